From an optimization exercise on the open Yosys and OpenROAD flow, aimed at small area, a short achievable clock period and few clock cycles per item; shortcuts taken in it are not production practice. RTL that was checked went through simulation tests only; none was proved equivalent to the original. The runs stand in the order in which they began. Some may have run side by side, so a run need not build on the results above it, and the first need not be the original design. Some runs may be left out. An edit can pass the tests and still lose a function that they never use. The RTL of runs 2 to 5 and 17 was laid out without a check of its function.

`flow/design.v`:
```
module rsmul (
    r_r, 
    r_i, 
    s_r, 
    mul_r, 
    mul_i
);
    input signed [5:0] r_r, r_i;
    input [1:0] s_r;
    output signed [8:0] mul_r, mul_i;
    wire signed [2:0] s;
    assign s = {1'b0, s_r};
    assign mul_r = s * r_r;
    assign mul_i = s * r_i;
endmodule
module ml_demodulator(
    i_clk,
    i_reset,
    i_trig,
    i_y_hat,
    i_r,
    i_rd_rdy,
    o_rd_vld,
    o_llr,
    o_hard_bit
);
input i_clk;
input i_reset;
input i_trig;
input [159:0] i_y_hat;
input [319:0] i_r;
input i_rd_rdy;
output o_rd_vld;
output [7:0] o_llr;
output o_hard_bit;
localparam IDLE = 0;
localparam R44_S = 4'd1;
localparam R33_S = 4'd2;
localparam R34_S = 4'd3;
localparam R22_S = 4'd4;
localparam BUF = 3'd1;
localparam CAL_AB = 3'd2;
localparam OUT = 3'd3;
localparam CAL_CD = 3'd4;
localparam CAL_EF = 3'd5;
localparam CAL_GH = 3'd6;
localparam COMPARE = 3'd7;
integer i, j, k, m, n, p, q;
wire       gclk1, gclk2, gclk3; 
wire [1:0] SQRT   = 2'b1_1;  
wire [39:0] r34, r23, r24, r12, r13, r14;
wire [19:0] r44, r33, r22, r11;
wire [39:0] y4, y3, y2, y1;
reg [9:0] r34_r_r, r24_r_r, r14_r_r, r23_r_r, r13_r_r, r12_r_r, r34_i_r, r24_i_r, r14_i_r, r23_i_r, r13_i_r, r12_i_r;
wire [9:0] r34_r_w, r24_r_w, r14_r_w, r23_r_w, r13_r_w, r12_r_w, r34_i_w, r24_i_w, r14_i_w, r23_i_w, r13_i_w, r12_i_w;
reg [9:0] r44_r_r, r33_r_r, r22_r_r, r11_r_r;
wire [9:0] r44_r_w, r33_r_w, r22_r_w, r11_r_w;
reg [7:0] y1_r_r, y2_r_r, y3_r_r, y4_r_r, y1_i_r, y2_i_r, y3_i_r, y4_i_r;
reg [7:0] y1_r_w, y2_r_w, y3_r_w, y4_r_w, y1_i_w, y2_i_w, y3_i_w, y4_i_w;
wire [8:0] rsmul_o_r, rsmul_o_i;
reg [5:0] rsmul_i_r_r, rsmul_i_r_i;
reg [1:0] rsmul_i_s_r;
reg [3:0] rs_state_r, rs_state_w;
reg [1:0] rs_count_r, rs_count_w;
reg [2:0] state_r, state_w;
reg [1:0] count_r, count_w;
reg [12:0] L_tmp_r[0:3];
reg [12:0] L_tmp_w[0:3];
reg [1:0] j2_path_r[0:3];
reg [1:0] j2_path_w[0:3];
reg [1:0] j1_path_r[0:3];
reg [1:0] j1_path_w[0:3];
reg [9:0] y_tmp_r, y_tmp_i;
reg [9:0] rs1r, rs1i, rs2r, rs2i, rs3r, rs3i, rs4r, rs4i;
reg [9:0] rs_other_r, rs_other_i;
reg signed [11:0] a, b;
reg signed [11:0] c, d;
reg signed [11:0] e[0:3];
reg signed [11:0] f[0:3];
reg signed [11:0] g[0:3];
reg signed [11:0] h[0:3];
reg [11:0] cal_tmp_r, cal_tmp_i;
reg [12:0] L_tmp1;
reg [12:0] L_tmp2;
reg [12:0] L_tmp3[0:3];
reg [12:0] L_tmp4[0:3];
reg [1:0] j3_r, j3_w, j4_r, j4_w, j2_r, j2_w, j1_r, j1_w;
reg [12:0] L_min1_r[0:3];
reg [12:0] L_min1_w[0:3];
reg [12:0] min_r;
reg [12:0] min_w;
reg [12:0] min_tmp[0:6];
reg [1:0] trace_r[0:3];
reg [1:0] trace_w[0:3];
reg [1:0] trace_tmp[0:2];
reg [143:0] output_buf_r, output_buf_w;
reg [7:0] buf_count_r, buf_count_w;
reg [7:0] buf_out_r, buf_out_w;
reg       gclk_detect_w, gclk_detect_r;
assign {r44, r34, r24, r14, r33, r23, r13, r22, r12, r11} = i_r;
assign {y4, y3, y2, y1} = i_y_hat;
assign r34_i_w = (i_trig) ? r34[39:30] : r34_i_r;
assign r34_r_w = (i_trig) ? r34[19:10] : r34_r_r;
assign r24_i_w = (i_trig) ? r24[39:30] : r24_i_r;
assign r24_r_w = (i_trig) ? r24[19:10] : r24_r_r;
assign r14_i_w = (i_trig) ? r14[39:30] : r14_i_r;
assign r14_r_w = (i_trig) ? r14[19:10] : r14_r_r;
assign r23_i_w = (i_trig) ? r23[39:32] : r23_i_r;
assign r23_r_w = (i_trig) ? r23[19:10] : r23_r_r;
assign r13_i_w = (i_trig) ? r13[39:30] : r13_i_r;
assign r13_r_w = (i_trig) ? r13[19:10] : r13_r_r;
assign r12_i_w = (i_trig) ? r12[39:30] : r12_i_r;
assign r12_r_w = (i_trig) ? r12[19:10] : r12_r_r;
assign r44_r_w = (i_trig) ? r44[19:10] : r44_r_r;
assign r33_r_w = (i_trig) ? r33[19:10] : r33_r_r;
assign r22_r_w = (i_trig) ? r22[19:10] : r22_r_r;
assign r11_r_w = (i_trig) ? r11[19:10] : r11_r_r;
assign o_llr = {o_hard_bit, 6'b0, 1'b1};
assign o_hard_bit = output_buf_r[buf_out_r];
assign o_rd_vld = i_rd_rdy & (buf_count_r != buf_out_r);
rsmul rsmul0(.r_r(rsmul_i_r_r), .r_i(rsmul_i_r_i), 
            .s_r(rsmul_i_s_r),  
            .mul_r(rsmul_o_r), .mul_i(rsmul_o_i));
always @(*) begin
    rs_state_w = rs_state_r;
    rs_count_w = rs_count_r;
    y4_i_w = y4_i_r;
    y4_r_w = y4_r_r;
    y3_i_w = y3_i_r;
    y3_r_w = y3_r_r;
    y2_i_w = y2_i_r;
    y2_r_w = y2_r_r;
    y1_i_w = y1_i_r;
    y1_r_w = y1_r_r;
    gclk_detect_w = 0;
    case (rs_state_r)
        IDLE: begin
            rsmul_i_r_i = 0;
            rsmul_i_r_r = 0;
            rsmul_i_s_r = 0;
            if (i_trig) begin
                rs_state_w = R44_S;
                y4_i_w = y4[38:33];
                y4_r_w = y4[18:13];
                y3_i_w = y3[38:33];
                y3_r_w = y3[18:13];
                y2_i_w = y2[38:33];
                y2_r_w = y2[18:13];
                y1_i_w = y1[38:33];
                y1_r_w = y1[18:13];
                gclk_detect_w = 1;
            end
            else rs_state_w = IDLE;
        end
        R44_S: begin
            gclk_detect_w = 1;
            rsmul_i_r_r = y4_r_r;
            rsmul_i_r_i = y4_i_r;
            rsmul_i_s_r = SQRT;
            y4_r_w = rsmul_o_r[7:0];
            y4_i_w = rsmul_o_i[7:0];
            rs_state_w = R33_S;
        end
        R33_S: begin
            gclk_detect_w = 1;
            rsmul_i_r_r = y3_r_r;
            rsmul_i_r_i = y3_i_r;
            rsmul_i_s_r = SQRT;
            y3_r_w = rsmul_o_r[7:0];
            y3_i_w = rsmul_o_i[7:0];
            rs_state_w = R34_S;
        end
        R34_S: begin
            gclk_detect_w = 1;
            rsmul_i_r_r = y2_r_r;
            rsmul_i_r_i = y2_i_r;
            rsmul_i_s_r = SQRT;
            y2_r_w = rsmul_o_r[7:0];
            y2_i_w = rsmul_o_i[7:0];
            rs_state_w = R22_S;
        end
        R22_S: begin
            gclk_detect_w = 1;
            rsmul_i_r_r = y1_r_r;
            rsmul_i_r_i = y1_i_r;
            rsmul_i_s_r = SQRT;
            y1_r_w = rsmul_o_r[7:0];
            y1_i_w = rsmul_o_i[7:0];
            rs_state_w = IDLE;
        end
        default: begin
            rs_state_w = rs_state_r;
            rs_count_w = rs_count_r;
            rsmul_i_r_i = 0;
            rsmul_i_r_r = 0;
            rsmul_i_s_r = 0;
        end
    endcase
end
always @(*) begin
    state_w = state_r;
    count_w = count_r;
    for (j = 0; j < 4; j = j + 1) begin
        L_tmp_w[j] = L_tmp_r[j];
        L_min1_w[j] = L_min1_r[j];
        trace_w[j] = trace_r[j];
        j2_path_w[j] = j2_path_r[j];
        j1_path_w[j] = j1_path_r[j];
    end
    j1_w = j1_r;
    j2_w = j2_r;
    j3_w = j3_r;
    j4_w = j4_r;
    min_w = min_r;
    output_buf_w = output_buf_r;
    buf_count_w = buf_count_r;
    rs4i = 0;
    y_tmp_r = 0;
    y_tmp_i = 0;
    rs_other_r = 0;
    rs_other_i = 0;
    rs4r = 0;
    case (state_r)
        IDLE: begin
            if (i_trig) begin
                state_w = BUF;
                count_w = 0;
            end
            else begin
                state_w = IDLE;
            end
        end
        BUF: begin
            if (count_r < 1) begin
                count_w = count_r + 1;
            end
            else begin
                count_w = 0;
                state_w = CAL_AB;
                j1_w = 0;
                j2_w = 0;
                j3_w = 0;
                j4_w = 0;
            end
        end
        CAL_AB: begin
            state_w = CAL_CD;
            y_tmp_r = {y4_r_r, 2'b0};
            y_tmp_i = {y4_i_r, 2'b0};
            rs4r = (r44_r_r ^ {{10{j4_r[0]}}, 1'b1});
            rs4i = (r44_r_r ^ {{10{j4_r[1]}}, 1'b1});
            rs_other_r = 0;
            rs_other_i = 0;
            a = $signed(y_tmp_r) - $signed(rs4r);
            b = $signed(y_tmp_i) - $signed(rs4i);
            if (a < 0) a = ~a;  
            if (b < 0) b = ~b;  
            L_tmp1 = a + b;
            L_tmp_w[0] = L_tmp1; 
            L_tmp_w[1] = L_tmp1; 
            L_tmp_w[2] = L_tmp1; 
            L_tmp_w[3] = L_tmp1; 
        end
        CAL_CD: begin
            state_w = CAL_EF;
            y_tmp_r = {y3_r_r, 2'b0};
            y_tmp_i = {y3_i_r, 2'b0};
            rs4r = (r34_r_r ^ {11{j4_r[0]}}) + (r34_i_r ^ {11{~j4_r[1]}});
            rs4i = (r34_r_r ^ {11{j4_r[1]}}) + (r34_i_r ^ {11{j4_r[0]}});
            cal_tmp_r = $signed(y_tmp_r) - $signed(rs4r);
            cal_tmp_i = $signed(y_tmp_i) - $signed(rs4i);
            for (m = 0; m < 4; m = m + 1) begin
                rs3r = r33_r_r ^ {11{m[0]}};
                rs3i = r33_r_r ^ {11{m[1]}};
                c = $signed(cal_tmp_r) - $signed(rs3r);
                d = $signed(cal_tmp_i) - $signed(rs3i);
                rs2r = 0;
                rs2i = 0;
                if (c < 0) c = ~c;  
                if (d < 0) d = ~d;  
                L_tmp2 = c + d;
                L_tmp_w[m] = L_tmp_r[m] + L_tmp2; 
            end
        end
        CAL_EF: begin
            j2_w = j2_r + 1;
            y_tmp_r = {y2_r_r, 2'b10};
            y_tmp_i = {y2_i_r, 2'b10};
            rs2r = r22_r_r ^ {11{j2_r[0]}};
            rs2i = r22_r_r ^ {11{j2_r[1]}};
            rs4r = (r24_r_r ^ {11{j4_r[0]}}) + (r24_i_r ^ {11{~j4_r[1]}});
            rs4i = (r24_r_r ^ {11{j4_r[1]}}) + (r24_i_r ^ {11{j4_r[0]}});
            cal_tmp_r = $signed(y_tmp_r) - $signed(rs4r) - $signed(rs2r);
            cal_tmp_i = $signed(y_tmp_i) - $signed(rs4i) - $signed(rs2i);
            for (m = 0; m < 4; m = m + 1) begin  
                rs3r = {r23_r_r ^ {{9{m[0]}}, 2'b0}} + {r23_i_r[7:0] ^ {9{~m[1]}}, 2'b00} ;
                rs3i = {r23_r_r[9:1] ^ {10{m[1]}}, 1'b0} + {r23_i_r[7:1] ^ {8{m[0]}}, 3'b0};
                e[m] = $signed(cal_tmp_r) - $signed(rs3r);
                f[m] = $signed(cal_tmp_i) - $signed(rs3i);
                if (e[m] < 0) e[m] = ~e[m];  
                if (f[m] < 0) f[m] = ~f[m];  
                L_tmp3[m] = e[m] + f[m];
                if (L_tmp3[m] <= L_min1_r[m] || j2_r == 2'b0) begin
                    L_min1_w[m] = L_tmp3[m];
                    j2_path_w[m] = j2_r;
                end
            end
            if (j2_r == 2'b11) begin
                state_w = CAL_GH;
            end
        end
        CAL_GH: begin
            if (count_r == 0 && j1_r == 0) begin
                L_tmp_w[0] = L_tmp_r[0] + L_min1_r[0];
                L_tmp_w[1] = L_tmp_r[1] + L_min1_r[1];
                L_tmp_w[2] = L_tmp_r[2] + L_min1_r[2];
                L_tmp_w[3] = L_tmp_r[3] + L_min1_r[3];
            end
            y_tmp_r = {y1_r_r, 2'b0};
            y_tmp_i = {y1_i_r, 2'b0};
            rs1r = r11_r_r ^ {11{j1_r[0]}};
            rs1i = r11_r_r ^ {11{j1_r[1]}};
            rs4r = (r14_r_r ^ {11{j4_r[0]}}) + (r14_i_r ^ {11{~j4_r[1]}});
            rs4i = (r14_r_r ^ {11{j4_r[1]}}) + (r14_i_r ^ {11{j4_r[0]}});
            cal_tmp_r = $signed(y_tmp_r) - $signed(rs4r) - $signed(rs1r);
            cal_tmp_i = $signed(y_tmp_i) - $signed(rs4i) - $signed(rs1i);
            if (count_r == 0) begin
                count_w = count_r + 1;
                for (m = 0; m < 2; m = m + 1) begin  
                    rs3r = (r13_r_r ^ {11{m[0]}}) + (r13_i_r ^ {11{~m[1]}});
                    rs3i = (r13_r_r ^ {11{m[1]}}) + (r13_i_r ^ {11{m[0]}});
                    rs2r = (r12_r_r ^ {11{j2_path_r[m][0]}}) + (r12_i_r ^ {11{~j2_path_r[m][1]}});
                    rs2i = (r12_r_r ^ {11{j2_path_r[m][1]}}) + (r12_i_r ^ {11{j2_path_r[m][0]}});
                    g[m] = $signed(cal_tmp_r) - $signed(rs2r) - $signed(rs3r);
                    h[m] = $signed(cal_tmp_i) - $signed(rs2i) - $signed(rs3i);
                    if (g[m] < 0) g[m] = ~g[m];  
                    if (h[m] < 0) h[m] = ~h[m];  
                    L_tmp4[m] = g[m] + h[m];
                    if (L_tmp4[m] <= L_min1_r[m] || j1_r == 2'b0) begin
                        L_min1_w[m] = L_tmp4[m];
                        j1_path_w[m] = j1_r;
                    end
                end
            end
            else begin
                count_w = 0;
                j1_w = j1_r + 1;
                for (m = 2; m < 4; m = m + 1) begin  
                    rs3r = (r13_r_r ^ {11{m[0]}}) + (r13_i_r ^ {11{~m[1]}});
                    rs3i = (r13_r_r ^ {11{m[1]}}) + (r13_i_r ^ {11{m[0]}});
                    rs2r = (r12_r_r ^ {11{j2_path_r[m][0]}}) + (r12_i_r ^ {11{~j2_path_r[m][1]}});
                    rs2i = (r12_r_r ^ {11{j2_path_r[m][1]}}) + (r12_i_r ^ {11{j2_path_r[m][0]}});
                    g[m] = $signed(cal_tmp_r) - $signed(rs2r) - $signed(rs3r);
                    h[m] = $signed(cal_tmp_i) - $signed(rs2i) - $signed(rs3i);
                    if (g[m] < 0) g[m] = ~g[m];  
                    if (h[m] < 0) h[m] = ~h[m];  
                    L_tmp4[m] = g[m] + h[m];
                    if (L_tmp4[m] <= L_min1_r[m] || j1_r == 2'b0) begin
                        L_min1_w[m] = L_tmp4[m];
                        j1_path_w[m] = j1_r;
                    end
                end
            end
            if (j1_r == 2'b11 && count_r[0] == 1'b1) begin
                state_w = COMPARE;
            end
        end
        COMPARE: begin
            j4_w = j4_r + 1;
            min_tmp[0] = L_tmp_r[0] + L_min1_r[0];
            min_tmp[1] = L_tmp_r[1] + L_min1_r[1];
            min_tmp[2] = L_tmp_r[2] + L_min1_r[2];
            min_tmp[3] = L_tmp_r[3] + L_min1_r[3];
            if (min_tmp[0] > min_tmp[1]) begin
                min_tmp[4] = min_tmp[1];
                trace_tmp[0] = 1;
            end
            else begin
                min_tmp[4] = min_tmp[0];
                trace_tmp[0] = 0;
            end
            if (min_tmp[2] > min_tmp[3]) begin
                min_tmp[5] = min_tmp[3];
                trace_tmp[1] = 3;
            end
            else begin
                min_tmp[5] = min_tmp[2];
                trace_tmp[1] = 2;
            end
            if (min_tmp[4] > min_tmp[5]) begin
                min_tmp[6] = min_tmp[5];
                trace_tmp[2] = trace_tmp[1];
            end
            else begin
                min_tmp[6] = min_tmp[4];
                trace_tmp[2] = trace_tmp[0];
            end
            if ((min_tmp[6] < min_r) || j4_r == 2'b0) begin
                min_w = min_tmp[6];
                trace_w[0] = j1_path_w[trace_tmp[2]];
                trace_w[1] = j2_path_r[trace_tmp[2]];
                trace_w[2] = trace_tmp[2];
                trace_w[3] = j4_r;
            end
            if (j4_r == 2'b11) begin
                state_w = OUT;
            end
            else begin
                state_w = CAL_AB;
            end
        end
        OUT: begin
            output_buf_w[buf_count_r] = trace_r[0][0];
            output_buf_w[buf_count_r + 1] = trace_r[0][1];
            output_buf_w[buf_count_r + 2] = trace_r[1][0];
            output_buf_w[buf_count_r + 3] = trace_r[1][1];
            output_buf_w[buf_count_r + 4] = trace_r[2][0];
            output_buf_w[buf_count_r + 5] = trace_r[2][1];
            output_buf_w[buf_count_r + 6] = trace_r[3][0];
            output_buf_w[buf_count_r + 7] = trace_r[3][1];
            if (buf_count_r != 8'd136) buf_count_w = buf_count_r + 8;
            else buf_count_w = 0;
            state_w = IDLE;
        end
        default: state_w = IDLE;
    endcase
end
always @(*) begin
    buf_out_w = buf_out_r;
    if (i_rd_rdy) begin
        if (o_rd_vld) begin
            if (buf_out_r == 8'd143) buf_out_w = 8'd0;
            else buf_out_w = buf_out_r + 1;
        end
    end
end
always @(posedge i_clk or posedge i_reset) begin
    if (i_reset) begin
        for (j = 0; j < 4; j = j + 1) begin
            L_tmp_r[j] <= 0;
            L_min1_r[j] <= 13'b1_1111_1111_1111;
            trace_r[j] <= 0;
            j2_path_r[j] <= 0;
            j1_path_r[j] <= 0;
        end
        r34_i_r <= 0;
        r34_r_r <= 0;
        r24_i_r <= 0;
        r24_r_r <= 0;
        r14_i_r <= 0;
        r14_r_r <= 0;
        r23_i_r <= 0;
        r23_r_r <= 0;
        r13_i_r <= 0;
        r13_r_r <= 0;
        r12_i_r <= 0;
        r12_r_r <= 0;
        r44_r_r <= 0;
        r33_r_r <= 0;
        r22_r_r <= 0;
        r11_r_r <= 0;
        y4_i_r <=  0;
        y4_r_r <=  0;
        y3_i_r <=  0;
        y3_r_r <=  0;
        y2_i_r <=  0;
        y2_r_r <=  0;
        y1_i_r <=  0;
        y1_r_r <=  0;
        rs_state_r <= IDLE;
        rs_count_r <= 0;
        state_r <= IDLE;
        count_r <= 0;
        j1_r <= 0;
        j2_r <= 0;
        j3_r <= 0;
        j4_r <= 0;
        min_r <= 0;
        output_buf_r <= 0;
        buf_count_r <= 0;
        buf_out_r <= 0;
        gclk_detect_r <= 0;
    end
    else begin
        for (j = 0; j < 4; j = j + 1) begin
            L_tmp_r[j] <= L_tmp_w[j];
            L_min1_r[j] <= L_min1_w[j];
            trace_r[j] <= trace_w[j];
            j2_path_r[j] <= j2_path_w[j];
            j1_path_r[j] <= j1_path_w[j];
        end
        r34_i_r <= r34_i_w;
        r34_r_r <= r34_r_w;
        r24_i_r <= r24_i_w;
        r24_r_r <= r24_r_w;
        r14_i_r <= r14_i_w;
        r14_r_r <= r14_r_w;
        r23_i_r <= r23_i_w;
        r23_r_r <= r23_r_w;
        r13_i_r <= r13_i_w;
        r13_r_r <= r13_r_w;
        r12_i_r <= r12_i_w;
        r12_r_r <= r12_r_w;
        r44_r_r <= r44_r_w;
        r33_r_r <= r33_r_w;
        r22_r_r <= r22_r_w;
        r11_r_r <= r11_r_w;
        y4_i_r <=  y4_i_w;
        y4_r_r <=  y4_r_w;
        y3_i_r <=  y3_i_w;
        y3_r_r <=  y3_r_w;
        y2_i_r <=  y2_i_w;
        y2_r_r <=  y2_r_w;
        y1_i_r <=  y1_i_w;
        y1_r_r <=  y1_r_w;
        rs_state_r <= rs_state_w;
        rs_count_r <= rs_count_w;
        state_r <= state_w;
        count_r <= count_w;
        j1_r <= j1_w;
        j2_r <= j2_w;
        j3_r <= j3_w;
        j4_r <= j4_w;
        min_r <= min_w;
        output_buf_r <= output_buf_w;
        buf_count_r <= buf_count_w;
        buf_out_r <= buf_out_w;
        gclk_detect_r <= gclk_detect_w;
    end
end
endmodule
```
`flow/run.sh`:
```
#!/bin/bash
# synth_recipe.tcl (not shown) runs the flow's synth.tcl, then flattens the netlist and writes it again
# the make line also repeats each setting of config.mk as NAME=value (left out here)
make -C /OpenROAD-flow-scripts/flow DESIGN_CONFIG=/design/flow/config.mk WORK_HOME=/design/flow/orfs CLKGATE_MAP_FILE= SYNTH_SCRIPT=/design/flow/synth_recipe.tcl finish
```
`flow/constraint.sdc`:
```
create_clock -name core_clock -period 11.0 [get_ports {i_clk}]
set_input_delay 2.2000 -clock core_clock [delete_from_list [all_inputs] [get_ports {i_clk}]]
set_output_delay 2.2000 -clock core_clock [all_outputs]
set_load 0.01 [all_outputs]
```
`flow/config.mk`:
```
export PLATFORM = sky130hd
export DESIGN_NAME = ml_demodulator
export DESIGN_NICKNAME = ml_demodulator
export VERILOG_FILES = /design/flow/design.v
export SDC_FILE = /design/flow/constraint.sdc
export NUM_CORES = 4
export LEC_CHECK = 0
export CAP_MARGIN = 20
export CORE_MARGIN = 2
export CORE_UTILIZATION = 40
export PLACE_DENSITY = 0.6
export SLEW_MARGIN = 20
```
==> results of run 1 <==
[state kept, by name (all words and copies together), names as in the netlist, 13 cells and up, named ones only]
register      cells
L_min1_r         52
min_r            13
output_buf_r    144
L_tmp_r          52
[metal layers]
layer	vias to the layer above	routed length [um]	track usage, %
met4	0	7373	8.218
met1	24750	93080	34.23
met2	1346	88520	38.33
li1	24610	-	-
met3	276	10500	2.846
met5	-	0	0
[layout by cell type (no fill, tap or decap), drive strengths merged, types with 110 or more instances in the layout]
cell type,n
mux2,160
nor3,110
buf,120
clkdlybuf4s50,211
nor2,384
xnor2,790
fa,220
o21ai,445
a21o,142
ha,871
xor2,435
o21bai,151
a21oi,498
inv,713
nand2,489
dfrtp,482
[logic make-up (layout without fill, tap and decap cells)]
kind of cell             after synthesis  after routing  synth area share (%)
XOR/XNOR                            1227           1227                 17.09
multiplexers                         315            315                 6.212
AND/OR/NAND/NOR                     1313           1313                 9.237
other                                  2              7               0.01184
buffers and inverters                963           1170                 5.928
flip-flops                           534            534                 21.16
adder cells (fa/ha/maj)             1091           1091                 24.12
AO/OA/AOI/OAI                       1649           1649                 16.24
[stage by stage]
step                cell area [um2]  hold WS, ps  setup slack, ps  utilization (%)  std cells
global route                  70730        493.8            7.058            44.76       9378
CTS                           70550        478.7            277.0            44.65       9376
global placement              68080        455.7            384.7            43.09       9250
detailed placement            68080        465.1            326.9            43.09       9250
finish                        70730        476.0            553.6            44.76       9378
floorplan                     63470        443.4            918.6                -       7099
[worst max-delay path, delay by kind of cell, from the launching register on]
kind / cells / cell delay (ps)
adder cells (fa/ha/maj): 9 / 2980
AO/OA/AOI/OAI: 18 / 3240
AND/OR/NAND/NOR: 8 / 1850
buffers and inverters: 4 / 570
flip-flops: 1 / 580
XOR/XNOR: 5 / 1020
[cell type report]
type | instances | area (um2)
multi-input cells | 5602 | 46440
repair buffers | 333 | 3126
well taps | 2072 | 2592
clock inverters | 36 | 494.2
inverters | 711 | 2673
flip-flops and latches | 534 | 13440
clock buffers | 90 | 1969
fillers | 15360 | 87280
[repair_timing]
action                                  in CTS  in global routing
resized for setup                            0                 24
buffers inserted                             0                  1
endpoints found under the setup margin       0                 57
[worst max path at each step]
stage                       start              end  slack, ps  depth (start not counted)
after global routing      j4_r[1]   L_min1_r[1][1]          7                         44
final                     j4_r[1]   L_min1_r[2][0]        550                         44
after CTS                 j4_r[0]   L_min1_r[1][3]        280                         44
after floorplan           j4_r[1]   L_min1_r[3][0]        920                         47
after detailed placement  j4_r[0]   L_min1_r[1][9]        330                         44
after global placement    j4_r[0]  L_min1_r[1][12]        380                         44
==> impl_metrics.ini, run 1 <==
[global_routing]
grt_start_max_net_pins = 153
grt_first_pass_wirelength_mm = 303.4
antenna_found_initial = 1
grt_usage_pct = 24.25
grt_pass1_vias = 50340
overflow = 0

[detailed_routing]
drc_errors = 0
vias = 50990
first_pass_iters = 8
post_drt_wl_per_cell_um = 21.27
wirelength_mm = 199.5
vias_per_cell = 5.437
drt_iter0_markers = 3692
ant_nets = 0

[hold_path]
hold_depth = 2
hp-class = reg2reg
worstHoldStart = output_buf_r[27]
min_to = output_buf_r[27]

[logic_synthesis]
syn_avg_cell_area_um2 = 8.944
yosys.area.top_type = dfrtp_1
synth_seq_cells = 534
syn-instance-count = 7094
yosysMostFrequentCell = ha_1
yosysSeqAreaShare_pct = 21.16
synth_top_cells_by_count = ha_1, xnor2_1, inv_1
ys.warnings.count = 19
synth_edf_count = 0
async_reset_ff_share_pct = 100.0
netlist_area_um2 = 63450
synthFlopType = dfrtp_1
synth_cell_types = 93
synth_area_leaders = dfrtp_1, ha_1, xnor2_1
synth_top_area_share_pct = 19.01

[timing]
slew_headroom_pct = 26.62
finalHoldViolations = 0
final.period_utilization_pct = 94.97
max_slew.worst_pin.slew_ps = 1098
finalSetupViolCount = 0
slew_viol_final = 0
setup_tns_ps = 0
fmax_ghz = 0.09573
rsz0062_at_grt = false
fin_crit_ps = 10450
finClkSkew_ps = 54.91

[clock_tree]
cts_buffers = 70
cts_tree = yes
clk_path_buf_depth = 3
path_clk_slew_ps = 70
clock_latency_ps = 700
ctsRootBufferMaster = clkbuf_16
cts.sinks = 534
postCtsHoldBufs = 0
htreeDepth = 3

[floorplan]
die_y_um = 402.3
rows = 146
start_util_pct = 40.15
io_pins = 494
dieArea_um2 = 161800
die_width_um = 402.3
coreArea_um2 = 158000

[setup_path]
cp.required_ps = 11580
cpMostUsedCell = ha_1
startpoint_type = register
crit_arrival_ps = 11020
cpPeakStageDelay_ps = 580
r2r-end = L_min1_r[2][0]
crit_path_end_kind = register
reg2reg_from = j4_r[1]
cp_slowest_cell = dfrtp_4
worstPathMaxFanout = 29
r2r_cells = 44
worstSetupPathType = reg2reg
reg2reg_setup_slack_ps = 550

[layout]
antenna_cells = 0
synthToLayoutAreaGrowth_pct = 11.48
final_nets = 8827
layout-drive-gt1-share_pct = 8.048

[run_status]
outcome = no timing/DRC/antenna violations

[placed_design]
dp_hpwl_mm = 164.3
numPortBuffers = 212
gp_congestion = 0.9809

[flow_run]
maxCapViolations = 0
Testbench counts, summed over its fixed seeds: cycles 68,168, items 960.
Power of run 1 is not shown: default switching activity piles up to over one toggle a cycle in this logic, so the estimate is an artifact.
==> run 2, diff against run 1 <==
==> flow/design.v (replaced) <==
module rsmul (
    r_r, 
    r_i, 
    s_r, 
    mul_r, 
    mul_i
);
    input signed [5:0] r_r, r_i;
    input [1:0] s_r;
    output signed [8:0] mul_r, mul_i;
    wire signed [2:0] s;
    assign s = {1'b0, s_r};
    assign mul_r = s * r_r;
    assign mul_i = s * r_i;
endmodule
module ml_demodulator(
    i_clk,
    i_reset,
    i_trig,
    i_y_hat,
    i_r,
    i_rd_rdy,
    o_rd_vld,
    o_llr,
    o_hard_bit
);
input i_clk;
input i_reset;
input i_trig;
input [159:0] i_y_hat;
input [319:0] i_r;
input i_rd_rdy;
output o_rd_vld;
output [7:0] o_llr;
output o_hard_bit;
function [11:0] abs1;             
    input [11:0] x;
    abs1 = x[11] ? ~x : x;
endfunction
function [11:0] sx10;             
    input [9:0] x;
    sx10 = {{2{x[9]}}, x};
endfunction
function [9:0] rsx;
    input [9:0] r, i;
    input s, t;
    rsx = (r ^ {10{s}}) + (i ^ {10{t}});
endfunction
function [11:0] wmin;
    input [11:0] x;
    input [9:0]  a;
    reg   [11:0] w;
    begin
        w = abs1(x) + {3'b111, ~(a[8:0] ^ {9{a[9]}})} + {11'd0, ~x[11]};
        wmin = abs1(w);
    end
endfunction
function warg;
    input [11:0] x;
    input [9:0]  a;
    warg = a[9] ? (~x[11] | (&x)) : x[11];
endfunction
wire [39:0] r34, r24, r14, r23, r13, r12;
wire [19:0] r44, r33, r22, r11;
assign {r44, r34, r24, r14, r33, r23, r13, r22, r12, r11} = i_r;
wire [39:0] y4 = i_y_hat[159:120], y3 = i_y_hat[119:80], y2 = i_y_hat[79:40], y1 = i_y_hat[39:0];
reg [5:0] y4r, y4i, y3r, y3i, y2r, y2i, y1r, y1i;
reg [9:0] q44, q33, q22, q11;
reg [9:0] q34r, q34i, q24r, q24i, q14r, q14i, q23r, q13r, q13i, q12r, q12i;
reg [7:0] q23i;
always @(posedge i_clk) begin
    if (i_trig) begin
        y4r <= y4[18:13]; y4i <= y4[38:33];
        y3r <= y3[18:13]; y3i <= y3[38:33];
        y2r <= y2[18:13]; y2i <= y2[38:33];
        y1r <= y1[18:13]; y1i <= y1[38:33];
        q44 <= r44[19:10]; q33 <= r33[19:10]; q22 <= r22[19:10]; q11 <= r11[19:10];
        q34r <= r34[19:10]; q34i <= r34[39:30];
        q24r <= r24[19:10]; q24i <= r24[39:30];
        q14r <= r14[19:10]; q14i <= r14[39:30];
        q23r <= r23[19:10]; q23i <= r23[39:32];
        q13r <= r13[19:10]; q13i <= r13[39:30];
        q12r <= r12[19:10]; q12i <= r12[39:30];
    end
end
function [11:0] y12;
    input [5:0] y;
    reg [7:0] t;
    begin
        t = {{2{y[5]}}, y} + {y[5], y, 1'b0};
        y12 = {{2{t[7]}}, t, 2'b00};
    end
endfunction
reg        run;         
reg [3:0]  idx;         
reg        vB, vC, vD;
reg [3:0]  idxB, idxC, idxD;
always @(posedge i_clk or posedge i_reset) begin
    if (i_reset) begin
        run <= 1'b0; idx <= 4'd0;
        vB <= 1'b0; vC <= 1'b0; vD <= 1'b0;
    end else begin
        if (i_trig) begin
            run <= 1'b1; idx <= 4'd0;
        end else if (run) begin
            idx <= idx + 4'd1;
            if (idx == 4'd15) run <= 1'b0;
        end
        vB <= run; vC <= vB; vD <= vC;
    end
end
wire [1:0] j4 = idx[3:2];
wire [1:0] m  = idx[1:0];
wire [9:0]  rs44r = q44 ^ {{9{j4[0]}}, 1'b1};
wire [9:0]  rs44i = q44 ^ {{9{j4[1]}}, 1'b1};
wire [11:0] a4r = y12(y4r) - sx10(rs44r);
wire [11:0] a4i = y12(y4i) - sx10(rs44i);
wire [9:0]  rs34r = rsx(q34r, q34i, j4[0], ~j4[1]);
wire [9:0]  rs34i = rsx(q34r, q34i, j4[1],  j4[0]);
wire [11:0] x3r = y12(y3r) - sx10(rs34r) - sx10(q33 ^ {10{m[0]}});
wire [11:0] x3i = y12(y3i) - sx10(rs34i) - sx10(q33 ^ {10{m[1]}});
wire [12:0] lA = abs1(a4r) + abs1(a4i) + abs1(x3r) + abs1(x3i);
wire [9:0]  rs24r = rsx(q24r, q24i, j4[0], ~j4[1]);
wire [9:0]  rs24i = rsx(q24r, q24i, j4[1],  j4[0]);
wire [10:0] t23r = {1'b0, q23r} ^ {{9{m[0]}}, 2'b0};
wire [10:0] t23r2 = {q23i ^ {8{~m[1]}}, 2'b00};
wire [10:0] t23i = {q23r[9:1] ^ {9{m[1]}}, 1'b0};
wire [10:0] t23i2 = {q23i[7:1] ^ {7{m[0]}}, 3'b0};
wire [9:0]  rs23r = t23r[9:0] + t23r2[9:0];
wire [9:0]  rs23i = t23i[9:0] + t23i2[9:0];
wire [11:0] x2r = {y12(y2r)} + 12'd2 - sx10(rs24r) - sx10(rs23r);
wire [11:0] x2i = {y12(y2i)} + 12'd2 - sx10(rs24i) - sx10(rs23i);
wire [9:0]  rs14r = rsx(q14r, q14i, j4[0], ~j4[1]);
wire [9:0]  rs14i = rsx(q14r, q14i, j4[1],  j4[0]);
wire [9:0]  rs13r = rsx(q13r, q13i, m[0], ~m[1]);
wire [9:0]  rs13i = rsx(q13r, q13i, m[1],  m[0]);
wire [11:0] x1br = y12(y1r) - sx10(rs14r) - sx10(rs13r);
wire [11:0] x1bi = y12(y1i) - sx10(rs14i) - sx10(rs13i);
reg [11:0] x2rB, x2iB, x1brB, x1biB;
reg [12:0] lB;
always @(posedge i_clk) begin
    x2rB <= x2r; x2iB <= x2i; x1brB <= x1br; x1biB <= x1bi;
    lB <= lA;
    idxB <= idx;
end
wire        p2r = warg(x2rB, q22);
wire        p2i = warg(x2iB, q22);
wire [12:0] lBn = lB + wmin(x2rB, q22) + wmin(x2iB, q22);
wire [9:0]  rs12r = rsx(q12r, q12i, p2r, ~p2i);
wire [9:0]  rs12i = rsx(q12r, q12i, p2i,  p2r);
wire [11:0] x1r = x1brB - sx10(rs12r);
wire [11:0] x1i = x1biB - sx10(rs12i);
reg [11:0] x1rC, x1iC;
reg [12:0] lC;
reg [1:0]  p2C;
always @(posedge i_clk) begin
    x1rC <= x1r; x1iC <= x1i;
    lC <= lBn;
    p2C <= {p2i, p2r};
    idxC <= idxB;
end
wire        p1r = warg(x1rC, q11);
wire        p1i = warg(x1iC, q11);
wire [12:0] tC = lC + wmin(x1rC, q11) + wmin(x1iC, q11);
reg [12:0] tD;
reg [1:0]  p1D, p2D;
always @(posedge i_clk) begin
    tD <= tC;
    p1D <= {p1i, p1r};
    p2D <= p2C;
    idxD <= idxC;
end
reg [12:0] best;
reg [7:0]  res;
reg        have;
reg [2:0]  ptr;
wire take = vD & ((idxD == 4'd0) | (tD < best));
wire rd   = i_rd_rdy & have;
always @(posedge i_clk) begin
    if (take) begin
        best <= tD;
        res  <= {idxD, p2D, p1D};
    end
end
always @(posedge i_clk or posedge i_reset) begin
    if (i_reset) begin
        have <= 1'b0;
        ptr  <= 3'd0;
    end else begin
        if (vD & (idxD == 4'd15)) begin
            have <= 1'b1;
            ptr  <= 3'd0;
        end else if (rd) begin
            ptr <= ptr + 3'd1;
            if (ptr == 3'd7) have <= 1'b0;
        end
    end
end
assign o_rd_vld   = rd;
assign o_hard_bit = res[ptr];
assign o_llr      = {o_hard_bit, 6'b000000, 1'b1};
endmodule
==> run 2 against run 1 <==
  * Routed wire length fell by 67%
  * Core utilization rose by 2.2 points
  * Via count fell by 62%
  * Synthesized area fell by 54%
  * Register-to-register slack improved by 2400 ps
  * Global-route usage fell by 6.7 points
  * Cell count fell by 58%
  * Flip-flop and latch count fell by 166
  * Die area fell by 54%
  * Hold slack got worse by 150 ps
==> impl_metrics.ini, run 2 <==
[global_routing]
overflow = 0
grt_first_pass_wirelength_mm = 103.7
antenna_found_initial = 2
grt_pass1_vias = 19980
grt_start_max_net_pins = 80
grt_usage_pct = 17.57

[clock_tree]
ctsRootBufferMaster = clkbuf_16
cts_resized = 0
postCtsHoldBufs = 0
path_clk_slew_ps = 60
cts_tree = yes
cts.sinks = 368
cts_buffers = 43
post_cts_buffers = 0
clock_latency_ps = 580
clk_path_buf_depth = 3
htreeDepth = 2

[floorplan]
die_width_um = 272.9
dieArea_um2 = 74450
start_util_pct = 40.45
coreArea_um2 = 71490
die_y_um = 272.9
rows = 98
io_pins = 494

[setup_path]
crit_arrival_ps = 8520
cpMostUsedCell = fa_1
cp_top_family = adder cells
cpPeakStageDelay_ps = 830
crit_path_end_kind = register
cp.required_ps = 11490
worstSetupPathType = reg2reg
crit_buf_inv = 5
cp_slowest_cell = dfrtp_4
startpoint_type = register
worstPathMaxFanout = 38

[logic_synthesis]
yosysSeqAreaShare_pct = 33.55
synth_top_cells_by_count = ha_1, xnor2_1, xor2_1
netlist_area_um2 = 28910
synth_cell_types = 75
synthFlopType = edfxtp_1
synth_top_area_share_pct = 23.58
yosys.area.top_type = edfxtp_1
syn_avg_cell_area_um2 = 10.60
synth_edf_count = 227
async_reset_ff_share_pct = 3.261
ys.warnings.count = 1
yosysMostFrequentCell = ha_1
synth_area_leaders = edfxtp_1, ha_1, xnor2_1
synth_seq_cells = 368
syn-instance-count = 2727

[detailed_routing]
first_pass_iters = 5
vias_per_cell = 4.960
ant_nets = 0
drt_iter0_markers = 834
wl_met3_mm = 2.579
drc_errors = 0
wirelength_mm = 65.36
top_layer = met4
met1_length_mm = 30.51
post_drt_wl_per_cell_um = 16.64
wl_met2_mm = 30.41
vias = 19480

[layout]
layout-drive-gt1-share_pct = 3.697
final_nets = 3907
layoutNonFillerInstCount = 3927
post-route-util_pct = 46.94
design_area_um2 = 33550
final_common_cell = ha_1
synthToLayoutAreaGrowth_pct = 16.04
layout_common_cells = ha_1, xnor2_1, xor2_1, inv_1, edfxtp_1
fillers = 6563

[flow_run]
maxCapViolations = 0

[timing]
slew_headroom_pct = 28.60
max_slew.worst_pin.slew_ps = 1063
fin_crit_ps = 8032
setup_tns_ps = 0
final.period_utilization_pct = 73.01
finalHoldViolations = 0
finalSetupViolCount = 0
slew_viol_final = 0
finClkSkew_ps = 16.71
fmax_ghz = 0.1245
rsz0062_at_grt = false

[hold_path]
hp-class = reg2reg

[placed_design]
dp_hpwl_mm = 53.61
dp_cells = 3847
dpl_cell_area_um2 = 32070
gp_congestion = 0.8756
numPortBuffers = 212

[run_status]
outcome = no timing/DRC/antenna violations
run 2: cell types whose count changed after synthesis, moves of 315 or more:
| cell | before | now |
|---|---|---|
| o21ai_0 | 439 | 81 |
| inv_1 | 707 | 285 |
| ha_1 | 871 | 356 |
| dfrtp_1 | 482 | 12 |
| nand2_1 | 489 | 81 |
| xnor2_1 | 786 | 329 |
| a21oi_1 | 492 | 177 |
run 2: per-layer routing:
metal | vias to the layer above | track usage [%]
li1 | 9823 | -
met1 | 9251 | 23.53
met2 | 317 | 29.27
met3 | 86 | 2.487
met4 | 0 | 5.596
met5 | - | 0
run 2: final cells by class:
class                           count  area (um2)  area share, %
Multi-Input combinational cell   2020       17890          53.31
Sequential cell                   368        9709          28.94
Timing Repair Buffer              224        2216          6.604
Clock buffer                       66        1355          4.039
Tap cell                          950        1189          3.543
Inverter                          285        1070          3.188
Clock inverter                     12       122.6         0.3655
Antenna cell                        2       5.005        0.01492
run 2: worst paths after layout:
| path | startpoint | cells after the start | slack (ps) | end |
|---|---|---|---|---|
| setup / recovery | idx[3] | 31 | 2970 | lB[11] |
| hold / removal | idxB[1] | 0 | 330 | idxC[1] |
| setup reg to reg | idx[3] | 31 | 2970 | lB[11] |
| hold reg to reg | idxB[1] | 0 | 330 | idxC[1] |
| max in group asynchronous | i_reset | 2 | 8370 | idx[2] |
| min in group asynchronous | i_reset | 2 | 2160 | vD |
run 2: logic make-up after synthesis:
| kind of cell | after synthesis | share of synthesized area (%) |
|---|---|---|
| compound gates | 486 | 10.82 |
| simple gates | 409 | 7.227 |
| flops | 368 | 33.55 |
| mux | 14 | 0.5842 |
| fa+ha+maj | 481 | 24.06 |
| buf+inv | 344 | 4.686 |
| other cells | 2 | 0.02597 |
| xor+xnor | 623 | 19.05 |
run 2: worst reg2reg max path, delay by kind of cell (launching register included):
kind	cells	cell delay, ps
and+or+nand+nor	6	1180
buffers and inverters	5	940
DFF	1	830
AOI/OAI and AO/OA	11	2020
adders and majority gates	7	2640
xor gates and xnor gates	2	360
run 2: through the flow:
step	worst slack [ps]	hold slack, ps
6_report	2968	325.7
5_1_grt	2288	327.8
4_1_cts	2897	325.2
3_5_place_dp	2919	312.1
3_3_place_gp	2995	311.8
2_1_floorplan	3675	309.6
Power of run 2 is left out for the same reason.
==> run 3, diff against run 2 <==
--- a/flow/design.v
+++ b/flow/design.v
@@ -121,3 +121,3 @@
 wire [11:0] x3i = y12(y3i) - sx10(rs34i) - sx10(q33 ^ {10{m[1]}});
-wire [12:0] lA = abs1(a4r) + abs1(a4i) + abs1(x3r) + abs1(x3i);
+wire [12:0] l4 = abs1(a4r) + abs1(a4i);
 wire [9:0]  rs24r = rsx(q24r, q24i, j4[0], ~j4[1]);
@@ -138,3 +138,3 @@
 wire [11:0] x1bi = y12(y1i) - sx10(rs14i) - sx10(rs13i);
-reg [11:0] x2rB, x2iB, x1brB, x1biB;
+reg [11:0] x2rB, x2iB, x1brB, x1biB, x3rB, x3iB;
 reg [12:0] lB;
@@ -142,3 +142,4 @@
     x2rB <= x2r; x2iB <= x2i; x1brB <= x1br; x1biB <= x1bi;
-    lB <= lA;
+    x3rB <= x3r; x3iB <= x3i;
+    lB <= l4;
     idxB <= idx;
@@ -147,3 +148,3 @@
 wire        p2i = warg(x2iB, q22);
-wire [12:0] lBn = lB + wmin(x2rB, q22) + wmin(x2iB, q22);
+wire [12:0] lBn = lB + abs1(x3rB) + abs1(x3iB) + wmin(x2rB, q22) + wmin(x2iB, q22);
 wire [9:0]  rs12r = rsx(q12r, q12i, p2r, ~p2i);
@@ -177,3 +178,4 @@
 wire take = vD & ((idxD == 4'd0) | (tD < best));
-wire rd   = i_rd_rdy & have;
+wire last = vD & (idxD == 4'd15);
+wire rd   = i_rd_rdy & (have | last);
 always @(posedge i_clk) begin
@@ -189,5 +191,5 @@
     end else begin
-        if (vD & (idxD == 4'd15)) begin
+        if (last) begin
             have <= 1'b1;
-            ptr  <= 3'd0;
+            ptr  <= {2'b00, i_rd_rdy};
         end else if (rd) begin
@@ -199,3 +201,3 @@
 assign o_rd_vld   = rd;
-assign o_hard_bit = res[ptr];
+assign o_hard_bit = last ? (take ? p1D[0] : res[0]) : res[ptr];
 assign o_llr      = {o_hard_bit, 6'b000000, 1'b1};
==> run 3 against run 2 <==
  * Critical path depth fell by 9
  * Still clean
  * Sequential share of layout area rose by 0.66 points
  * Hold slack improved by 0.69 ps
  * Die area rose by 2.1%
  * Non-clock buffer count fell by 2
==> impl_metrics.ini, run 3 <==
[timing]
setup_tns_ps = 0
final.period_utilization_pct = 55.65
slew_viol_final = 0
rsz0062_at_grt = false
fin_crit_ps = 6122
fin_ws_ps = 4878
finalHoldViolations = 0
max_slew.worst_pin.slew_ps = 905.5
finClkSkew_ps = 24.45
slew_headroom_pct = 39.20
fmax_ghz = 0.1634
finalSetupViolCount = 0

[hold_path]
hp-class = reg2reg
worstHoldStart = idxC[2]

[layout]
layout_common_cells = ha_1, inv_1, xor2_1, xnor2_1, edfxtp_1
post-route-util_pct = 46.92
antenna_cells = 0
final_nets = 3974
layout-drive-gt1-share_pct = 4.066
fillers = 6738
final_common_cell = ha_1
reg_top3 = best (13), lC (13), tD (13)
layoutNonFillerInstCount = 4009
synthToLayoutAreaGrowth_pct = 16.13

[clock_tree]
htreeDepth = 2
postCtsHoldBufs = 0
cts_resized = 0
cts.sinks = 390
ctsRootBufferMaster = clkbuf_16
cts_buffers = 45
cts_tree = yes
clk_path_buf_depth = 3
path_clk_slew_ps = 60
post_cts_buffers = 0
clock_latency_ps = 590

[detailed_routing]
first_pass_iters = 16
post_drt_wl_per_cell_um = 15.88
drc_errors = 0
ant_nets = 0
vias = 19720
vias_per_cell = 4.919
drt_iter0_markers = 778
wirelength_mm = 63.66

[logic_synthesis]
ys.warnings.count = 1
yosysSeqAreaShare_pct = 34.34
synth_area_leaders = edfxtp_1, ha_1, dfxtp_1
async_reset_ff_share_pct = 3.077
synth_seq_cells = 390
synth_cell_types = 77
syn-instance-count = 2791
netlist_area_um2 = 29530
synth_top_cells_by_count = ha_1, inv_1, xor2_1
synthFlopType = edfxtp_1
yosysMostFrequentCell = ha_1
syn_avg_cell_area_um2 = 10.58
synth_edf_count = 227
synth_top_area_share_pct = 23.08
yosys.area.top_type = edfxtp_1

[setup_path]
crit_arrival_ps = 6620
cp_top_family = adder cells
startpoint_type = register
startpoint = q22[9]
worstPathMaxFanout = 13
crit_chain = xnor2_1, ha_1, a21oi_1, nand2_1, o211ai_1, a31oi_1, o211ai_2, nand2_2, xor2_1, fa_1, inv_1, fa_1, inv_1, ha_1, fa_1, a21o_1, a21oi_1, o21bai_1, a21oi_1, o21ai_0, or4_1, nand3_1
worstSetupPathType = reg2reg
crit_buf_inv = 2
reg2reg_from = q22[9]
reg2reg_setup_slack_ps = 4880
crit_path_end_kind = register
cp.required_ps = 11500
cp_slowest_cell = edfxtp_1
cpPeakStageDelay_ps = 870

[floorplan]
io_pins = 494
start_util_pct = 40.41
coreArea_um2 = 73080
dieArea_um2 = 76010
die_y_um = 275.7
rows = 99
die_width_um = 275.7

[placed_design]
dp_hpwl_mm = 52.15
gp_congestion = 0.8785
dp_cells = 3925
place_ws_ps = 4878
numPortBuffers = 212

[global_routing]
antenna_found_initial = 0
grt_usage_pct = 16.71
grt_pass1_vias = 20120
grt_start_max_net_pins = 96
grt_first_pass_wirelength_mm = 101.7
overflow = 0

[flow_run]
maxCapViolations = 0

[run_status]
outcome = no timing/DRC/antenna violations
run 3: changes by cell type after synthesis, moves of 10 or more:
cell,before,now
inv_1,285,335
xnor2_1,329,300
dfxtp_1,129,151
nor2_1,104,82
xor2_1,289,309
or4_1,9,24
o21ai_0,81,94
nand4_1,21,31
run 3: final timing paths:
path / end / cells after the start
min in group asynchronous: ptr[0] / 2
max in group asynchronous: idx[3] / 2
worst min-delay path: idxD[2] / 0
worst min register to register: idxD[2] / 0
worst max-delay path: lC[11] / 22
worst max register to register: lC[11] / 22
run 3: cell type report:
| class | instances | area [um2] | area share [%] |
|---|---|---|---|
| multi-input cells | 2019 | 17930 | 52.29 |
| clock inverters | 22 | 261.5 | 0.7626 |
| repair buffers | 222 | 2201 | 6.418 |
| clock buffers | 62 | 1292 | 3.769 |
| inverters | 335 | 1257 | 3.667 |
| well taps | 959 | 1200 | 3.499 |
| flip-flops and latches | 390 | 10150 | 29.60 |
run 3: kinds of logic after synthesis:
group,share of synthesized area (%)
XOR/XNOR,18.40
other,0.02543
adder cells (fa/ha/maj),23.39
buffers and inverters,5.072
flip-flops,34.34
AO/OA/AOI/OAI,11.09
multiplexers,0.8432
AND/OR/NAND/NOR,6.843
run 3: metrics by stage:
step,hold WS (ps),cell area (um2)
floorplan,309.6,29550
global placement,311.2,32730
detailed placement,312.1,32730
CTS,326.4,34280
global route,329.9,34290
finish,326.4,34290
run 3: layer usage:
metal | share of wire [%] | up-vias | GRT usage (%)
met1 | 47 | 9348 | 22.68
met3 | 3.1 | 67 | 2.018
li1 | - | 10010 | -
met5 | 0 | - | 0
met4 | 2.1 | 0 | 4.046
met2 | 48 | 296 | 28.38
Power of run 3 is left out for the same reason.
==> run 4, diff against run 3 <==
--- a/flow/config.mk
+++ b/flow/config.mk
@@ -11,2 +11,3 @@
 export PLACE_DENSITY = 0.6
+export SETUP_SLACK_MARGIN = 5
 export SLEW_MARGIN = 20
==> run 4 against run 3 <==
  * Still clean on timing, DRC and antenna
  * Synthesized area unchanged
  * Die area unchanged
  * Clock-buffer cell count unchanged
  * Sequential share of layout area decreased by 0.060 points
  * Critical path depth decreased by 19
  * Cell area increased by 0.22%
  * Setup slack improved by 430 ps
  * Non-clock buffer count increased by 6
  * Hold slack unchanged
  * Fmax increased by 7.6%
  * Via count increased by 0.38%
==> impl_metrics.ini, run 4 <==
[logic_synthesis]
syn-instance-count = 2791
yosysSeqAreaShare_pct = 34.34
yosysMostFrequentCell = ha_1
ys.warnings.count = 1
netlist_area_um2 = 29530
synthFlopType = edfxtp_1
synth_area_leaders = edfxtp_1, ha_1, dfxtp_1
synth_seq_cells = 390
syn_avg_cell_area_um2 = 10.58
synth_cell_types = 77
yosys.area.top_type = edfxtp_1
synth_top_area_share_pct = 23.08
synth_top_cells_by_count = ha_1, inv_1, xor2_1
async_reset_ff_share_pct = 3.077
synth_edf_count = 227

[detailed_routing]
wirelength_mm = 63.72
ant_nets = 0
drt_iter0_markers = 846
first_pass_iters = 16
vias = 19800
vias_per_cell = 4.931
post_drt_wl_per_cell_um = 15.87
drc_errors = 0

[hold_path]
worstHoldStart = idxC[2]
hp-class = reg2reg

[timing]
fmax_ghz = 0.1758
finalHoldViolations = 0
slew_headroom_pct = 40.96
hold-worst-slack_ps = 326.4
fin_crit_ps = 5689
finalSetupViolCount = 0
finClkSkew_ps = 24.32
final.period_utilization_pct = 51.72
max_slew.worst_pin.slew_ps = 879.3
rsz0062_at_grt = false
slew_viol_final = 0
setup_tns_ps = 0

[layout]
antenna_cells = 0
final_nets = 3980
layout_common_cells = ha_1, inv_1, xor2_1, xnor2_1, edfxtp_1
layout-drive-gt1-share_pct = 4.385
final_common_cell = ha_1
reg_top3 = best (13), lC (13), tD (13)
synthToLayoutAreaGrowth_pct = 16.38

[run_status]
outcome = no timing/DRC/antenna violations

[setup_path]
worstPathMaxFanout = 4
cpPeakStageDelay_ps = 580
crit_chain = clkdlybuf4s50_1, o21a_1, clkdlybuf4s50_1
crit_buf_inv = 2
crit_path_end_kind = primary output
reg2reg_setup_slack_ps = 5370
cp_top_family = buffers and inverters
startpoint = i_rd_rdy
reg2reg_from = q22[9]
startpoint_type = primary input
cp_slowest_cell = clkdlybuf4s50_1
cpMostUsedCell = clkdlybuf4s50_1
worstSetupPathType = in2out
crit_arrival_ps = 3490
cp.required_ps = 8800

[clock_tree]
htreeDepth = 2
ctsRootBufferMaster = clkbuf_16
path_clk_slew_ps = 60
clock_latency_ps = 590
cts_buffers = 45
cts.sinks = 390
cts_tree = yes
clk_path_buf_depth = 3
postCtsHoldBufs = 0

[floorplan]
die_width_um = 275.7
die_y_um = 275.7
dieArea_um2 = 76010
rows = 99
io_pins = 494
coreArea_um2 = 73080
start_util_pct = 40.41

[global_routing]
grt_start_max_net_pins = 96
grt_usage_pct = 16.73
grt_first_pass_wirelength_mm = 101.8
overflow = 0
antenna_found_initial = 0
grt_pass1_vias = 20120

[placed_design]
numPortBuffers = 212
dp_hpwl_mm = 52.15
gp_congestion = 0.8785

[flow_run]
maxCapViolations = 0
run 4: path summary, 6_finish.rpt:
check | to | cells after the start
max in group asynchronous | idx[3] | 2
worst min-delay path | idxD[2] | 0
worst max-delay path | o_rd_vld | 3
worst max register to register | lC[11] | 20
min in group asynchronous | ptr[0] | 2
worst min register to register | idxD[2] | 0
run 4: repair_timing:
item,4_1_cts,5_1_grt
gates resized for setup,0,5
pin swaps,0,1
endpoints found under the setup margin,1,1
buffers inserted,5,1
run 4: cell type report:
class / instances / area, um2
inverter: 335 / 1257
sequential: 390 / 10150
fill: 6737 / 38720
tap: 959 / 1200
timing repair buffer: 228 / 2246
clock inverter: 22 / 261.5
clock buffer: 62 / 1292
multi-input combinational: 2019 / 17960
run 4: metrics by stage:
step	util, %	worst slack (ps)	instances	instance area [um2]
after floorplan	-	5736	2796	29550
after global placement	44.79	4961	3925	32730
after detailed placement	44.79	4878	3925	32730
after CTS	46.96	5189	4014	34320
after global routing	47.02	4992	4015	34370
final	47.02	5311	4015	34370
run 4: logic make-up (layout without fill, tap and decap cells):
group | count (synthesis) | count (layout) | synth area share [%]
xor+xnor | 614 | 614 | 18.40
compound gates | 514 | 514 | 11.09
fa+ha+maj | 477 | 477 | 23.39
flops | 390 | 390 | 34.34
buf+inv | 387 | 647 | 5.072
simple gates | 385 | 385 | 6.843
mux | 22 | 22 | 0.8432
other cells | 2 | 7 | 0.02543
run 4: routing by layer:
layer	track usage [%]	share of wire, %	vias to the layer above
li1	-	-	10030
met5	0	0	-
met1	22.70	47	9374
met2	28.40	48	318
met4	4.117	2.2	0
met3	2.018	3.1	76
run 4: worst reg2reg max path, stage by stage, from the launching register on:
cell and delay, ps:
edfxtp_1 350, buf_4 180, buf_4 180, xnor2_1 410
ha_1 410, a21oi_1 420, nand2_4 170, xor2_1 200
fa_1 540, inv_1 50, fa_1 470, inv_1 40
ha_1 200, fa_1 460, a21o_1 180, a21oi_1 210
o21bai_1 100, a21oi_1 220, o21ai_0 180, or4_1 450
nand3_1 100
Power of run 4 is left out for the same reason.
==> run 5, diff against run 4 <==
==> flow/flow/run.sh (new file) <==
#!/bin/bash
# Standard layout, with the port buffers made of plain buffer cells
# (buf_2) instead of the delay-buffer cells buffer_ports picks by default.
set -o pipefail
cp standard.sh standard.sh.txt 2>/dev/null
export BUFFER_PORTS_ARGS="-buffer_cell sky130_fd_sc_hd__buf_2"
bash standard.sh > standard_flow.log 2>&1
==> flow/standard.sh (new file) <==
#!/bin/bash
# synth_recipe.tcl (not shown) runs the flow's synth.tcl, then flattens the netlist and writes it again
# the make line also repeats each setting of config.mk as NAME=value (left out here)
make -C /OpenROAD-flow-scripts/flow DESIGN_CONFIG=/design/flow/config.mk WORK_HOME=/design/flow/orfs CLKGATE_MAP_FILE= SYNTH_SCRIPT=/design/flow/synth_recipe.tcl "${@:-finish}"
--- a/flow/config.mk
+++ b/flow/config.mk
@@ -11,3 +11,2 @@
 export PLACE_DENSITY = 0.6
-export SETUP_SLACK_MARGIN = 5
 export SLEW_MARGIN = 20
removed: flow/run.sh
==> run 5 against run 4 <==
  * Routed wire length is 4.4% lower
  * Die area stayed put
  * Clock-buffer cell count stayed put
  * Flip-flop and latch count stayed put
  * First-iteration DRC count is 16% lower
  * Synthesized cell count stayed put
  * Sequential share of layout area is 1.0 points higher
  * Via count is 2.9% lower
  * Critical path depth is 19 higher
  * Core utilization is 1.6 points lower
  * Clock skew is 4.2 ps lower
==> impl_metrics.ini, run 5 <==
[logic_synthesis]
synth_compound_area_share_pct = 11.09
synth_seq_cells = 390
netlist_area_um2 = 29530
synthXorXnorAreaFrac_pct = 18.40
synthFlopType = edfxtp_1
syn-instance-count = 2791
yosysSeqAreaShare_pct = 34.34
synth_top_cells_by_count = ha_1, inv_1, xor2_1
synthSimpleGateAreaFrac_pct = 6.843
synth_edf_count = 227
synth_cell_types = 77
yosys.area.top_type = edfxtp_1
yosysMostFrequentCell = ha_1
syn_avg_cell_area_um2 = 10.58
synth_fa_ha_area_share_pct = 23.39
synth_top_family_by_area = adder cells
synth_area_leaders = edfxtp_1, ha_1, dfxtp_1
async_reset_ff_share_pct = 3.077
ys.warnings.count = 1
synth_mux_area_share_pct = 0.8432
synth_top_area_share_pct = 23.08

[setup_path]
crit_path_end_kind = register
worstSetupPathType = reg2reg
worstPathMaxFanout = 13
r2r_cells = 22
cp.required_ps = 11490
crit_arrival_ps = 6570
startpoint_type = register

[hold_path]
hp-class = reg2reg
hold_depth = 0

[floorplan]
die_width_um = 275.7
rows = 99
io_pins = 494
start_util_pct = 40.41
die_y_um = 275.7
coreArea_um2 = 73080
dieArea_um2 = 76010

[detailed_routing]
first_pass_iters = 15
wirelength_mm = 60.92
vias = 19220
ant_nets = 0
vias_per_cell = 4.801
drt_iter0_markers = 712
post_drt_wl_per_cell_um = 15.22
drc_errors = 0

[layout]
reg_top3 = best (13), lC (13), tD (13)
antenna_cells = 0
synthToLayoutAreaGrowth_pct = 12.38
final_nets = 3973
layout_common_cells = ha_1, inv_1, xor2_1, xnor2_1, edfxtp_1
fillers = 6930
layout-drive-gt1-share_pct = 10.91
register_area_um2 = 10150
final_common_cell = ha_1
multiInputGateArea_um2 = 17920

[clock_tree]
cts.sinks = 390
clk_path_buf_depth = 3
cts_tree = yes
cts_resized = 0
post_cts_buffers = 0
cts_buffers = 44
htreeDepth = 2
path_clk_slew_ps = 60
clock_latency_ps = 570
ctsRootBufferMaster = clkbuf_16
postCtsHoldBufs = 0

[flow_run]
maxCapViolations = 0

[timing]
final.period_utilization_pct = 55.22
fmax_ghz = 0.1646
max_slew.worst_pin.slew_ps = 899.7
finClkSkew_ps = 20.15
finalSetupViolCount = 0
rsz0062_at_grt = false
slew_headroom_pct = 39.59
setup_tns_ps = 0
slew_viol_final = 0
fin_crit_ps = 6074
finalHoldViolations = 0

[global_routing]
grt_first_pass_wirelength_mm = 97.38
grt_pass1_vias = 18970
antenna_found_initial = 1
grt_usage_pct = 16.11
grt_start_max_net_pins = 132
met1_usage_pct = 22.51
grt_util_met3_pct = 2.314
grtUsageMet2_pct = 26.27
overflow = 0
grt_busiest_layer = met2

[placed_design]
numPortBuffers = 212
gp_congestion = 0.8405
dp_hpwl_mm = 49.38

[run_status]
outcome = no timing/DRC/antenna violations
[run 5: layer usage]
| metal | vias up | wire [um] |
|---|---|---|
| met5 | - | 0 |
| met4 | 0 | 1203 |
| met3 | 66 | 1911 |
| met2 | 221 | 27980 |
| met1 | 8918 | 29820 |
| li1 | 10010 | - |
[run 5: critical path, cell delays in order (launching register included)]
cell and delay (ps):
edfxtp_1 880, xnor2_1 260, ha_1 430, a21oi_1 180
nand2_1 70, o211ai_1 160, a31oi_1 100, o211ai_2 310
nand2_2 220, xor2_1 220, fa_1 560, inv_1 50
fa_1 470, inv_1 40, ha_1 200, fa_1 460
a21o_1 170, a21oi_1 210, o21bai_1 90, a21oi_1 210
o21ai_0 180, or4_1 420, nand3_1 100
[run 5: layout make-up]
| class | count | area share [%] |
|---|---|---|
| Clock buffer | 62 | 4.046 |
| Clock inverter | 16 | 0.4675 |
| Inverter | 335 | 3.789 |
| Multi-Input combinational cell | 2019 | 54.01 |
| Sequential cell | 390 | 30.59 |
| Tap cell | 959 | 3.616 |
| Timing Repair Buffer | 222 | 3.488 |
[run 5: path summary, 6_finish.rpt]
path | from | endpoint | slack [ps]
worst max-delay path | q22[9] | lC[11] | 4930
worst min-delay path | p2C[0] | p2D[0] | 320
worst max register to register | q22[9] | lC[11] | 4930
worst min register to register | p2C[0] | p2D[0] | 320
max in group asynchronous | i_reset | idx[3] | 8930
min in group asynchronous | i_reset | ptr[2] | 1660
[run 5: stage by stage]
step | util (%) | cells | setup slack (ps) | hold slack (ps) | cell area (um2)
final | 45.41 | 4003 | 4926 | 318.2 | 33180
after global placement | 43.36 | 3925 | 4969 | 310.3 | 31690
after CTS | 45.41 | 4003 | 4905 | 319.5 | 33180
after global routing | 45.41 | 4003 | 4483 | 329.5 | 33180
after detailed placement | 43.36 | 3925 | 4946 | 312.8 | 31690
after floorplan | - | 2796 | 5736 | 309.6 | 29550
[run 5: cells by family after synthesis]
family | after synthesis
buffers and inverters | 387
AND/OR/NAND/NOR | 385
AO/OA/AOI/OAI | 514
flip-flops | 390
multiplexers | 22
other | 2
adder cells (fa/ha/maj) | 477
XOR/XNOR | 614
Power of run 5 is left out for the same reason.
==> run 6, diff against run 5 <==
--- a/flow/design.v
+++ b/flow/design.v
@@ -53,3 +53,3 @@
     begin
-        w = abs1(x) + {3'b111, ~(a[8:0] ^ {9{a[9]}})} + {11'd0, ~x[11]};
+        w = abs1(x) + {3'b111, a[8:0]} + {11'd0, ~x[11]};
         wmin = abs1(w);
@@ -76,3 +76,4 @@
         y1r <= y1[18:13]; y1i <= y1[38:33];
-        q44 <= r44[19:10]; q33 <= r33[19:10]; q22 <= r22[19:10]; q11 <= r11[19:10];
+        q44 <= r44[19:10]; q33 <= r33[19:10]; q22 <= {r22[19], ~(r22[18:10] ^ {9{r22[19]}})};
+        q11 <= {r11[19], ~(r11[18:10] ^ {9{r11[19]}})};
         q34r <= r34[19:10]; q34i <= r34[39:30];
==> flow/flow/run.sh (replaced) <==
#!/bin/bash
# Standard layout (standard.sh), with the port buffers made of plain
# buffer cells (buf_1) instead of the delay-buffer cells buffer_ports picks
# by default. Every input and output port still gets its own buffer.
set -o pipefail
export BUFFER_PORTS_ARGS="-buffer_cell sky130_fd_sc_hd__buf_1"
bash standard.sh > standard_flow.log 2>&1
--- a/flow/config.mk
+++ b/flow/config.mk
@@ -11,2 +11,3 @@
 export PLACE_DENSITY = 0.6
+export SETUP_SLACK_MARGIN = 5
 export SLEW_MARGIN = 20
==> run 6 against run 5 <==
  * Still clean on timing, DRC and antenna
  * Setup slack improved by 410 ps
  * Synthesized area fell by 3.2%
  * Via count is 4.9% lower
  * Register-to-register slack gained 410 ps
  * Hold slack better by 7.7 ps
  * Synthesized cell count down 5.3%
  * Clock skew is 7.8 ps higher
  * Clock-buffer cell count is 6 lower
  * Critical path type unchanged
  * Highest routed layer unchanged
==> impl_metrics.ini, run 6 <==
[run_status]
outcome = no timing/DRC/antenna violations

[timing]
finalSetupViolCount = 0
max_slew.worst_pin.slew_ps = 1005
finClkSkew_ps = 27.96
slew_headroom_pct = 32.73
finalHoldViolations = 0
rsz0062_at_grt = true
fin_crit_ps = 5663
slew_viol_final = 0
final.period_utilization_pct = 51.48
setup_tns_ps = 0
fmax_ghz = 0.1766

[logic_synthesis]
synth_top_cells_by_count = ha_1, xnor2_1, inv_1
syn_avg_cell_area_um2 = 10.82
synth_fa_ha_area_share_pct = 24.25
synth_edf_count = 227
synth_top_area_share_pct = 23.85
synth_area_leaders = edfxtp_1, ha_1, dfxtp_1
syn-instance-count = 2643
async_reset_ff_share_pct = 3.077
synthSimpleGateAreaFrac_pct = 4.377
synthFlopType = edfxtp_1
ys.warnings.count = 1
netlist_area_um2 = 28580
yosys.area.top_type = edfxtp_1
synth_cell_types = 61
synth_mux_area_share_pct = 0.6741
synthXorXnorAreaFrac_pct = 19.44
yosysMostFrequentCell = ha_1
synth_seq_cells = 390
yosysSeqAreaShare_pct = 35.47
synth_top_family_by_area = adder cells
synth_compound_area_share_pct = 10.87

[clock_tree]
postCtsHoldBufs = 0
cts.sinks = 390
clk_path_buf_depth = 3
clock_latency_ps = 600
htreeDepth = 2
cts_buffers = 46
ctsRootBufferMaster = clkbuf_16
path_clk_slew_ps = 60
cts_tree = yes

[layout]
fillers = 6752
reg_top3 = best (13), lC (13), tD (13)
design_area_um2 = 32090
final_common_cell = ha_1
synthToLayoutAreaGrowth_pct = 12.28
layout_common_cells = ha_1, xnor2_1, inv_1, xor2_1, edfxtp_1
layout-drive-gt1-share_pct = 4.261
final_nets = 3838

[setup_path]
crit_arrival_ps = 6180
worstPathMaxFanout = 13
crit_chain = xor2_1, ha_1, a21o_1, a21oi_1, nor2_1, a31oi_1, o31a_1, nor2b_1, nand2_2, xnor2_1, fa_1, inv_1, fa_1, inv_1, ha_1, fa_1, a21oi_1, nor2_1, nor2_1, o21bai_1, a21oi_1, o21bai_1, or4_1, nand4_1
startpoint_type = register
cp_slowest_cell = fa_1
cpPeakStageDelay_ps = 540
worstSetupPathType = reg2reg
r2r_cells = 24
cp.required_ps = 11520
crit_path_end_kind = register

[placed_design]
numPortBuffers = 212
dp_hpwl_mm = 50.26
gp_congestion = 0.8488
dpl_cell_area_um2 = 30470

[floorplan]
die_width_um = 271.3
die_y_um = 271.3
rows = 98
coreArea_um2 = 71120
start_util_pct = 40.19
dieArea_um2 = 73620
io_pins = 494

[hold_path]
hold_depth = 0
hp-class = reg2reg

[detailed_routing]
wirelength_mm = 60.82
vias = 18270
ant_nets = 0
first_pass_iters = 7
vias_per_cell = 4.729
drt_iter0_markers = 678
drc_errors = 0
post_drt_wl_per_cell_um = 15.74

[global_routing]
antenna_found_initial = 3
grt_pass1_vias = 18930
grt_usage_pct = 16.58
grt_start_max_net_pins = 79
overflow = 0
grt_first_pass_wirelength_mm = 97.43

[flow_run]
maxCapViolations = 0
## run 6: cell types whose count changed after synthesis, moves of 12 or more
cell / previous run / this run
a21o_1: 72 / 88
and3_1: 13 / 0
inv_1: 335 / 310
nand4_1: 31 / 16
nor2_1: 82 / 98
nor3_1: 34 / 10
nor4_1: 16 / 4
o21ai_0: 94 / 71
or4_1: 24 / 3
xnor2_1: 300 / 330
## run 6: logic make-up after synthesis
family / Yosys count
adder cells (fa/ha/maj): 479
AO/OA/AOI/OAI: 493
flip-flops: 390
AND/OR/NAND/NOR: 270
XOR/XNOR: 633
multiplexers: 16
buffers and inverters: 360
other: 2
## run 6: cell type report
type / instances / area (um2) / share of cell area [%]
clock buffer: 56 / 1275 / 3.973
clock inverter: 27 / 297.8 / 0.9278
inverter: 310 / 1164 / 3.626
timing repair buffer: 229 / 927.1 / 2.889
multi-input combinational: 1898 / 17080 / 53.22
sequential: 390 / 10150 / 31.64
antenna: 3 / 7.507 / 0.02339
tap: 950 / 1189 / 3.704
## run 6: final timing paths
path                       startpoint  endpoint  slack (ps)
max                          x2rB[11]    lC[11]        5340
min reg2reg                   idxC[3]   idxD[3]         330
min                           idxC[3]   idxD[3]         330
max in group asynchronous     i_reset    idx[3]        8960
min in group asynchronous     i_reset    ptr[2]        1610
max reg2reg                  x2rB[11]    lC[11]        5340
## run 6: stage by stage
| stage | instances | utilization [%] | hold slack (ps) | setup slack, ps |
|---|---|---|---|---|
| 2_1_floorplan | 2648 | - | 309.6 | 5770 |
| 5_1_grt | 3863 | 45.13 | 332.9 | 4994 |
| 3_5_place_dp | 3772 | 42.84 | 312.1 | 4973 |
| 3_3_place_gp | 3772 | 42.84 | 314.4 | 5123 |
| 6_report | 3863 | 45.13 | 325.9 | 5337 |
| 4_1_cts | 3855 | 45.05 | 325.9 | 5185 |
## run 6: what timing repair did
item | CTS | global route
endpoints found under the hold margin | 0 | 0
resized for setup | 1 | 3
setup buffers | 0 | 5
pin swaps | 0 | 1
endpoints found under the setup margin | 1 | 3
cloned | 0 | 0
## run 6: metal layers
layer  global-route usage, %  vias up  routed length, um
met5                       0        -                  0
met4                   5.451        0               1702
met3                   2.388       87               2049
met2                   26.64      254              27610
met1                   22.95     8563              29460
li1                        -     9365                  -
## run 6: worst max-delay path, delay by kind of cell, from the launching register on
family | cells | cell delay (ps)
adders and majority gates | 5 | 2020
AOI/OAI and AO/OA | 8 | 1360
and+or+nand+nor | 7 | 1240
DFF | 1 | 450
xor gates and xnor gates | 2 | 420
buffers and inverters | 2 | 90
Testbench counts for the RTL of run 6, summed over its fixed seeds: cycles 24,968, items 960.
Power of run 6 is left out for the same reason.
==> run 7, diff against run 6 <==
==> flow/flow/run.sh (replaced) <==
#!/bin/bash
# Standard layout (standard.sh), with the port buffers made of plain
# buffer cells (buf_2) instead of the delay-buffer cells buffer_ports picks
# by default. Every input and output port still gets its own buffer.
set -o pipefail
export BUFFER_PORTS_ARGS="-buffer_cell sky130_fd_sc_hd__buf_2"
bash standard.sh > standard_flow.log 2>&1
==> run 7 against run 6 <==
  * Cell count about the same
  * Core utilization increased by 0.31 points
  * Largest cell class unchanged
  * Hold slack got worse by 0.80 ps
  * Critical path type unchanged
==> impl_metrics.ini, run 7 <==
[clock_tree]
htreeDepth = 2
ctsRootBufferMaster = clkbuf_16
cts.sinks = 390
cts_tree = yes
path_clk_slew_ps = 60
cts_buffers = 46
clk_path_buf_depth = 3
clock_latency_ps = 580

[placed_design]
gp_congestion = 0.8643
dpl_cell_area_um2 = 30730
numPortBuffers = 212
dp_hpwl_mm = 50.05

[global_routing]
grt_util_met3_pct = 2.486
antenna_found_initial = 3
overflow = 0
grt_pass1_vias = 18770
grt_usage_pct = 16.38
grtUsageMet2_pct = 26.93
met1_usage_pct = 22.41
grt_start_max_net_pins = 81
grt_first_pass_wirelength_mm = 96.13
grt_busiest_layer = met2

[layout]
design_area_um2 = 32320
final_common_cell = ha_1
fillers = 6658
layout-drive-gt1-share_pct = 11.52
final_nets = 3837
synthToLayoutAreaGrowth_pct = 13.05
reg_top3 = best (13), lC (13), tD (13)
layout_common_cells = ha_1, xnor2_1, inv_1, xor2_1, edfxtp_1

[timing]
finClkSkew_ps = 16.89
final.period_utilization_pct = 50.78
finalHoldViolations = 0
slew_viol_final = 0
max_slew.worst_pin.slew_ps = 1025
setup_tns_ps = 0
fmax_ghz = 0.1790
finalSetupViolCount = 0
fin_crit_ps = 5586
slew_headroom_pct = 31.35
rsz0062_at_grt = true

[detailed_routing]
wirelength_mm = 60.63
ant_nets = 0
drt_iter0_markers = 684
post_drt_wl_per_cell_um = 15.70
drc_errors = 0
vias_per_cell = 4.761
first_pass_iters = 4
vias = 18390

[hold_path]
worstHoldStart = p2C[1]
hold_depth = 0
min_to = p2D[1]
hp-class = reg2reg

[logic_synthesis]
synthFlopType = edfxtp_1
synth_edf_count = 227
synth_top_area_share_pct = 23.85
synth_area_leaders = edfxtp_1, ha_1, dfxtp_1
yosysMostFrequentCell = ha_1
syn-instance-count = 2643
synth_seq_cells = 390
yosys.area.top_type = edfxtp_1
async_reset_ff_share_pct = 3.077
syn_avg_cell_area_um2 = 10.82
netlist_area_um2 = 28580
synth_top_cells_by_count = ha_1, xnor2_1, inv_1
ys.warnings.count = 1
yosysSeqAreaShare_pct = 35.47
synth_cell_types = 61

[floorplan]
coreArea_um2 = 71120
start_util_pct = 40.19
dieArea_um2 = 73620
io_pins = 494
rows = 98
die_y_um = 271.3
die_width_um = 271.3

[setup_path]
r2r-end = lC[11]
reg2reg_from = q22[4]
crit_arrival_ps = 6100
r2r_cells = 23
cp.required_ps = 11510
worstPathMaxFanout = 9
startpoint_type = register
reg2reg_setup_slack_ps = 5410
worstSetupPathType = reg2reg
crit_path_end_kind = register

[run_status]
outcome = no timing/DRC/antenna violations

[flow_run]
maxCapViolations = 0
==> run 7: cell types whose count changed in the layout (fill, tap and decap cells not counted), sizes merged <==
cell,before,now
clkbuf,57,59
buf,228,227
clkinv,13,11
==> run 7: what timing repair did <==
action	4_1_cts	5_1_grt
hold buffers	0	0
resized for setup	0	4
endpoints found under the hold margin	0	0
buffers inserted	0	5
setup endpoints to repair	0	4
==> run 7: cell type report <==
cell class / instances / area [um2] / area share (%)
Multi-Input combinational cell: 1898 / 17080 / 52.85
Sequential cell: 390 / 10150 / 31.42
Clock buffer: 58 / 1235 / 3.821
Timing Repair Buffer: 228 / 1190 / 3.682
Tap cell: 950 / 1189 / 3.678
Inverter: 310 / 1164 / 3.601
Clock inverter: 25 / 296.5 / 0.9176
Antenna cell: 3 / 7.507 / 0.02323
==> run 7: kinds of logic (layout without fill, tap and decap cells) <==
logic type | Yosys count | in the layout | share of synthesized area [%]
XOR/XNOR | 633 | 633 | 19.44
adder cells (fa/ha/maj) | 479 | 479 | 24.25
multiplexers | 16 | 16 | 0.6741
AND/OR/NAND/NOR | 270 | 270 | 4.377
AO/OA/AOI/OAI | 493 | 493 | 10.87
buffers and inverters | 360 | 621 | 4.889
flip-flops | 390 | 390 | 35.47
other | 2 | 10 | 0.02627
==> run 7: how the worst max path moves through the flow <==
stage | from | to | slack (ps)
finish | q22[4] | lC[11] | 5410
global route | x2rB[11] | lC[11] | 4990
CTS | x2rB[11] | lC[11] | 5080
detailed placement | x2rB[11] | lC[11] | 5110
global placement | x2rB[11] | lC[11] | 5220
floorplan | x2rB[11] | lC[11] | 5770
==> run 7: critical path, cell delays in order (launching register included) <==
cell and delay [ps]:
edfxtp_1 530, ha_1 440, a21o_1 180, a21oi_1 180, nor2_1 70, a31oi_1 150, o31a_1 200, nor2b_1 220
nand2_2 220, xnor2_1 210, fa_1 540, inv_1 50, fa_1 470, inv_1 40, ha_1 200, fa_1 460
a21oi_1 160, nor2_1 50, nor2_1 150, o21bai_1 90, a21oi_1 230, o21bai_1 150, or4_1 420, nand4_1 100
==> run 7: metal layers <==
metal  wire length (um)  part of all wire (%)
met1              29410                    48
met2              27880                    46
met3               1983                   3.3
met4               1360                   2.2
met5                  0                     0
==> run 7: per-stage QoR <==
step	std cells	hold WS (ps)	util [%]	worst slack, ps
floorplan	2648	309.6	-	5770
detailed placement	3771	312.8	43.21	5110
CTS	3854	324.7	45.36	5083
global placement	3771	314.9	43.21	5217
finish	3862	325.1	45.44	5414
global route	3861	326.8	45.44	4989
Power of run 7 is left out for the same reason.
==> run 8, diff against run 7 <==
==> flow/flow/run.sh (replaced) <==
#!/bin/bash
# Standard layout (standard.sh), with
#  - the port buffers made of plain buffer cells (buf_2) instead of the
#    delay-buffer cells buffer_ports picks by default (every input and
#    output port still gets its own buffer);
#  - timing repair asked to over-fix setup by 6.3 ns (the constraints and
#    the clock period are unchanged).
set -o pipefail
export BUFFER_PORTS_ARGS="-buffer_cell sky130_fd_sc_hd__buf_2"
export SETUP_SLACK_MARGIN=6.3
bash standard.sh > standard_flow.log 2>&1
--- a/flow/config.mk
+++ b/flow/config.mk
@@ -11,3 +11,2 @@
 export PLACE_DENSITY = 0.6
-export SETUP_SLACK_MARGIN = 5
 export SLEW_MARGIN = 20
==> run 8 against run 7 <==
  * Still clean
  * Clock skew increased by 9.7 ps
  * Clock-buffer cell count decreased by 5
  * Hold slack worse by 0.87 ps
  * Fmax up 14%
  * Global-route usage is 0.83 points higher
  * Critical path type unchanged
==> impl_metrics.ini, run 8 <==
[logic_synthesis]
synth_area_leaders = edfxtp_1, ha_1, dfxtp_1
synth_top_area_share_pct = 23.85
ys.warnings.count = 1
synth_seq_cells = 390
syn-instance-count = 2643
synthFlopType = edfxtp_1
syn_avg_cell_area_um2 = 10.82
yosys.area.top_type = edfxtp_1
synth_edf_count = 227
netlist_area_um2 = 28580
synth_cell_types = 61
async_reset_ff_share_pct = 3.077
synth_top_cells_by_count = ha_1, xnor2_1, inv_1
yosysSeqAreaShare_pct = 35.47
yosysMostFrequentCell = ha_1

[hold_path]
min_to = idxD[3]
hold_depth = 0
hp-class = reg2reg
worstHoldStart = idxC[3]

[timing]
slew_viol_final = 0
final.period_utilization_pct = 44.69
fmax_ghz = 0.2034
finClkSkew_ps = 26.63
fin_crit_ps = 4916
slew_headroom_pct = 31.90
hold-worst-slack_ps = 324.3
max_slew.worst_pin.slew_ps = 1021
finalHoldViolations = 0
setup_tns_ps = 0
finalSetupViolCount = 0
rsz0062_at_grt = true
fin_ws_ps = 6084

[layout]
synthToLayoutAreaGrowth_pct = 19.25
reg_top3 = best (13), lC (13), tD (13)
final_common_cell = ha_1
layout-drive-gt1-share_pct = 19.27
post-route-util_pct = 47.93
layout_common_cells = ha_1, xnor2_1, inv_1, xor2_1, edfxtp_1
final_nets = 3936

[clock_tree]
clock_latency_ps = 590
htreeDepth = 2
cts_buffers = 46
path_clk_slew_ps = 60
cts.sinks = 390
ctsRootBufferMaster = clkbuf_16
clk_path_buf_depth = 3
cts_tree = yes

[floorplan]
dieArea_um2 = 73620
start_util_pct = 40.19
coreArea_um2 = 71120
die_width_um = 271.3
die_y_um = 271.3
io_pins = 494
rows = 98

[detailed_routing]
ant_nets = 0
post_drt_wl_per_cell_um = 16.32
first_pass_iters = 5
wirelength_mm = 64.67
vias_per_cell = 4.806
drt_iter0_markers = 778
drc_errors = 0
vias = 19050

[setup_path]
reg2reg_setup_slack_ps = 6080
cpPeakStageDelay_ps = 500
cp_top_family = adder cells
worstSetupPathType = reg2reg
worstPathMaxFanout = 5
startpoint_type = register
crit_arrival_ps = 5430
crit_path_end_kind = register
crit_buf_inv = 3
reg2reg_from = x2rB[11]
r2r-end = lC[11]
cp_slowest_cell = fa_1
r2r_cells = 25
cp.required_ps = 11510

[global_routing]
grt_usage_pct = 17.21
grt_pass1_vias = 19460
overflow = 0
grt_first_pass_wirelength_mm = 100.5
antenna_found_initial = 6
grt_start_max_net_pins = 79

[placed_design]
numPortBuffers = 212
gp_congestion = 0.8642
place_ws_ps = 5400
dp_hpwl_mm = 50.42

[flow_run]
maxCapViolations = 0

[run_status]
outcome = no timing/DRC/antenna violations
==> run 8: cell types whose count changed in the layout (fill, tap and decap cells not counted), moves of 12 or more <==
cell,previous run,this run
buf_4,16,94
a21oi_1,183,139
a21oi_2,1,45
ha_1,354,330
xnor2_1,330,310
xnor2_2,0,20
ha_4,0,14
xor2_1,302,289
xor2_2,0,12
==> run 8: final cells by class <==
class | instances | area [um2]
fill | 6573 | 37030
multi-input combinational | 1899 | 17890
sequential | 390 | 10170
timing repair buffer | 326 | 2132
clock buffer | 53 | 1219
tap | 950 | 1189
inverter | 310 | 1164
clock inverter | 32 | 321.6
antenna | 3 | 7.507
==> run 8: layer usage <==
metal / track usage [%] / vias to the layer above / wire length (um)
met4: 5.451 / 0 / 1982
met1: 24.06 / 9063 / 31210
met5: 0 / - / 0
li1: - / 9580 / -
met2: 27.49 / 305 / 29160
met3: 2.494 / 99 / 2306
==> run 8: cell families after synthesis <==
family | synth area share (%)
AO/OA/AOI/OAI | 10.87
XOR/XNOR | 19.44
adder cells (fa/ha/maj) | 24.25
buffers and inverters | 4.889
flip-flops | 35.47
multiplexers | 0.6741
other | 0.02627
AND/OR/NAND/NOR | 4.377
==> run 8: worst max path at each step <==
stage | cells after the start | from | slack [ps] | end
after floorplan | 25 | x2rB[11] | 6120 | lC[11]
after global placement | 24 | x2rB[11] | 5520 | lC[11]
after detailed placement | 24 | x2rB[11] | 5400 | lC[11]
after CTS | 25 | x2rB[11] | 6050 | lC[11]
after global routing | 25 | x2rB[11] | 5810 | lC[11]
final | 25 | x2rB[11] | 6080 | lC[11]
==> run 8: timing repair <==
item                                    CTS  global route
cloned                                    2             2
resized for setup                        78           113
pin swaps                                37            87
hold buffers                              0             0
endpoints found under the setup margin   46            37
setup buffers                            50            49
==> run 8: per-stage QoR <==
stage	instances	area [um2]
6_report	3963	34090
4_1_cts	3909	33140
3_5_place_dp	3772	30800
3_3_place_gp	3772	30800
2_1_floorplan	2648	28690
5_1_grt	3962	34090
Power of run 8 is left out for the same reason.
==> run 9, diff against run 8 <==
--- a/flow/flow/run.sh
+++ b/flow/flow/run.sh
@@ -5,3 +5,3 @@
 #    output port still gets its own buffer);
-#  - timing repair asked to over-fix setup by 6.3 ns (the constraints and
+#  - timing repair asked to over-fix setup by 5 ns (the constraints and
 #    the clock period are unchanged).
@@ -9,3 +9,3 @@
 export BUFFER_PORTS_ARGS="-buffer_cell sky130_fd_sc_hd__buf_2"
-export SETUP_SLACK_MARGIN=6.3
+export SETUP_SLACK_MARGIN=5
 bash standard.sh > standard_flow.log 2>&1
--- a/flow/config.mk
+++ b/flow/config.mk
@@ -10,3 +10,6 @@
 export CORE_UTILIZATION = 40
+export CTS_BUF_LIST = sky130_fd_sc_hd__clkbuf_8
+export CTS_CLUSTER_SIZE = 30
 export PLACE_DENSITY = 0.6
+export SETUP_SLACK_MARGIN = 5
 export SLEW_MARGIN = 20
==> run 9 against run 8 <==
  * Non-clock buffer count down 98
  * Sequential share of layout area up 1.5 points
  * Critical path type unchanged
  * Largest cell class unchanged
  * Via count decreased by 2.7%
  * Hold slack worse by 3.9 ps
  * Still clean
  * Synthesized area stayed put
==> impl_metrics.ini, run 9 <==
[clock_tree]
postCtsHoldBufs = 0
htreeDepth = 3
clock_latency_ps = 650
ctsRootBufferMaster = clkbuf_8
clk_path_buf_depth = 3
path_clk_slew_ps = 60
cts.sinks = 390
cts_buffers = 72
cts_tree = yes

[layout]
layout_common_cells = ha_1, xnor2_1, inv_1, xor2_1, edfxtp_1
register_area_um2 = 10150
fillers = 6688
final_common_cell = ha_1
multiInputGateArea_um2 = 17090
layout-drive-gt1-share_pct = 12.58
synthToLayoutAreaGrowth_pct = 13.25
final_nets = 3863
design_area_um2 = 32370
reg_top3 = best (13), lC (13), tD (13)

[global_routing]
antenna_found_initial = 4
grt_first_pass_wirelength_mm = 96.86
grt_start_max_net_pins = 81
grt_pass1_vias = 19060
overflow = 0
grt_usage_pct = 16.54

[detailed_routing]
drt_iter0_markers = 629
post_drt_wl_per_cell_um = 15.56
vias = 18540
vias_per_cell = 4.739
drc_errors = 0
first_pass_iters = 5
wirelength_mm = 60.84
ant_nets = 0

[setup_path]
startpoint_type = register
crit_path_end_kind = register
crit_buf_inv = 2
cp.required_ps = 11560
reg2reg_setup_slack_ps = 5410
crit_chain = xor2_1, ha_1, a21o_1, a21oi_1, nor2_1, a31oi_1, o31a_1, nor2b_1, nand2_4, xnor2_1, fa_1, inv_1, fa_1, inv_1, ha_1, fa_1, a21oi_1, nor2_1, nor2_1, o21bai_1, a21oi_1, o21bai_1, or4_1, nand4_1
cpPeakStageDelay_ps = 540
worstPathMaxFanout = 13
crit_arrival_ps = 6150
cp_slowest_cell = fa_1
cp_top_family = adder cells
worstSetupPathType = reg2reg

[timing]
finalSetupViolCount = 0
fmax_ghz = 0.1788
fin_crit_ps = 5593
setup_tns_ps = 0
fin_ws_ps = 5407
slew_viol_final = 0
finClkSkew_ps = 33.55
rsz0062_at_grt = true
slew_headroom_pct = 32.52
max_slew.worst_pin.slew_ps = 1008
final.period_utilization_pct = 50.85
hold-worst-slack_ps = 320.4
finalHoldViolations = 0

[floorplan]
io_pins = 494
dieArea_um2 = 73620
start_util_pct = 40.19
die_y_um = 271.3
rows = 98
die_width_um = 271.3
coreArea_um2 = 71120

[logic_synthesis]
synthFlopType = edfxtp_1
synth_top_area_share_pct = 23.85
syn_avg_cell_area_um2 = 10.82
synth_area_leaders = edfxtp_1, ha_1, dfxtp_1
synth_edf_count = 227
yosys.area.top_type = edfxtp_1
synth_cell_types = 61
ys.warnings.count = 1
yosysMostFrequentCell = ha_1
synth_seq_cells = 390
netlist_area_um2 = 28580
yosysSeqAreaShare_pct = 35.47
syn-instance-count = 2643
async_reset_ff_share_pct = 3.077
synth_top_cells_by_count = ha_1, xnor2_1, inv_1

[placed_design]
numPortBuffers = 212
dpl_cell_area_um2 = 30730
place_ws_ps = 5110
dp_hpwl_mm = 50.05
gp_congestion = 0.8643

[hold_path]
hp-class = reg2reg

[flow_run]
maxCapViolations = 0

[run_status]
outcome = no timing/DRC/antenna violations
run 9: cell counts after synthesis:
Identical to the previous run, type by type.
run 9: layout make-up:
cell class,count,share of cell area (%)
Timing Repair Buffer,228,3.676
Inverter,310,3.594
Clock buffer,83,3.529
Tap cell,950,3.672
Clock inverter,48,1.353
Sequential cell,390,31.37
Multi-Input combinational cell,1898,52.78
Antenna cell,4,0.03092
run 9: per-stage QoR:
step / utilization [%] / cells
6_report: 45.52 / 3911
5_1_grt: 45.52 / 3910
4_1_cts: 45.43 / 3902
3_5_place_dp: 43.21 / 3771
3_3_place_gp: 43.21 / 3771
2_1_floorplan: - / 2648
run 9: cells by family after synthesis:
| family | after synthesis | synth area share (%) |
|---|---|---|
| XOR/XNOR | 633 | 19.44 |
| AO/OA/AOI/OAI | 493 | 10.87 |
| adder cells (fa/ha/maj) | 479 | 24.25 |
| flip-flops | 390 | 35.47 |
| buffers and inverters | 360 | 4.889 |
| AND/OR/NAND/NOR | 270 | 4.377 |
| multiplexers | 16 | 0.6741 |
| other | 2 | 0.02627 |
run 9: worst paths after layout:
check                              start      to  cells after the start
worst min-delay path              p2C[0]  p2D[0]                      0
max in group asynchronous        i_reset  idx[2]                      2
min in group asynchronous        i_reset  ptr[2]                      2
worst max register to register  x2rB[11]  lC[11]                     24
worst min register to register    p2C[0]  p2D[0]                      0
worst max-delay path            x2rB[11]  lC[11]                     24
run 9: per-layer routing:
metal	global-route usage (%)	share of wire, %
met1	22.34	48
met2	26.88	46
met3	2.813	3.7
met4	5.581	2.3
met5	0	0
run 9: what timing repair did:
item                       CTS  global route
resized for setup            0             5
setup endpoints to repair    0             4
setup buffers                0             5
hold endpoints to repair     0             0
Power of run 9 is left out for the same reason.
==> run 10, diff against run 9 <==
==> flow/flow/run.sh (replaced) <==
#!/bin/bash
# Standard layout (standard.sh), with
#  - the port buffers made of plain buffer cells (buf_1) instead of the
#    delay-buffer cells buffer_ports picks by default (every input and
#    output port still gets its own buffer);
#  - timing repair asked to over-fix setup by 6.3 ns (the constraints and
#    the clock period are unchanged).
set -o pipefail
export BUFFER_PORTS_ARGS="-buffer_cell sky130_fd_sc_hd__buf_1"
export SETUP_SLACK_MARGIN=6.3
bash standard.sh > standard_flow.log 2>&1
--- a/flow/config.mk
+++ b/flow/config.mk
@@ -7,2 +7,3 @@
 export LEC_CHECK = 0
+export ABC_AREA = 1
 export CAP_MARGIN = 20
@@ -10,6 +11,3 @@
 export CORE_UTILIZATION = 40
-export CTS_BUF_LIST = sky130_fd_sc_hd__clkbuf_8
-export CTS_CLUSTER_SIZE = 30
 export PLACE_DENSITY = 0.6
-export SETUP_SLACK_MARGIN = 5
 export SLEW_MARGIN = 20
==> run 10 against run 9 <==
  * Synthesized cell count up 13%
  * Synthesized area up 2.7%
  * Clock-buffer cell count down 19
  * Highest routed layer unchanged
  * Register-to-register slack better by 1000 ps
  * Critical endpoint is now o_rd_vld
==> impl_metrics.ini, run 10 <==
[clock_tree]
path_clk_slew_ps = 60
clk_path_buf_depth = 3
ctsRootBufferMaster = clkbuf_16
clock_latency_ps = 580
cts_buffers = 45
cts_tree = yes
postCtsHoldBufs = 0
cts.sinks = 390
htreeDepth = 2

[layout]
reg_top3 = best (13), lC (13), tD (13)
layout_common_cells = inv_1, xor2_1, ha_1, nand2_1, a21oi_1
multiInputGateArea_um2 = 17820
final_nets = 4209
synthToLayoutAreaGrowth_pct = 14.89
register_area_um2 = 10160
layout-drive-gt1-share_pct = 7.280
fillers = 6917
final_common_cell = inv_1
antenna_cells = 0

[setup_path]
cp.required_ps = 8800
crit_path_end_kind = primary output
worstPathMaxFanout = 2
crit_chain = buf_8, o21ai_4, inv_2, buf_6
cp_slowest_cell = buf_6
reg2reg_from = x2rB[11]
worstSetupPathType = in2out
r2r_cells = 28
crit_arrival_ps = 2560
cp_num_cells = 4
cp_top_family = buffers and inverters
startpoint_type = primary input
cpPeakStageDelay_ps = 130
crit_buf_inv = 3
startpoint = i_rd_rdy

[logic_synthesis]
syn-instance-count = 2983
synth_seq_cells = 390
synth_top_area_share_pct = 23.23
yosysMostFrequentCell = inv_1
netlist_area_um2 = 29350
yosysSeqAreaShare_pct = 34.55
synth_top_cells_by_count = inv_1, xor2_1, ha_1
synth_edf_count = 227
syn_avg_cell_area_um2 = 9.838
yosys.area.top_type = edfxtp_1
synthFlopType = edfxtp_1
ys.warnings.count = 1
synth_area_leaders = edfxtp_1, ha_1, xor2_1
synth_cell_types = 48
async_reset_ff_share_pct = 3.077

[global_routing]
grt_first_pass_wirelength_mm = 99.22
met1_usage_pct = 23.59
grt_usage_pct = 16.73
grt_start_max_net_pins = 148
grtUsageMet2_pct = 26.84
antenna_found_initial = 0
grt_util_met3_pct = 2.688
grt_pass1_vias = 19200
overflow = 0
grt_busiest_layer = met2

[timing]
fmax_ghz = 0.2102
fin_crit_ps = 4757
slew_viol_final = 0
rsz0062_at_grt = true
max_slew.worst_pin.slew_ps = 896.7
finalSetupViolCount = 0
finalHoldViolations = 0
setup_tns_ps = 0
slew_headroom_pct = 40.22
finClkSkew_ps = 21.97
final.period_utilization_pct = 43.24

[detailed_routing]
vias_per_cell = 4.620
ant_nets = 0
drt_iter0_markers = 739
vias = 19600
first_pass_iters = 5
post_drt_wl_per_cell_um = 15.03
drc_errors = 0
wirelength_mm = 63.76

[hold_path]
hp-class = reg2reg
hold_depth = 0
worstHoldStart = idxC[3]

[run_status]
outcome = no timing/DRC/antenna violations

[flow_run]
maxCapViolations = 0

[floorplan]
die_width_um = 274.9
die_y_um = 274.9
rows = 99
coreArea_um2 = 72830
io_pins = 494
dieArea_um2 = 75550
start_util_pct = 40.29

[placed_design]
gp_congestion = 0.8597
numPortBuffers = 212
dp_hpwl_mm = 50.77
## run 10: changes by cell type after synthesis, moves of 70 or more
| cell | change |
|---|---|
| inv_1 | +147 |
| a21o_1 | -70 |
| xnor2_1 | -104 |
| xor2_1 | +113 |
| a21oi_1 | +74 |
| nand3_1 | +94 |
| nand2_1 | +202 |
## run 10: cells by family (layout without fill, tap and decap cells)
logic type               after synthesis  in the layout  share of synthesized area [%]
XOR/XNOR                             643            643                          19.28
AND/OR/NAND/NOR                      534            534                          7.692
buffers and inverters                506            801                          6.690
adder cells (fa/ha/maj)              479            479                          23.62
AO/OA/AOI/OAI                        429            429                          8.139
flip-flops                           390            390                          34.55
other                                  2              7                        0.02559
## run 10: final timing paths
check	to	slack, ps
max	o_rd_vld	6240
min	idxD[3]	320
max reg2reg	lC[11]	6430
min reg2reg	idxD[3]	320
max in group asynchronous	idx[2]	8840
min in group asynchronous	vD	1720
## run 10: layout make-up
class                      count  share of cell area, %
sequential                   390                  30.14
multi-input combinational   2092                  52.85
clock buffer                  64                  3.956
inverter                     458                  5.099
clock inverter                20                 0.4713
timing repair buffer         259                  3.923
tap                          959                  3.559
## run 10: repair_timing
item,in CTS,in global routing
gates cloned,0,1
buffers inserted,21,18
endpoints found under the setup margin,45,35
gates resized for setup,45,105
pin swaps,16,40
## run 10: per-stage QoR
step                hold slack, ps  setup WS [ps]  utilization (%)  area (um2)  instances
finish                       322.8           6243            46.29       33710       4242
global route                 329.1           6132            46.29       33710       4242
CTS                          324.2           6204            45.40       33070       4223
detailed placement           312.1           5511            42.83       31190       4118
global placement             310.4           5516            42.83       31190       4118
floorplan                    309.6           6304                -       29370       2988
## run 10: per-layer routing
| metal | routed length (um) | vias to the layer above |
|---|---|---|
| met2 | 28580 | 279 |
| li1 | - | 10290 |
| met4 | 1268 | 0 |
| met1 | 31300 | 8960 |
| met5 | 0 | - |
| met3 | 2607 | 69 |
Power of run 10 is left out for the same reason.
==> run 11, diff against run 10 <==
==> flow/flow/run.sh (replaced) <==
#!/bin/bash
# Standard layout (standard.sh), with
#  - the port buffers made of plain buffer cells (buf_2) instead of the
#    delay-buffer cells buffer_ports picks by default (every input and
#    output port still gets its own buffer);
#  - timing repair asked to over-fix setup by 6.3 ns (the constraints and
#    the clock period are unchanged).
set -o pipefail
export BUFFER_PORTS_ARGS="-buffer_cell sky130_fd_sc_hd__buf_2"
export SETUP_SLACK_MARGIN=6.3
bash standard.sh > standard_flow.log 2>&1
==> run 11 against run 10 <==
  * Synthesized area did not move
  * Critical path depth did not move
  * Via count rose by 0.34%
  * First-iteration DRC count rose by 5.5%
  * Critical endpoint unchanged
  * Highest routed layer is now met5
==> impl_metrics.ini, run 11 <==
[clock_tree]
cts.sinks = 390
cts_tree = yes
postCtsHoldBufs = 0
ctsRootBufferMaster = clkbuf_16
clock_latency_ps = 590
htreeDepth = 2
cts_buffers = 44
path_clk_slew_ps = 60
clk_path_buf_depth = 3

[logic_synthesis]
syn_avg_cell_area_um2 = 9.838
synth_seq_cells = 390
ys.warnings.count = 1
yosys.area.top_type = edfxtp_1
yosysMostFrequentCell = inv_1
syn-instance-count = 2983
async_reset_ff_share_pct = 3.077
synth_top_area_share_pct = 23.23
synth_area_leaders = edfxtp_1, ha_1, xor2_1
netlist_area_um2 = 29350
synth_top_cells_by_count = inv_1, xor2_1, ha_1
synth_edf_count = 227
synth_cell_types = 48
yosysSeqAreaShare_pct = 34.55
synthFlopType = edfxtp_1

[layout]
final_common_cell = inv_1
final_nets = 4226
reg_top3 = best (13), lC (13), tD (13)
layout-drive-gt1-share_pct = 14.22
layout_common_cells = inv_1, xor2_1, ha_1, nand2_1, a21oi_1
post-route-util_pct = 47.02
fillers = 6908
multiInputGateArea_um2 = 17870
synthToLayoutAreaGrowth_pct = 16.70
antenna_cells = 0
layoutNonFillerInstCount = 4257
design_area_um2 = 34250
register_area_um2 = 10170

[detailed_routing]
drt_iter0_markers = 780
ant_nets = 0
vias = 19670
vias_per_cell = 4.619
wirelength_mm = 64.42
first_pass_iters = 5
post_drt_wl_per_cell_um = 15.13
drc_errors = 0

[timing]
rsz0062_at_grt = true
finClkSkew_ps = 23.83
slew_viol_final = 0
slew_headroom_pct = 37.96
fin_crit_ps = 4749
finalSetupViolCount = 0
finalHoldViolations = 0
final.period_utilization_pct = 43.17
max_slew.worst_pin.slew_ps = 930.6
fmax_ghz = 0.2106
setup_tns_ps = 0

[floorplan]
coreArea_um2 = 72830
die_width_um = 274.9
start_util_pct = 40.29
die_y_um = 274.9
rows = 99
io_pins = 494
dieArea_um2 = 75550

[global_routing]
overflow = 0
grt_start_max_net_pins = 76
grt_util_met3_pct = 3.177
grt_usage_pct = 16.78
grtUsageMet2_pct = 26.91
grt_first_pass_wirelength_mm = 99.77
grt_busiest_layer = met2
grt_pass1_vias = 19260
antenna_found_initial = 2
met1_usage_pct = 23.17

[setup_path]
crit_arrival_ps = 2550
crit_path_end_kind = primary output
worstSetupPathType = in2out
startpoint_type = primary input
cp.required_ps = 8800
worstPathMaxFanout = 2

[placed_design]
dp_cells = 4120
dp_hpwl_mm = 51.15
dpl_cell_area_um2 = 31470
gp_congestion = 0.8489
numPortBuffers = 212

[flow_run]
maxCapViolations = 0

[hold_path]
hp-class = reg2reg

[run_status]
outcome = no timing/DRC/antenna violations
==> run 11: cell counts after synthesis <==
Identical to the previous run, type by type.
==> run 11: worst paths after layout <==
| check | from | endpoint | slack (ps) | depth (start not counted) |
|---|---|---|---|---|
| setup / recovery | i_rd_rdy | o_rd_vld | 6250 | 4 |
| hold / removal | idxC[3] | idxD[3] | 330 | 0 |
| setup reg to reg | x2rB[11] | lC[11] | 6470 | 26 |
| hold reg to reg | idxC[3] | idxD[3] | 330 | 0 |
| max in group asynchronous | i_reset | idx[2] | 8860 | 2 |
| min in group asynchronous | i_reset | ptr[1] | 1690 | 2 |
==> run 11: kinds of logic after synthesis <==
family                     after synthesis  synth area share (%)
other                                    2               0.02559
DFF                                    390                 34.55
adders and majority gates              479                 23.62
and+or+nand+nor                        534                 7.692
AOI/OAI and AO/OA                      429                 8.139
xor gates and xnor gates               643                 19.28
buffers and inverters                  506                 6.690
==> run 11: critical path, stage by stage <==
cell	delay, ps
buf_6	100
o21ai_4	60
inv_2	60
buf_6	120
==> run 11: area by class of cell <==
type	count	area share (%)
multi-input cells	2092	52.18
well taps	959	3.504
inverters	458	5.020
clock buffers	49	3.391
repair buffers	277	5.031
flip-flops and latches	390	29.70
clock inverters	32	1.176
==> run 11: what timing repair did <==
action | in CTS | in global routing
pin swaps | 15 | 38
endpoints found under the setup margin | 43 | 37
buffers inserted | 14 | 40
gates resized for setup | 46 | 111
gates cloned | 0 | 2
==> run 11: metrics by stage <==
stage | hold WS (ps) | setup WS [ps]
floorplan | 309.6 | 6304
global placement | 311.1 | 5853
detailed placement | 312.1 | 5824
CTS | 326.5 | 6248
global route | 332.6 | 6205
finish | 325.8 | 6251
==> run 11: routing by layer <==
metal | wire [um] | part of all wire, %
met5 | 30 | 0.047
met4 | 1426 | 2.2
met3 | 2688 | 4.2
met2 | 29090 | 45
met1 | 31190 | 48
Power of run 11 is left out for the same reason.
==> run 12, diff against run 11 <==
--- a/flow/design.v
+++ b/flow/design.v
@@ -54,3 +54,3 @@
         w = abs1(x) + {3'b111, a[8:0]} + {11'd0, ~x[11]};
-        wmin = abs1(w);
+        wmin = {1'b0, abs1(w)} & 12'h7ff;      
     end
@@ -97,3 +97,3 @@
 reg        vB, vC, vD;
-reg [3:0]  idxB, idxC, idxD;
+reg [3:0]  idxD;        
 always @(posedge i_clk or posedge i_reset) begin
@@ -102,2 +102,3 @@
         vB <= 1'b0; vC <= 1'b0; vD <= 1'b0;
+        idxD <= 4'd0;
     end else begin
@@ -110,2 +111,3 @@
         vB <= run; vC <= vB; vD <= vC;
+        if (vD) idxD <= idxD + 4'd1;
     end
@@ -116,3 +118,3 @@
 wire [9:0]  rs44i = q44 ^ {{9{j4[1]}}, 1'b1};
-wire [11:0] a4r = y12(y4r) - sx10(rs44r);
+wire [11:0] a4r = y12(y4r) - sx10(rs44r);     
 wire [11:0] a4i = y12(y4i) - sx10(rs44i);
@@ -122,3 +124,5 @@
 wire [11:0] x3i = y12(y3i) - sx10(rs34i) - sx10(q33 ^ {10{m[1]}});
-wire [12:0] l4 = abs1(a4r) + abs1(a4i);
+wire [10:0] a4ra = abs1(a4r);
+wire [10:0] a4ia = abs1(a4i);
+wire [10:0] l4 = {1'b0, a4ra[9:0]} + {1'b0, a4ia[9:0]};
 wire [9:0]  rs24r = rsx(q24r, q24i, j4[0], ~j4[1]);
@@ -140,3 +144,3 @@
 reg [11:0] x2rB, x2iB, x1brB, x1biB, x3rB, x3iB;
-reg [12:0] lB;
+reg [10:0] lB;
 always @(posedge i_clk) begin
@@ -145,3 +149,2 @@
     lB <= l4;
-    idxB <= idx;
 end
@@ -161,3 +164,2 @@
     p2C <= {p2i, p2r};
-    idxC <= idxB;
 end
@@ -172,3 +174,2 @@
     p2D <= p2C;
-    idxD <= idxC;
 end
==> flow/flow/run.sh (replaced) <==
#!/bin/bash
# Standard layout (standard.sh), with
#  - the port buffers made of plain buffer cells (buf_1) instead of the
#    delay-buffer cells buffer_ports picks by default (every input and
#    output port still gets its own buffer);
#  - timing repair asked to over-fix setup by 6.3 ns (the constraints and
#    the clock period are unchanged);
#  - a clock tree with larger sink clusters and no dummy loads.
set -o pipefail
export BUFFER_PORTS_ARGS="-buffer_cell sky130_fd_sc_hd__buf_1"
export SETUP_SLACK_MARGIN=6.3
export CTS_ARGS="-sink_clustering_enable -repair_clock_nets -dont_use_dummy_load -sink_clustering_size 24 -sink_clustering_max_diameter 80 -buf_list sky130_fd_sc_hd__clkbuf_16"
bash standard.sh > standard_flow.log 2>&1
==> run 12 against run 11 <==
  * Synthesized cell count down 1.1%
  * Non-clock buffer count rose by 3
  * Core utilization fell by 1.8 points
  * Critical endpoint unchanged
  * Clock skew grew 22 ps
  * Largest cell class unchanged
  * Fmax about the same
  * Flip-flop and latch count decreased by 8
==> impl_metrics.ini, run 12 <==
[run_status]
outcome = no timing/DRC/antenna violations

[floorplan]
die_width_um = 274.0
dieArea_um2 = 75100
coreArea_um2 = 72590
die_y_um = 274.0
rows = 99
io_pins = 494
start_util_pct = 40.18

[clock_tree]
cts_tree = yes
path_clk_slew_ps = 70
clock_latency_ps = 610
cts_buffers = 30
clk_path_buf_depth = 3
htreeDepth = 1
cts.sinks = 382
ctsRootBufferMaster = clkbuf_16

[logic_synthesis]
netlist_area_um2 = 29170
async_reset_ff_share_pct = 4.188
yosysMostFrequentCell = inv_1
synthFlopType = edfxtp_1
yosys.area.top_type = edfxtp_1
synthSimpleGateAreaFrac_pct = 7.764
yosysSeqAreaShare_pct = 34.28
synth_fa_ha_area_share_pct = 23.85
synth_top_cells_by_count = inv_1, xor2_1, ha_1
synth_top_family_by_area = adder cells
syn_avg_cell_area_um2 = 9.891
synth_top_area_share_pct = 23.37
ys.warnings.count = 1
synth_edf_count = 227
synthXorXnorAreaFrac_pct = 19.61
syn-instance-count = 2949
synth_seq_cells = 382
synth_compound_area_share_pct = 7.944
synth_mux_area_share_pct = 0.03861
synth_area_leaders = edfxtp_1, ha_1, xor2_1
synth_cell_types = 52

[layout]
layout-drive-gt1-share_pct = 6.252
layout_common_cells = inv_1, xor2_1, ha_1, nand2_1, a21oi_1
design_area_um2 = 32850
reg_top3 = best (13), lC (13), tD (13)
post-route-util_pct = 45.25
synthToLayoutAreaGrowth_pct = 12.61
final_nets = 4182
final_common_cell = inv_1

[setup_path]
startpoint_type = primary input
worstPathMaxFanout = 2
cp.required_ps = 8800
r2r-end = lC[11]
reg2reg_setup_slack_ps = 6400
reg2reg_from = x2rB[11]
r2r_cells = 26
crit_path_end_kind = primary output
crit_arrival_ps = 2550
worstSetupPathType = in2out

[timing]
fin_crit_ps = 4750
finalHoldViolations = 0
final.period_utilization_pct = 43.19
finalSetupViolCount = 0
finClkSkew_ps = 46.10
rsz0062_at_grt = true
slew_viol_final = 0
setup_tns_ps = 0
hold-worst-slack_ps = 344.3
max_slew.worst_pin.slew_ps = 906.9
slew_headroom_pct = 39.54
fmax_ghz = 0.2105

[detailed_routing]
drc_errors = 0
first_pass_iters = 4
vias = 19320
ant_nets = 0
drt_iter0_markers = 741
wirelength_mm = 62.98
post_drt_wl_per_cell_um = 15.08
vias_per_cell = 4.627

[placed_design]
dp_hpwl_mm = 50.71
dpl_cell_area_um2 = 31010
gp_congestion = 0.8865
numPortBuffers = 212

[hold_path]
worstHoldStart = p2C[0]
hold_depth = 0
min_to = p2D[0]
hp-class = reg2reg

[global_routing]
antenna_found_initial = 8
grt_usage_pct = 16.74
grt_start_max_net_pins = 155
grt_first_pass_wirelength_mm = 98.88
overflow = 0
grt_pass1_vias = 19060

[flow_run]
maxCapViolations = 0
==> run 12: cell count changes after synthesis, moves of 4 or more <==
cell,delta
dfrtp_1,+4
inv_1,-22
o2111ai_1,-5
nor2_1,+6
nor3_1,-4
nor4_1,+4
xnor2_1,+15
dfxtp_1,-12
xor2_1,-13
nand3_1,-7
==> run 12: through the flow <==
step,cells,setup slack [ps]
final,4175,6250
after global routing,4174,6187
after CTS,4156,6277
after detailed placement,4083,5554
after global placement,4083,5542
after floorplan,2954,6327
==> run 12: kinds of logic after synthesis <==
kind of cell    Yosys count
compound gates          418
mux                       1
fa+ha+maj               481
buf+inv                 485
other cells               2
flops                   382
xor+xnor                647
simple gates            533
==> run 12: layer usage <==
metal | wire (um) | track usage, %
met4 | 1356 | 4.047
met3 | 2621 | 2.531
met5 | 42 | 0
met1 | 29910 | 23.03
met2 | 29050 | 27.62
==> run 12: worst max-delay path by stage <==
| stage | endpoint | slack [ps] | cells past startpoint | start |
|---|---|---|---|---|
| floorplan | o_rd_vld | 6330 | 2 | i_rd_rdy |
| global placement | x2rB[11] | 5540 | 20 | idx[3] |
| detailed placement | x2rB[11] | 5550 | 20 | idx[3] |
| CTS | o_rd_vld | 6280 | 4 | i_rd_rdy |
| global route | lC[11] | 6190 | 26 | x2rB[11] |
| finish | o_rd_vld | 6250 | 4 | i_rd_rdy |
==> run 12: timing repair <==
action	CTS	global route
setup endpoints to repair	39	37
gates cloned	1	0
hold buffers	0	0
pin swaps	4	47
setup buffers	42	18
resized for setup	30	111
==> run 12: critical path, stage by stage <==
cell and delay, ps:
buf_8 100, o21ai_4 60, inv_2 70, buf_6 120
==> run 12: layout make-up <==
| cell class | count | area [um2] |
|---|---|---|
| well taps | 959 | 1200 |
| inverters | 436 | 1637 |
| flip-flops and latches | 382 | 10030 |
| clock buffers | 30 | 750.7 |
| fillers | 7076 | 39740 |
| multi-input cells | 2087 | 17730 |
| repair buffers | 280 | 1498 |
| diodes | 1 | 2.502 |
Testbench counts for the RTL of run 12, summed over its fixed seeds: cycles 24,968, items 960.
Power of run 12 is left out for the same reason.
==> run 13, diff against run 12 <==
--- a/flow/flow/run.sh
+++ b/flow/flow/run.sh
@@ -11,3 +11,3 @@
 export SETUP_SLACK_MARGIN=6.3
-export CTS_ARGS="-sink_clustering_enable -repair_clock_nets -dont_use_dummy_load -sink_clustering_size 24 -sink_clustering_max_diameter 80 -buf_list sky130_fd_sc_hd__clkbuf_16"
+export CTS_ARGS="-sink_clustering_enable -repair_clock_nets -dont_use_dummy_load -sink_clustering_size 16 -sink_clustering_max_diameter 60 -buf_list sky130_fd_sc_hd__clkbuf_8"
 bash standard.sh > standard_flow.log 2>&1
==> run 13 against run 12 <==
  * Still clean
  * Non-clock buffer count up 5
  * Setup slack worse by 1.6 ps
  * Register-to-register slack better by 50 ps
  * Clock-buffer cell count up 15
  * Hold slack worse by 31 ps
  * Clock skew up 28 ps
  * Cell area about the same
  * Core utilization about the same
  * Synthesized cell count unchanged
==> impl_metrics.ini, run 13 <==
[global_routing]
grt_first_pass_wirelength_mm = 99.20
antenna_found_initial = 7
grt_usage_pct = 16.88
grt_pass1_vias = 19210
overflow = 0
grt_start_max_net_pins = 155

[timing]
fin_crit_ps = 4752
rsz0062_at_grt = true
fmax_ghz = 0.2104
setup_tns_ps = 0
finClkSkew_ps = 73.79
final.period_utilization_pct = 43.20
slew_headroom_pct = 39.16
slew_viol_final = 0
finalHoldViolations = 0
max_slew.worst_pin.slew_ps = 912.7
finalSetupViolCount = 0

[placed_design]
numPortBuffers = 212
dp_hpwl_mm = 50.71
gp_congestion = 0.8865

[floorplan]
die_y_um = 274.0
rows = 99
dieArea_um2 = 75100
start_util_pct = 40.18
io_pins = 494
die_width_um = 274.0
coreArea_um2 = 72590

[detailed_routing]
vias = 19410
first_pass_iters = 4
drt_iter0_markers = 756
ant_nets = 0
vias_per_cell = 4.627
drc_errors = 0
wirelength_mm = 63.37
post_drt_wl_per_cell_um = 15.10

[logic_synthesis]
synth_seq_cells = 382
syn-instance-count = 2949
async_reset_ff_share_pct = 4.188
yosys.area.top_type = edfxtp_1
ys.warnings.count = 1
synth_area_leaders = edfxtp_1, ha_1, xor2_1
netlist_area_um2 = 29170
synth_top_area_share_pct = 23.37
synthFlopType = edfxtp_1
yosysSeqAreaShare_pct = 34.28
yosysMostFrequentCell = inv_1
synth_cell_types = 52
synth_edf_count = 227
synth_top_cells_by_count = inv_1, xor2_1, ha_1
syn_avg_cell_area_um2 = 9.891

[clock_tree]
cts.sinks = 382
path_clk_slew_ps = 90
cts_tree = yes
cts_buffers = 45
htreeDepth = 2
clock_latency_ps = 650
ctsRootBufferMaster = clkbuf_8
clk_path_buf_depth = 3
postCtsHoldBufs = 0

[run_status]
outcome = no timing/DRC/antenna violations

[hold_path]
min_to = p2D[0]
hp-class = reg2reg
hold_depth = 0
worstHoldStart = p2C[0]

[layout]
reg_top3 = best (13), lC (13), tD (13)
synthToLayoutAreaGrowth_pct = 12.50
final_common_cell = inv_1
layout_common_cells = inv_1, xor2_1, ha_1, nand2_1, a21oi_1
layout-drive-gt1-share_pct = 7.110
final_nets = 4202

[setup_path]
worstSetupPathType = in2out
cp.required_ps = 8800
reg2reg_from = x2rB[11]
worstPathMaxFanout = 2
reg2reg_setup_slack_ps = 6450
r2r-end = lC[12]
startpoint_type = primary input
crit_arrival_ps = 2550
crit_path_end_kind = primary output
r2r_cells = 24

[flow_run]
maxCapViolations = 0
-- run 13: cell count changes in the layout (fill, tap and decap cells not counted), moves of 3 or more --
cell       delta
a21oi_4       +3
buf_8         +3
clkbuf_8     +45
buf_4         +4
a21oi_1       -3
clkbuf_16    -30
-- run 13: cell families (layout without fill, tap and decap cells) --
kind of cell / Yosys count / after routing / synth area share (%)
xor gates and xnor gates: 647 / 647 / 19.61
and+or+nand+nor: 533 / 533 / 7.764
buffers and inverters: 485 / 766 / 6.486
adders and majority gates: 481 / 481 / 23.85
AOI/OAI and AO/OA: 418 / 418 / 7.944
DFF: 382 / 382 / 34.28
other: 2 / 8 / 0.02575
muxes: 1 / 1 / 0.03860
-- run 13: per-stage QoR --
step                area [um2]  std cells  util (%)  setup slack (ps)  hold WS [ps]
floorplan                29190       2954         -              6327         309.6
global placement         31010       4083     42.72              5542         313.9
detailed placement       31010       4083     42.72              5554         329.4
CTS                      32120       4171     44.26              6277         323.8
global route             32820       4195     45.21              6178         314.3
finish                   32820       4195     45.21              6248         312.8
-- run 13: critical path: stages --
cell and delay (ps):
buf_8 100, o21ai_4 60, inv_2 70, buf_6 120
-- run 13: timing repair --
item	CTS	global route
cloned	1	0
pin swaps	6	61
gates resized for setup	36	121
setup endpoints to repair	42	37
buffers inserted	42	23
-- run 13: worst max-delay path by stage --
stage	slack [ps]	from	to
after floorplan	6330	i_rd_rdy	o_rd_vld
after global placement	5540	idx[3]	x2rB[11]
after detailed placement	5550	idx[3]	x2rB[11]
after CTS	6280	i_rd_rdy	o_rd_vld
after global routing	6180	x2rB[11]	lC[12]
final	6250	i_rd_rdy	o_rd_vld
-- run 13: metal layers --
metal,wire (um),vias to the layer above,track usage (%)
li1,-,10180,-
met1,30000,8857,22.85
met2,29030,272,27.66
met3,2630,95,3.083
met4,1652,10,4.591
met5,50,-,0
-- run 13: area by class of cell --
cell class	count	area (um2)
Fill cell	7086	39770
Multi-Input combinational cell	2087	17800
Sequential cell	382	10030
Inverter	436	1637
Timing Repair Buffer	285	1533
Tap cell	959	1200
Clock buffer	45	619.3
Antenna cell	1	2.502
Power of run 13 is left out for the same reason.
==> run 14, diff against run 13 <==
--- a/flow/config.mk
+++ b/flow/config.mk
@@ -10,4 +10,4 @@
 export CORE_MARGIN = 2
-export CORE_UTILIZATION = 40
-export PLACE_DENSITY = 0.6
+export CORE_UTILIZATION = 55
+export PLACE_DENSITY = 0.7
 export SLEW_MARGIN = 20
==> run 14 against run 13 <==
  * Cell count decreased by 6.7%
  * Synthesized cell count is the same
  * Highest routed layer unchanged
  * Clock-buffer cell count decreased by 9
  * Critical path depth unchanged
  * Die area down 27%
  * Non-clock buffer count is 4 lower
  * Hold slack improved by 20 ps
  * Critical endpoint unchanged
  * Global-route usage is 5.7 points higher
  * Core utilization increased by 16 points
  * Sequential share of layout area rose by 0.45 points
  * Synthesized area unchanged
==> impl_metrics.ini, run 14 <==
[run_status]
outcome = no timing/DRC/antenna violations

[logic_synthesis]
yosys.area.top_type = edfxtp_1
yosysSeqAreaShare_pct = 34.28
synth_top_cells_by_count = inv_1, xor2_1, ha_1
synth_top_area_share_pct = 23.37
async_reset_ff_share_pct = 4.188
syn_avg_cell_area_um2 = 9.891
synthFlopType = edfxtp_1
yosysMostFrequentCell = inv_1
synth_seq_cells = 382
synth_area_leaders = edfxtp_1, ha_1, xor2_1
syn-instance-count = 2949
synth_edf_count = 227
synth_cell_types = 52
ys.warnings.count = 1
netlist_area_um2 = 29170

[detailed_routing]
drt_iter0_markers = 743
drc_errors = 0
ant_nets = 0
first_pass_iters = 5
vias_per_cell = 5.108
vias = 20000
post_drt_wl_per_cell_um = 15.95
wirelength_mm = 62.46

[setup_path]
crit_chain = buf_8, o21ai_4, inv_2, buf_6
r2r_cells = 26
crit_arrival_ps = 2530
crit_buf_inv = 3
cp.required_ps = 8800
cp_top_family = buffers and inverters
reg2reg_from = x2rB[11]
startpoint_type = primary input
worstPathMaxFanout = 2
cpPeakStageDelay_ps = 120
crit_path_end_kind = primary output
cp_slowest_cell = buf_6
reg2reg_setup_slack_ps = 6320
worstSetupPathType = in2out
r2r-end = lC[11]

[floorplan]
rows = 84
die_y_um = 234.3
coreArea_um2 = 52450
dieArea_um2 = 54890
io_pins = 494
die_width_um = 234.3
start_util_pct = 55.62

[global_routing]
grt_first_pass_wirelength_mm = 97.22
overflow = 0
antenna_found_initial = 7
grt_usage_pct = 22.60
grt_start_max_net_pins = 151
grt_pass1_vias = 19800

[timing]
slew_viol_final = 0
max_slew.worst_pin.slew_ps = 932.5
fin_ws_ps = 6272
rsz0062_at_grt = true
finClkSkew_ps = 43.72
setup_tns_ps = 0
final.period_utilization_pct = 42.98
finalSetupViolCount = 0
fin_crit_ps = 4728
finalHoldViolations = 0
slew_headroom_pct = 37.83
fmax_ghz = 0.2115

[clock_tree]
cts.sinks = 382
path_clk_slew_ps = 90
clk_path_buf_depth = 3
clock_latency_ps = 620
htreeDepth = 2
ctsRootBufferMaster = clkbuf_8
cts_buffers = 36
cts_tree = yes

[layout]
synthToLayoutAreaGrowth_pct = 10.91
final_nets = 4190
final_common_cell = inv_1
fillers = 4333
reg_top3 = best (13), lC (13), tD (13)
post-route-util_pct = 61.68
layout-drive-gt1-share_pct = 6.888
multiInputGateArea_um2 = 17830
layout_common_cells = inv_1, xor2_1, ha_1, nand2_1, a21oi_1
register_area_um2 = 10030

[flow_run]
maxCapViolations = 0

[hold_path]
min_to = p2D[1]
worstHoldStart = p2C[1]
hp-class = reg2reg
hold_depth = 0

[placed_design]
gp_congestion = 0.9301
place_ws_ps = 5756
dp_hpwl_mm = 50.19
numPortBuffers = 212
==> run 14: changes by cell type in the layout (fill, tap and decap cells not counted), sizes merged <==
| cell | before | now |
|---|---|---|
| clkbuf | 46 | 41 |
| nand2 | 272 | 273 |
| diode | 1 | 4 |
| buf | 283 | 276 |
| bufbuf | 1 | 0 |
==> run 14: through the flow <==
step                hold slack [ps]  instance area, um2  instances
finish                        332.7               32350       3915
detailed placement            312.1               30660       3811
CTS                           333.7               31430       3866
global route                  341.3               32340       3913
floorplan                     309.6               29190       2954
global placement              313.1               30660       3811
==> run 14: area by class of cell <==
type	instances	share of cell area, %
diodes	4	0.03094
clock buffers	36	1.532
inverters	436	5.059
multi-input cells	2088	55.12
flip-flops and latches	382	31.00
well taps	688	2.661
repair buffers	281	4.595
==> run 14: worst register-to-register path: stages, from the launching register on <==
cell      delay (ps)
dfxtp_4          490
buf_6            150
buf_6             90
nand2_2           40
o21ai_2           80
inv_1             80
fa_2             350
a21oi_2          160
o21bai_2         130
a21oi_2          160
nor2_1            60
nor2_1           130
xor2_1           270
xnor2_2          190
fa_2             500
fa_2             550
inv_2             50
ha_4             280
buf_4            120
nand3_2           70
nand2_2           90
nand3_2           70
nand2_2           80
a21oi_2           50
nor2_1           110
nor2_1            70
xor2_1           150
==> run 14: timing repair <==
item | CTS | global route
endpoints found under the setup margin | 43 | 39
hold buffers | 0 | 0
cloned | 0 | 3
resized for setup | 37 | 116
setup buffers | 19 | 42
pin swaps | 5 | 53
==> run 14: worst max-delay path by stage <==
stage                         from       end  slack [ps]  cells past startpoint
after floorplan           i_rd_rdy  o_rd_vld        6330                      2
after detailed placement  x2iB[11]  x1iC[11]        5760                     25
after global placement    x2iB[11]  x1rC[11]        5920                     26
final                     i_rd_rdy  o_rd_vld        6270                      4
after global routing      x2rB[11]    lC[12]        6070                     24
after CTS                 i_rd_rdy  o_rd_vld        6260                      4
==> run 14: metal layers <==
| layer | vias to the layer above | wire length [um] | GRT usage [%] |
|---|---|---|---|
| met4 | 6 | 2453 | 8.491 |
| met3 | 114 | 2644 | 3.368 |
| met5 | - | 41 | 0 |
| met1 | 9329 | 27880 | 29.29 |
| li1 | 10190 | - | - |
| met2 | 362 | 29440 | 38.27 |
==> run 14: kinds of logic (layout without fill, tap and decap cells) <==
family                     after synthesis  after routing  share of synthesized area, %
xor gates and xnor gates               647            647                         19.61
and+or+nand+nor                        533            534                         7.764
buffers and inverters                  485            753                         6.486
adders and majority gates              481            481                         23.85
AOI/OAI and AO/OA                      418            418                         7.944
DFF                                    382            382                         34.28
other                                    2             11                       0.02575
muxes                                    1              1                       0.03860
Power of run 14 is left out for the same reason.
==> run 15, diff against run 14 <==
--- a/flow/config.mk
+++ b/flow/config.mk
@@ -10,4 +10,4 @@
 export CORE_MARGIN = 2
-export CORE_UTILIZATION = 55
-export PLACE_DENSITY = 0.7
+export CORE_UTILIZATION = 62
+export PLACE_DENSITY = 0.78
 export SLEW_MARGIN = 20
==> run 15 against run 14 <==
  * Non-clock buffer count increased by 15
  * Cell area is 0.35% higher
  * Via count is 2.2% higher
  * Synthesized area did not move
  * Clock skew increased by 2.8 ps
  * Die area down 11%
  * Routed wire length is 5.4% higher
  * Synthesized cell count unchanged
  * Hold slack got worse by 57 ps
  * Clock-buffer cell count up 1
  * Register-to-register slack hardly changed
==> impl_metrics.ini, run 15 <==
[logic_synthesis]
yosysMostFrequentCell = inv_1
syn_avg_cell_area_um2 = 9.891
synthXorXnorAreaFrac_pct = 19.61
syn-instance-count = 2949
synth_area_leaders = edfxtp_1, ha_1, xor2_1
ys.warnings.count = 1
synth_seq_cells = 382
yosysSeqAreaShare_pct = 34.28
synth_top_area_share_pct = 23.37
yosys.area.top_type = edfxtp_1
synth_top_cells_by_count = inv_1, xor2_1, ha_1
async_reset_ff_share_pct = 4.188
synth_compound_area_share_pct = 7.944
synth_mux_area_share_pct = 0.03861
synth_fa_ha_area_share_pct = 23.85
synth_top_family_by_area = adder cells
synth_edf_count = 227
synthFlopType = edfxtp_1
synth_cell_types = 52
synthSimpleGateAreaFrac_pct = 7.764
netlist_area_um2 = 29170

[setup_path]
worstSetupPathType = in2reg
crit_path_end_kind = register
cpMostUsedCell = buf_4
cpPeakStageDelay_ps = 130
startpoint_type = primary input
reg2reg_setup_slack_ps = 6310
r2r-end = lC[11]
cp.required_ps = 11520
r2r_cells = 27
reg2reg_from = x2rB[11]
cp_slowest_cell = buf_4
worstPathMaxFanout = 2
crit_arrival_ps = 5440

[clock_tree]
htreeDepth = 2
cts.sinks = 382
path_clk_slew_ps = 90
clock_latency_ps = 620
cts_buffers = 37
ctsRootBufferMaster = clkbuf_8
cts_tree = yes
clk_path_buf_depth = 3

[detailed_routing]
post_drt_wl_per_cell_um = 17.11
vias_per_cell = 5.311
drc_errors = 0
vias = 20440
first_pass_iters = 5
wirelength_mm = 65.84
ant_nets = 0
drt_iter0_markers = 1121

[layout]
post-route-util_pct = 69.88
final_nets = 4206
final_common_cell = inv_1
fillers = 3513
layout-drive-gt1-share_pct = 7.657
layout_common_cells = inv_1, xor2_1, ha_1, nand2_1, a21oi_1
reg_top3 = best (13), lC (13), tD (13)
synthToLayoutAreaGrowth_pct = 11.29

[global_routing]
overflow = 0
grt_pass1_vias = 20570
grt_start_max_net_pins = 157
grt_usage_pct = 25.94
grt_first_pass_wirelength_mm = 101.2
antenna_found_initial = 7

[timing]
final.period_utilization_pct = 44.77
slew_headroom_pct = 42.90
fmax_ghz = 0.2031
max_slew.worst_pin.slew_ps = 855.5
rsz0062_at_grt = true
finalHoldViolations = 0
finalSetupViolCount = 0
finClkSkew_ps = 46.52
fin_crit_ps = 4924
hold-worst-slack_ps = 275.7
setup_tns_ps = 0
slew_viol_final = 0

[hold_path]
hold_depth = 0
worstHoldStart = p2C[1]
min_to = p2D[1]
hp-class = reg2reg

[run_status]
outcome = no timing/DRC/antenna violations

[flow_run]
maxCapViolations = 0

[floorplan]
rows = 79
die_width_um = 220.9
io_pins = 494
start_util_pct = 62.78
coreArea_um2 = 46460
die_y_um = 220.9
dieArea_um2 = 48800

[placed_design]
dp_hpwl_mm = 50.76
numPortBuffers = 212
gp_congestion = 0.8911
[run 15: cell counts after synthesis]
No cell type changed its count.
[run 15: routing by layer]
layer	share of wire [%]	GRT usage, %
met1	44	33.67
met2	48	44.36
met3	4.4	4.342
met4	3.2	8.227
met5	0.091	0
[run 15: kinds of logic (layout without fill, tap and decap cells)]
| group | after synthesis | after routing |
|---|---|---|
| AO/OA/AOI/OAI | 418 | 418 |
| XOR/XNOR | 647 | 647 |
| adder cells (fa/ha/maj) | 481 | 481 |
| buffers and inverters | 485 | 769 |
| flip-flops | 382 | 382 |
| multiplexers | 1 | 1 |
| other | 2 | 9 |
| AND/OR/NAND/NOR | 533 | 534 |
[run 15: per-stage QoR]
stage               instance area, um2  worst slack, ps  cells
finish                           32460             6076   3848
global route                     32460             6062   3846
CTS                              31590             6271   3816
detailed placement               30570             5695   3731
global placement                 30570             5796   3731
floorplan                        29190             6327   2954
[run 15: critical path: cells and delay by family]
kind	cells	cell delay [ps]
buf+inv	26	3030
compound gates	2	130
simple gates	1	50
[run 15: area by class of cell]
cell class              count  area, um2  area share, %
multi-input cells        2088      17910          55.16
flip-flops and latches    382      10030          30.89
inverters                 436       1637          5.041
repair buffers            296       1618          4.984
well taps                 607      759.5          2.340
clock buffers              37      509.2          1.569
diodes                      2      5.005        0.01542
[run 15: how the worst max path moves through the flow]
stage               slack, ps  startpoint       end  depth (start not counted)
floorplan                6330    i_rd_rdy  o_rd_vld                          2
global placement         5800      idx[2]  x2iB[11]                         23
CTS                      6270    i_rd_rdy  o_rd_vld                          4
finish                   6080    i_rd_rdy    ptr[2]                         29
detailed placement       5690      idx[3]  x2iB[11]                         23
global route             6060    x2rB[11]    lC[11]                         27
[run 15: timing repair]
action / in CTS / in global routing
hold buffers: 0 / 0
resized for setup: 39 / 129
setup buffers: 48 / 27
pin swaps: 6 / 58
endpoints found under the setup margin: 31 / 29
gates cloned: 0 / 3
Power of run 15 is left out for the same reason.
==> run 16, diff against run 15 <==
==> flow/flow/run.sh (replaced) <==
#!/bin/bash
# Standard layout (standard.sh), with
#  - the port buffers made of plain buffer cells (buf_1) instead of the
#    delay-buffer cells buffer_ports picks by default (every input and
#    output port still gets its own buffer);
#  - timing repair asked to over-fix setup by 6.25 ns (the constraints and
#    the clock period are unchanged);
#  - a clock tree with larger sink clusters and no dummy loads.
set -o pipefail
export BUFFER_PORTS_ARGS="-buffer_cell sky130_fd_sc_hd__buf_1"
export SETUP_SLACK_MARGIN=6.25
export CTS_ARGS="-sink_clustering_enable -repair_clock_nets -dont_use_dummy_load -sink_clustering_size 20 -sink_clustering_max_diameter 70 -buf_list sky130_fd_sc_hd__clkbuf_8"
bash standard.sh > standard_flow.log 2>&1
--- a/flow/config.mk
+++ b/flow/config.mk
@@ -10,4 +10,4 @@
 export CORE_MARGIN = 2
-export CORE_UTILIZATION = 62
-export PLACE_DENSITY = 0.78
+export CORE_UTILIZATION = 55
+export PLACE_DENSITY = 0.7
 export SLEW_MARGIN = 20
==> run 16 against run 15 <==
  * Global-route usage is 2.9 points lower
  * Highest routed layer unchanged
  * Fmax grew 3.9%
  * Routed wire length decreased by 4.3%
  * First-iteration DRC count shrank 25%
  * Synthesized area is the same
  * Register-to-register slack improved by 90 ps
  * Via count decreased by 3.0%
  * Setup slack better by 180 ps
  * Cell area decreased by 1.7%
  * Core utilization fell by 9.1 points
==> impl_metrics.ini, run 16 <==
[flow_run]
maxCapViolations = 0

[logic_synthesis]
synth_area_leaders = edfxtp_1, ha_1, xor2_1
syn-instance-count = 2949
synth_top_cells_by_count = inv_1, xor2_1, ha_1
ys.warnings.count = 1
syn_avg_cell_area_um2 = 9.891
yosysMostFrequentCell = inv_1
synth_cell_types = 52
synth_edf_count = 227
synthFlopType = edfxtp_1
synth_top_area_share_pct = 23.37
yosysSeqAreaShare_pct = 34.28
netlist_area_um2 = 29170
yosys.area.top_type = edfxtp_1
async_reset_ff_share_pct = 4.188
synth_seq_cells = 382

[floorplan]
start_util_pct = 55.62
coreArea_um2 = 52450
die_width_um = 234.3
dieArea_um2 = 54890
io_pins = 494
rows = 84
die_y_um = 234.3

[global_routing]
grt_busiest_layer = met2
grtUsageMet2_pct = 38.48
grt_pass1_vias = 19770
grt_first_pass_wirelength_mm = 98.87
antenna_found_initial = 4
overflow = 0
grt_usage_pct = 23.00
grt_util_met3_pct = 3.332
grt_start_max_net_pins = 158
met1_usage_pct = 30.47

[timing]
fmax_ghz = 0.2109
finalHoldViolations = 0
finalSetupViolCount = 0
slew_headroom_pct = 37.82
max_slew.worst_pin.slew_ps = 932.7
rsz0062_at_grt = true
hold-worst-slack_ps = 336.5
setup_tns_ps = 0
final.period_utilization_pct = 43.10
finClkSkew_ps = 81.30
fin_crit_ps = 4741
slew_viol_final = 0

[setup_path]
crit_buf_inv = 3
startpoint_type = primary input
cpPeakStageDelay_ps = 120
worstPathMaxFanout = 2
crit_path_end_kind = primary output
cp_slowest_cell = buf_6
crit_arrival_ps = 2540
reg2reg_setup_slack_ps = 6400
cp.required_ps = 8800
worstSetupPathType = in2out
crit_chain = buf_6, o21ai_4, inv_2, buf_6
cpMostUsedCell = buf_6
cp_top_family = buffers and inverters

[clock_tree]
path_clk_slew_ps = 90
clock_latency_ps = 630
postCtsHoldBufs = 0
ctsRootBufferMaster = clkbuf_8
cts.sinks = 382
cts_tree = yes
clk_path_buf_depth = 3
htreeDepth = 2
cts_buffers = 35

[layout]
final_common_cell = inv_1
reg_top3 = best (13), lC (13), tD (13)
synthToLayoutAreaGrowth_pct = 9.351
fillers = 4506
final_nets = 4164
layout-drive-gt1-share_pct = 5.130
layout_common_cells = inv_1, xor2_1, ha_1, nand2_1, a21oi_1
layoutNonFillerInstCount = 3888

[detailed_routing]
vias_per_cell = 5.099
wirelength_mm = 63.02
ant_nets = 0
drc_errors = 0
vias = 19830
drt_iter0_markers = 836
first_pass_iters = 5
post_drt_wl_per_cell_um = 16.21

[placed_design]
dp_hpwl_mm = 50.84
dp_cells = 3811
numPortBuffers = 212
gp_congestion = 0.9292

[hold_path]
hp-class = reg2reg

[run_status]
outcome = no timing/DRC/antenna violations
[run 16: cell types whose count changed in the layout (fill, tap and decap cells not counted), sizes merged]
| cell | previous run | this run |
|---|---|---|
| diode | 2 | 3 |
| clkbuf | 40 | 38 |
| buf | 293 | 253 |
[run 16: kinds of logic after synthesis]
family	share of synthesized area [%]
xor gates and xnor gates	19.61
and+or+nand+nor	7.764
buffers and inverters	6.486
adders and majority gates	23.85
AOI/OAI and AO/OA	7.944
DFF	34.28
other	0.02575
muxes	0.03860
[run 16: metal layers]
metal  up-vias  part of all wire, %
li1      10130                    -
met1      9223                   46
met2       368                   46
met3       103                  4.0
met4         2                  3.6
met5         -                0.017
[run 16: per-stage QoR]
step           worst slack (ps)  cell area, um2  utilization [%]
4_1_cts                    6251           31330            59.73
3_5_place_dp               5663           30660            58.46
6_report                   6259           31900            60.82
3_3_place_gp               5731           30660            58.46
5_1_grt                    6103           31890            60.81
2_1_floorplan              6298           29190                -
[run 16: final cells by class]
cell class                 instances  area (um2)  share of cell area (%)
multi-input combinational       2088       17630                   55.26
sequential                       382       10030                   31.44
inverter                         436        1637                   5.131
timing repair buffer             256        1255                   3.935
tap                              688       860.8                   2.699
clock buffer                      35       481.7                   1.510
antenna                            3       7.507                 0.02354
[run 16: worst paths after layout]
| check | from | endpoint | depth (start not counted) |
|---|---|---|---|
| worst max-delay path | i_rd_rdy | o_rd_vld | 4 |
| worst min-delay path | p2C[1] | p2D[1] | 0 |
| worst max register to register | y4r[2] | lB[10] | 25 |
| worst min register to register | p2C[1] | p2D[1] | 0 |
| max in group asynchronous | i_reset | idx[1] | 2 |
| min in group asynchronous | i_reset | idx[2] | 2 |
[run 16: what timing repair did]
action                     CTS  global route
setup buffers               13            24
gates cloned                 0             2
pin swaps                    2            34
resized for setup           26            75
setup endpoints to repair   37            25
Power of run 16 is left out for the same reason.
==> run 17, diff against run 16 <==
--- a/flow/design.v
+++ b/flow/design.v
@@ -95,23 +95,23 @@
 reg        run;         
-reg [3:0]  idx;         
+reg [2:0]  idx;         
 reg        vB, vC, vD;
-reg [3:0]  idxD;        
+reg [2:0]  idxD;        
 always @(posedge i_clk or posedge i_reset) begin
     if (i_reset) begin
-        run <= 1'b0; idx <= 4'd0;
+        run <= 1'b0; idx <= 3'd0;
         vB <= 1'b0; vC <= 1'b0; vD <= 1'b0;
-        idxD <= 4'd0;
+        idxD <= 3'd0;
     end else begin
         if (i_trig) begin
-            run <= 1'b1; idx <= 4'd0;
+            run <= 1'b1; idx <= 3'd0;
         end else if (run) begin
-            idx <= idx + 4'd1;
-            if (idx == 4'd15) run <= 1'b0;
+            idx <= idx + 3'd1;
+            if (idx == 3'd7) run <= 1'b0;
         end
         vB <= run; vC <= vB; vD <= vC;
-        if (vD) idxD <= idxD + 4'd1;
-    end
-end
-wire [1:0] j4 = idx[3:2];
-wire [1:0] m  = idx[1:0];
+        if (vD) idxD <= idxD + 3'd1;
+    end
+end
+wire [1:0] j4 = idx[2:1];
+wire       k  = idx[0];
 wire [9:0]  rs44r = q44 ^ {{9{j4[0]}}, 1'b1};
@@ -120,6 +120,2 @@
 wire [11:0] a4i = y12(y4i) - sx10(rs44i);
-wire [9:0]  rs34r = rsx(q34r, q34i, j4[0], ~j4[1]);
-wire [9:0]  rs34i = rsx(q34r, q34i, j4[1],  j4[0]);
-wire [11:0] x3r = y12(y3r) - sx10(rs34r) - sx10(q33 ^ {10{m[0]}});
-wire [11:0] x3i = y12(y3i) - sx10(rs34i) - sx10(q33 ^ {10{m[1]}});
 wire [10:0] a4ra = abs1(a4r);
@@ -127,49 +123,66 @@
 wire [10:0] l4 = {1'b0, a4ra[9:0]} + {1'b0, a4ia[9:0]};
+wire [9:0]  rs34r = rsx(q34r, q34i, j4[0], ~j4[1]);
+wire [9:0]  rs34i = rsx(q34r, q34i, j4[1],  j4[0]);
+wire [11:0] u3r = y12(y3r) - sx10(rs34r);
+wire [11:0] x3ra = u3r - sx10(q33);
+wire [11:0] x3rb = u3r - sx10(~q33);
+wire [11:0] x3i  = y12(y3i) - sx10(rs34i) - sx10(q33 ^ {10{k}});
 wire [9:0]  rs24r = rsx(q24r, q24i, j4[0], ~j4[1]);
 wire [9:0]  rs24i = rsx(q24r, q24i, j4[1],  j4[0]);
-wire [10:0] t23r = {1'b0, q23r} ^ {{9{m[0]}}, 2'b0};
-wire [10:0] t23r2 = {q23i ^ {8{~m[1]}}, 2'b00};
-wire [10:0] t23i = {q23r[9:1] ^ {9{m[1]}}, 1'b0};
-wire [10:0] t23i2 = {q23i[7:1] ^ {7{m[0]}}, 3'b0};
-wire [9:0]  rs23r = t23r[9:0] + t23r2[9:0];
-wire [9:0]  rs23i = t23i[9:0] + t23i2[9:0];
-wire [11:0] x2r = {y12(y2r)} + 12'd2 - sx10(rs24r) - sx10(rs23r);
-wire [11:0] x2i = {y12(y2i)} + 12'd2 - sx10(rs24i) - sx10(rs23i);
+wire [11:0] u2r = (y12(y2r) | 12'd2) - sx10(rs24r);
+wire [11:0] u2i = (y12(y2i) | 12'd2) - sx10(rs24i);
+wire [9:0]  rs23ra = q23r + {q23i ^ {8{~k}}, 2'b00};
+wire [9:0]  rs23rb = (q23r ^ 10'h3fc) + {q23i ^ {8{~k}}, 2'b00};
+wire [9:0]  rs23ia = {q23r[9:1] ^ {9{k}}, 1'b0} + {q23i[7:1], 3'b0};
+wire [9:0]  rs23ib = {q23r[9:1] ^ {9{k}}, 1'b0} + {~q23i[7:1], 3'b0};
+wire [11:0] x2ra = u2r - sx10(rs23ra);
+wire [11:0] x2rb = u2r - sx10(rs23rb);
+wire [11:0] x2ia = u2i - sx10(rs23ia);
+wire [11:0] x2ib = u2i - sx10(rs23ib);
 wire [9:0]  rs14r = rsx(q14r, q14i, j4[0], ~j4[1]);
 wire [9:0]  rs14i = rsx(q14r, q14i, j4[1],  j4[0]);
-wire [9:0]  rs13r = rsx(q13r, q13i, m[0], ~m[1]);
-wire [9:0]  rs13i = rsx(q13r, q13i, m[1],  m[0]);
-wire [11:0] x1br = y12(y1r) - sx10(rs14r) - sx10(rs13r);
-wire [11:0] x1bi = y12(y1i) - sx10(rs14i) - sx10(rs13i);
-reg [11:0] x2rB, x2iB, x1brB, x1biB, x3rB, x3iB;
+wire [11:0] u1r = y12(y1r) - sx10(rs14r);
+wire [11:0] u1i = y12(y1i) - sx10(rs14i);
+wire [11:0] x1bra = u1r - sx10(rsx(q13r, q13i, 1'b0, ~k));
+wire [11:0] x1brb = u1r - sx10(rsx(q13r, q13i, 1'b1, ~k));
+wire [11:0] x1bia = u1i - sx10(rsx(q13r, q13i, k, 1'b0));
+wire [11:0] x1bib = u1i - sx10(rsx(q13r, q13i, k, 1'b1));
+reg [11:0] x3raB, x3rbB, x3iB;
+reg [11:0] x2raB, x2iaB, x2rbB, x2ibB;
+reg [11:0] x1braB, x1biaB, x1brbB, x1bibB;
 reg [10:0] lB;
 always @(posedge i_clk) begin
-    x2rB <= x2r; x2iB <= x2i; x1brB <= x1br; x1biB <= x1bi;
-    x3rB <= x3r; x3iB <= x3i;
+    x3raB <= x3ra; x3rbB <= x3rb; x3iB <= x3i;
+    x2raB <= x2ra; x2iaB <= x2ia; x2rbB <= x2rb; x2ibB <= x2ib;
+    x1braB <= x1bra; x1biaB <= x1bia; x1brbB <= x1brb; x1bibB <= x1bib;
     lB <= l4;
 end
-wire        p2r = warg(x2rB, q22);
-wire        p2i = warg(x2iB, q22);
-wire [12:0] lBn = lB + abs1(x3rB) + abs1(x3iB) + wmin(x2rB, q22) + wmin(x2iB, q22);
-wire [9:0]  rs12r = rsx(q12r, q12i, p2r, ~p2i);
-wire [9:0]  rs12i = rsx(q12r, q12i, p2i,  p2r);
-wire [11:0] x1r = x1brB - sx10(rs12r);
-wire [11:0] x1i = x1biB - sx10(rs12i);
-reg [11:0] x1rC, x1iC;
-reg [12:0] lC;
-reg [1:0]  p2C;
-always @(posedge i_clk) begin
-    x1rC <= x1r; x1iC <= x1i;
-    lC <= lBn;
-    p2C <= {p2i, p2r};
-end
-wire        p1r = warg(x1rC, q11);
-wire        p1i = warg(x1iC, q11);
-wire [12:0] tC = lC + wmin(x1rC, q11) + wmin(x1iC, q11);
-reg [12:0] tD;
-reg [1:0]  p1D, p2D;
-always @(posedge i_clk) begin
-    tD <= tC;
-    p1D <= {p1i, p1r};
-    p2D <= p2C;
+wire [11:0] l3i = abs1(x3iB);
+wire        p2ra = warg(x2raB, q22);
+wire        p2ia = warg(x2iaB, q22);
+wire        p2rb = warg(x2rbB, q22);
+wire        p2ib = warg(x2ibB, q22);
+wire [12:0] lBa = lB + abs1(x3raB) + l3i + wmin(x2raB, q22) + wmin(x2iaB, q22);
+wire [12:0] lBb = lB + abs1(x3rbB) + l3i + wmin(x2rbB, q22) + wmin(x2ibB, q22);
+wire [11:0] x1ra = x1braB - sx10(rsx(q12r, q12i, p2ra, ~p2ia));
+wire [11:0] x1ia = x1biaB - sx10(rsx(q12r, q12i, p2ia,  p2ra));
+wire [11:0] x1rb = x1brbB - sx10(rsx(q12r, q12i, p2rb, ~p2ib));
+wire [11:0] x1ib = x1bibB - sx10(rsx(q12r, q12i, p2ib,  p2rb));
+reg [11:0] x1raC, x1iaC, x1rbC, x1ibC;
+reg [12:0] lCa, lCb;
+reg [1:0]  p2aC, p2bC;
+always @(posedge i_clk) begin
+    x1raC <= x1ra; x1iaC <= x1ia; x1rbC <= x1rb; x1ibC <= x1ib;
+    lCa <= lBa; lCb <= lBb;
+    p2aC <= {p2ia, p2ra}; p2bC <= {p2ib, p2rb};
+end
+wire [12:0] tCa = lCa + wmin(x1raC, q11) + wmin(x1iaC, q11);
+wire [12:0] tCb = lCb + wmin(x1rbC, q11) + wmin(x1ibC, q11);
+reg [12:0] tDa, tDb;
+reg [1:0]  p1aD, p1bD, p2aD, p2bD;
+always @(posedge i_clk) begin
+    tDa <= tCa; tDb <= tCb;
+    p1aD <= {warg(x1iaC, q11), warg(x1raC, q11)};
+    p1bD <= {warg(x1ibC, q11), warg(x1rbC, q11)};
+    p2aD <= p2aC; p2bD <= p2bC;
 end
@@ -179,9 +192,17 @@
 reg [2:0]  ptr;
-wire take = vD & ((idxD == 4'd0) | (tD < best));
-wire last = vD & (idxD == 4'd15);
+wire first = idxD == 3'd0;
+wire ua = first | (tDa < best);
+wire ub = tDb < best;
+wire ba = tDb < tDa;
+wire selb = vD & (ua ? ba : ub);
+wire sela = vD & ua & ~ba;
+wire last = vD & (idxD == 3'd7);
 wire rd   = i_rd_rdy & (have | last);
 always @(posedge i_clk) begin
-    if (take) begin
-        best <= tD;
-        res  <= {idxD, p2D, p1D};
+    if (sela) begin
+        best <= tDa;
+        res  <= {idxD, 1'b0, p2aD, p1aD};
+    end else if (selb) begin
+        best <= tDb;
+        res  <= {idxD, 1'b1, p2bD, p1bD};
     end
@@ -203,3 +224,3 @@
 assign o_rd_vld   = rd;
-assign o_hard_bit = last ? (take ? p1D[0] : res[0]) : res[ptr];
+assign o_hard_bit = last ? (sela ? p1aD[0] : selb ? p1bD[0] : res[0]) : res[ptr];
 assign o_llr      = {o_hard_bit, 6'b000000, 1'b1};
==> run 17 against run 16 <==
  * Die area grew 45%
  * Non-clock buffer count grew 66
  * Cell count grew 59%
  * Critical path type is now reg2out
  * Register-to-register slack lost 210 ps
  * Sequential share of layout area shrank 5.5 points
  * Hold slack gained 2.8 ps
  * Synthesized cell count grew 64%
  * Via count grew 60%
  * Highest routed layer unchanged
  * Routed wire length grew 54%
  * Flip-flop and latch count grew 109
  * Global-route usage grew 0.77 points
  * Synthesized area grew 46%
==> impl_metrics.ini, run 17 <==
[global_routing]
grt_busiest_layer = met2
grt_first_pass_wirelength_mm = 149.9
grtUsageMet2_pct = 37.89
antenna_found_initial = 2
grt_util_met3_pct = 2.940
overflow = 0
grt_usage_pct = 23.77
grt_start_max_net_pins = 153
met1_usage_pct = 33.75
grt_pass1_vias = 30100

[timing]
setup_tns_ps = 0
finalSetupViolCount = 0
slew_headroom_pct = 39.55
max_slew.worst_pin.slew_ps = 906.7
fmax_ghz = 0.2071
slew_viol_final = 0
fin_ws_ps = 6172
finClkSkew_ps = 93.20
fin_crit_ps = 4828
finalHoldViolations = 0
final.period_utilization_pct = 43.89
rsz0062_at_grt = true

[setup_path]
startpoint_type = register
cp_slowest_cell = edfxtp_1
crit_buf_inv = 5
worstSetupPathType = reg2out
cp.required_ps = 8800
cp_top_family = simple AND/OR/NAND/NOR gates
worstPathMaxFanout = 2
crit_chain = inv_2, ha_4, nand2_4, inv_2, nand3_4, nor3_4, o21ai_1, nand2_2, nand3_2, nand2_4, clkinvlp_4, nand3_2, nand2_2, o21ai_2, inv_1, buf_2
cpPeakStageDelay_ps = 360
crit_arrival_ps = 2630
crit_path_end_kind = primary output

[floorplan]
dieArea_um2 = 79590
coreArea_um2 = 76200
die_width_um = 282.1
io_pins = 494
start_util_pct = 55.83
rows = 101
die_y_um = 282.1

[logic_synthesis]
synth_edf_count = 226
synth_top_area_share_pct = 16.88
synth_seq_cells = 491
synth_fa_ha_area_share_pct = 23.66
yosysMostFrequentCell = inv_1
synth_cell_types = 52
synth_mux_area_share_pct = 0.07941
syn-instance-count = 4834
synth_area_leaders = ha_1, edfxtp_1, xor2_1
synthSimpleGateAreaFrac_pct = 11.09
synth_compound_area_share_pct = 10.37
ys.warnings.count = 1
synthXorXnorAreaFrac_pct = 18.73
synthFlopType = dfxtp_1
yosysSeqAreaShare_pct = 28.59
synth_top_cells_by_count = inv_1, xor2_1, nand2_1
yosys.area.top_type = ha_1
syn_avg_cell_area_um2 = 8.801
synth_top_family_by_area = adder cells
async_reset_ff_share_pct = 2.851
netlist_area_um2 = 42540

[detailed_routing]
drc_errors = 0
vias = 31700
ant_nets = 0
drt_iter0_markers = 1683
wirelength_mm = 96.84
post_drt_wl_per_cell_um = 15.70
first_pass_iters = 5
vias_per_cell = 5.141

[layout]
synthToLayoutAreaGrowth_pct = 10.62
layout_common_cells = inv_1, xor2_1, nand2_1, ha_1, a21oi_1
final_nets = 6340
layout-drive-gt1-share_pct = 7.671
fillers = 6560
final_common_cell = inv_1
design_area_um2 = 47060
layoutNonFillerInstCount = 6167

[clock_tree]
cts_buffers = 41
clk_path_buf_depth = 3
cts_tree = yes
path_clk_slew_ps = 110
ctsRootBufferMaster = clkbuf_8
htreeDepth = 2
cts.sinks = 491
clock_latency_ps = 670
postCtsHoldBufs = 0

[placed_design]
numPortBuffers = 212
gp_congestion = 0.9233
place_ws_ps = 5639
dp_hpwl_mm = 79.08
dp_cells = 6021
dpl_cell_area_um2 = 44370

[run_status]
outcome = no timing/DRC/antenna violations

[flow_run]
maxCapViolations = 0

[hold_path]
hp-class = reg2reg
==> run 17: changes by cell type after synthesis, moves of 71 or more <==
cell and change:
nand2_1 +373, ha_1 +218, o21ai_0 +75, nor2_1 +74, dfxtp_1 +112, xor2_1 +239
inv_1 +312, a21oi_1 +166, nand3_1 +71
==> run 17: worst paths after layout <==
path / from / endpoint / slack [ps] / cells after the start
worst max-delay path: best[12] / o_llr[7] / 6170 / 16
worst min-delay path: p2bC[0] / p2bD[0] / 340 / 0
worst max register to register: x2raB[11] / lCa[11] / 6190 / 27
worst min register to register: p2bC[0] / p2bD[0] / 340 / 0
max in group asynchronous: i_reset / idx[1] / 8660 / 2
min in group asynchronous: i_reset / vD / 1700 / 2
==> run 17: area by class of cell <==
type / instances / area, um2 / area share (%)
diodes: 1 / 2.502 / 0.005318
well taps: 1030 / 1289 / 2.739
clock buffers: 41 / 564.3 / 1.199
inverters: 749 / 2818 / 5.988
flip-flops and latches: 491 / 12200 / 25.92
repair inverters: 1 / 5.005 / 0.01064
multi-input cells: 3532 / 28400 / 60.35
repair buffers: 322 / 1782 / 3.786
==> run 17: routing by layer <==
layer | part of all wire [%] | routed length, um
met2 | 44 | 43070
met3 | 4.8 | 4695
met4 | 3.0 | 2951
met5 | 0.013 | 13
met1 | 48 | 46110
==> run 17: kinds of logic after synthesis <==
kind of cell | Yosys count
compound gates | 783
xor+xnor | 907
fa+ha+maj | 718
buf+inv | 817
flops | 491
mux | 3
other cells | 2
simple gates | 1113
==> run 17: what timing repair did <==
item | 4_1_cts | 5_1_grt
gates cloned | 2 | 2
setup buffers | 40 | 60
gates resized for setup | 99 | 196
endpoints found under the setup margin | 77 | 65
pin swaps | 25 | 91
==> run 17: per-stage QoR <==
stage          util [%]  hold slack, ps
6_report          61.76           339.3
5_1_grt           61.76           347.5
4_1_cts           59.95           338.3
3_5_place_dp      58.23           312.1
3_3_place_gp      58.23           310.7
2_1_floorplan         -           309.6
Power of run 17 is left out for the same reason.
==> run 18, diff against run 17 <==
==> flow/design.v: back to that of run 12 <==
--- a/flow/config.mk
+++ b/flow/config.mk
@@ -10,4 +10,4 @@
 export CORE_MARGIN = 2
-export CORE_UTILIZATION = 55
-export PLACE_DENSITY = 0.7
+export CORE_UTILIZATION = 50
+export PLACE_DENSITY = 0.65
 export SLEW_MARGIN = 20
==> run 18 against run 17 <==
  * Critical path type is now in2out
  * Cell area down 32%
  * Register-to-register slack better by 200 ps
  * Clock skew is 2.1 ps lower
  * Still clean
  * Global-route usage down 3.3 points
  * Highest routed layer unchanged
  * Largest cell class unchanged
  * Flip-flop and latch count is 109 lower
  * Die area is 24% lower
  * Routed wire length decreased by 36%
  * Setup slack better by 110 ps
  * Hold slack barely moved
  * First-iteration DRC count fell by 50%
==> impl_metrics.ini, run 18 <==
[setup_path]
crit_path_end_kind = primary output
startpoint_type = primary input
reg2reg_setup_slack_ps = 6390
reg2reg_from = x2rB[11]
r2r_cells = 26
worstSetupPathType = in2out
crit_arrival_ps = 2520
r2r-end = lC[11]
worstPathMaxFanout = 2
cp.required_ps = 8800

[timing]
max_slew.worst_pin.slew_ps = 876.7
fmax_ghz = 0.2118
rsz0062_at_grt = true
setup_tns_ps = 0
slew_headroom_pct = 41.56
finalHoldViolations = 0
finalSetupViolCount = 0
finClkSkew_ps = 91.10
final.period_utilization_pct = 42.93
slew_viol_final = 0
hold-worst-slack_ps = 339.8
fin_crit_ps = 4722

[logic_synthesis]
yosysMostFrequentCell = inv_1
synth_edf_count = 227
synthXorXnorAreaFrac_pct = 19.61
async_reset_ff_share_pct = 4.188
yosys.area.top_type = edfxtp_1
syn-instance-count = 2949
synth_compound_area_share_pct = 7.944
netlist_area_um2 = 29170
syn_avg_cell_area_um2 = 9.891
synth_top_area_share_pct = 23.37
synthFlopType = edfxtp_1
synth_top_cells_by_count = inv_1, xor2_1, ha_1
synth_mux_area_share_pct = 0.03861
yosysSeqAreaShare_pct = 34.28
synth_fa_ha_area_share_pct = 23.85
synth_top_family_by_area = adder cells
synth_cell_types = 52
synthSimpleGateAreaFrac_pct = 7.764
ys.warnings.count = 1
synth_seq_cells = 382
synth_area_leaders = edfxtp_1, ha_1, xor2_1

[detailed_routing]
drc_errors = 0
first_pass_iters = 7
wirelength_mm = 62.38
post_drt_wl_per_cell_um = 15.74
vias_per_cell = 4.962
drt_iter0_markers = 837
ant_nets = 0
vias = 19660

[clock_tree]
ctsRootBufferMaster = clkbuf_8
clock_latency_ps = 700
htreeDepth = 1
cts_buffers = 31
clk_path_buf_depth = 3
postCtsHoldBufs = 0
cts_tree = yes
cts.sinks = 382
path_clk_slew_ps = 110

[run_status]
outcome = no timing/DRC/antenna violations

[layout]
layout_common_cells = inv_1, xor2_1, ha_1, nand2_1, a21oi_1
reg_top3 = best (13), lC (13), tD (13)
synthToLayoutAreaGrowth_pct = 10.50
layoutNonFillerInstCount = 3962
fillers = 5164
final_common_cell = inv_1
final_nets = 4160
layout-drive-gt1-share_pct = 6.170

[flow_run]
maxCapViolations = 0

[placed_design]
dp_hpwl_mm = 51.04
gp_congestion = 0.9182
numPortBuffers = 212
dp_cells = 3888

[hold_path]
hold_depth = 0
worstHoldStart = p2C[0]
min_to = p2D[0]
hp-class = reg2reg

[floorplan]
rows = 88
start_util_pct = 50.56
dieArea_um2 = 60290
die_y_um = 245.5
coreArea_um2 = 57700
die_width_um = 245.5
io_pins = 494

[global_routing]
grt_start_max_net_pins = 155
grt_first_pass_wirelength_mm = 98.61
grt_pass1_vias = 19730
overflow = 0
antenna_found_initial = 12
grt_usage_pct = 20.48
-- run 18: timing repair --
action / 4_1_cts / 5_1_grt
setup buffers: 19 / 19
endpoints found under the setup margin: 37 / 31
pin swaps: 13 / 51
cloned: 0 / 1
resized for setup: 47 / 108
-- run 18: kinds of logic after synthesis --
family	after synthesis
AOI/OAI and AO/OA	418
xor gates and xnor gates	647
adders and majority gates	481
buffers and inverters	485
DFF	382
muxes	1
other	2
and+or+nand+nor	533
-- run 18: critical path, stage by stage --
cell,delay [ps]
buf_6,90
o21ai_2,60
inv_2,50
buf_6,110
-- run 18: how the worst max path moves through the flow --
stage	startpoint	end	depth (start not counted)
detailed placement	x2iB[11]	x1rC[11]	25
floorplan	i_rd_rdy	o_rd_vld	2
finish	i_rd_rdy	o_rd_vld	4
global placement	idx[2]	x2rB[11]	20
global route	best[2]	o_llr[7]	12
CTS	x2iB[11]	x1rC[11]	25
-- run 18: layout make-up --
type                            instances  area (um2)  area share (%)
Multi-Input combinational cell       2087       17900           55.53
Sequential cell                       382       10020           31.10
Inverter                              436        1637           5.078
Timing Repair Buffer                  257        1281           3.975
Tap cell                              765       957.2           2.970
Clock buffer                           31       426.7           1.324
Antenna cell                            4       10.01         0.03106
-- run 18: per-stage QoR --
step           setup WS (ps)  area (um2)  util (%)
2_1_floorplan           6298       29190         -
3_3_place_gp            5755       30760     53.31
3_5_place_dp            5710       30760     53.31
4_1_cts                 6190       31580     54.74
5_1_grt                 6166       32230     55.86
6_report                6278       32230     55.86
-- run 18: metal layers --
metal / share of wire (%) / vias up / wire length (um) / global-route usage (%)
met5: 0.16 / - / 99 / 0
met4: 2.8 / 16 / 1725 / 6.381
met3: 4.0 / 94 / 2480 / 3.001
met2: 47 / 302 / 29360 / 34.43
met1: 46 / 9118 / 28710 / 27.24
li1: - / 10130 / - / -
Testbench counts for the RTL of run 18, summed over its fixed seeds: cycles 24,968, items 960.
Power of run 18 is left out for the same reason.
==> run 19, diff against run 18 <==
--- a/flow/config.mk
+++ b/flow/config.mk
@@ -10,4 +10,5 @@
 export CORE_MARGIN = 2
-export CORE_UTILIZATION = 50
-export PLACE_DENSITY = 0.65
+export CORE_UTILIZATION = 55
+export GPL_TIMING_DRIVEN = 0
+export PLACE_DENSITY = 0.7
 export SLEW_MARGIN = 20
==> run 19 against run 18 <==
  * Still clean
  * Non-clock buffer count increased by 67
  * Synthesized area unchanged
  * Cell count decreased by 0.30%
  * Core utilization increased by 6.5 points
  * Die area decreased by 8.9%
  * Clock-buffer cell count unchanged
  * Sequential share of layout area decreased by 0.50 points
  * Register-to-register slack got worse by 30 ps
  * Cell area increased by 1.4%
  * Largest cell class unchanged
==> impl_metrics.ini, run 19 <==
[run_status]
outcome = no timing/DRC/antenna violations

[logic_synthesis]
async_reset_ff_share_pct = 4.188
synth_cell_types = 52
synth_top_cells_by_count = inv_1, xor2_1, ha_1
syn_avg_cell_area_um2 = 9.891
synth_area_leaders = edfxtp_1, ha_1, xor2_1
yosys.area.top_type = edfxtp_1
yosysSeqAreaShare_pct = 34.28
syn-instance-count = 2949
synth_seq_cells = 382
synthFlopType = edfxtp_1
yosysMostFrequentCell = inv_1
ys.warnings.count = 1
synth_top_area_share_pct = 23.37
netlist_area_um2 = 29170
synth_edf_count = 227

[floorplan]
io_pins = 494
rows = 84
die_y_um = 234.3
dieArea_um2 = 54890
coreArea_um2 = 52450
start_util_pct = 55.62
die_width_um = 234.3

[setup_path]
crit_chain = buf_8, o21ai_4, inv_2, buf_6, buf_6
reg2reg_setup_slack_ps = 6360
startpoint_type = primary input
startpoint = i_rd_rdy
r2r-end = lC[12]
setup.worst_path.end = o_rd_vld
crit_buf_inv = 4
worstPathMaxFanout = 2
worstSetupPathType = in2out
reg2reg_from = x2rB[11]
cpMostUsedCell = buf_6
r2r_cells = 26
cp.required_ps = 8800
cp_slowest_cell = buf_6
cp_num_cells = 5
cp_top_family = buffers and inverters
cpPeakStageDelay_ps = 110
crit_path_end_kind = primary output
crit_arrival_ps = 2660

[layout]
final_common_cell = inv_1
layout_common_cells = inv_1, xor2_1, ha_1, nand2_1, a21oi_1
layout-drive-gt1-share_pct = 8.282
synthToLayoutAreaGrowth_pct = 12.09
final_nets = 4227
reg_top3 = best (13), lC (13), tD (13)

[global_routing]
grt_first_pass_wirelength_mm = 103.9
grt_usage_pct = 24.24
grt_start_max_net_pins = 38
overflow = 0
grt_pass1_vias = 20500
antenna_found_initial = 2

[detailed_routing]
drt_iter0_markers = 979
first_pass_iters = 7
wirelength_mm = 67.30
ant_nets = 0
drc_errors = 0
vias = 20170
vias_per_cell = 5.107
post_drt_wl_per_cell_um = 17.04

[timing]
finClkSkew_ps = 53.98
finalSetupViolCount = 0
fin_crit_ps = 4859
fmax_ghz = 0.2058
max_slew.worst_pin.slew_ps = 883.6
rsz0062_at_grt = true
final.period_utilization_pct = 44.17
setup_tns_ps = 0
slew_viol_final = 0
slew_headroom_pct = 41.03
finalHoldViolations = 0

[hold_path]
hp-class = reg2reg

[clock_tree]
cts_buffers = 31
htreeDepth = 1
path_clk_slew_ps = 100
clk_path_buf_depth = 3
postCtsHoldBufs = 0
ctsRootBufferMaster = clkbuf_8
cts.sinks = 382
cts_tree = yes
clock_latency_ps = 670

[placed_design]
gp_congestion = 0.9581
numPortBuffers = 212
dp_hpwl_mm = 55.01

[flow_run]
maxCapViolations = 0
[run 19: cell types whose count changed in the layout (fill, tap and decap cells not counted), sizes merged]
cell    delta
diode      -2
clkbuf    +13
buf       +54
[run 19: metal layers]
metal / up-vias / share of wire [%] / track usage [%]
met5: - / 0 / 0
met4: 0 / 3.1 / 6.702
met3: 97 / 3.2 / 2.006
met2: 376 / 50 / 43.29
met1: 9463 / 44 / 31.53
li1: 10240 / - / -
[run 19: how the worst min path moves through the flow]
stage                      start  endpoint  slack (ps)  cells after the start
after floorplan           p2C[0]    p2D[0]         310                      0
after global placement    p2C[1]    p2D[1]         310                      0
after detailed placement  p2C[0]    p2D[0]         320                      0
after CTS                 p2C[0]    p2D[0]         340                      0
after global routing      p2C[0]    p2D[0]         350                      0
final                     p2C[0]    p2D[0]         340                      0
[run 19: kinds of logic (layout without fill, tap and decap cells)]
family                   count (synthesis)  count (layout)  share of synthesized area [%]
AND/OR/NAND/NOR                        533             533                          7.764
AO/OA/AOI/OAI                          418             418                          7.944
XOR/XNOR                               647             647                          19.61
flip-flops                             382             382                          34.28
adder cells (fa/ha/maj)                481             481                          23.85
other                                    2               9                        0.02575
multiplexers                             1               1                        0.03860
buffers and inverters                  485             791                          6.486
[run 19: through the flow]
stage,hold WS [ps],area [um2],worst slack (ps),cells,util (%)
2_1_floorplan,309.6,29190,6298,2954,-
3_3_place_gp,314.3,30840,194.2,3854,58.81
3_5_place_dp,317.9,30970,5353,3860,59.06
4_1_cts,342.2,31850,6095,3923,60.73
5_1_grt,345.7,32700,6052,3950,62.34
6_report,338.2,32700,6141,3950,62.34
[run 19: timing repair]
item | 4_1_cts | 5_1_grt
buffers inserted | 32 | 25
gates cloned | 0 | 0
gates resized for setup | 74 | 167
pin swaps | 8 | 55
setup endpoints to repair | 40 | 33
[run 19: area by class of cell]
type | instances | area, um2
clock buffer | 31 | 426.7
buffer | 49 | 382.9
timing repair buffer | 275 | 1460
antenna | 2 | 5.005
inverter | 436 | 1637
fill | 4342 | 19750
sequential | 382 | 10000
multi-input combinational | 2087 | 17920
tap | 688 | 860.8
Power of run 19 is left out for the same reason.
==> run 20, diff against run 19 <==
--- a/flow/flow/run.sh
+++ b/flow/flow/run.sh
@@ -11,3 +11,3 @@
 export SETUP_SLACK_MARGIN=6.25
-export CTS_ARGS="-sink_clustering_enable -repair_clock_nets -dont_use_dummy_load -sink_clustering_size 20 -sink_clustering_max_diameter 70 -buf_list sky130_fd_sc_hd__clkbuf_8"
+export CTS_ARGS="-sink_clustering_enable -repair_clock_nets -dont_use_dummy_load -sink_clustering_size 16 -sink_clustering_max_diameter 60 -buf_list sky130_fd_sc_hd__clkbuf_8"
 bash standard.sh > standard_flow.log 2>&1
--- a/flow/config.mk
+++ b/flow/config.mk
@@ -11,3 +11,2 @@
 export CORE_UTILIZATION = 55
-export GPL_TIMING_DRIVEN = 0
 export PLACE_DENSITY = 0.7
==> run 20 against run 19 <==
  * Clock-buffer cell count grew 8
  * Non-clock buffer count shrank 65
  * Fmax rose by 2.3%
  * First-iteration DRC count decreased by 17%
  * Synthesized area is the same
  * Cell count fell by 1.4%
  * Routed wire length shrank 6.4%
  * Hold slack got worse by 1.6 ps
  * Register-to-register slack improved by 40 ps
  * Via count down 1.7%
  * Critical path type unchanged
==> impl_metrics.ini, run 20 <==
[detailed_routing]
first_pass_iters = 5
wl_met3_mm = 2.770
ant_nets = 0
top_layer = met5
wl_met2_mm = 29.35
drt_iter0_markers = 811
post_drt_wl_per_cell_um = 16.18
drc_errors = 0
vias = 19840
met1_length_mm = 28.60
vias_per_cell = 5.094
wirelength_mm = 62.99

[layout]
reg_top3 = best (13), lC (13), tD (13)
register_area_um2 = 10020
layout_common_cells = inv_1, xor2_1, ha_1, nand2_1, a21oi_1
fillers = 4480
final_common_cell = inv_1
layoutNonFillerInstCount = 3894
final_nets = 4170
multiInputGateArea_um2 = 17750
synthToLayoutAreaGrowth_pct = 9.982
layout-drive-gt1-share_pct = 5.901

[logic_synthesis]
synth_area_leaders = edfxtp_1, ha_1, xor2_1
synth_cell_types = 52
synth_top_cells_by_count = inv_1, xor2_1, ha_1
ys.warnings.count = 1
netlist_area_um2 = 29170
synthFlopType = edfxtp_1
yosys.area.top_type = edfxtp_1
syn_avg_cell_area_um2 = 9.891
syn-instance-count = 2949
yosysSeqAreaShare_pct = 34.28
async_reset_ff_share_pct = 4.188
yosysMostFrequentCell = inv_1
synth_edf_count = 227
synth_seq_cells = 382
synth_top_area_share_pct = 23.37

[global_routing]
overflow = 0
grt_pass1_vias = 19740
grt_start_max_net_pins = 158
grt_usage_pct = 22.97
antenna_found_initial = 4
grt_first_pass_wirelength_mm = 98.66

[floorplan]
coreArea_um2 = 52450
dieArea_um2 = 54890
die_width_um = 234.3
start_util_pct = 55.62
io_pins = 494
rows = 84
die_y_um = 234.3

[timing]
fin_crit_ps = 4748
fmax_ghz = 0.2106
final.period_utilization_pct = 43.17
rsz0062_at_grt = true
slew_viol_final = 0
max_slew.worst_pin.slew_ps = 928.7
fin_ws_ps = 6252
setup_tns_ps = 0
finalHoldViolations = 0
slew_headroom_pct = 38.08
finClkSkew_ps = 86.24
finalSetupViolCount = 0

[setup_path]
startpoint_type = primary input
r2r-end = lC[12]
cp.required_ps = 8800
reg2reg_from = x2rB[11]
crit_arrival_ps = 2550
crit_chain = buf_6, o21ai_4, inv_2, buf_6
worstSetupPathType = in2out
cpPeakStageDelay_ps = 120
crit_path_end_kind = primary output
cpMostUsedCell = buf_6
reg2reg_setup_slack_ps = 6400
worstPathMaxFanout = 2
r2r_cells = 24
cp_slowest_cell = buf_6

[clock_tree]
cts_buffers = 39
path_clk_slew_ps = 90
htreeDepth = 2
clk_path_buf_depth = 3
ctsRootBufferMaster = clkbuf_8
cts_tree = yes
cts.sinks = 382
clock_latency_ps = 650

[placed_design]
dp_hpwl_mm = 50.84
gp_congestion = 0.9292
place_ws_ps = 5663
dp_cells = 3811
numPortBuffers = 212

[hold_path]
worstHoldStart = p2C[1]
hp-class = reg2reg
hold_depth = 0
min_to = p2D[1]

[flow_run]
maxCapViolations = 0

[run_status]
outcome = no timing/DRC/antenna violations
-- run 20: worst max path at each step --
stage,from,endpoint,slack (ps),cells after the start
after floorplan,i_rd_rdy,o_rd_vld,6300,2
final,i_rd_rdy,o_rd_vld,6250,4
after global placement,idx[2],x2rB[11],5730,20
after global routing,x2rB[11],lC[12],6130,25
after detailed placement,x2iB[11],x1rC[11],5660,26
after CTS,x2rB[11],lC[12],6230,24
-- run 20: per-stage QoR --
step,hold WS (ps),cell area [um2],util (%)
3_5_place_dp,315.0,30660,58.46
4_1_cts,337.2,31420,59.92
6_report,336.5,32080,61.17
2_1_floorplan,309.6,29190,-
5_1_grt,353.4,32080,61.16
3_3_place_gp,312.0,30660,58.46
-- run 20: cell families after synthesis --
family          count (synthesis)  share of synthesized area, %
compound gates                418                         7.944
xor+xnor                      647                         19.61
fa+ha+maj                     481                         23.85
buf+inv                       485                         6.486
flops                         382                         34.28
mux                             1                       0.03860
other cells                     2                       0.02575
simple gates                  533                         7.764
-- run 20: worst max-delay path: cells and delay by family --
| family | cells | cell delay [ps] |
|---|---|---|
| buf+inv | 3 | 290 |
| compound gates | 1 | 60 |
-- run 20: layout make-up --
| cell class | instances | share of cell area, % |
|---|---|---|
| clock buffer | 39 | 1.673 |
| antenna | 3 | 0.02340 |
| sequential | 382 | 31.24 |
| timing repair buffer | 259 | 3.947 |
| inverter | 436 | 5.102 |
| multi-input combinational | 2087 | 55.33 |
| tap | 688 | 2.683 |
-- run 20: layer usage --
layer / vias to the layer above / GRT usage (%)
li1: 10140 / -
met1: 9212 / 30.28
met2: 375 / 38.36
met3: 107 / 3.502
met4: 2 / 8.412
met5: - / 0
-- run 20: what timing repair did --
| item | CTS | global route |
|---|---|---|
| setup buffers | 14 | 27 |
| pin swaps | 3 | 36 |
| resized for setup | 32 | 101 |
| endpoints found under the setup margin | 37 | 24 |
| hold buffers | 0 | 0 |
Power of run 20 is left out for the same reason.

afterwards: timing with drivers on the ports:
Ports are ideal in the flow. The routed layouts listed here were re-timed in OpenROAD. Step 1, drivers: a clkbuf_16 drives i_clk and a buf_2 each remaining input, both assumed. Step 2, shift: input delay + t, output delay - t, t = (earliest + latest rising clock arrival at the registers) / 2. This alone moves slack from input paths to output paths. Slacks: no drivers / after step 1 / after step 2; pairs: no drivers / after step 1.
| run | t (ns) | setup WS [ns] | slew at the worst register clock pin (ns) |
|---|---|---|---|
| run 1 | 0.750 | 0.554 / 0.554 / 0.554 | 0.08 / 0.08 |
| run 2 | 0.636 | 2.968 / 2.968 / 2.968 | 0.06 / 0.06 |
| run 3 | 0.629 | 4.878 / 4.878 / 4.878 | 0.06 / 0.06 |
| run 4 | 0.629 | 5.311 / 5.283 / 5.283 | 0.06 / 0.06 |
| run 5 | 0.623 | 4.926 / 4.926 / 4.926 | 0.06 / 0.06 |
| run 6 | 0.649 | 5.337 / 5.337 / 5.337 | 0.07 / 0.07 |
| run 7 | 0.640 | 5.414 / 5.414 / 5.414 | 0.06 / 0.06 |
| run 8 | 0.641 | 6.084 / 6.084 / 6.084 | 0.07 / 0.07 |
| run 9 | 0.696 | 5.407 / 5.407 / 5.407 | 0.06 / 0.06 |
| run 10 | 0.630 | 6.243 / 6.189 / 6.189 | 0.06 / 0.06 |
| run 11 | 0.635 | 6.251 / 6.190 / 6.190 | 0.07 / 0.07 |
| run 12 | 0.649 | 6.250 / 6.208 / 5.707 | 0.09 / 0.09 |
| run 13 | 0.672 | 6.248 / 6.206 / 5.674 | 0.10 / 0.10 |
| run 14 | 0.662 | 6.272 / 6.224 / 6.224 | 0.09 / 0.09 |
| run 15 | 0.654 | 6.076 / 6.082 / 5.428 | 0.10 / 0.10 |
| run 16 | 0.649 | 6.259 / 6.214 / 6.214 | 0.12 / 0.12 |
| run 17 | 0.688 | 6.172 / 6.109 / 6.191 | 0.12 / 0.12 |
| run 18 | 0.718 | 6.278 / 6.242 / 6.242 | 0.12 / 0.12 |
| run 19 | 0.710 | 6.141 / 6.100 / 5.544 | 0.12 / 0.12 |
| run 20 | 0.667 | 6.252 / 6.207 / 6.207 | 0.10 / 0.10 |
After both steps setup and hold are still met in every run listed. The setup slack of run 15, which loses most, moves by +0.006 ns with the drivers and by -0.648 ns with both steps.
